Background: an optimization exercise with open tools, aiming at small area. Do not read the settings as production practice. Where RTL was checked, it was by simulation tests only, not by an equivalence proof against the original. The runs stand in the order in which they began. Some may have run side by side, so a run need not build on the results above it, and the first need not be the original design. Not every run is shown, and edits may drop behaviour that the tests do not exercise. Only the layout flow was run in runs 2, 13 and 25; the RTL was not checked for function there. Power is estimated from default activity; no workload was simulated.

--- run.sh ---
#!/bin/bash
# synth_recipe.tcl (not shown) runs the flow's synth.tcl, then flattens the netlist and writes it again
# the make line also repeats each setting of config.mk as NAME=value (left out here)
make -C /OpenROAD-flow-scripts/flow DESIGN_CONFIG=/design/flow/config.mk WORK_HOME=/design/flow/orfs CLKGATE_MAP_FILE= SYNTH_SCRIPT=/design/flow/synth_recipe.tcl finish
--- config.mk ---
export PLATFORM = sky130hd
export DESIGN_NAME = rgb2gray_uhd_4ppc
export DESIGN_NICKNAME = rgb2gray_uhd_4ppc
export VERILOG_FILES = /design/flow/design.v
export SDC_FILE = /design/flow/constraint.sdc
export NUM_CORES = 4
export LEC_CHECK = 0
export CAP_MARGIN = 20
export CORE_MARGIN = 2
export CORE_UTILIZATION = 40
export SLEW_MARGIN = 20
--- constraint.sdc ---
create_clock -name core_clock -period 4.0 [get_ports {s_axis_video_aclk}]
set_input_delay 0.8000 -clock core_clock [delete_from_list [all_inputs] [get_ports {s_axis_video_aclk}]]
set_output_delay 0.8000 -clock core_clock [all_outputs]
set_load 0.01 [all_outputs]
--- design.v ---
`timescale 1ns / 1ps
module Delay
#(
    parameter Width = 1,
    parameter Delay = 1
)
(
    input [Width-1:0]Input,
    input CLK_in,
    output [Width-1:0]Output
);
wire [Width-1:0]chain[Delay:0];
assign chain[0] = Input;
assign Output = chain[Delay];
genvar i;
generate
    for(i=0;i<Delay;i=i+1)
    begin
        register #(.Width(Width)) reg_i
        (
            .CLK_in(CLK_in),
            .d(chain[i]),
            .q(chain[i+1])
        );
    end
endgenerate
endmodule
module register
#(
    parameter Width=1
)
(
input CLK_in,
input [Width-1:0]d,
output [Width-1:0]q
);
reg [Width-1:0] val;
always @(posedge CLK_in)
begin
    val<=d;
end
assign q=val;
endmodule
`timescale 1ns / 1ps
module mult_R
(
    input CLK,
    input [7:0] A,
    output [15:0] P
);
reg [7:0] a_q;
reg [15:0] p_q1;
reg [15:0] p_q2;
always @(posedge CLK)
begin
    a_q <= A;
    p_q1 <= a_q * 16'd77;
    p_q2 <= p_q1;
end
assign P = p_q2;
endmodule
`timescale 1ns / 1ps
module mult_G
(
    input CLK,
    input [7:0] A,
    output [15:0] P
);
reg [7:0] a_q;
reg [15:0] p_q1;
reg [15:0] p_q2;
always @(posedge CLK)
begin
    a_q <= A;
    p_q1 <= a_q * 16'd150;
    p_q2 <= p_q1;
end
assign P = p_q2;
endmodule
`timescale 1ns / 1ps
module mult_B
(
    input CLK,
    input [7:0] A,
    output [15:0] P
);
reg [7:0] a_q;
reg [15:0] p_q1;
reg [15:0] p_q2;
always @(posedge CLK)
begin
    a_q <= A;
    p_q1 <= a_q * 16'd29;
    p_q2 <= p_q1;
end
assign P = p_q2;
endmodule
`timescale 1ns / 1ps
module adder_rgb2gray
(
    input [15:0] A,
    input [15:0] B,
    input CLK,
    output [15:0] S
);
reg [15:0] s_q1;
reg [15:0] s_q2;
always @(posedge CLK)
begin
    s_q1 <= A + B;
    s_q2 <= s_q1;
end
assign S = s_q2;
endmodule
`timescale 1ns / 1ps
module Delay_B
(
    input [15:0] Input,
    input CLK_in,
    output [15:0] Output
);
Delay #(.Width(16), .Delay(2)) inst
(
    .Input(Input),
    .CLK_in(CLK_in),
    .Output(Output)
);
endmodule
`timescale 1ns / 1ps
module Delay_RGB2GraySync
(
    input [2:0] Input,
    input CLK_in,
    output [2:0] Output
);
Delay #(.Width(3), .Delay(7)) inst
(
    .Input(Input),
    .CLK_in(CLK_in),
    .Output(Output)
);
endmodule
`timescale 1ns / 1ps
module rgb2gray_uhd_4ppc
(
    input [95:0] VIDEO_IN_tdata,
    input VIDEO_IN_tlast,
    output VIDEO_IN_tready,
    input VIDEO_IN_tuser,
    input VIDEO_IN_tvalid,
    input s_axis_video_aclk,
    output [31:0] VIDEO_OUT_tdata,
    output VIDEO_OUT_tlast,
    input VIDEO_OUT_tready,
    output VIDEO_OUT_tuser,
    output VIDEO_OUT_tvalid
);
wire [23:0] px1 = VIDEO_IN_tdata[24*0+:24];
wire [23:0] px2 = VIDEO_IN_tdata[24*1+:24];
wire [23:0] px3 = VIDEO_IN_tdata[24*2+:24];
wire [23:0] px4 = VIDEO_IN_tdata[24*3+:24];
wire [15:0] R_1;
wire [15:0] R_2;
wire [15:0] R_3;
wire [15:0] R_4;
wire [15:0] G_1;
wire [15:0] G_2;
wire [15:0] G_3;
wire [15:0] G_4;
wire [15:0] B_1;
wire [15:0] B_2;
wire [15:0] B_3;
wire [15:0] B_4;
wire [15:0] delB_1;
wire [15:0] delB_2;
wire [15:0] delB_3;
wire [15:0] delB_4;
wire [15:0] RG_1;
wire [15:0] RG_2;
wire [15:0] RG_3;
wire [15:0] RG_4;
wire [15:0] Gray_1;
wire [15:0] Gray_2;
wire [15:0] Gray_3;
wire [15:0] Gray_4;
mult_R R1
(
    .CLK(s_axis_video_aclk),
    .A(px1[16+:8]),
    .P(R_1)
);
mult_R R2
(
    .CLK(s_axis_video_aclk),
    .A(px2[16+:8]),
    .P(R_2)
);
mult_R R3
(
    .CLK(s_axis_video_aclk),
    .A(px3[16+:8]),
    .P(R_3)
);
mult_R R4
(
    .CLK(s_axis_video_aclk),
    .A(px4[16+:8]),
    .P(R_4)
);
mult_B B1
(
    .CLK(s_axis_video_aclk),
    .A(px1[8+:8]),
    .P(B_1)
);
mult_B B2
(
    .CLK(s_axis_video_aclk),
    .A(px2[8+:8]),
    .P(B_2)
);
mult_B B3
(
    .CLK(s_axis_video_aclk),
    .A(px3[8+:8]),
    .P(B_3)
);
mult_B B4
(
    .CLK(s_axis_video_aclk),
    .A(px4[8+:8]),
    .P(B_4)
);
mult_G G1
(
    .CLK(s_axis_video_aclk),
    .A(px1[0+:8]),
    .P(G_1)
);
mult_G G2
(
    .CLK(s_axis_video_aclk),
    .A(px2[0+:8]),
    .P(G_2)
);
mult_G G3
(
    .CLK(s_axis_video_aclk),
    .A(px3[0+:8]),
    .P(G_3)
);
mult_G G4
(
    .CLK(s_axis_video_aclk),
    .A(px4[0+:8]),
    .P(G_4)
);
Delay_B delB1
(
    .Input(B_1),
    .CLK_in(s_axis_video_aclk),
    .Output(delB_1)
);
Delay_B delB2
(
    .Input(B_2),
    .CLK_in(s_axis_video_aclk),
    .Output(delB_2)
);
Delay_B delB3
(
    .Input(B_3),
    .CLK_in(s_axis_video_aclk),
    .Output(delB_3)
);
Delay_B delB4
(
    .Input(B_4),
    .CLK_in(s_axis_video_aclk),
    .Output(delB_4)
);
adder_rgb2gray RG1
(
    .A(R_1),
    .B(G_1),
    .CLK(s_axis_video_aclk),
    .S(RG_1)
);
adder_rgb2gray RG2
(
    .A(R_2),
    .B(G_2),
    .CLK(s_axis_video_aclk),
    .S(RG_2)
);
adder_rgb2gray RG3
(
    .A(R_3),
    .B(G_3),
    .CLK(s_axis_video_aclk),
    .S(RG_3)
);
adder_rgb2gray RG4
(
    .A(R_4),
    .B(G_4),
    .CLK(s_axis_video_aclk),
    .S(RG_4)
);
adder_rgb2gray Gray1
(
    .A(RG_1),
    .B(delB_1),
    .CLK(s_axis_video_aclk),
    .S(Gray_1)
);
adder_rgb2gray Gray2
(
    .A(RG_2),
    .B(delB_2),
    .CLK(s_axis_video_aclk),
    .S(Gray_2)
);
adder_rgb2gray Gray3
(
    .A(RG_3),
    .B(delB_3),
    .CLK(s_axis_video_aclk),
    .S(Gray_3)
);
adder_rgb2gray Gray4
(
    .A(RG_4),
    .B(delB_4),
    .CLK(s_axis_video_aclk),
    .S(Gray_4)
);
Delay_RGB2GraySync DelSync
(
    .Input({VIDEO_IN_tlast, VIDEO_IN_tuser, VIDEO_IN_tvalid}),
    .CLK_in(s_axis_video_aclk),
    .Output({VIDEO_OUT_tlast, VIDEO_OUT_tuser, VIDEO_OUT_tvalid})
);
assign VIDEO_OUT_tdata[0*8+:8] = Gray_1[15:8];
assign VIDEO_OUT_tdata[1*8+:8] = Gray_2[15:8];
assign VIDEO_OUT_tdata[2*8+:8] = Gray_3[15:8];
assign VIDEO_OUT_tdata[3*8+:8] = Gray_4[15:8];
assign VIDEO_IN_tready = VIDEO_OUT_tready;
endmodule
==> impl_metrics.tcl, run 1 <==
set metrics [dict create \
    status "timing/DRC/antenna clean" \
    critPathKind "reg2reg" \
    vias 16780 \
    ant_nets 0 \
    hpwl_um 34900 \
    ys_seq_area_share_pct 50.6 \
    tns_ns 0 \
    multi_input_area_um2 13700 \
    clk_pin_slew_ns 0.06 \
    root_buffer "clkbuf_16" \
    synth_area_leader_cell "dfxtp_1" \
    fillCellCount 6651 \
    nNetsFinal 3397 \
    synth_xor_xnor_area_share_pct 5.38 \
    io_buffer_count 134 \
    post-cts-setup-buffers 0 \
    slowest_delay_ns 0.52 \
    cts_htree_levels 3 \
    synth-edff-count 0 \
    crit_fanout 5 \
    hold_end "RG4.s_q2[7]" \
    cellLeakagePower_nw 16.7 \
    final_core_util_pct 47.5 \
    hold_depth 0 \
    ff_latch_area_um2 15200 \
    rows 100 \
    dr.first_iter.drc_count 509 \
    diodes 0 \
    synth.distinct_cells 54 \
    post-route-period-util_pct 90.6 \
    grt_pass1_wl_um 79800 \
    reg2reg_depth 13 \
    tritoncts "built" \
    worstHoldPathType "reg2reg" \
    required_ns 4.54 \
    setup_violations 0 \
    dieHeight_um 278 \
    max_freq_ghz 0.276 \
    ys_seq_elements 757 \
    die-area_um2 77100 \
    syn-mean-instance-area_um2 12.1 \
    startpoint "R4.a_q[5]" \
    synth-adder-area-share_pct 27.9 \
    place_congestion 0.824 \
    ir_drop_mv 0.366 \
    drv_cap 0 \
    area_growth_pct 17.8 \
    antenna_found_initial 1 \
    setup.worst_path.start_class "flip-flop" \
    reg2reg_to "R4.p_q1[12]" \
    synth_flop_cell "dfxtp_1" \
    cts_resized 0 \
    wl_per_cell_um 12.2 \
    min_from "RG4.s_q1[7]" \
    drt_wl_total_um 45500 \
    io_pins 137 \
    hold_ws_ns 0.310 \
    drive_above_1_share_pct 5.67 \
    relSlewSlack_pct 62.4 \
    grt_start_max_net_pins 16 \
    route.detailed.drc 0 \
    drv_slew 0 \
    finalWorstPathRequiredPeriod_ns 3.62 \
    rsz0062_at_grt "no" \
    arrival_ns 4.17 \
    synthTopCellsByArea "dfxtp_1 (51%), ha_1 (21%), fa_1 (7.2%)" \
    syn-cell-area_um2 30000 \
    clock-sinks 757 \
    endpoint_kind "flip-flop" \
    hold_violations 0 \
    synth_compound_area_share_pct 8.09 \
    cts_made_buffers 80 \
    die_x_um 278 \
    crit_chain "ha_1, ha_1, inv_1, fa_1, fa_1, inv_1, ha_1, nand2_1, o211ai_1, a21o_1, and4_1, o31ai_2, o41a_1" \
    viasPerCell 4.51 \
    grt-ovfl-total 0 \
    skew_ns 0.0182 \
    grt_pass1_vias 17548 \
    yosys.area_share.simple_pct 4.39 \
    core-area_um2 74300 \
    async_reset_ff_share_pct 0 \
    cp_common_cell "ha_1" \
    power_density_nw_per_um2 776 \
    synth_cells 2476 \
    firstDrtPassIters 5 \
    layout_commonest_cell "dfxtp_1" \
    synth_top_family_by_area "adder cells" \
    synth_top_area_share_pct 50.6 \
    mostFrequentLayoutCells "dfxtp_1 (757), ha_1 (496), inv_1 (287)" \
    crit_slowest_cell "fa_1" \
    worst_pin_slew_ns 0.560 \
    synth_mux_area_share_pct 0 \
    reg2reg_from "R4.a_q[5]" \
    r2r_slack_ns 0.38 \
    yosysWarnings 8 \
    postCtsHoldBufs 0 \
    grt_use_total_pct 12.3 \
    cts_buffer_depth 3 \
    initial_core_util_pct 40.3 \
    worstSkewPairLatency_ns 0.61 \
]
per-stage QoR:
step           setup slack (ns)  cell area (um^2)  total power (W)  cells
2_1_floorplan             0.629             30000           0.0178   2476
3_3_place_gp              0.515             32500           0.0198   3579
3_5_place_dp              0.410             32500           0.0200   3579
4_1_cts                   0.363             35300           0.0279   3721
5_1_grt                   0.177             35300           0.0295   3721
6_report                  0.377             35300           0.0274   3721
registers in the layout, indices dropped and copies added, names as in the netlist, 21 cells and up:
register / cells
DelSync.inst.genblk1.reg_i.val: 21
delB3.inst.genblk1.reg_i.val: 26
delB4.inst.genblk1.reg_i.val: 26
delB1.inst.genblk1.reg_i.val: 26
delB2.inst.genblk1.reg_i.val: 26
how the worst max path moves through the flow:
| stage | to | slack (ns) | cells past startpoint |
|---|---|---|---|
| 2_1_floorplan | G3.p_q1[13] | 0.63 | 13 |
| 3_3_place_gp | G3.p_q1[13] | 0.52 | 13 |
| 4_1_cts | R4.p_q1[12] | 0.36 | 13 |
| 5_1_grt | R4.p_q1[12] | 0.18 | 13 |
| 6_report | R4.p_q1[12] | 0.38 | 13 |
| 3_5_place_dp | R4.p_q1[12] | 0.41 | 13 |
metal layers:
layer	vias up	wire, um	global-route usage, %
li1	8770	-	-
met1	7720	21100	15.3
met2	223	21600	21.1
met3	67	1910	2.75
met4	0	871	3.73
met5	-	0	0
critical path, delay by kind of cell (launching register included):
family                     cells  cell delay [ns]
AOI/OAI and AO/OA              4             0.79
and+or+nand+nor                2             0.32
adders and majority gates      5             1.92
DFF                            1             0.42
buffers and inverters          2             0.10
power breakdown:
group | switching (W) | internal (W) | total (W)
sequential | 0.000789 | 0.0104 | 0.0111
combinational | 0.00446 | 0.00419 | 0.00865
clock | 0.00291 | 0.00470 | 0.00761
total | 0.00816 | 0.0192 | 0.0274
cell usage after synthesis, drive strengths merged (10+ instances only):
| library cell | count |
|---|---|
| nor2 | 75 |
| o21ai | 67 |
| fa | 108 |
| dfxtp | 757 |
| nand2 | 80 |
| a21o | 56 |
| ha | 496 |
| nor2b | 19 |
| a211oi | 13 |
| o21bai | 23 |
| a31oi | 11 |
| nor3 | 22 |
| nand2b | 20 |
| o21a | 15 |
| nand3 | 15 |
| a21oi | 121 |
| xor2 | 48 |
| inv | 287 |
| xnor2 | 136 |
| or3 | 10 |
logic make-up (layout without fill, tap and decap cells):
logic type      Yosys count  in the layout
compound gates          366            366
xor+xnor                184            184
fa+ha+maj               604            604
buf+inv                 288            564
flops                   757            757
simple gates            277            277
final cells by class:
cell class                 instances  area share [%]
clock buffer                     108            6.38
timing repair buffer             135            3.82
clock inverter                    34            1.53
inverter                         287            3.05
tap                              969            3.43
multi-input combinational       1431            38.9
sequential                       757            42.9
==> run 2, diff against run 1 <==
==> design.v (replaced) <==
`timescale 1ns / 1ps
module Delay
#(
    parameter Width = 1,
    parameter Delay = 1
)
(
    input [Width-1:0]Input,
    input CLK_in,
    output [Width-1:0]Output
);
wire [Width-1:0]chain[Delay:0];
assign chain[0] = Input;
assign Output = chain[Delay];
genvar i;
generate
    for(i=0;i<Delay;i=i+1)
    begin
        register #(.Width(Width)) reg_i
        (
            .CLK_in(CLK_in),
            .d(chain[i]),
            .q(chain[i+1])
        );
    end
endgenerate
endmodule
module register
#(
    parameter Width=1
)
(
input CLK_in,
input [Width-1:0]d,
output [Width-1:0]q
);
reg [Width-1:0] val;
always @(posedge CLK_in)
begin
    val<=d;
end
assign q=val;
endmodule
`timescale 1ns / 1ps
module mult_R
(
    input CLK,
    input [7:0] A,
    output [15:0] P
);
reg [7:0] a_q;
reg [15:0] p_q1;
reg [15:0] p_q2;
always @(posedge CLK)
begin
    a_q <= A;
    p_q1 <= a_q * 16'd77;
    p_q2 <= p_q1;
end
assign P = p_q2;
endmodule
`timescale 1ns / 1ps
module mult_G
(
    input CLK,
    input [7:0] A,
    output [15:0] P
);
reg [7:0] a_q;
reg [15:0] p_q1;
reg [15:0] p_q2;
always @(posedge CLK)
begin
    a_q <= A;
    p_q1 <= a_q * 16'd150;
    p_q2 <= p_q1;
end
assign P = p_q2;
endmodule
`timescale 1ns / 1ps
module mult_B
(
    input CLK,
    input [7:0] A,
    output [15:0] P
);
reg [7:0] a_q;
reg [15:0] p_q1;
reg [15:0] p_q2;
always @(posedge CLK)
begin
    a_q <= A;
    p_q1 <= a_q * 16'd29;
    p_q2 <= p_q1;
end
assign P = p_q2;
endmodule
`timescale 1ns / 1ps
module adder_rgb2gray
(
    input [15:0] A,
    input [15:0] B,
    input CLK,
    output [15:0] S
);
reg [15:0] s_q1;
reg [15:0] s_q2;
always @(posedge CLK)
begin
    s_q1 <= A + B;
    s_q2 <= s_q1;
end
assign S = s_q2;
endmodule
`timescale 1ns / 1ps
module Delay_B
(
    input [15:0] Input,
    input CLK_in,
    output [15:0] Output
);
Delay #(.Width(16), .Delay(2)) inst
(
    .Input(Input),
    .CLK_in(CLK_in),
    .Output(Output)
);
endmodule
`timescale 1ns / 1ps
module Delay_RGB2GraySync
(
    input [2:0] Input,
    input CLK_in,
    output [2:0] Output
);
Delay #(.Width(3), .Delay(7)) inst
(
    .Input(Input),
    .CLK_in(CLK_in),
    .Output(Output)
);
endmodule
`timescale 1ns / 1ps
module rgb2gray_uhd_4ppc
(
    input [95:0] VIDEO_IN_tdata,
    input VIDEO_IN_tlast,
    output VIDEO_IN_tready,
    input VIDEO_IN_tuser,
    input VIDEO_IN_tvalid,
    input s_axis_video_aclk,
    output [31:0] VIDEO_OUT_tdata,
    output VIDEO_OUT_tlast,
    input VIDEO_OUT_tready,
    output VIDEO_OUT_tuser,
    output VIDEO_OUT_tvalid
);
wire [31:0] gray;
genvar k;
generate
    for (k = 0; k < 4; k = k + 1)
    begin : px
        wire [7:0] a = VIDEO_IN_tdata[24*k+16+:8];
        wire [7:0] b = VIDEO_IN_tdata[24*k+8+:8];
        wire [7:0] c = VIDEO_IN_tdata[24*k+0+:8];
        wire [15:0] s = a * 16'd77 + b * 16'd29 + c * 16'd150;
        assign gray[8*k+:8] = s[15:8];
    end
endgenerate
reg [34:0] r1, r2, r3, r4, r5, r6, r7;
always @(posedge s_axis_video_aclk)
begin
    r1 <= {VIDEO_IN_tlast, VIDEO_IN_tuser, VIDEO_IN_tvalid, gray};
    r2 <= r1;
    r3 <= r2;
    r4 <= r3;
    r5 <= r4;
    r6 <= r5;
    r7 <= r6;
end
assign VIDEO_OUT_tdata = r7[31:0];
assign {VIDEO_OUT_tlast, VIDEO_OUT_tuser, VIDEO_OUT_tvalid} = r7[34:32];
assign VIDEO_IN_tready = VIDEO_OUT_tready;
endmodule
==> impl_metrics.tcl, run 2 <==
set metrics [dict create \
    status "complete, but fails checks" \
    violatedChecks "negative setup slack" \
    antenna_found_initial 0 \
    drv_cap 0 \
    yosysWarnings 1 \
    place_congestion 0.841 \
    grt_start_max_net_pins 17 \
    final_core_util_pct 54.9 \
    async_reset_ff_share_pct 0 \
    worstSkewPairLatency_ns 0.51 \
    firstDrtPassIters 4 \
    nNetsFinal 2562 \
    synth.distinct_cells 52 \
    synth_most_common_cell "inv_1" \
    cts_htree_levels 1 \
    layout_commonest_cell "inv_1" \
    syn-cell-area_um2 17100 \
    die_x_um 211 \
    fillCellCount 3645 \
    worst_pin_slew_ns 0.401 \
    relSlewSlack_pct 73.1 \
    arrival_ns 6.52 \
    rsz0062_at_grt "yes" \
    hpwl_um 26200 \
    rows 75 \
    viasPerCell 4.44 \
    synth_top_area_share_pct 28.7 \
    grt_pass1_vias 11998 \
    diodes 0 \
    synth-edff-count 0 \
    core-area_um2 42000 \
    drive_above_1_share_pct 25.9 \
    mostFrequentLayoutCells "inv_1 (348), ha_1 (275), dfxtp_1 (245)" \
    critPathKind "in2reg" \
    reg2reg_depth 0 \
    wl_per_cell_um 12.5 \
    ant_nets 0 \
    synth_area_leader_cell "dfxtp_1" \
    root_buffer "clkbuf_16" \
    clk_pin_slew_ns 0.07 \
    post-route-period-util_pct 152 \
    dr.first_iter.drc_count 185 \
    hold_violations 0 \
    ys_top_cells_by_count "inv_1 (383), ha_1 (336), dfxtp_1 (245), fa_1 (220), xnor2_1 (49)" \
    ys_seq_area_share_pct 28.7 \
    vias 10915 \
    reg2reg_from "r5[25]" \
    startpoint "VIDEO_IN_tdata[30]" \
    worst_slack_ns -2.08 \
    io_buffer_count 134 \
    worstHoldPathType "reg2reg" \
    die-area_um2 44400 \
    max_freq_ghz 0.164 \
    min_from "r3[28]" \
    initial_core_util_pct 40.7 \
    synth_cells 1503 \
    route.detailed.drc 0 \
    synthTopCellsByArea "dfxtp_1 (29%), fa_1 (26%), ha_1 (25%)" \
    grt-ovfl-total 0 \
    syn-mean-instance-area_um2 11.4 \
    skew_ns 0.0219 \
    grt_use_total_pct 14.6 \
    hold_depth 0 \
    tritoncts "built" \
    io_pins 137 \
    clock-sinks 245 \
    grt_pass1_wl_um 53800 \
    synth_flop_cell "dfxtp_1" \
    crit_fanout 3 \
    setup_violations 32 \
    drv_slew 0 \
    slowest_delay_ns 0.54 \
    required_ns 4.45 \
    drt_wl_total_um 30800 \
    finalWorstPathRequiredPeriod_ns 6.08 \
    cts_made_buffers 22 \
    cts_buffer_depth 3 \
    setup.worst_path.start_class "input port" \
    crit_slowest_cell "fa_1" \
    area_growth_pct 34.9 \
    dieHeight_um 211 \
    ys_seq_elements 245 \
    cp_common_cell "fa_1" \
    endpoint_kind "flip-flop" \
]
==> run 2: logic make-up after synthesis <==
group | after synthesis | synth area share (%)
adder cells (fa/ha/maj) | 556 | 50.3
flip-flops | 245 | 28.7
buffers and inverters | 384 | 8.45
AND/OR/NAND/NOR | 102 | 3.06
multiplexers | 1 | 0.0585
XOR/XNOR | 73 | 3.74
AO/OA/AOI/OAI | 142 | 5.70
==> run 2: worst max-delay path, delay by kind of cell <==
kind	cells	cell delay, ns
adder cells (fa/ha/maj)	10	3.77
AO/OA/AOI/OAI	5	0.98
buffers and inverters	6	0.41
AND/OR/NAND/NOR	3	0.33
XOR/XNOR	2	0.23
==> run 2: cell type report <==
type / count / area (um^2) / area share (%)
Timing Repair Buffer: 379 / 3270 / 14.2
Multi-Input combinational cell: 874 / 12100 / 52.3
Inverter: 383 / 1440 / 6.24
Clock buffer: 25 / 572 / 2.48
Clock inverter: 13 / 144 / 0.624
Sequential cell: 245 / 4900 / 21.3
Tap cell: 539 / 674 / 2.92
==> run 2: what timing repair did <==
item | in CTS | in global routing
gates cloned | 0 | 0
pin swaps | 131 | 62
setup buffers | 19 | 9
gates resized for setup | 245 | 46
endpoints found under the setup margin | 32 | 32
hold buffers | 0 | 0
==> run 2: final timing paths <==
| path | slack (ns) | to |
|---|---|---|
| max | -2.08 | r1[14] |
| min | 0.31 | r4[28] |
| max reg2reg | 3.57 | r6[25] |
| min reg2reg | 0.31 | r4[28] |
==> run 2: per-layer routing <==
metal  GRT usage [%]  vias up  share of wire [%]
met1            19.4     5256                 46
met3            1.93       28                2.1
met5               0        -                  0
met2            26.3       91                 51
li1                -     5540                  -
met4            1.70        0                1.1
==> run 2: stage by stage <==
| stage | setup TNS (ns) | worst slack (ns) | area, um^2 | instances | hold WS (ns) |
|---|---|---|---|---|---|
| 3_5_place_dp | -81.91 | -3.09 | 21200 | 2392 | 0.312 |
| 5_1_grt | -54.97 | -2.19 | 23100 | 2458 | 0.323 |
| 4_1_cts | -50.17 | -2.06 | 22700 | 2449 | 0.312 |
| 6_report | -50.74 | -2.08 | 23100 | 2458 | 0.309 |
| 2_1_floorplan | -57.07 | -2.41 | 17500 | 1503 | 0.310 |
| 3_3_place_gp | -81.08 | -3.05 | 21200 | 2392 | 0.310 |
Power of run 2 is not shown: default switching activity piles up to over one toggle a cycle in this logic, so the estimate is an artifact.
==> run 3, diff against run 2 <==
--- a/design.v
+++ b/design.v
@@ -155,23 +155,271 @@
     output VIDEO_OUT_tuser,
     output VIDEO_OUT_tvalid
 );
+wire [31:0] hx, hy;
+wire [3:0] c8;
 wire [31:0] gray;
+reg [31:0] x1, y1;
+reg [3:0] c1;
+reg [2:0] s1;
+reg [34:0] r2, r3, r4, r5, r6, r7;
 genvar k;
 generate
     for (k = 0; k < 4; k = k + 1)
     begin : px
         wire [7:0] a = VIDEO_IN_tdata[24*k+16+:8];
         wire [7:0] b = VIDEO_IN_tdata[24*k+8+:8];
-        wire [7:0] c = VIDEO_IN_tdata[24*k+0+:8];
-        wire [15:0] s = a * 16'd77 + b * 16'd29 + c * 16'd150;
-        assign gray[8*k+:8] = s[15:8];
+        wire [7:0] c = VIDEO_IN_tdata[24*k+:8];
+        wire hs1;
+        wire hc2;
+        wire fs3;
+        wire fc4;
+        wire fs5;
+        wire fc6;
+        wire hs7;
+        wire hc8;
+        wire fs9;
+        wire fc10;
+        wire fs11;
+        wire fc12;
+        wire hs13;
+        wire hc14;
+        wire fs15;
+        wire fc16;
+        wire fs17;
+        wire fc18;
+        wire fs19;
+        wire fc20;
+        wire fs21;
+        wire fc22;
+        wire fs23;
+        wire fc24;
+        wire fs25;
+        wire fc26;
+        wire fs27;
+        wire fc28;
+        wire fs29;
+        wire fc30;
+        wire hs31;
+        wire hc32;
+        wire fs33;
+        wire fc34;
+        wire fs35;
+        wire fc36;
+        wire fs37;
+        wire fc38;
+        wire fs39;
+        wire fc40;
+        wire fs41;
+        wire fc42;
+        wire fs43;
+        wire fc44;
+        wire fs45;
+        wire fc46;
+        wire fs47;
+        wire fc48;
+        wire fs49;
+        wire fc50;
+        wire fs51;
+        wire fc52;
+        wire fs53;
+        wire fc54;
+        wire fs55;
+        wire fc56;
+        wire fs57;
+        wire fc58;
+        wire fs59;
+        wire fc60;
+        wire fs61;
+        wire fc62;
+        wire fs63;
+        wire fc64;
+        wire hs65;
+        wire hc66;
+        wire fs67;
+        wire fc68;
+        wire fs69;
+        wire fc70;
+        wire fs71;
+        wire fc72;
+        wire fs73;
+        wire fc74;
+        wire fs75;
+        wire fc76;
+        wire fs77;
+        wire fc78;
+        wire fs79;
+        wire fc80;
+        wire fs81;
+        wire fc82;
+        wire fs83;
+        wire fc84;
+        wire fs85;
+        wire fc86;
+        wire fs87;
+        wire fc88;
+        wire fs89;
+        wire fc90;
+        wire fs91;
+        wire fc92;
+        wire fs93;
+        wire fc94;
+        wire fs95;
+        wire fc96;
+        wire fs97;
+        wire fc98;
+        wire hs99;
+        wire hc100;
+        wire fs101;
+        wire fc102;
+        wire fs103;
+        wire fc104;
+        wire fs105;
+        wire fc106;
+        wire fs107;
+        wire fc108;
+        wire fs109;
+        wire fc110;
+        wire fs111;
+        wire fc112;
+        wire fs113;
+        wire fc114;
+        wire fs115;
+        wire fc116;
+        wire fs117;
+        wire fc118;
+        wire fs119;
+        wire fc120;
+        wire hs121;
+        wire hc122;
+        wire fs123;
+        wire fc124;
+        wire fs125;
+        wire fc126;
+        wire fs127;
+        wire fc128;
+        wire fs129;
+        wire fc130;
+        wire fs131;
+        wire fc132;
+        wire fs133;
+        wire fc134;
+        wire fs135;
+        wire fc136;
+        wire fs137;
+        wire fc138;
+        wire fs139;
+        wire fc140;
+        wire fs141;
+        wire fc142;
+        wire fs143;
+        wire fc144;
+        wire fs145;
+        wire fc146;
+            rg_ha u2 (.a(a[4]), .b(a[2]), .s(hs1), .co(hc2));
+            rg_fa u4 (.a(a[5]), .b(a[3]), .c(a[2]), .s(fs3), .co(fc4));
+            rg_fa u6 (.a(a[6]), .b(a[4]), .c(a[3]), .s(fs5), .co(fc6));
+            rg_ha u8 (.a(a[0]), .b(b[6]), .s(hs7), .co(hc8));
+            rg_fa u10 (.a(a[7]), .b(a[5]), .c(a[4]), .s(fs9), .co(fc10));
+            rg_fa u12 (.a(a[1]), .b(b[7]), .c(b[5]), .s(fs11), .co(fc12));
+            rg_ha u14 (.a(b[4]), .b(b[3]), .s(hs13), .co(hc14));
+            rg_fa u16 (.a(a[6]), .b(a[5]), .c(a[2]), .s(fs15), .co(fc16));
+            rg_fa u18 (.a(b[6]), .b(b[5]), .c(b[4]), .s(fs17), .co(fc18));
+            rg_fa u20 (.a(a[7]), .b(a[6]), .c(a[3]), .s(fs19), .co(fc20));
+            rg_fa u22 (.a(a[3]), .b(a[1]), .c(a[0]), .s(fs21), .co(fc22));
+            rg_fa u24 (.a(a[1]), .b(b[4]), .c(b[2]), .s(fs23), .co(fc24));
+            rg_fa u26 (.a(b[1]), .b(b[0]), .c(c[3]), .s(fs25), .co(fc26));
+            rg_fa u28 (.a(b[5]), .b(b[3]), .c(b[2]), .s(fs27), .co(fc28));
+            rg_fa u30 (.a(b[1]), .b(c[4]), .c(c[3]), .s(fs29), .co(fc30));
+            rg_ha u32 (.a(c[1]), .b(hc2), .s(hs31), .co(hc32));
+            rg_fa u34 (.a(b[4]), .b(b[3]), .c(b[2]), .s(fs33), .co(fc34));
+            rg_fa u36 (.a(c[5]), .b(c[4]), .c(c[2]), .s(fs35), .co(fc36));
+            rg_fa u38 (.a(hs7), .b(fc4), .c(fs5), .s(fs37), .co(fc38));
+            rg_fa u40 (.a(c[6]), .b(c[5]), .c(c[3]), .s(fs39), .co(fc40));
+            rg_fa u42 (.a(c[0]), .b(hc8), .c(hs13), .s(fs41), .co(fc42));
+            rg_fa u44 (.a(fc6), .b(fs9), .c(fs11), .s(fs43), .co(fc44));
+            rg_fa u46 (.a(c[7]), .b(c[6]), .c(c[4]), .s(fs45), .co(fc46));
+            rg_fa u48 (.a(c[1]), .b(hc14), .c(fc10), .s(fs47), .co(fc48));
+            rg_fa u50 (.a(fc12), .b(fs15), .c(fs17), .s(fs49), .co(fc50));
+            rg_fa u52 (.a(b[7]), .b(b[6]), .c(b[5]), .s(fs51), .co(fc52));
+            rg_fa u54 (.a(c[7]), .b(c[5]), .c(c[2]), .s(fs53), .co(fc54));
+            rg_fa u56 (.a(fc16), .b(fc18), .c(fs19), .s(fs55), .co(fc56));
+            rg_fa u58 (.a(a[7]), .b(a[4]), .c(b[7]), .s(fs57), .co(fc58));
+            rg_fa u60 (.a(b[6]), .b(c[6]), .c(c[3]), .s(fs59), .co(fc60));
+            rg_fa u62 (.a(a[2]), .b(a[0]), .c(b[2]), .s(fs61), .co(fc62));
+            rg_fa u64 (.a(b[3]), .b(b[1]), .c(b[0]), .s(fs63), .co(fc64));
+            rg_ha u66 (.a(c[2]), .b(c[1]), .s(hs65), .co(hc66));
+            rg_fa u68 (.a(c[2]), .b(c[0]), .c(hs1), .s(fs67), .co(fc68));
+            rg_fa u70 (.a(fc22), .b(fs23), .c(fs25), .s(fs69), .co(fc70));
+            rg_fa u72 (.a(fc24), .b(fc26), .c(fs27), .s(fs71), .co(fc72));
+            rg_fa u74 (.a(fs29), .b(hs31), .c(fs3), .s(fs73), .co(fc74));
+            rg_fa u76 (.a(hc32), .b(fc28), .c(fc30), .s(fs75), .co(fc76));
+            rg_fa u78 (.a(fs33), .b(fs35), .c(fs37), .s(fs77), .co(fc78));
+            rg_fa u80 (.a(fc34), .b(fc36), .c(fs39), .s(fs79), .co(fc80));
+            rg_fa u82 (.a(fs41), .b(fc38), .c(fs43), .s(fs81), .co(fc82));
+            rg_fa u84 (.a(fc40), .b(fs45), .c(fc42), .s(fs83), .co(fc84));
+            rg_fa u86 (.a(fc44), .b(fs47), .c(fs49), .s(fs85), .co(fc86));
+            rg_fa u88 (.a(fc46), .b(fs51), .c(fs53), .s(fs87), .co(fc88));
+            rg_fa u90 (.a(fc48), .b(fc50), .c(fs55), .s(fs89), .co(fc90));
+            rg_fa u92 (.a(fc52), .b(fc54), .c(fc20), .s(fs91), .co(fc92));
+            rg_fa u94 (.a(fs57), .b(fs59), .c(fc56), .s(fs93), .co(fc94));
+            rg_fa u96 (.a(a[5]), .b(b[7]), .c(c[7]), .s(fs95), .co(fc96));
+            rg_fa u98 (.a(c[4]), .b(fc58), .c(fc60), .s(fs97), .co(fc98));
+            rg_ha u100 (.a(b[0]), .b(c[1]), .s(hs99), .co(hc100));
+            rg_fa u102 (.a(hs65), .b(fc62), .c(fs63), .s(fs101), .co(fc102));
+            rg_fa u104 (.a(hc66), .b(fc64), .c(fs67), .s(fs103), .co(fc104));
+            rg_fa u106 (.a(fc68), .b(fc70), .c(fs71), .s(fs105), .co(fc106));
+            rg_fa u108 (.a(fc72), .b(fc74), .c(fs75), .s(fs107), .co(fc108));
+            rg_fa u110 (.a(fc76), .b(fs79), .c(fc78), .s(fs109), .co(fc110));
+            rg_fa u112 (.a(fc80), .b(fs83), .c(fc82), .s(fs111), .co(fc112));
+            rg_fa u114 (.a(fs87), .b(fc84), .c(fc86), .s(fs113), .co(fc114));
+            rg_fa u116 (.a(fc88), .b(fs91), .c(fc90), .s(fs115), .co(fc116));
+            rg_fa u118 (.a(fs95), .b(fc92), .c(fs97), .s(fs117), .co(fc118));
+            rg_fa u120 (.a(a[6]), .b(c[5]), .c(fc96), .s(fs119), .co(fc120));
+            rg_ha u122 (.a(a[1]), .b(b[1]), .s(hs121), .co(hc122));
+            rg_fa u124 (.a(c[0]), .b(hs99), .c(fs61), .s(fs123), .co(fc124));
+            rg_fa u126 (.a(hc100), .b(fs21), .c(fs101), .s(fs125), .co(fc126));
+            rg_fa u128 (.a(fc102), .b(fs69), .c(fs103), .s(fs127), .co(fc128));
+            rg_fa u130 (.a(fs73), .b(fc104), .c(fs105), .s(fs129), .co(fc130));
+            rg_fa u132 (.a(fc106), .b(fs107), .c(fs77), .s(fs131), .co(fc132));
+            rg_fa u134 (.a(fc108), .b(fs81), .c(fs109), .s(fs133), .co(fc134));
+            rg_fa u136 (.a(fs85), .b(fc110), .c(fs111), .s(fs135), .co(fc136));
+            rg_fa u138 (.a(fs89), .b(fc112), .c(fs113), .s(fs137), .co(fc138));
+            rg_fa u140 (.a(fs93), .b(fc114), .c(fs115), .s(fs139), .co(fc140));
+            rg_fa u142 (.a(fc94), .b(fs117), .c(fc116), .s(fs141), .co(fc142));
+            rg_fa u144 (.a(fc98), .b(fs119), .c(fc118), .s(fs143), .co(fc144));
+            rg_fa u146 (.a(a[7]), .b(c[6]), .c(fc120), .s(fs145), .co(fc146));
+        wire [8:0] lc;
+        assign lc[0] = 1'b0;
+        assign lc[1] = (a[0] & b[0]) | (lc[0] & (a[0] | b[0]));
+        assign lc[2] = (c[0] & hs121) | (lc[1] & (c[0] | hs121));
+        assign lc[3] = (hc122 & fs123) | (lc[2] & (hc122 | fs123));
+        assign lc[4] = (fc124 & fs125) | (lc[3] & (fc124 | fs125));
+        assign lc[5] = (fc126 & fs127) | (lc[4] & (fc126 | fs127));
+        assign lc[6] = (fc128 & fs129) | (lc[5] & (fc128 | fs129));
+        assign lc[7] = (fc130 & fs131) | (lc[6] & (fc130 | fs131));
+        assign lc[8] = (fc132 & fs133) | (lc[7] & (fc132 | fs133));
+        assign c8[k] = lc[8];
+        assign hx[8*k+:8] = {1'b0, c[7], fs145, fs143, fc140, fc138, fc136, fc134};
+        assign hy[8*k+:8] = {1'b0, fc146, fc144, fc142, fs141, fs139, fs137, fs135};
+        wire [8:0] rc;
+        assign rc[0] = c1[k];
+        rg_fa f2_0 (.a(x1[8*k+0]), .b(y1[8*k+0]), .c(rc[0]), .s(gray[8*k+0]), .co(rc[1]));
+        rg_fa f2_1 (.a(x1[8*k+1]), .b(y1[8*k+1]), .c(rc[1]), .s(gray[8*k+1]), .co(rc[2]));
+        rg_fa f2_2 (.a(x1[8*k+2]), .b(y1[8*k+2]), .c(rc[2]), .s(gray[8*k+2]), .co(rc[3]));
+        rg_fa f2_3 (.a(x1[8*k+3]), .b(y1[8*k+3]), .c(rc[3]), .s(gray[8*k+3]), .co(rc[4]));
+        rg_fa f2_4 (.a(x1[8*k+4]), .b(y1[8*k+4]), .c(rc[4]), .s(gray[8*k+4]), .co(rc[5]));
+        rg_fa f2_5 (.a(x1[8*k+5]), .b(y1[8*k+5]), .c(rc[5]), .s(gray[8*k+5]), .co(rc[6]));
+        rg_fa f2_6 (.a(x1[8*k+6]), .b(y1[8*k+6]), .c(rc[6]), .s(gray[8*k+6]), .co(rc[7]));
+        rg_fa f2_7 (.a(x1[8*k+7]), .b(y1[8*k+7]), .c(rc[7]), .s(gray[8*k+7]), .co(rc[8]));
     end
 endgenerate
-reg [34:0] r1, r2, r3, r4, r5, r6, r7;
 always @(posedge s_axis_video_aclk)
 begin
-    r1 <= {VIDEO_IN_tlast, VIDEO_IN_tuser, VIDEO_IN_tvalid, gray};
-    r2 <= r1;
+    x1 <= hx;
+    y1 <= hy;
+    c1 <= c8;
+    s1 <= {VIDEO_IN_tlast, VIDEO_IN_tuser, VIDEO_IN_tvalid};
+    r2 <= {s1, gray};
     r3 <= r2;
     r4 <= r3;
     r5 <= r4;
@@ -182,3 +430,11 @@
 assign {VIDEO_OUT_tlast, VIDEO_OUT_tuser, VIDEO_OUT_tvalid} = r7[34:32];
 assign VIDEO_IN_tready = VIDEO_OUT_tready;
 endmodule
+module rg_fa (input a, input b, input c, output s, output co);
+assign s = a ^ b ^ c;
+assign co = (a & b) | (a & c) | (b & c);
+endmodule
+module rg_ha (input a, input b, output s, output co);
+assign s = a ^ b;
+assign co = a & b;
+endmodule
--- a/config.mk
+++ b/config.mk
@@ -9,3 +9,4 @@
 export CORE_MARGIN = 2
 export CORE_UTILIZATION = 40
 export SLEW_MARGIN = 20
+export SYNTH_HIERARCHICAL = 1
==> impl_metrics.tcl, run 3 <==
set metrics [dict create \
    mostFrequentLayoutCells "fa_1 (296), dfxtp_1 (273), clkdlybuf4s50_1 (134)" \
    rsz0062_at_grt "no" \
    async_reset_ff_share_pct 0 \
    die_x_um 179 \
    ys_top_cells_by_count "fa_1 (296), dfxtp_1 (273), ha_1 (28)" \
    grt_pass1_vias 6608 \
    drv_slew 0 \
    rows 63 \
    vias 5789 \
    synth_cells 673 \
    required_ns 4.39 \
    yosysWarnings 7 \
    dieHeight_um 179 \
    hpwl_um 16800 \
    arrival_ns 4.27 \
    initial_core_util_pct 40.9 \
    syn-mean-instance-area_um2 18.1 \
    synth_top_area_share_pct 48.6 \
    worstSkewPairLatency_ns 0.51 \
    nNetsFinal 1363 \
    cts_buffer_depth 3 \
    setup.worst_path.start_class "input port" \
    p_total_w 0.0104 \
    drv_cap 0 \
    synth_most_common_cell "fa_1" \
    wl_per_cell_um 14.3 \
    crit_fanout 4 \
    fin_area_um2 15700 \
    grt_pass1_wl_um 32200 \
    power_density_nw_per_um2 665 \
    synth.distinct_cells 27 \
    ys_seq_elements 273 \
    drive_above_1_share_pct 14.8 \
    place_congestion 0.806 \
    grt_use_total_pct 12.9 \
    clock-sinks 273 \
    drt_wl_total_um 19300 \
    hold_ws_ns 0.318 \
    ir_drop_mv 0.316 \
    grt-ovfl-total 0 \
    dr.first_iter.drc_count 164 \
    endpoint_kind "flip-flop" \
    tritoncts "built" \
    synth_flop_cell "dfxtp_1" \
    firstDrtPassIters 4 \
    antenna_found_initial 0 \
    diodes 0 \
    skew_ns 0.0126 \
    cellLeakagePower_nw 6.32 \
    core-area_um2 29800 \
    ant_nets 0 \
    grt_start_max_net_pins 16 \
    hold_violations 0 \
    synth-edff-count 0 \
    max_freq_ghz 0.258 \
    status "timing/DRC/antenna clean" \
    post-route-period-util_pct 96.9 \
    ys_seq_area_share_pct 44.8 \
    cts_htree_levels 1 \
    post_dp_cell_area_um2 14800 \
    synthTopCellsByArea "fa_1 (49%), dfxtp_1 (45%), ha_1 (2.9%)" \
    finalWorstPathRequiredPeriod_ns 3.88 \
    setup_violations 0 \
    cts_made_buffers 27 \
    route.detailed.drc 0 \
    layout_commonest_cell "fa_1" \
    area_growth_pct 28.9 \
    io_pins 137 \
    root_buffer "clkbuf_16" \
    worstHoldPathType "reg2reg" \
    synth_area_leader_cell "fa_1" \
    die-area_um2 31900 \
    io_buffer_count 134 \
    clk_pin_slew_ns 0.07 \
    viasPerCell 4.30 \
    critPathKind "in2reg" \
    syn-cell-area_um2 12200 \
]
run 3: power by group:
part,internal (W),switching [W],leakage (nW)
Combinational,0.00178,0.00161,3.55
Clock,0.00160,0.000996,0.463
Sequential,0.00410,0.000349,2.30
Total,0.00749,0.00296,6.32
run 3: worst paths after layout:
| path | end | cells after the start | slack, ns | startpoint |
|---|---|---|---|---|
| worst min register to register | r7[27] | 0 | 0.32 | r6[27] |
| worst max register to register | r2[23] | 8 | 0.34 | x1[16] |
| worst max-delay path | c1[0] | 9 | 0.12 | VIDEO_IN_tdata[19] |
| worst min-delay path | r7[27] | 0 | 0.32 | r6[27] |
run 3: metal layers:
layer / vias to the layer above / track usage [%] / share of wire, %
met5: - / 0 / 0
met4: 0 / 2.78 / 1.8
met3: 29 / 2.26 / 3.9
met2: 102 / 21.7 / 50
met1: 2958 / 17.8 / 44
li1: 2700 / - / -
run 3: final cells by class:
| class | instances | area, um^2 |
|---|---|---|
| Fill cell | 2517 | 14100 |
| Clock inverter | 12 | 183 |
| Multi-Input combinational cell | 403 | 6740 |
| Sequential cell | 273 | 5470 |
| Clock buffer | 36 | 759 |
| Inverter | 3 | 11.3 |
| Timing Repair Buffer | 230 | 2060 |
| Tap cell | 390 | 488 |
run 3: per-module statistics from Yosys, one instance, submodules excluded:
module             cell area (um^2)  cells inside  times used  flops+latches
rg_ha                          12.5             1          28              0
rgb2gray_uhd_4ppc              5910           349           1            273
rg_fa                          20.0             1         296              0
run 3: cell families (layout without fill, tap and decap cells):
family | count (synthesis) | count (layout) | share of synthesized area [%]
DFF | 273 | 273 | 44.8
other | 1 | 8 | 0.0308
AOI/OAI and AO/OA | 48 | 48 | 2.66
and+or+nand+nor | 23 | 23 | 0.821
adders and majority gates | 324 | 324 | 51.5
buffers and inverters | 4 | 281 | 0.154
run 3: per-stage QoR:
step,utilization [%],TNS (ns),std cells,setup WS (ns)
after detailed placement,49.5,-1.05,1299,-0.431
after floorplan,-,0,680,0.251
final,52.7,0,1347,0.123
after CTS,52.7,0,1347,0.125
after global routing,52.7,0,1347,0.0299
after global placement,49.5,-0.894,1299,-0.416
run 3: repair_timing:
action | in CTS | in global routing
buffers inserted | 0 | 0
setup endpoints to repair | 0 | 1
resized for setup | 0 | 2
hold buffers | 0 | 0
run 3: critical path: stages:
cell and delay (ns):
clkdlybuf4s50_1 0.58, fa_1 0.47, fa_1 0.48, fa_1 0.39, fa_1 0.51, fa_1 0.42
and2_1 0.18, a2111oi_1 0.35, nor4_1 0.09
==> run 4, diff against run 3 <==
--- a/config.mk
+++ b/config.mk
@@ -8,5 +8,6 @@
 export CAP_MARGIN = 20
 export CORE_MARGIN = 2
 export CORE_UTILIZATION = 40
+export GPL_TIMING_DRIVEN = 0
 export SLEW_MARGIN = 20
 export SYNTH_HIERARCHICAL = 1
==> impl_metrics.tcl, run 4 <==
set metrics [dict create \
    status "timing/DRC/antenna clean" \
    die_x_um 179 \
    synth_most_common_cell "fa_1" \
    layout_commonest_cell "fa_1" \
    cp_common_cell "fa_1" \
    postCtsHoldBufs 0 \
    hold_ws_ns 0.321 \
    grt_start_max_net_pins 16 \
    rsz0062_at_grt "no" \
    async_reset_ff_share_pct 0 \
    grt-ovfl-total 0 \
    ir_drop_mv 0.377 \
    die-area_um2 31900 \
    syn-mean-instance-area_um2 18.1 \
    dp_slack_ns -0.562 \
    crit_chain "clkdlybuf4s50_1, fa_1, fa_1, fa_1, fa_1, fa_1, and2_1, a2111oi_1, nor4_1" \
    final_cells 1253 \
    place_congestion 0.793 \
    dpl.cell_count 1205 \
    critPathKind "in2reg" \
    slowest_delay_ns 0.55 \
    synthTopCellsByArea "fa_1 (49%), dfxtp_1 (45%), ha_1 (2.9%)" \
    cellLeakagePower_nw 5.85 \
    ys_top_cells_by_count "fa_1 (296), dfxtp_1 (273), ha_1 (28)" \
    io_buffer_count 135 \
    root_buffer "clkbuf_16" \
    viasPerCell 4.43 \
    clkPwrFrac_pct 23.6 \
    firstDrtPassIters 4 \
    hpwl_um 15700 \
    post-route-period-util_pct 97.3 \
    arrival_ns 4.28 \
    ys_seq_area_share_pct 44.8 \
    area_growth_pct 22.5 \
    nNetsFinal 1268 \
    diodes 0 \
    synth_flop_cell "dfxtp_1" \
    rows 63 \
    clk_pin_slew_ns 0.06 \
    worstHoldPathType "reg2reg" \
    initial_core_util_pct 40.9 \
    syn-cell-area_um2 12200 \
    ys_seq_elements 273 \
    core-area_um2 29800 \
    grt_pass1_wl_um 31200 \
    intPower_w 0.00725 \
    grt_pass1_vias 6300 \
    antenna_found_initial 0 \
    mostFrequentLayoutCells "fa_1 (296), dfxtp_1 (273), clkdlybuf4s50_1 (130)" \
    drive_above_1_share_pct 5.10 \
    ant_nets 0 \
    grt_use_total_pct 12.6 \
    cts_made_buffers 26 \
    worst_slack_ns 0.107 \
    synth_area_leader_cell "fa_1" \
    wl_per_cell_um 14.9 \
    route.detailed.drc 0 \
    tns_ns 0 \
    post-cts-setup-buffers 0 \
    setup.worst_path.start_class "input port" \
    p_seq_share_pct 43.7 \
    fillCellCount 2534 \
    drv_cap 0 \
    switching_share_pct 28.9 \
    worstSkewPairLatency_ns 0.51 \
    skew_ns 0.0103 \
    hold_violations 0 \
    dr.first_iter.drc_count 139 \
    synth.distinct_cells 27 \
    crit_slowest_cell "clkdlybuf4s50_1" \
    p_sw_w 0.00295 \
    required_ns 4.38 \
    dieHeight_um 179 \
    crit_fanout 4 \
    max_freq_ghz 0.257 \
    synth-edff-count 0 \
    io_pins 137 \
    cts_buffer_depth 3 \
    setup_violations 0 \
    power_density_nw_per_um2 683 \
    tritoncts "built" \
    p_total_w 0.0102 \
    drt_wl_total_um 18600 \
    clock-sinks 273 \
    drv_slew 0 \
    cts_htree_levels 1 \
    yosysWarnings 7 \
    p_comb_share_pct 32.7 \
    synth_top_area_share_pct 48.6 \
    endpoint_kind "flip-flop" \
    finalWorstPathRequiredPeriod_ns 3.89 \
    synth_cells 673 \
    vias 5549 \
]
run 4: per-module statistics from Yosys (local to each module, per instance):
module	flops+latches	cells inside
rg_ha	0	1
rgb2gray_uhd_4ppc	273	349
rg_fa	0	1
run 4: power groups by stage:
stage | clock (W) | sequential (W) | combinational [W]
CTS | 0.00249 | 0.00450 | 0.00344
finish | 0.00241 | 0.00446 | 0.00333
detailed placement | 0 | 0.00455 | 0.00342
floorplan | 0 | 0.00453 | 0.00212
global route | 0.00260 | 0.00460 | 0.00394
global placement | 0 | 0.00452 | 0.00336
run 4: cell families after synthesis:
logic type | after synthesis | share of synthesized area (%)
buf+inv | 4 | 0.154
flops | 273 | 44.8
fa+ha+maj | 324 | 51.5
compound gates | 48 | 2.66
simple gates | 23 | 0.821
other cells | 1 | 0.0308
run 4: metrics by stage:
| stage | area [um^2] | utilization, % |
|---|---|---|
| after floorplan | 12200 | - |
| after global placement | 14100 | 47.2 |
| after detailed placement | 14100 | 47.2 |
| after CTS | 14900 | 50.1 |
| after global routing | 14900 | 50.1 |
| final | 14900 | 50.1 |
run 4: final timing paths:
path | from | end | slack (ns) | cells after the start
worst max-delay path | VIDEO_IN_tdata[18] | c1[0] | 0.11 | 9
worst min-delay path | r3[25] | r4[25] | 0.32 | 0
worst max register to register | x1[24] | r2[31] | 0.30 | 8
worst min register to register | r3[25] | r4[25] | 0.32 | 0
run 4: worst max-delay path: cells and delay by family:
| kind | cells | cell delay [ns] |
|---|---|---|
| adder cells (fa/ha/maj) | 5 | 2.30 |
| AND/OR/NAND/NOR | 2 | 0.28 |
| buffers and inverters | 1 | 0.55 |
| AO/OA/AOI/OAI | 1 | 0.34 |
run 4: cell type report:
| class | count | area [um^2] | share of cell area (%) |
|---|---|---|---|
| sequential | 273 | 5470 | 36.6 |
| clock buffer | 37 | 743 | 4.98 |
| inverter | 3 | 11.3 | 0.0754 |
| clock inverter | 11 | 128 | 0.854 |
| timing repair buffer | 135 | 1360 | 9.08 |
| tap | 390 | 488 | 3.27 |
| buffer | 1 | 7.51 | 0.0503 |
| multi-input combinational | 403 | 6740 | 45.1 |
run 4: repair_timing:
action                                  4_1_cts  5_1_grt
endpoints found under the hold margin         0        0
endpoints found under the setup margin        1        1
resized for setup                             2        5
run 4: metal layers:
| layer | track usage, % | up-vias | wire length, um |
|---|---|---|---|
| li1 | - | 2500 | - |
| met1 | 17.6 | 2910 | 8150 |
| met2 | 21.1 | 112 | 9440 |
| met3 | 1.79 | 27 | 664 |
| met4 | 3.05 | 0 | 381 |
| met5 | 0 | - | 0 |
==> run 5, diff against run 4 <==
--- a/config.mk
+++ b/config.mk
@@ -8,6 +8,7 @@
 export CAP_MARGIN = 20
 export CORE_MARGIN = 2
 export CORE_UTILIZATION = 40
+export CTS_BUF_LIST = sky130_fd_sc_hd__clkbuf_4
 export GPL_TIMING_DRIVEN = 0
 export SLEW_MARGIN = 20
 export SYNTH_HIERARCHICAL = 1
==> impl_metrics.tcl, run 5 <==
set metrics [dict create \
    synth_top_area_share_pct 48.6 \
    core-area_um2 29800 \
    setup.worst_path.start_class "input port" \
    grt_start_max_net_pins 11 \
    rsz0062_at_grt "no" \
    viasPerCell 4.42 \
    cellLeakagePower_nw 5.88 \
    drv_cap 0 \
    use_met1_pct 17.2 \
    worstSkewPairLatency_ns 0.60 \
    route.detailed.drc 0 \
    mostFrequentLayoutCells "fa_1 (296), dfxtp_1 (273), clkdlybuf4s50_1 (135)" \
    grtUsageMet3_pct 3.01 \
    post-route-period-util_pct 98.4 \
    post-cts-setup-buffers 0 \
    async_reset_ff_share_pct 0 \
    tritoncts "built" \
    arrival_ns 4.42 \
    synthTopCellsByArea "fa_1 (49%), dfxtp_1 (45%), ha_1 (2.9%)" \
    grt-busiest-layer "met2" \
    area_growth_pct 22.0 \
    initial_core_util_pct 40.9 \
    synth_cells 673 \
    hold_violations 0 \
    yosysWarnings 7 \
    dieHeight_um 179 \
    nNetsFinal 1310 \
    grt-ovfl-total 0 \
    cts_made_buffers 68 \
    drive_above_1_share_pct 10.6 \
    io_pins 137 \
    max_freq_ghz 0.254 \
    ant_nets 0 \
    dr.first_iter.drc_count 146 \
    synth-edff-count 0 \
    status "timing/DRC/antenna clean" \
    grtUsageMet2_pct 21.3 \
    drt_wl_total_um 18700 \
    place_congestion 0.793 \
    cts_buffer_depth 3 \
    io_buffer_count 135 \
    cts_resized 0 \
    synth.distinct_cells 27 \
    ys_top_cells_by_count "fa_1 (296), dfxtp_1 (273), ha_1 (28)" \
    cts_htree_levels 3 \
    skew_ns 0.0288 \
    power_density_nw_per_um2 669 \
    grt_pass1_wl_um 32000 \
    clock-sinks 273 \
    critPathKind "in2reg" \
    worstHoldPathType "reg2reg" \
    die-area_um2 31900 \
    rows 63 \
    ys_seq_area_share_pct 44.8 \
    synth_most_common_cell "fa_1" \
    clk_pin_slew_ns 0.07 \
    endpoint_kind "flip-flop" \
    final_cells 1307 \
    grt_use_total_pct 13.1 \
    firstDrtPassIters 4 \
    crit_fanout 4 \
    vias 5782 \
    antenna_found_initial 1 \
    synth_area_leader_cell "fa_1" \
    postCtsHoldBufs 0 \
    required_ns 4.48 \
    hpwl_um 15700 \
    layout_commonest_cell "fa_1" \
    syn-cell-area_um2 12200 \
    ys_seq_elements 273 \
    drv_slew 0 \
    wl_per_cell_um 14.3 \
    final_core_util_pct 49.9 \
    die_x_um 179 \
    syn-mean-instance-area_um2 18.1 \
    dpl.cell_count 1205 \
    p_total_w 0.00995 \
    finalWorstPathRequiredPeriod_ns 3.94 \
    synth_flop_cell "dfxtp_1" \
    setup_violations 0 \
    grt_pass1_vias 6694 \
    root_buffer "clkbuf_4" \
    ir_drop_mv 0.251 \
    hold_ws_ns 0.304 \
]
## run 5: cell count changes in the layout (fill, tap and decap cells not counted), sizes merged
cell / before / now
dlymetal6s2s: 3 / 0
diode: 0 / 1
clkinv: 4 / 9
inv: 6 / 4
bufinv: 2 / 4
clkinvlp: 2 / 1
dlygate4sd2: 2 / 0
clkbuf: 37 / 86
clkdlybuf4s50: 130 / 135
## run 5: final cells by class
type	count	area [um^2]
Multi-Input combinational cell	403	6730
Clock buffer	86	646
Antenna cell	1	2.50
Inverter	3	11.3
Fill cell	2581	14900
Sequential cell	273	5470
Clock inverter	15	173
Tap cell	390	488
Timing Repair Buffer	135	1350
Buffer	1	7.51
## run 5: kinds of logic (layout without fill, tap and decap cells)
family                     after synthesis  in the layout  share of synthesized area [%]
adders and majority gates              324            324                           51.5
DFF                                    273            273                           44.8
AOI/OAI and AO/OA                       48             48                           2.66
and+or+nand+nor                         23             23                          0.821
buffers and inverters                    4            240                          0.154
other                                    1              9                         0.0308
## run 5: routing by layer
layer | vias up | part of all wire [%]
li1 | 2608 | -
met5 | - | 0
met4 | 0 | 1.5
met3 | 27 | 4.0
met2 | 128 | 52
met1 | 3019 | 43
## run 5: modules after synthesis (local to each module, per instance)
| module | cell area [um^2] | cells | times used | flip-flops and latches |
|---|---|---|---|---|
| rgb2gray_uhd_4ppc | 5910 | 349 | 1 | 273 |
| rg_fa | 20.0 | 1 | 296 | 0 |
| rg_ha | 12.5 | 1 | 28 | 0 |
## run 5: stage by stage
stage	TNS (ns)	worst slack [ns]	area [um^2]
after global routing	0	0.0244	14900
after global placement	-1.35	-0.510	14100
after floorplan	0	0.251	12200
after CTS	0	0.138	14900
final	0	0.0624	14900
after detailed placement	-1.44	-0.562	14100
## run 5: critical path, stage by stage
cell	delay [ns]
clkdlybuf4s50_1	0.66
fa_1	0.49
fa_1	0.49
fa_1	0.40
fa_1	0.50
fa_1	0.42
and2_1	0.17
a2111oi_0	0.38
nor4_1	0.10
## run 5: worst paths after layout
check / start / end / slack, ns / cells after the start
hold reg to reg: r5[24] / r6[24] / 0.30 / 0
hold / removal: r5[24] / r6[24] / 0.30 / 0
setup reg to reg: x1[0] / r2[7] / 0.36 / 8
setup / recovery: VIDEO_IN_tdata[19] / c1[0] / 0.06 / 9
## run 5: report_power, final
part | internal [W] | total, W | switching [W]
combinational | 0.00170 | 0.00330 | 0.00160
clock | 0.00125 | 0.00219 | 0.000936
sequential | 0.00410 | 0.00446 | 0.000359
==> run 6, diff against run 5 <==
--- a/config.mk
+++ b/config.mk
@@ -8,7 +8,9 @@
 export CAP_MARGIN = 20
 export CORE_MARGIN = 2
 export CORE_UTILIZATION = 40
-export CTS_BUF_LIST = sky130_fd_sc_hd__clkbuf_4
+export CTS_BUF_LIST = sky130_fd_sc_hd__clkbuf_8
+export CTS_CLUSTER_DIAMETER = 50
+export CTS_CLUSTER_SIZE = 15
 export GPL_TIMING_DRIVEN = 0
 export SLEW_MARGIN = 20
 export SYNTH_HIERARCHICAL = 1
==> impl_metrics.tcl, run 6 <==
set metrics [dict create \
    status "timing/DRC/antenna clean" \
    die-area_um2 31900 \
    reg2reg_depth 8 \
    dp_slack_ns -0.562 \
    rsz0062_at_grt "no" \
    root_buffer "clkbuf_8" \
    worstSkewPairLatency_ns 0.53 \
    postCtsHoldBufs 0 \
    wl_met1_um 8140 \
    ant_nets 0 \
    io_buffer_count 135 \
    dr_wl_met3_um 689 \
    area_growth_pct 19.2 \
    mostFrequentLayoutCells "fa_1 (296), dfxtp_1 (273), clkdlybuf4s50_1 (131)" \
    viasPerCell 4.43 \
    wl_per_cell_um 14.8 \
    hold_end "r3[1]" \
    syn-mean-instance-area_um2 18.1 \
    firstDrtPassIters 4 \
    hpwl_um 15700 \
    synth-edff-count 0 \
    wl_met2_um 9230 \
    required_ns 4.40 \
    synth_most_common_cell "fa_1" \
    r2r_slack_ns 0.31 \
    antenna_found_initial 0 \
    reg2reg_from "x1[24]" \
    setup.worst_path.start_class "input port" \
    tritoncts "built" \
    skew_ns 0.0220 \
    tns_ns 0 \
    grt-ovfl-total 0 \
    synth_top_area_share_pct 48.6 \
    drive_above_1_share_pct 4.23 \
    synth_area_leader_cell "fa_1" \
    synth.distinct_cells 27 \
    power_density_nw_per_um2 639 \
    grt_use_total_pct 12.6 \
    ys_top_cells_by_count "fa_1 (296), dfxtp_1 (273), ha_1 (28)" \
    layout_commonest_cell "fa_1" \
    drv_slew 0 \
    core-area_um2 29800 \
    drv_cap 0 \
    top_layer "met4" \
    p_total_w 0.00928 \
    drt_wl_total_um 18400 \
    max_freq_ghz 0.256 \
    syn-cell-area_um2 12200 \
    cellLeakagePower_nw 5.68 \
    fin_area_um2 14500 \
    worst_slack_ns 0.0987 \
    async_reset_ff_share_pct 0 \
    cts_htree_levels 1 \
    synth_flop_cell "dfxtp_1" \
    crit_fanout 4 \
    diodes 0 \
    endpoint_kind "flip-flop" \
    ir_drop_mv 0.314 \
    ys_seq_area_share_pct 44.8 \
    hold_violations 0 \
    ys_seq_elements 273 \
    arrival_ns 4.30 \
    synthTopCellsByArea "fa_1 (49%), dfxtp_1 (45%), ha_1 (2.9%)" \
    grt_pass1_wl_um 31100 \
    critPathKind "in2reg" \
    post_dp_cell_area_um2 14100 \
    setup_violations 0 \
    dr.first_iter.drc_count 175 \
    io_pins 137 \
    post-route-period-util_pct 97.5 \
    dieHeight_um 179 \
    clk_pin_slew_ns 0.08 \
    reg2reg_to "r2[31]" \
    die_x_um 179 \
    vias 5496 \
    worstHoldPathType "reg2reg" \
    place_congestion 0.793 \
    min_from "r2[1]" \
    nNetsFinal 1268 \
    grt_start_max_net_pins 16 \
    finalWorstPathRequiredPeriod_ns 3.90 \
    route.detailed.drc 0 \
    grt_pass1_vias 6256 \
    final_core_util_pct 48.8 \
    synth_cells 673 \
    yosysWarnings 7 \
    post-cts-setup-buffers 0 \
    initial_core_util_pct 40.9 \
    rows 63 \
    cts_made_buffers 26 \
    hold_depth 0 \
    clock-sinks 273 \
    cts_buffer_depth 3 \
]
## run 6: worst max-delay path: stages
cell and delay, ns:
clkdlybuf4s50_1 0.55, fa_1 0.45, fa_1 0.52, fa_1 0.40, fa_1 0.50, fa_1 0.42, and2_1 0.17, a2111oi_0 0.38
nor4_1 0.10
## run 6: what timing repair did
item / CTS / global route
gates resized for setup: 0 / 4
hold endpoints to repair: 0 / 0
setup endpoints to repair: 0 / 1
## run 6: stage by stage
step | cells | hold WS, ns
CTS | 1242 | 0.324
global route | 1242 | 0.321
global placement | 1205 | 0.310
finish | 1242 | 0.324
floorplan | 680 | 0.310
detailed placement | 1205 | 0.312
## run 6: how the worst max path moves through the flow
stage	to	slack, ns	startpoint	depth (start not counted)
floorplan	c1[0]	0.25	VIDEO_IN_tdata[22]	8
CTS	c1[0]	0.01	VIDEO_IN_tdata[19]	9
global placement	c1[0]	-0.51	VIDEO_IN_tdata[22]	9
detailed placement	c1[0]	-0.56	VIDEO_IN_tdata[19]	9
global route	c1[0]	0.04	VIDEO_IN_tdata[14]	9
finish	c1[0]	0.1	VIDEO_IN_tdata[18]	9
## run 6: area by class of cell
type | count | area [um^2]
Timing Repair Buffer | 135 | 1360
Inverter | 3 | 11.3
Sequential cell | 273 | 5470
Tap cell | 390 | 488
Buffer | 1 | 7.51
Clock inverter | 10 | 98.8
Fill cell | 2573 | 15300
Clock buffer | 27 | 372
Multi-Input combinational cell | 403 | 6730
## run 6: metal layers
layer	global-route usage (%)	vias to the layer above
li1	-	2483
met1	17.6	2887
met2	20.8	101
met3	1.90	25
met4	2.71	0
met5	0	-
## run 6: cells by family (layout without fill, tap and decap cells)
family | count (synthesis) | count (layout) | synth area share (%)
compound gates | 48 | 48 | 2.66
other cells | 1 | 8 | 0.0308
flops | 273 | 273 | 44.8
simple gates | 23 | 23 | 0.821
fa+ha+maj | 324 | 324 | 51.5
buf+inv | 4 | 176 | 0.154
## run 6: Yosys stat by module (local to each module, per instance)
module	cells	cell area, um^2	copies in the design	flops+latches
rg_fa	1	20.0	296	0
rg_ha	1	12.5	28	0
rgb2gray_uhd_4ppc	349	5910	1	273
## run 6: report_power, final
group          internal [W]  switching (W)
registers           0.00410       0.000355
clock network      0.000652       0.000876
logic               0.00170        0.00161
==> run 7, diff against run 6 <==
--- a/config.mk
+++ b/config.mk
@@ -8,9 +8,9 @@
 export CAP_MARGIN = 20
 export CORE_MARGIN = 2
 export CORE_UTILIZATION = 40
-export CTS_BUF_LIST = sky130_fd_sc_hd__clkbuf_8
-export CTS_CLUSTER_DIAMETER = 50
-export CTS_CLUSTER_SIZE = 15
+export CTS_BUF_LIST = sky130_fd_sc_hd__clkbuf_16
+export CTS_CLUSTER_DIAMETER = 80
+export CTS_CLUSTER_SIZE = 25
 export GPL_TIMING_DRIVEN = 0
 export SLEW_MARGIN = 20
 export SYNTH_HIERARCHICAL = 1
==> impl_metrics.tcl, run 7 <==
set metrics [dict create \
    core-area_um2 29800 \
    ant_nets 0 \
    ys_seq_area_share_pct 44.8 \
    root_buffer "clkbuf_16" \
    synth_top_family_by_area "adder cells" \
    route.detailed.drc 0 \
    clk_pin_slew_ns 0.09 \
    max_freq_ghz 0.258 \
    place_congestion 0.793 \
    slowest_delay_ns 0.58 \
    grt_start_max_net_pins 26 \
    crit_slowest_cell "clkdlybuf4s50_1" \
    finalWorstPathRequiredPeriod_ns 3.87 \
    cp_common_cell "fa_1" \
    synthTopCellsByArea "fa_1 (49%), dfxtp_1 (45%), ha_1 (2.9%)" \
    p_sw_w 0.00277 \
    firstDrtPassIters 4 \
    mostFrequentLayoutCells "fa_1 (296), dfxtp_1 (273), clkdlybuf4s50_1 (128)" \
    dr.first_iter.drc_count 176 \
    synth_area_leader_cell "fa_1" \
    ys_top_cells_by_count "fa_1 (296), dfxtp_1 (273), ha_1 (28)" \
    hold_violations 0 \
    switching_share_pct 29.9 \
    clkPwrFrac_pct 16.2 \
    endpoint_kind "flip-flop" \
    synth_top_area_share_pct 48.6 \
    power_density_nw_per_um2 640 \
    synth-edff-count 0 \
    async_reset_ff_share_pct 0 \
    rows 63 \
    grt_pass1_vias 6174 \
    synth_mux_area_share_pct 0 \
    r2r_slack_ns 0.31 \
    io_pins 137 \
    syn-cell-area_um2 12200 \
    critPathKind "in2reg" \
    synth_compound_area_share_pct 2.66 \
    post-cts-setup-buffers 0 \
    min_from "r4[30]" \
    drive_above_1_share_pct 2.40 \
    synth_flop_cell "dfxtp_1" \
    reg2reg_to "r2[31]" \
    synth-adder-area-share_pct 51.5 \
    arrival_ns 4.21 \
    synth.distinct_cells 27 \
    crit_fanout 4 \
    reg2reg_from "x1[24]" \
    status "timing/DRC/antenna clean" \
    vias 5473 \
    grt_pass1_wl_um 31000 \
    fillCellCount 2569 \
    tritoncts "built" \
    grt_use_total_pct 12.6 \
    dieHeight_um 179 \
    die_x_um 179 \
    required_ns 4.34 \
    p_seq_share_pct 48.1 \
    p_comb_share_pct 35.7 \
    grt-ovfl-total 0 \
    setup_violations 0 \
    cts_htree_levels 1 \
    area_growth_pct 18.7 \
    nNetsFinal 1257 \
    ir_drop_mv 0.372 \
    synth_xor_xnor_area_share_pct 0 \
    clock-sinks 273 \
    io_buffer_count 135 \
    rsz0062_at_grt "no" \
    drv_slew 0 \
    post-route-period-util_pct 96.8 \
    hold_ws_ns 0.323 \
    intPower_w 0.00649 \
    cts_made_buffers 15 \
    drt_wl_total_um 18400 \
    cts_buffer_depth 3 \
    crit_chain "clkdlybuf4s50_1, fa_1, fa_1, fa_1, fa_1, o22ai_1, a211oi_2, a2111oi_1, nor4_1" \
    yosys.area_share.simple_pct 0.821 \
    worstHoldPathType "reg2reg" \
    cellLeakagePower_nw 5.63 \
    synth_most_common_cell "fa_1" \
    diodes 0 \
    hold_end "r5[30]" \
    worstSkewPairLatency_ns 0.47 \
    layout_commonest_cell "fa_1" \
    yosysWarnings 7 \
    setup.worst_path.start_class "input port" \
    initial_core_util_pct 40.9 \
    reg2reg_depth 8 \
    drv_cap 0 \
    ys_seq_elements 273 \
    wl_per_cell_um 15.0 \
    hpwl_um 15700 \
    skew_ns 0.0119 \
    viasPerCell 4.48 \
    syn-mean-instance-area_um2 18.1 \
    synth_cells 673 \
    antenna_found_initial 0 \
    hold_depth 0 \
    tns_ns 0 \
    die-area_um2 31900 \
]
## run 7: power groups by stage
stage	clock network, W	logic [W]	registers [W]
final	0.00150	0.00331	0.00445
after global routing	0.00168	0.00392	0.00460
after CTS	0.00158	0.00343	0.00449
after detailed placement	0	0.00342	0.00455
after global placement	0	0.00336	0.00452
after floorplan	0	0.00212	0.00453
## run 7: Yosys stat by module (local to each module, per instance)
module             cells inside  times used
rg_fa                         1         296
rg_ha                         1          28
rgb2gray_uhd_4ppc           349           1
## run 7: cell families after synthesis
group           Yosys count
buf+inv                   4
compound gates           48
simple gates             23
other cells               1
flops                   273
fa+ha+maj               324
## run 7: final cells by class
class | instances | area [um^2] | area share (%)
sequential | 273 | 5470 | 37.8
tap | 390 | 488 | 3.37
inverter | 3 | 11.3 | 0.0779
multi-input combinational | 403 | 6730 | 46.5
buffer | 1 | 7.51 | 0.0519
clock inverter | 3 | 30.0 | 0.208
timing repair buffer | 135 | 1350 | 9.36
clock buffer | 15 | 375 | 2.60
## run 7: critical path: cells and delay by family
kind	cells	cell delay, ns
and+or+nand+nor	1	0.10
adders and majority gates	4	1.98
AOI/OAI and AO/OA	3	0.75
buffers and inverters	1	0.58
## run 7: worst max path at each step
stage	start	endpoint	slack, ns	cells past startpoint
finish	VIDEO_IN_tdata[17]	c1[0]	0.13	9
global route	VIDEO_IN_tdata[17]	c1[0]	0.002	9
CTS	VIDEO_IN_tdata[18]	c1[0]	0.06	9
detailed placement	VIDEO_IN_tdata[19]	c1[0]	-0.56	9
global placement	VIDEO_IN_tdata[22]	c1[0]	-0.51	9
floorplan	VIDEO_IN_tdata[22]	c1[0]	0.25	8
## run 7: what timing repair did
action / 4_1_cts / 5_1_grt
setup endpoints to repair: 1 / 1
resized for setup: 4 / 4
hold buffers: 0 / 0
## run 7: layer usage
metal / routed length [um] / vias to the layer above / global-route usage [%]
met2: 9310 / 98 / 21.0
met3: 609 / 18 / 1.49
met1: 8170 / 2902 / 17.8
li1: - / 2455 / -
met4: 303 / 0 / 2.54
met5: 0 / - / 0
## run 7: metrics by stage
step | power [W] | util, % | instance area (um^2) | setup slack [ns] | std cells
3_5_place_dp | 0.00797 | 47.2 | 14100 | -0.562 | 1205
5_1_grt | 0.0102 | 48.5 | 14500 | 0.00202 | 1223
6_report | 0.00926 | 48.5 | 14500 | 0.129 | 1223
4_1_cts | 0.00950 | 48.5 | 14500 | 0.0624 | 1223
2_1_floorplan | 0.00665 | - | 12200 | 0.251 | 680
3_3_place_gp | 0.00788 | 47.2 | 14100 | -0.510 | 1205
==> run 8, diff against run 7 <==
==> flow/run.sh (new file) <==
#!/bin/bash
# Standard layout, with plain buf_1 cells as the port buffers.
set -euo pipefail
export BUFFER_PORTS_ARGS="-buffer_cell sky130_fd_sc_hd__buf_1"
bash standard.sh > standard.log 2>&1
==> standard.sh (new file) <==
#!/bin/bash
# synth_recipe.tcl (not shown) runs the flow's synth.tcl, then flattens the netlist and writes it again
# the make line also repeats each setting of config.mk as NAME=value (left out here)
make -C /OpenROAD-flow-scripts/flow DESIGN_CONFIG=/design/flow/config.mk WORK_HOME=/design/flow/orfs CLKGATE_MAP_FILE= SYNTH_SCRIPT=/design/flow/synth_recipe.tcl "${@:-finish}"
removed: run.sh
==> impl_metrics.tcl, run 8 <==
set metrics [dict create \
    mostFrequentLayoutCells "fa_1 (296), dfxtp_1 (273), buf_1 (135)" \
    finalWorstPathRequiredPeriod_ns 3.66 \
    synth_flop_cell "dfxtp_1" \
    tns_ns 0 \
    syn-mean-instance-area_um2 18.1 \
    yosysWarnings 7 \
    nNetsFinal 1259 \
    synth_top_area_share_pct 48.6 \
    ant_nets 0 \
    critPathKind "in2reg" \
    synth.distinct_cells 27 \
    root_buffer "clkbuf_16" \
    synthTopCellsByArea "fa_1 (49%), dfxtp_1 (45%), ha_1 (2.9%)" \
    rows 63 \
    place_congestion 0.815 \
    required_ns 4.36 \
    endpoint_kind "flip-flop" \
    die-area_um2 31900 \
    startpoint "VIDEO_IN_tdata[20]" \
    grt-ovfl-total 0 \
    area_growth_pct 12.7 \
    ys_seq_elements 273 \
    status "timing/DRC/antenna clean" \
    antenna_found_initial 1 \
    drive_above_1_share_pct 3.21 \
    min_from "r6[9]" \
    clk_pin_slew_ns 0.09 \
    r2r_slack_ns 0.34 \
    post-route-period-util_pct 91.5 \
    dpl.cell_count 1205 \
    hold_violations 0 \
    skew_ns 0.0107 \
    grt_start_max_net_pins 26 \
    worstSkewPairLatency_ns 0.48 \
    worst_slack_ns 0.339 \
    max_freq_ghz 0.273 \
    ys_top_cells_by_count "fa_1 (296), dfxtp_1 (273), ha_1 (28)" \
    synth_area_leader_cell "fa_1" \
    setup_violations 0 \
    final_cells 1231 \
    hold_end "r7[9]" \
    grt_use_total_pct 12.2 \
    diodes 0 \
    io_pins 137 \
    drv_slew 0 \
    hpwl_um 15300 \
    cts_htree_levels 1 \
    dieHeight_um 179 \
    async_reset_ff_share_pct 0 \
    route.detailed.drc 0 \
    firstDrtPassIters 4 \
    core-area_um2 29800 \
    reg2reg_depth 8 \
    io_buffer_count 135 \
    worstHoldPathType "reg2reg" \
    setup.worst_path.start_class "input port" \
    hold_depth 0 \
    cellLeakagePower_nw 5.29 \
    grt_pass1_wl_um 30400 \
    crit_fanout 4 \
    syn-cell-area_um2 12200 \
    synth_cells 673 \
    ir_drop_mv 0.257 \
    die_x_um 179 \
    post-cts-setup-buffers 0 \
    power_density_nw_per_um2 671 \
    cts_resized 0 \
    drv_cap 0 \
    hold_ws_ns 0.323 \
    vias 5447 \
    grt_pass1_vias 6274 \
    synth-edff-count 0 \
    synth_most_common_cell "fa_1" \
    dp_slack_ns -0.189 \
    reg2reg_to "r2[15]" \
    layout_commonest_cell "fa_1" \
    rsz0062_at_grt "no" \
    initial_core_util_pct 40.9 \
    dr.first_iter.drc_count 177 \
    tritoncts "built" \
    clock-sinks 273 \
    viasPerCell 4.42 \
    arrival_ns 4.02 \
    wl_per_cell_um 14.6 \
    cts_made_buffers 17 \
    postCtsHoldBufs 0 \
    drt_wl_total_um 17900 \
    cts_buffer_depth 3 \
    ys_seq_area_share_pct 44.8 \
    reg2reg_from "x1[8]" \
]
[run 8: cell counts after synthesis]
Identical to the previous run, type by type.
[run 8: per-module statistics from Yosys, one instance, submodules excluded]
module	cells inside	cell area, um^2	flops+latches
rgb2gray_uhd_4ppc	349	5910	273
rg_fa	1	20.0	0
rg_ha	1	12.5	0
[run 8: worst max-delay path by stage]
stage	end	slack, ns	cells after the start
after floorplan	c1[0]	0.25	8
after global placement	c1[0]	-0.14	9
after detailed placement	c1[0]	-0.19	9
after CTS	r2[15]	0.27	8
after global routing	c1[0]	0.11	9
final	c1[0]	0.34	9
[run 8: logic make-up after synthesis]
family / after synthesis / share of synthesized area [%]
flip-flops: 273 / 44.8
adder cells (fa/ha/maj): 324 / 51.5
buffers and inverters: 4 / 0.154
AO/OA/AOI/OAI: 48 / 2.66
AND/OR/NAND/NOR: 23 / 0.821
other: 1 / 0.0308
[run 8: layout make-up]
type / count / area (um^2)
Inverter: 3 / 11.3
Multi-Input combinational cell: 403 / 6730
Clock buffer: 17 / 425
Sequential cell: 273 / 5470
Timing Repair Buffer: 135 / 507
Buffer: 1 / 7.51
Fill cell: 2663 / 16100
Tap cell: 390 / 488
Clock inverter: 9 / 106
[run 8: critical path: stages]
cell       delay, ns
buf_1           0.29
fa_1            0.50
fa_1            0.48
fa_1            0.40
fa_1            0.52
fa_1            0.42
and2_1          0.17
a2111oi_0       0.35
nor4_1          0.09
[run 8: stage by stage]
| stage | total power, W | area, um^2 | util (%) |
|---|---|---|---|
| 3_5_place_dp | 0.00769 | 13200 | 44.3 |
| 2_1_floorplan | 0.00665 | 12200 | - |
| 3_3_place_gp | 0.00760 | 13200 | 44.3 |
| 4_1_cts | 0.00947 | 13700 | 46.1 |
| 5_1_grt | 0.0101 | 13700 | 46.1 |
| 6_report | 0.00922 | 13700 | 46.1 |
[run 8: metal layers]
layer  routed length [um]  track usage, %  vias up
met5                    0               0        -
met1                 7820            16.6     2853
met2                 9070            20.6      103
met4                  371            2.95        0
li1                     -               -     2472
met3                  669            1.85       19
[run 8: where the power goes]
part	internal [W]	switching, W
Combinational	0.00143	0.00160
Sequential	0.00409	0.000353
Clock	0.000821	0.000916
==> run 9, diff against run 8 <==
--- a/design.v
+++ b/design.v
@@ -410,7 +410,7 @@
         rg_fa f2_4 (.a(x1[8*k+4]), .b(y1[8*k+4]), .c(rc[4]), .s(gray[8*k+4]), .co(rc[5]));
         rg_fa f2_5 (.a(x1[8*k+5]), .b(y1[8*k+5]), .c(rc[5]), .s(gray[8*k+5]), .co(rc[6]));
         rg_fa f2_6 (.a(x1[8*k+6]), .b(y1[8*k+6]), .c(rc[6]), .s(gray[8*k+6]), .co(rc[7]));
-        rg_fa f2_7 (.a(x1[8*k+7]), .b(y1[8*k+7]), .c(rc[7]), .s(gray[8*k+7]), .co(rc[8]));
+        assign gray[8*k+7] = rc[7];
     end
 endgenerate
 always @(posedge s_axis_video_aclk)
--- a/config.mk
+++ b/config.mk
@@ -9,8 +9,8 @@
 export CORE_MARGIN = 2
 export CORE_UTILIZATION = 40
 export CTS_BUF_LIST = sky130_fd_sc_hd__clkbuf_16
-export CTS_CLUSTER_DIAMETER = 80
-export CTS_CLUSTER_SIZE = 25
+export CTS_CLUSTER_DIAMETER = 100
+export CTS_CLUSTER_SIZE = 35
 export GPL_TIMING_DRIVEN = 0
 export SLEW_MARGIN = 20
 export SYNTH_HIERARCHICAL = 1
==> impl_metrics.tcl, run 9 <==
set metrics [dict create \
    status "timing/DRC/antenna clean" \
    multi_input_area_um2 6620 \
    postCtsHoldBufs 0 \
    layout_commonest_cell "fa_1" \
    area_growth_pct 10.8 \
    firstDrtPassIters 4 \
    setup.worst_path.start_class "input port" \
    initial_core_util_pct 40.7 \
    final_cells 1206 \
    tritoncts "built" \
    syn-mean-instance-area_um2 18.1 \
    route.detailed.drc 0 \
    dieHeight_um 178 \
    synth_cells 668 \
    dpl.cell_count 1193 \
    ir_drop_mv 0.438 \
    synth_compound_area_share_pct 2.68 \
    grt_pass1_vias 6050 \
    synth_most_common_cell "fa_1" \
    hold_violations 0 \
    synth-adder-area-share_pct 51.2 \
    ys_seq_elements 273 \
    wl_met2_um 9030 \
    antenna_found_initial 1 \
    worst_pin_slew_ns 0.440 \
    rsz0062_at_grt "no" \
    synth_area_leader_cell "fa_1" \
    arrival_ns 4.04 \
    fin_area_um2 13400 \
    ys_top_cells_by_count "fa_1 (292), dfxtp_1 (273), ha_1 (28)" \
    hpwl_um 15600 \
    post_dp_cell_area_um2 13100 \
    fillCellCount 2653 \
    mostFrequentLayoutCells "fa_1 (292), dfxtp_1 (273), buf_1 (135)" \
    clock-sinks 273 \
    wl_met1_um 7680 \
    dr_wl_met3_um 947 \
    finalWorstPathRequiredPeriod_ns 3.69 \
    drv_cap 0 \
    rows 63 \
    ff_latch_area_um2 5470 \
    grt_pass1_wl_um 30300 \
    core-area_um2 29700 \
    worstSkewPairLatency_ns 0.48 \
    synth_xor_xnor_area_share_pct 0 \
    clk_pin_slew_ns 0.12 \
    io_pins 137 \
    ant_nets 0 \
    drive_above_1_share_pct 1.84 \
    root_buffer "clkbuf_16" \
    wl_per_cell_um 14.9 \
    nNetsFinal 1237 \
    post-cts-setup-buffers 0 \
    hold_ws_ns 0.318 \
    synth.distinct_cells 26 \
    die-area_um2 31700 \
    vias 5474 \
    cts_buffer_depth 3 \
    synth-edff-count 0 \
    drt_wl_total_um 17900 \
    critPathKind "in2reg" \
    io_buffer_count 135 \
    synthTopCellsByArea "fa_1 (48%), dfxtp_1 (45%), ha_1 (2.9%)" \
    setup_violations 0 \
    crit_fanout 4 \
    async_reset_ff_share_pct 0 \
    max_freq_ghz 0.271 \
    post-route-period-util_pct 92.2 \
    required_ns 4.35 \
    viasPerCell 4.54 \
    synth_mux_area_share_pct 0 \
    diodes 0 \
    grt-ovfl-total 0 \
    cellLeakagePower_nw 5.13 \
    synth_top_family_by_area "adder cells" \
    cts_made_buffers 11 \
    top_layer "met5" \
    p_total_w 0.00876 \
    dr.first_iter.drc_count 195 \
    relSlewSlack_pct 70.7 \
    grt_start_max_net_pins 36 \
    yosys.area_share.simple_pct 0.827 \
    final_core_util_pct 45.1 \
    synth_top_area_share_pct 48.3 \
    endpoint_kind "flip-flop" \
    cts_htree_levels 1 \
    synth_flop_cell "dfxtp_1" \
    skew_ns 0.0226 \
    cts_resized 0 \
    ys_seq_area_share_pct 45.2 \
    grt_use_total_pct 12.2 \
    yosysWarnings 7 \
    worstHoldPathType "reg2reg" \
    syn-cell-area_um2 12100 \
    die_x_um 178 \
    power_density_nw_per_um2 653 \
    drv_slew 0 \
    place_congestion 0.768 \
]
==> run 9: cell type report <==
class,count,area share [%]
clock inverter,2,0.261
tap,390,3.64
clock buffer,11,2.05
sequential,273,40.8
inverter,3,0.0840
buffer,1,0.0560
multi-input combinational,391,49.4
timing repair buffer,135,3.78
==> run 9: power by group <==
part / switching (W) / internal, W
logic: 0.00160 / 0.00142
registers: 0.000354 / 0.00407
clock network: 0.000745 / 0.000570
==> run 9: critical path, stage by stage <==
cell	delay, ns
buf_1	0.30
fa_1	0.50
fa_1	0.48
fa_1	0.39
fa_1	0.51
fa_1	0.42
and2_1	0.18
a2111oi_0	0.35
nor4_1	0.09
==> run 9: per-stage QoR <==
stage | setup TNS (ns) | setup slack [ns]
5_1_grt | 0 | 0.223
4_1_cts | 0 | 0.326
3_3_place_gp | -0.140 | -0.140
2_1_floorplan | 0 | 0.251
6_report | 0 | 0.311
3_5_place_dp | -0.191 | -0.191
==> run 9: worst paths after layout <==
kind                           start  endpoint  slack (ns)  cells after the start
setup / recovery  VIDEO_IN_tdata[19]     c1[0]        0.31                      9
hold / removal                 r4[0]     r5[0]        0.32                      0
setup reg to reg               x1[0]     r2[6]        0.74                      7
hold reg to reg                r4[0]     r5[0]        0.32                      0
==> run 9: routing by layer <==
metal,global-route usage (%),vias to the layer above
met2,20.5,104
met4,1.84,2
met1,16.8,2913
met5,0,-
met3,2.61,24
li1,-,2431
==> run 9: logic make-up (layout without fill, tap and decap cells) <==
logic type / count (synthesis) / count (layout)
AND/OR/NAND/NOR: 23 / 23
AO/OA/AOI/OAI: 48 / 48
adder cells (fa/ha/maj): 320 / 320
buffers and inverters: 4 / 152
flip-flops: 273 / 273
==> run 9: Yosys stat by module, one instance, submodules excluded <==
module             flip-flops and latches  area [um^2]  copies in the design  cells
rg_fa                                   0         20.0                   292      1
rg_ha                                   0         12.5                    28      1
rgb2gray_uhd_4ppc                     273         5910                     1    348
==> run 10, diff against run 9 <==
--- a/config.mk
+++ b/config.mk
@@ -9,8 +9,8 @@
 export CORE_MARGIN = 2
 export CORE_UTILIZATION = 40
 export CTS_BUF_LIST = sky130_fd_sc_hd__clkbuf_16
-export CTS_CLUSTER_DIAMETER = 100
-export CTS_CLUSTER_SIZE = 35
+export CTS_CLUSTER_DIAMETER = 80
+export CTS_CLUSTER_SIZE = 25
 export GPL_TIMING_DRIVEN = 0
 export SLEW_MARGIN = 20
 export SYNTH_HIERARCHICAL = 1
==> impl_metrics.tcl, run 10 <==
set metrics [dict create \
    status "timing/DRC/antenna clean" \
    hold_violations 0 \
    firstDrtPassIters 4 \
    use_met1_pct 16.8 \
    tritoncts "built" \
    async_reset_ff_share_pct 0 \
    dpl.cell_count 1193 \
    grt_pass1_wl_um 30600 \
    switching_share_pct 31.0 \
    drive_above_1_share_pct 2.43 \
    io_buffer_count 135 \
    vias 5486 \
    worst_slack_ns 0.337 \
    path_delay_family "adder cells" \
    yosysWarnings 7 \
    grt_pass1_vias 6102 \
    hpwl_um 15600 \
    cellLeakagePower_nw 5.18 \
    skew_ns 0.0179 \
    setup.worst_path.start_class "input port" \
    intPower_w 0.00620 \
    ant_nets 0 \
    cts_made_buffers 15 \
    p_sw_w 0.00279 \
    finalWorstPathRequiredPeriod_ns 3.66 \
    synth_flop_cell "dfxtp_1" \
    postCtsHoldBufs 0 \
    drv_cap 0 \
    grtUsageMet3_pct 2.76 \
    synth-edff-count 0 \
    cts_resized 0 \
    crit_fanout 4 \
    initial_core_util_pct 40.7 \
    cts_buffer_depth 3 \
    slowest_delay_ns 0.51 \
    drv_slew 0 \
    layout_commonest_cell "fa_1" \
    ys_top_cells_by_count "fa_1 (292), dfxtp_1 (273), ha_1 (28)" \
    crit_slowest_cell "fa_1" \
    required_ns 4.36 \
    antenna_found_initial 1 \
    worstHoldPathType "reg2reg" \
    synth_most_common_cell "fa_1" \
    clkPwrFrac_pct 16.9 \
    ir_drop_mv 0.368 \
    endpoint_kind "flip-flop" \
    crit_chain "buf_1, fa_1, fa_1, fa_1, fa_1, fa_1, and2_1, a2111oi_0, nor4_1" \
    ys_seq_area_share_pct 45.2 \
    ys_seq_elements 273 \
    core-area_um2 29700 \
    synth_cells 668 \
    cp_common_cell "fa_1" \
    area_growth_pct 11.7 \
    clock-sinks 273 \
    synthTopCellsByArea "fa_1 (48%), dfxtp_1 (45%), ha_1 (2.9%)" \
    power_density_nw_per_um2 665 \
    post-route-period-util_pct 91.6 \
    die_x_um 178 \
    grtUsageMet2_pct 20.8 \
    p_seq_share_pct 49.3 \
    cts_htree_levels 1 \
    dp_slack_ns -0.191 \
    grt-busiest-layer "met2" \
    grt-ovfl-total 0 \
    cp_num_buf_inv 1 \
    synth_area_leader_cell "fa_1" \
    route.detailed.drc 0 \
    grt_start_max_net_pins 26 \
    synth.distinct_cells 26 \
    io_pins 137 \
    relSlewSlack_pct 70.9 \
    root_buffer "clkbuf_16" \
    synth_top_area_share_pct 48.3 \
    final_cells 1213 \
    worstSkewPairLatency_ns 0.49 \
    max_freq_ghz 0.273 \
    die-area_um2 31700 \
    wl_per_cell_um 15.0 \
    critPathKind "in2reg" \
    post-cts-setup-buffers 0 \
    mostFrequentLayoutCells "fa_1 (292), dfxtp_1 (273), buf_1 (135)" \
    viasPerCell 4.52 \
    clk_pin_slew_ns 0.09 \
    dieHeight_um 178 \
    nNetsFinal 1241 \
    p_comb_share_pct 33.8 \
    arrival_ns 4.03 \
    syn-cell-area_um2 12100 \
    setup_violations 0 \
    rsz0062_at_grt "no" \
    place_congestion 0.768 \
    diodes 0 \
    dr.first_iter.drc_count 187 \
    fillCellCount 2648 \
    worst_pin_slew_ns 0.436 \
    syn-mean-instance-area_um2 18.1 \
    rows 63 \
    drt_wl_total_um 18200 \
    grt_use_total_pct 12.4 \
]
## run 10: cell counts after synthesis
No cell type changed its count.
## run 10: power by group through the flow
stage	registers, W	logic [W]	clock network (W)
global placement	0.00450	0.00309	0
finish	0.00443	0.00304	0.00152
CTS	0.00447	0.00316	0.00161
detailed placement	0.00453	0.00313	0
global route	0.00459	0.00362	0.00172
floorplan	0.00450	0.00210	0
## run 10: modules after synthesis, one instance, submodules excluded
module	area (um^2)	copies in the design
rgb2gray_uhd_4ppc	5910	1
rg_fa	20.0	292
rg_ha	12.5	28
## run 10: kinds of logic after synthesis
group / Yosys count / synth area share [%]
AO/OA/AOI/OAI: 48 / 2.68
buffers and inverters: 4 / 0.155
flip-flops: 273 / 45.2
AND/OR/NAND/NOR: 23 / 0.827
adder cells (fa/ha/maj): 320 / 51.2
## run 10: final cells by class
class                   instances  area [um^2]  share of cell area (%)
inverters                       3         11.3                  0.0833
multi-input cells             391         6620                    49.0
well taps                     390          488                    3.61
plain buffers                   1         7.51                  0.0555
clock inverters                 5         41.3                   0.305
clock buffers                  15          375                    2.78
repair buffers                135          507                    3.75
flip-flops and latches        273         5470                    40.4
## run 10: final timing paths
check | slack, ns | start | end | depth (start not counted)
max | 0.34 | VIDEO_IN_tdata[19] | c1[0] | 9
min | 0.32 | r4[16] | r5[16] | 0
max reg2reg | 0.71 | x1[0] | r2[6] | 7
min reg2reg | 0.32 | r4[16] | r5[16] | 0
## run 10: per-layer routing
| metal | part of all wire [%] | vias up | wire length (um) |
|---|---|---|---|
| met2 | 50 | 101 | 9050 |
| li1 | - | 2443 | - |
| met5 | 0.044 | - | 8 |
| met3 | 5.3 | 27 | 956 |
| met1 | 43 | 2913 | 7830 |
| met4 | 1.6 | 2 | 299 |
## run 10: metrics by stage
step                setup TNS (ns)  hold WS, ns  instance area [um^2]  power, W  utilization (%)
finish                           0        0.323                 13500   0.00899             45.5
global placement            -0.140        0.310                 13100   0.00759             44.1
global route                     0        0.317                 13500   0.00993             45.5
CTS                              0        0.306                 13500   0.00924             45.5
floorplan                        0        0.310                 12100   0.00661                -
detailed placement          -0.191        0.312                 13100   0.00766             44.1
==> run 11, diff against run 10 <==
--- a/config.mk
+++ b/config.mk
@@ -9,8 +9,8 @@
 export CORE_MARGIN = 2
 export CORE_UTILIZATION = 40
 export CTS_BUF_LIST = sky130_fd_sc_hd__clkbuf_16
-export CTS_CLUSTER_DIAMETER = 80
-export CTS_CLUSTER_SIZE = 25
+export CTS_CLUSTER_DIAMETER = 90
+export CTS_CLUSTER_SIZE = 30
 export GPL_TIMING_DRIVEN = 0
 export SLEW_MARGIN = 20
 export SYNTH_HIERARCHICAL = 1
==> impl_metrics.tcl, run 11 <==
set metrics [dict create \
    status "timing/DRC/antenna clean" \
    rows 63 \
    drv_slew 0 \
    yosysWarnings 7 \
    worstSkewPairLatency_ns 0.47 \
    layout_commonest_cell "fa_1" \
    tritoncts "built" \
    synth_flop_cell "dfxtp_1" \
    synth.distinct_cells 26 \
    top_layer "met5" \
    antenna_found_initial 1 \
    fillCellCount 2625 \
    ys_seq_elements 273 \
    mostFrequentLayoutCells "fa_1 (292), dfxtp_1 (273), buf_1 (135)" \
    max_freq_ghz 0.273 \
    vias 5468 \
    clk_pin_slew_ns 0.10 \
    final_core_util_pct 45.6 \
    power_density_nw_per_um2 665 \
    post_dp_cell_area_um2 13100 \
    p_total_w 0.00901 \
    ir_drop_mv 0.437 \
    initial_core_util_pct 40.7 \
    fin_area_um2 13500 \
    core-area_um2 29700 \
    io_pins 137 \
    die_x_um 178 \
    post-route-period-util_pct 91.6 \
    critPathKind "in2reg" \
    grt_use_total_pct 12.3 \
    cts_htree_levels 1 \
    grt-ovfl-total 0 \
    crit_fanout 4 \
    hold_violations 0 \
    cellLeakagePower_nw 5.19 \
    wl_met1_um 7690 \
    dr_wl_met3_um 962 \
    rsz0062_at_grt "no" \
    area_growth_pct 11.9 \
    synthTopCellsByArea "fa_1 (48%), dfxtp_1 (45%), ha_1 (2.9%)" \
    synth-edff-count 0 \
    ant_nets 0 \
    synth_area_leader_cell "fa_1" \
    wl_met2_um 9060 \
    nNetsFinal 1240 \
    finalWorstPathRequiredPeriod_ns 3.66 \
    cts_buffer_depth 3 \
    reg2reg_depth 7 \
    synth_top_area_share_pct 48.3 \
    grt_pass1_vias 6076 \
    grt_pass1_wl_um 30400 \
    cts_made_buffers 14 \
    setup_violations 0 \
    wl_per_cell_um 14.9 \
    firstDrtPassIters 4 \
    postCtsHoldBufs 0 \
    synth_cells 668 \
    io_buffer_count 135 \
    required_ns 4.37 \
    viasPerCell 4.51 \
    dr.first_iter.drc_count 203 \
    dieHeight_um 178 \
    hold_depth 0 \
    ys_top_cells_by_count "fa_1 (292), dfxtp_1 (273), ha_1 (28)" \
    hpwl_um 15600 \
    dp_slack_ns -0.191 \
    post-cts-setup-buffers 0 \
    syn-mean-instance-area_um2 18.1 \
    async_reset_ff_share_pct 0 \
    worst_pin_slew_ns 0.440 \
    drt_wl_total_um 18000 \
    grt_start_max_net_pins 31 \
    cts_resized 0 \
    place_congestion 0.768 \
    clock-sinks 273 \
    ys_seq_area_share_pct 45.2 \
    die-area_um2 31700 \
    root_buffer "clkbuf_16" \
    drv_cap 0 \
    skew_ns 0.0200 \
    route.detailed.drc 0 \
    endpoint_kind "flip-flop" \
    arrival_ns 4.03 \
    drive_above_1_share_pct 2.55 \
    worst_slack_ns 0.338 \
    worstHoldPathType "reg2reg" \
    syn-cell-area_um2 12100 \
    diodes 0 \
    relSlewSlack_pct 70.7 \
    synth_most_common_cell "fa_1" \
    setup.worst_path.start_class "input port" \
]
run 11: cell counts after synthesis:
No cell type changed its count.
run 11: cell families (layout without fill, tap and decap cells):
kind of cell	after synthesis	in the layout	synth area share (%)
AND/OR/NAND/NOR	23	23	0.827
flip-flops	273	273	45.2
AO/OA/AOI/OAI	48	48	2.68
adder cells (fa/ha/maj)	320	320	51.2
buffers and inverters	4	158	0.155
run 11: Yosys stat by module (local to each module, per instance):
module / flip-flops and latches / cells / area (um^2)
rgb2gray_uhd_4ppc: 273 / 348 / 5910
rg_fa: 0 / 1 / 20.0
rg_ha: 0 / 1 / 12.5
run 11: area by class of cell:
cell class	count	area [um^2]	share of cell area (%)
Clock inverter	4	72.6	0.536
Clock buffer	15	375	2.77
Multi-Input combinational cell	391	6620	48.9
Sequential cell	273	5470	40.3
Timing Repair Buffer	135	507	3.74
Inverter	3	11.3	0.0831
Tap cell	390	488	3.60
Buffer	1	7.51	0.0554
run 11: final timing paths:
path | from | end | slack (ns)
worst min register to register | r3[17] | r4[17] | 0.32
worst min-delay path | r3[17] | r4[17] | 0.32
worst max register to register | x1[0] | r2[6] | 0.72
worst max-delay path | VIDEO_IN_tdata[19] | c1[0] | 0.34
run 11: per-layer routing:
| layer | track usage [%] | vias up |
|---|---|---|
| li1 | - | 2438 |
| met2 | 20.7 | 102 |
| met5 | 0 | - |
| met1 | 16.7 | 2902 |
| met4 | 1.98 | 2 |
| met3 | 2.68 | 24 |
run 11: per-stage QoR:
step	std cells	TNS, ns	hold slack, ns
3_5_place_dp	1193	-0.191	0.312
6_report	1212	0	0.316
4_1_cts	1212	0	0.306
3_3_place_gp	1193	-0.140	0.310
2_1_floorplan	668	0	0.310
5_1_grt	1212	0	0.315
run 11: critical path, cell delays in order:
cell and delay, ns:
buf_1 0.30, fa_1 0.50, fa_1 0.48, fa_1 0.39
fa_1 0.51, fa_1 0.42, and2_1 0.18, a2111oi_0 0.35
nor4_1 0.09
run 11: report_power, final:
part	switching, W	internal [W]	total, W
clock network	0.000846	0.000710	0.00156
registers	0.000355	0.00407	0.00443
logic	0.00160	0.00142	0.00302
total	0.00280	0.00621	0.00901
==> run 12, diff against run 11 <==
==> flow/run.sh (replaced) <==
#!/bin/bash
# Standard layout, with plain buf_1 cells as the port buffers and a clock tree
# without dummy loads.
set -euo pipefail
export BUFFER_PORTS_ARGS="-buffer_cell sky130_fd_sc_hd__buf_1"
export CTS_ARGS="-sink_clustering_enable -repair_clock_nets -sink_clustering_size 25 -sink_clustering_max_diameter 80 -buf_list sky130_fd_sc_hd__clkbuf_16 -dont_use_dummy_load"
bash standard.sh > standard.log 2>&1
--- a/config.mk
+++ b/config.mk
@@ -9,8 +9,8 @@
 export CORE_MARGIN = 2
 export CORE_UTILIZATION = 40
 export CTS_BUF_LIST = sky130_fd_sc_hd__clkbuf_16
-export CTS_CLUSTER_DIAMETER = 90
-export CTS_CLUSTER_SIZE = 30
+export CTS_CLUSTER_DIAMETER = 80
+export CTS_CLUSTER_SIZE = 25
 export GPL_TIMING_DRIVEN = 0
 export SLEW_MARGIN = 20
 export SYNTH_HIERARCHICAL = 1
==> impl_metrics.tcl, run 12 <==
set metrics [dict create \
    required_ns 4.37 \
    hold_violations 0 \
    hold_end "r5[16]" \
    post-route-period-util_pct 91.6 \
    hpwl_um 15600 \
    dieHeight_um 178 \
    worstSkewPairLatency_ns 0.49 \
    relSlewSlack_pct 70.9 \
    grt-ovfl-total 0 \
    io_pins 137 \
    root_buffer "clkbuf_16" \
    dr.first_iter.drc_count 202 \
    nNetsFinal 1241 \
    synth.distinct_cells 26 \
    grt_pass1_wl_um 30500 \
    vias 5469 \
    ys_seq_elements 273 \
    synth_xor_xnor_area_share_pct 0 \
    async_reset_ff_share_pct 0 \
    skew_ns 0.0347 \
    status "timing/DRC/antenna clean" \
    cts_htree_levels 1 \
    drive_above_1_share_pct 2.08 \
    dpl.cell_count 1193 \
    cts_resized 0 \
    cts_buffer_depth 3 \
    intPower_w 0.00617 \
    grt_start_max_net_pins 26 \
    area_growth_pct 11.3 \
    ys_top_cells_by_count "fa_1 (292), dfxtp_1 (273), ha_1 (28)" \
    multi_input_area_um2 6620 \
    firstDrtPassIters 4 \
    post-cts-setup-buffers 0 \
    rows 63 \
    clock-sinks 273 \
    rsz0062_at_grt "no" \
    worstHoldPathType "reg2reg" \
    route.detailed.drc 0 \
    crit_fanout 4 \
    finalWorstPathRequiredPeriod_ns 3.66 \
    place_congestion 0.768 \
    mostFrequentLayoutCells "fa_1 (292), dfxtp_1 (273), buf_1 (135)" \
    reg2reg_from "x1[0]" \
    synth_flop_cell "dfxtp_1" \
    postCtsHoldBufs 0 \
    p_total_w 0.00891 \
    synth_mux_area_share_pct 0 \
    tritoncts "built" \
    ys_seq_area_share_pct 45.2 \
    synth-adder-area-share_pct 51.2 \
    p_sw_w 0.00273 \
    r2r_slack_ns 0.69 \
    setup.worst_path.start_class "input port" \
    yosysWarnings 7 \
    synth-edff-count 0 \
    worst_pin_slew_ns 0.436 \
    diodes 0 \
    power_density_nw_per_um2 661 \
    synth_cells 668 \
    layout_commonest_cell "fa_1" \
    p_comb_share_pct 34.0 \
    io_buffer_count 135 \
    p_seq_share_pct 49.8 \
    syn-mean-instance-area_um2 18.1 \
    reg2reg_depth 7 \
    hold_depth 0 \
    wl_per_cell_um 15.0 \
    fin_area_um2 13500 \
    drt_wl_total_um 18100 \
    yosys.area_share.simple_pct 0.827 \
    grt_use_total_pct 12.3 \
    endpoint_kind "flip-flop" \
    reg2reg_to "r2[6]" \
    synth_top_family_by_area "adder cells" \
    post_dp_cell_area_um2 13100 \
    final_core_util_pct 45.3 \
    final_cells 1208 \
    synth_most_common_cell "fa_1" \
    drv_slew 0 \
    fillCellCount 2647 \
    die_x_um 178 \
    ant_nets 0 \
    ff_latch_area_um2 5470 \
    synthTopCellsByArea "fa_1 (48%), dfxtp_1 (45%), ha_1 (2.9%)" \
    max_freq_ghz 0.273 \
    syn-cell-area_um2 12100 \
    viasPerCell 4.53 \
    setup_violations 0 \
    cellLeakagePower_nw 5.16 \
    cts_made_buffers 15 \
    synth_top_area_share_pct 48.3 \
    clkPwrFrac_pct 16.2 \
    switching_share_pct 30.7 \
    synth_area_leader_cell "fa_1" \
    synth_compound_area_share_pct 2.68 \
    grt_pass1_vias 6093 \
    clk_pin_slew_ns 0.09 \
    arrival_ns 4.03 \
    core-area_um2 29700 \
    ir_drop_mv 0.368 \
    die-area_um2 31700 \
    critPathKind "in2reg" \
    antenna_found_initial 1 \
    drv_cap 0 \
    initial_core_util_pct 40.7 \
    min_from "r4[16]" \
]
## run 12: cell counts after synthesis
No cell type changed its count.
## run 12: how the worst max path moves through the flow
stage,end,slack [ns],cells after the start,start
final,c1[0],0.34,9,VIDEO_IN_tdata[19]
after global routing,c1[0],0.24,9,VIDEO_IN_tdata[22]
after CTS,c1[0],0.34,9,VIDEO_IN_tdata[19]
after detailed placement,c1[0],-0.19,9,VIDEO_IN_tdata[19]
after global placement,c1[0],-0.14,9,VIDEO_IN_tdata[19]
after floorplan,c1[0],0.25,8,VIDEO_IN_tdata[22]
## run 12: power by group through the flow
stage,clock (W),combinational [W],sequential (W)
after floorplan,0,0.00210,0.00450
after global placement,0,0.00309,0.00450
after detailed placement,0,0.00313,0.00453
after CTS,0.00153,0.00316,0.00447
after global routing,0.00164,0.00362,0.00459
final,0.00145,0.00303,0.00443
## run 12: stage by stage
step           worst slack (ns)  setup TNS, ns  hold WS, ns
4_1_cts                   0.343              0        0.291
3_3_place_gp             -0.140         -0.140        0.310
3_5_place_dp             -0.191         -0.191        0.312
6_report                  0.337              0        0.306
5_1_grt                   0.238              0        0.302
2_1_floorplan             0.251              0        0.310
## run 12: critical path, stage by stage
cell and delay (ns):
buf_1 0.30, fa_1 0.50, fa_1 0.48, fa_1 0.39, fa_1 0.51, fa_1 0.42, and2_1 0.18, a2111oi_0 0.35
nor4_1 0.09
## run 12: final cells by class
| class | count | share of cell area (%) |
|---|---|---|
| flip-flops and latches | 273 | 40.6 |
| repair buffers | 135 | 3.76 |
| inverters | 3 | 0.0836 |
| multi-input cells | 391 | 49.1 |
| plain buffers | 1 | 0.0557 |
| clock buffers | 15 | 2.79 |
| well taps | 390 | 3.62 |
## run 12: logic make-up (layout without fill, tap and decap cells)
logic type / after synthesis / after routing
compound gates: 48 / 48
fa+ha+maj: 320 / 320
buf+inv: 4 / 154
flops: 273 / 273
simple gates: 23 / 23
## run 12: per-module statistics from Yosys, one instance, submodules excluded
module | cells inside | copies in the design | cell area, um^2
rg_fa | 1 | 292 | 20.0
rg_ha | 1 | 28 | 12.5
rgb2gray_uhd_4ppc | 348 | 1 | 5910
## run 12: routing by layer
layer	routed length [um]	GRT usage [%]
met3	967	2.78
met1	7820	16.8
met5	8	0
met4	300	1.98
met2	9040	20.7
==> run 13, diff against run 12 <==
--- a/design.v
+++ b/design.v
@@ -391,13 +391,13 @@
         wire [8:0] lc;
         assign lc[0] = 1'b0;
         assign lc[1] = (a[0] & b[0]) | (lc[0] & (a[0] | b[0]));
-        assign lc[2] = (c[0] & hs121) | (lc[1] & (c[0] | hs121));
-        assign lc[3] = (hc122 & fs123) | (lc[2] & (hc122 | fs123));
-        assign lc[4] = (fc124 & fs125) | (lc[3] & (fc124 | fs125));
-        assign lc[5] = (fc126 & fs127) | (lc[4] & (fc126 | fs127));
-        assign lc[6] = (fc128 & fs129) | (lc[5] & (fc128 | fs129));
-        assign lc[7] = (fc130 & fs131) | (lc[6] & (fc130 | fs131));
-        assign lc[8] = (fc132 & fs133) | (lc[7] & (fc132 | fs133));
+        rg_maj m1 (.a(c[0]), .b(hs121), .c(lc[1]), .y(lc[2]));
+        rg_maj m2 (.a(hc122), .b(fs123), .c(lc[2]), .y(lc[3]));
+        rg_maj m3 (.a(fc124), .b(fs125), .c(lc[3]), .y(lc[4]));
+        rg_maj m4 (.a(fc126), .b(fs127), .c(lc[4]), .y(lc[5]));
+        rg_maj m5 (.a(fc128), .b(fs129), .c(lc[5]), .y(lc[6]));
+        rg_maj m6 (.a(fc130), .b(fs131), .c(lc[6]), .y(lc[7]));
+        rg_maj m7 (.a(fc132), .b(fs133), .c(lc[7]), .y(lc[8]));
         assign c8[k] = lc[8];
         assign hx[8*k+:8] = {1'b0, c[7], fs145, fs143, fc140, fc138, fc136, fc134};
         assign hy[8*k+:8] = {1'b0, fc146, fc144, fc142, fs141, fs139, fs137, fs135};
@@ -434,6 +434,9 @@
 assign s = a ^ b ^ c;
 assign co = (a & b) | (a & c) | (b & c);
 endmodule
+module rg_maj (input a, input b, input c, output y);
+assign y = (a & b) | (a & c) | (b & c);
+endmodule
 module rg_ha (input a, input b, output s, output co);
 assign s = a ^ b;
 assign co = a & b;
==> impl_metrics.tcl, run 13 <==
set metrics [dict create \
    hpwl_um 14700 \
    ant_nets 0 \
    ys_top_cells_by_count "fa_1 (292), dfxtp_1 (273), ha_1 (28), maj3_2 (28), and2_1 (4)" \
    final_core_util_pct 45.1 \
    clock-sinks 273 \
    post-route-period-util_pct 94.1 \
    grt_pass1_vias 5919 \
    firstDrtPassIters 4 \
    hold_ws_ns 0.295 \
    core-area_um2 29600 \
    ys_seq_elements 273 \
    area_growth_pct 11.4 \
    synthTopCellsByArea "fa_1 (49%), dfxtp_1 (46%), ha_1 (2.9%)" \
    place_congestion 0.791 \
    layout_commonest_cell "fa_1" \
    finalWorstPathRequiredPeriod_ns 3.76 \
    reg2reg_depth 7 \
    dieHeight_um 177 \
    post-cts-setup-buffers 0 \
    mostFrequentLayoutCells "fa_1 (292), dfxtp_1 (273), buf_1 (135)" \
    critical_path.endpoint "c1[0]" \
    arrival_ns 4.10 \
    grt_start_max_net_pins 26 \
    cts_resized 0 \
    reg2reg_to "r2[6]" \
    async_reset_ff_share_pct 0 \
    synth_cells 626 \
    endpoint_kind "flip-flop" \
    synth.distinct_cells 6 \
    syn-mean-instance-area_um2 19.2 \
    max_freq_ghz 0.266 \
    required_ns 4.33 \
    rsz0062_at_grt "no" \
    yosysWarnings 7 \
    syn-cell-area_um2 12000 \
    synth_area_leader_cell "fa_1" \
    cellLeakagePower_nw 5.14 \
    dr.first_iter.drc_count 138 \
    synth_flop_cell "dfxtp_1" \
    fin_area_um2 13400 \
    skew_ns 0.0304 \
    diodes 0 \
    nNetsFinal 1199 \
    ys_seq_area_share_pct 45.5 \
    vias 5085 \
    clk_pin_slew_ns 0.09 \
    drive_above_1_share_pct 5.67 \
    crit_fanout 4 \
    grt_pass1_wl_um 29500 \
    ir_drop_mv 0.406 \
    viasPerCell 4.36 \
    root_buffer "clkbuf_16" \
    wl_per_cell_um 14.5 \
    cts_buffer_depth 3 \
    io_pins 137 \
    hold_violations 0 \
    drv_cap 0 \
    postCtsHoldBufs 0 \
    grt-ovfl-total 0 \
    power_density_nw_per_um2 640 \
    worst_slack_ns 0.237 \
    dp_slack_ns -0.245 \
    drt_wl_total_um 16900 \
    critPathKind "in2reg" \
    hold_depth 0 \
    synth_most_common_cell "fa_1" \
    synth_top_area_share_pct 48.7 \
    final_cells 1166 \
    post_dp_cell_area_um2 13000 \
    relSlewSlack_pct 70.0 \
    setup.worst_path.start_class "input port" \
    startpoint "VIDEO_IN_tdata[18]" \
    worst_pin_slew_ns 0.449 \
    worstHoldPathType "reg2reg" \
    grt_use_total_pct 12.0 \
    status "timing/DRC/antenna clean" \
    antenna_found_initial 0 \
    reg2reg_from "x1[0]" \
    tritoncts "built" \
    initial_core_util_pct 40.5 \
    route.detailed.drc 0 \
    cts_made_buffers 15 \
    setup_violations 0 \
    die_x_um 177 \
    synth-edff-count 0 \
    die-area_um2 31400 \
    cts_htree_levels 1 \
    io_buffer_count 135 \
    dpl.cell_count 1151 \
    drv_slew 0 \
    r2r_slack_ns 0.73 \
    rows 63 \
    worstSkewPairLatency_ns 0.47 \
]
## run 13: per-layer routing
layer | global-route usage [%] | share of wire, % | vias to the layer above
li1 | - | - | 2243
met1 | 16.3 | 42 | 2746
met2 | 20.3 | 52 | 81
met3 | 2.60 | 4.9 | 15
met4 | 1.67 | 1.3 | 0
met5 | 0 | 0 | -
## run 13: worst min path at each step
stage            from  endpoint  slack, ns
4_1_cts         r2[5]     r3[5]       0.29
5_1_grt         r2[6]     r3[6]       0.30
3_5_place_dp   r3[11]    r4[11]       0.31
2_1_floorplan   s1[0]    r2[32]       0.31
6_report        r2[5]     r3[5]       0.29
3_3_place_gp   r4[25]    r5[25]       0.31
## run 13: where the power goes
part | switching [W] | internal, W
Combinational | 0.00136 | 0.00135
Sequential | 0.000347 | 0.00408
Clock | 0.000754 | 0.000671
## run 13: cells by family (layout without fill, tap and decap cells)
kind of cell             count (synthesis)  in the layout  share of synthesized area, %
flip-flops                             273            273                          45.5
adder cells (fa/ha/maj)                348            348                          54.2
buffers and inverters                    1            151                        0.0625
AND/OR/NAND/NOR                          4              4                         0.208
## run 13: modules after synthesis (local to each module, per instance)
| module | flops+latches | copies in the design | cell area [um^2] |
|---|---|---|---|
| rgb2gray_uhd_4ppc | 273 | 1 | 5500 |
| rg_ha | 0 | 28 | 12.5 |
| rg_maj | 0 | 28 | 11.3 |
| rg_fa | 0 | 292 | 20.0 |
## run 13: final cells by class
cell class	instances	area, um^2
tap	390	488
fill	2691	16300
multi-input combinational	352	6540
timing repair buffer	135	507
sequential	273	5470
buffer	1	7.51
clock buffer	15	375
## run 13: through the flow
stage,total power [W],TNS (ns)
3_3_place_gp,0.00733,-0.893
4_1_cts,0.00883,0
6_report,0.00856,0
3_5_place_dp,0.00737,-0.891
5_1_grt,0.00950,0
2_1_floorplan,0.00643,0
## run 13: critical path, stage by stage
cell    delay, ns
buf_1        0.31
ha_1         0.35
fa_1         0.46
fa_1         0.51
fa_1         0.41
maj3_2       0.32
maj3_2       0.31
maj3_2       0.31
maj3_2       0.30
==> run 14, diff against run 13 <==
--- a/design.v
+++ b/design.v
@@ -396,8 +396,8 @@
         rg_maj m3 (.a(fc124), .b(fs125), .c(lc[3]), .y(lc[4]));
         rg_maj m4 (.a(fc126), .b(fs127), .c(lc[4]), .y(lc[5]));
         rg_maj m5 (.a(fc128), .b(fs129), .c(lc[5]), .y(lc[6]));
-        rg_maj m6 (.a(fc130), .b(fs131), .c(lc[6]), .y(lc[7]));
-        rg_maj m7 (.a(fc132), .b(fs133), .c(lc[7]), .y(lc[8]));
+        assign lc[7] = (fc130 & fs131) | (lc[6] & (fc130 | fs131));
+        assign lc[8] = (fc132 & fs133) | (lc[7] & (fc132 | fs133));
         assign c8[k] = lc[8];
         assign hx[8*k+:8] = {1'b0, c[7], fs145, fs143, fc140, fc138, fc136, fc134};
         assign hy[8*k+:8] = {1'b0, fc146, fc144, fc142, fs141, fs139, fs137, fs135};
==> impl_metrics.tcl, run 14 <==
set metrics [dict create \
    ir_drop_mv 0.433 \
    antenna_found_initial 3 \
    dpl.cell_count 1159 \
    path_delay_family "adder cells" \
    setup_violations 0 \
    core-area_um2 29600 \
    io_buffer_count 135 \
    place_congestion 0.793 \
    synth-edff-count 0 \
    ant_nets 0 \
    grt-ovfl-total 0 \
    drv_cap 0 \
    endpoint_kind "flip-flop" \
    synth_area_leader_cell "fa_1" \
    worstHoldPathType "reg2reg" \
    slowest_delay_ns 0.51 \
    cellLeakagePower_nw 5.15 \
    worst_slack_ns 0.657 \
    rsz0062_at_grt "no" \
    viasPerCell 4.36 \
    drive_above_1_share_pct 4.71 \
    wl_met1_um 7410 \
    synthTopCellsByArea "fa_1 (49%), dfxtp_1 (46%), ha_1 (2.9%)" \
    cts_resized 0 \
    dp_slack_ns 0.163 \
    finalWorstPathRequiredPeriod_ns 3.34 \
    status "timing/DRC/antenna clean" \
    synth_top_area_share_pct 48.7 \
    grt_pass1_wl_um 29800 \
    wl_met2_um 8460 \
    post-route-period-util_pct 83.6 \
    dieHeight_um 177 \
    ys_seq_elements 273 \
    crit_fanout 4 \
    grt_use_total_pct 12.1 \
    die_x_um 177 \
    worstSkewPairLatency_ns 0.48 \
    max_freq_ghz 0.299 \
    clock-sinks 273 \
    worst_pin_slew_ns 0.433 \
    grt_pass1_vias 6048 \
    grt_start_max_net_pins 26 \
    dr_wl_met3_um 902 \
    critPathKind "in2reg" \
    tritoncts "built" \
    route.detailed.drc 0 \
    hold_ws_ns 0.292 \
    cts_buffer_depth 3 \
    diodes 0 \
    initial_core_util_pct 40.6 \
    final_core_util_pct 45.3 \
    postCtsHoldBufs 0 \
    synth_flop_cell "dfxtp_1" \
    required_ns 4.36 \
    dr.first_iter.drc_count 167 \
    async_reset_ff_share_pct 0 \
    die-area_um2 31400 \
    fillCellCount 2645 \
    synth.distinct_cells 10 \
    synth_most_common_cell "fa_1" \
    wl_per_cell_um 14.6 \
    hold_violations 0 \
    crit_slowest_cell "fa_1" \
    hpwl_um 14600 \
    synth_cells 634 \
    tns_ns 0 \
    arrival_ns 3.71 \
    cp_common_cell "fa_1" \
    multi_input_area_um2 6530 \
    firstDrtPassIters 4 \
    nNetsFinal 1208 \
    power_density_nw_per_um2 646 \
    drt_wl_total_um 17100 \
    vias 5120 \
    drv_slew 0 \
    final_cells 1175 \
    clk_pin_slew_ns 0.09 \
    io_pins 137 \
    syn-cell-area_um2 12000 \
    yosysWarnings 7 \
    skew_ns 0.0396 \
    cp_num_buf_inv 1 \
    ys_seq_area_share_pct 45.5 \
    ff_latch_area_um2 5470 \
    setup.worst_path.start_class "input port" \
    mostFrequentLayoutCells "fa_1 (292), dfxtp_1 (273), buf_1 (135)" \
    layout_commonest_cell "fa_1" \
    cts_htree_levels 1 \
    crit_chain "buf_1, fa_1, fa_1, fa_1, fa_1, fa_1, o22ai_1, o21ai_1" \
    ys_top_cells_by_count "fa_1 (292), dfxtp_1 (273), ha_1 (28), maj3_2 (20)" \
    syn-mean-instance-area_um2 18.9 \
    cts_made_buffers 16 \
    root_buffer "clkbuf_16" \
    post-cts-setup-buffers 0 \
    relSlewSlack_pct 71.1 \
    area_growth_pct 11.6 \
    rows 63 \
    top_layer "met5" \
]
## run 14: cell count changes in the layout (fill, tap and decap cells not counted), sizes merged
cell | previous run | this run
maj3 | 28 | 20
o21ai | 0 | 4
o22ai | 0 | 4
a21oi | 0 | 4
clkbuf | 15 | 16
nand2 | 0 | 4
## run 14: power breakdown
part / internal [W] / switching (W) / leakage (nW)
registers: 0.00408 / 0.000338 / 2.30
logic: 0.00134 / 0.00141 / 2.65
clock network: 0.000714 / 0.000775 / 0.197
total: 0.00613 / 0.00253 / 5.15
## run 14: modules after synthesis, one instance, submodules excluded
module / cells inside / flip-flops and latches / copies in the design
rg_fa: 1 / 0 / 292
rg_maj: 1 / 0 / 20
rgb2gray_uhd_4ppc: 294 / 273 / 1
rg_ha: 1 / 0 / 28
## run 14: worst paths after layout
path                      start  depth (start not counted)  slack (ns)  endpoint
max          VIDEO_IN_tdata[19]                          8        0.66     c1[0]
min                      r3[21]                          0        0.29    r4[21]
max reg2reg               x1[0]                          7        0.73     r2[6]
min reg2reg              r3[21]                          0        0.29    r4[21]
## run 14: stage by stage
| stage | power (W) | area [um^2] |
|---|---|---|
| 2_1_floorplan | 0.00643 | 12000 |
| 3_3_place_gp | 0.00730 | 13000 |
| 3_5_place_dp | 0.00737 | 13000 |
| 4_1_cts | 0.00889 | 13400 |
| 5_1_grt | 0.00959 | 13400 |
| 6_report | 0.00865 | 13400 |
## run 14: cell type report
type / instances / share of cell area (%)
Clock buffer: 16 / 2.99
Tap cell: 390 / 3.64
Buffer: 1 / 0.0560
Sequential cell: 273 / 40.8
Timing Repair Buffer: 135 / 3.78
Multi-Input combinational cell: 360 / 48.7
## run 14: routing by layer
layer / vias to the layer above / GRT usage, %
met5: - / 0
met1: 2716 / 16.1
met4: 6 / 2.58
li1: 2278 / -
met2: 95 / 20.5
met3: 25 / 2.73
## run 14: cell families (layout without fill, tap and decap cells)
family	after synthesis	count (layout)	synth area share, %
flops	273	273	45.5
fa+ha+maj	340	340	53.5
compound gates	12	12	0.542
simple gates	8	8	0.334
buf+inv	1	152	0.0626
==> run 15, diff against run 14 <==
==> flow/run.sh (replaced) <==
#!/bin/bash
# Standard layout, with plain buf_1 cells as the port buffers and a clock tree
# without dummy loads and with a small root buffer.
set -euo pipefail
export BUFFER_PORTS_ARGS="-buffer_cell sky130_fd_sc_hd__buf_1"
export CTS_ARGS="-sink_clustering_enable -repair_clock_nets -sink_clustering_size 25 -sink_clustering_max_diameter 80 -buf_list {sky130_fd_sc_hd__clkbuf_8 sky130_fd_sc_hd__clkbuf_16} -sink_clustering_buffer sky130_fd_sc_hd__clkbuf_16 -root_buf sky130_fd_sc_hd__clkbuf_4 -dont_use_dummy_load"
bash standard.sh > standard.log 2>&1
==> impl_metrics.tcl, run 15 <==
set metrics [dict create \
    worst_pin_slew_ns 0.433 \
    drt_wl_total_um 17100 \
    synth_cells 634 \
    root_buffer "clkbuf_4" \
    hold_depth 1 \
    synth_compound_area_share_pct 0.542 \
    syn-mean-instance-area_um2 18.9 \
    endpoint_kind "flip-flop" \
    tns_ns 0 \
    dr.first_iter.drc_count 178 \
    tritoncts "built" \
    drv_slew 0 \
    grt_use_total_pct 12.1 \
    initial_core_util_pct 40.6 \
    wl_met1_um 7380 \
    cts_made_buffers 16 \
    viasPerCell 4.36 \
    antenna_found_initial 4 \
    worstHoldPathType "in2reg" \
    rsz0062_at_grt "no" \
    post-cts-setup-buffers 0 \
    synth_area_leader_cell "fa_1" \
    synth-edff-count 0 \
    clk_pin_slew_ns 0.10 \
    synth_flop_cell "dfxtp_1" \
    setup_violations 0 \
    hold_end "s1[0]" \
    dr_wl_met3_um 928 \
    critPathKind "reg2reg" \
    power_density_nw_per_um2 639 \
    core-area_um2 29600 \
    wl_met2_um 8450 \
    worst_slack_ns 0.732 \
    final_core_util_pct 45.1 \
    cts_buffer_depth 3 \
    firstDrtPassIters 4 \
    synth_mux_area_share_pct 0 \
    drive_above_1_share_pct 4.71 \
    reg2reg_depth 7 \
    rows 63 \
    place_congestion 0.793 \
    hold_violations 0 \
    yosys.area_share.simple_pct 0.334 \
    grt_pass1_wl_um 29800 \
    synthTopCellsByArea "fa_1 (49%), dfxtp_1 (46%), ha_1 (2.9%)" \
    skew_ns 0.0402 \
    postCtsHoldBufs 0 \
    ant_nets 0 \
    r2r_slack_ns 0.73 \
    grt-ovfl-total 0 \
    setup.worst_path.start_class "flip-flop" \
    async_reset_ff_share_pct 0 \
    dp_slack_ns 0.163 \
    drv_cap 0 \
    top_layer "met5" \
    status "timing/DRC/antenna clean" \
    route.detailed.drc 0 \
    vias 5129 \
    crit_fanout 1 \
    max_freq_ghz 0.306 \
    post-route-period-util_pct 81.7 \
    worstSkewPairLatency_ns 0.65 \
    mostFrequentLayoutCells "fa_1 (292), dfxtp_1 (273), buf_1 (135)" \
    die-area_um2 31400 \
    dieHeight_um 177 \
    grt_start_max_net_pins 26 \
    ys_top_cells_by_count "fa_1 (292), dfxtp_1 (273), ha_1 (28), maj3_2 (20)" \
    yosysWarnings 7 \
    finalWorstPathRequiredPeriod_ns 3.27 \
    min_from "VIDEO_IN_tvalid" \
    synth_xor_xnor_area_share_pct 0 \
    p_total_w 0.00853 \
    area_growth_pct 11.2 \
    relSlewSlack_pct 71.1 \
    synth_most_common_cell "fa_1" \
    io_pins 137 \
    cts_resized 0 \
    layout_commonest_cell "fa_1" \
    clock-sinks 273 \
    synth_top_family_by_area "adder cells" \
    fillCellCount 2650 \
    required_ns 4.49 \
    syn-cell-area_um2 12000 \
    hold_ws_ns 0.271 \
    ir_drop_mv 0.431 \
    arrival_ns 3.76 \
    die_x_um 177 \
    cellLeakagePower_nw 5.13 \
    synth_top_area_share_pct 48.7 \
    reg2reg_to "r2[6]" \
    synth.distinct_cells 10 \
    ys_seq_area_share_pct 45.5 \
    wl_per_cell_um 14.5 \
    cts_htree_levels 1 \
    nNetsFinal 1208 \
    synth-adder-area-share_pct 53.5 \
    hpwl_um 14600 \
    grt_pass1_vias 6048 \
    reg2reg_from "x1[0]" \
    io_buffer_count 135 \
    ys_seq_elements 273 \
]
## run 15: worst max-delay path, stage by stage (launching register included)
cell	delay, ns
dfxtp_1	0.33
fa_1	0.43
fa_1	0.39
fa_1	0.39
fa_1	0.38
fa_1	0.38
fa_1	0.40
fa_1	0.44
## run 15: power breakdown
group / switching (W) / internal [W] / total, W
sequential: 0.000338 / 0.00408 / 0.00441
clock: 0.000766 / 0.000604 / 0.00137
combinational: 0.00141 / 0.00134 / 0.00275
total: 0.00252 / 0.00602 / 0.00853
## run 15: kinds of logic after synthesis
kind of cell,after synthesis
fa+ha+maj,340
flops,273
simple gates,8
buf+inv,1
compound gates,12
## run 15: metrics by stage
| stage | area (um^2) | instances |
|---|---|---|
| 3_5_place_dp | 13000 | 1159 |
| 6_report | 13300 | 1176 |
| 5_1_grt | 13300 | 1176 |
| 3_3_place_gp | 13000 | 1159 |
| 2_1_floorplan | 12000 | 634 |
| 4_1_cts | 13300 | 1175 |
## run 15: cell type report
cell class	count	area [um^2]	share of cell area (%)
Clock buffer	16	348	2.61
Buffer	1	7.51	0.0563
Tap cell	390	488	3.66
Antenna cell	1	2.50	0.0188
Timing Repair Buffer	135	507	3.80
Multi-Input combinational cell	360	6530	48.9
Sequential cell	273	5470	41.0
## run 15: how the worst max path moves through the flow
stage,start,to,slack (ns),cells after the start
after detailed placement,VIDEO_IN_tdata[9],c1[0],0.16,9
after global routing,x1[24],r2[30],0.63,7
after global placement,VIDEO_IN_tdata[81],c1[3],0.19,9
final,x1[0],r2[6],0.73,7
after CTS,x1[24],r2[30],0.69,7
after floorplan,VIDEO_IN_tdata[22],c1[0],0.60,7
## run 15: per-module statistics from Yosys (local to each module, per instance)
| module | area (um^2) | times used |
|---|---|---|
| rgb2gray_uhd_4ppc | 5580 | 1 |
| rg_maj | 11.3 | 20 |
| rg_ha | 12.5 | 28 |
| rg_fa | 20.0 | 292 |
## run 15: routing by layer
metal	global-route usage [%]	vias up
li1	-	2278
met2	20.5	99
met4	2.58	6
met1	16.1	2721
met5	0	-
met3	2.73	25
==> run 16, diff against run 15 <==
==> flow/run.sh (replaced) <==
#!/bin/bash
# Standard layout, with plain buf_1 cells as the port buffers and a clock tree
# without dummy loads and with a small root buffer.
set -euo pipefail
export BUFFER_PORTS_ARGS="-buffer_cell sky130_fd_sc_hd__buf_1"
export CTS_ARGS="-sink_clustering_enable -repair_clock_nets -sink_clustering_size 20 -sink_clustering_max_diameter 60 -buf_list {sky130_fd_sc_hd__clkbuf_8 sky130_fd_sc_hd__clkbuf_16} -sink_clustering_buffer sky130_fd_sc_hd__clkbuf_8 -root_buf sky130_fd_sc_hd__clkbuf_4 -dont_use_dummy_load"
bash standard.sh > standard.log 2>&1
==> impl_metrics.tcl, run 16 <==
set metrics [dict create \
    clk_pin_slew_ns 0.11 \
    endpoint_kind "flip-flop" \
    rows 63 \
    firstDrtPassIters 6 \
    worstSkewPairLatency_ns 0.63 \
    place_congestion 0.793 \
    layout_commonest_cell "fa_1" \
    syn-cell-area_um2 12000 \
    hold_violations 0 \
    drv_cap 0 \
    synth_most_common_cell "fa_1" \
    initial_core_util_pct 40.6 \
    hold_ws_ns 0.294 \
    dieHeight_um 177 \
    worst_pin_slew_ns 0.435 \
    synth_cells 634 \
    post-cts-setup-buffers 0 \
    cts_htree_levels 1 \
    required_ns 4.48 \
    post-route-period-util_pct 81.7 \
    async_reset_ff_share_pct 0 \
    yosysWarnings 7 \
    grt_pass1_vias 6082 \
    grt_start_max_net_pins 21 \
    drv_slew 0 \
    clock-sinks 273 \
    drive_above_1_share_pct 5.20 \
    crit_fanout 1 \
    switching_share_pct 29.9 \
    relSlewSlack_pct 71.0 \
    cts_resized 0 \
    die_x_um 177 \
    hpwl_um 14600 \
    tritoncts "built" \
    final_cells 1180 \
    cts_buffer_depth 3 \
    drt_wl_total_um 17000 \
    grt_use_total_pct 12.1 \
    power_density_nw_per_um2 626 \
    ys_seq_elements 273 \
    root_buffer "clkbuf_4" \
    finalWorstPathRequiredPeriod_ns 3.27 \
    arrival_ns 3.75 \
    ir_drop_mv 0.390 \
    intPower_w 0.00582 \
    area_growth_pct 10.4 \
    p_sw_w 0.00248 \
    nNetsFinal 1212 \
    core-area_um2 29600 \
    vias 5140 \
    skew_ns 0.0585 \
    setup.worst_path.start_class "flip-flop" \
    ys_seq_area_share_pct 45.5 \
    synthTopCellsByArea "fa_1 (49%), dfxtp_1 (46%), ha_1 (2.9%)" \
    tns_ns 0 \
    setup_violations 0 \
    critPathKind "reg2reg" \
    rsz0062_at_grt "no" \
    ant_nets 0 \
    die-area_um2 31400 \
    cts_made_buffers 20 \
    synth_flop_cell "dfxtp_1" \
    dpl.cell_count 1159 \
    antenna_found_initial 3 \
    clkPwrFrac_pct 13.8 \
    grt_pass1_wl_um 29800 \
    viasPerCell 4.36 \
    wl_per_cell_um 14.4 \
    final_core_util_pct 44.8 \
    ys_top_cells_by_count "fa_1 (292), dfxtp_1 (273), ha_1 (28), maj3_2 (20)" \
    mostFrequentLayoutCells "fa_1 (292), dfxtp_1 (273), buf_1 (135)" \
    io_pins 137 \
    cellLeakagePower_nw 5.09 \
    p_comb_share_pct 33.0 \
    synth.distinct_cells 10 \
    grt-ovfl-total 0 \
    route.detailed.drc 0 \
    p_seq_share_pct 53.2 \
    synth_area_leader_cell "fa_1" \
    worstHoldPathType "reg2reg" \
    postCtsHoldBufs 0 \
    dr.first_iter.drc_count 172 \
    io_buffer_count 135 \
    max_freq_ghz 0.306 \
    status "timing/DRC/antenna clean" \
    synth-edff-count 0 \
    syn-mean-instance-area_um2 18.9 \
    synth_top_area_share_pct 48.7 \
]
-- run 16: cell counts after synthesis --
Identical to the previous run, type by type.
-- run 16: layout make-up --
cell class | count | area, um^2
fillers | 2660 | 16300
multi-input cells | 360 | 6530
flip-flops and latches | 273 | 5470
repair buffers | 135 | 507
well taps | 390 | 488
clock buffers | 20 | 256
plain buffers | 1 | 7.51
diodes | 1 | 2.50
-- run 16: power by group through the flow --
stage               Sequential (W)  Clock [W]  Combinational (W)
finish                     0.00441    0.00115            0.00274
global route               0.00455    0.00133            0.00335
CTS                        0.00444    0.00123            0.00286
detailed placement         0.00451          0            0.00286
global placement           0.00448          0            0.00282
floorplan                  0.00450          0            0.00193
-- run 16: kinds of logic after synthesis --
family | share of synthesized area (%)
AOI/OAI and AO/OA | 0.542
adders and majority gates | 53.5
buffers and inverters | 0.0626
DFF | 45.5
and+or+nand+nor | 0.334
-- run 16: path summary, 6_finish.rpt --
kind | depth (start not counted) | end | slack, ns | startpoint
worst min register to register | 0 | r3[18] | 0.29 | r2[18]
worst min-delay path | 0 | r3[18] | 0.29 | r2[18]
worst max-delay path | 7 | r2[22] | 0.73 | x1[16]
worst max register to register | 7 | r2[22] | 0.73 | x1[16]
-- run 16: worst max-delay path: stages, from the launching register on --
cell,delay [ns]
dfxtp_1,0.33
fa_1,0.43
fa_1,0.38
fa_1,0.39
fa_1,0.39
fa_1,0.38
fa_1,0.39
fa_1,0.43
-- run 16: through the flow --
| stage | setup WS (ns) | power, W | cell area [um^2] |
|---|---|---|---|
| floorplan | 0.601 | 0.00643 | 12000 |
| global placement | 0.186 | 0.00730 | 13000 |
| detailed placement | 0.163 | 0.00737 | 13000 |
| CTS | 0.692 | 0.00854 | 13300 |
| global route | 0.635 | 0.00923 | 13300 |
| finish | 0.731 | 0.00830 | 13300 |
-- run 16: modules after synthesis (local to each module, per instance) --
module             flops+latches  times used  cells inside  cell area [um^2]
rg_ha                          0          28             1              12.5
rgb2gray_uhd_4ppc            273           1           294              5580
rg_maj                         0          20             1              11.3
rg_fa                          0         292             1              20.0
-- run 16: routing by layer --
metal	wire length [um]	track usage [%]	share of wire [%]
met3	857	2.58	5.0
met2	8450	20.4	50
met5	27	0	0.16
met4	365	2.82	2.1
met1	7300	15.9	43
==> run 17, diff against run 16 <==
==> flow/run.sh (replaced) <==
#!/bin/bash
# Standard layout, with plain buf_1 cells as the port buffers and a clock tree
# without dummy loads and with a small root buffer.
set -euo pipefail
export BUFFER_PORTS_ARGS="-buffer_cell sky130_fd_sc_hd__buf_1"
export CTS_ARGS="-sink_clustering_enable -repair_clock_nets -sink_clustering_size 16 -sink_clustering_max_diameter 50 -buf_list {sky130_fd_sc_hd__clkbuf_8 sky130_fd_sc_hd__clkbuf_16} -sink_clustering_buffer sky130_fd_sc_hd__clkbuf_8 -root_buf sky130_fd_sc_hd__clkbuf_4 -dont_use_dummy_load"
bash standard.sh > standard.log 2>&1
==> impl_metrics.tcl, run 17 <==
set metrics [dict create \
    status "timing/DRC/antenna clean" \
    cts_htree_levels 1 \
    min_from "VIDEO_IN_tvalid" \
    die_x_um 177 \
    switching_share_pct 29.6 \
    dr.first_iter.drc_count 144 \
    die-area_um2 31400 \
    grt_start_max_net_pins 17 \
    p_comb_share_pct 32.5 \
    hold_violations 0 \
    dieHeight_um 177 \
    clkPwrFrac_pct 15.3 \
    reg2reg_depth 7 \
    synth_most_common_cell "fa_1" \
    required_ns 4.52 \
    rsz0062_at_grt "no" \
    setup_violations 0 \
    place_congestion 0.793 \
    crit_fanout 1 \
    post-cts-setup-buffers 0 \
    slowest_delay_ns 0.44 \
    reg2reg_to "r2[30]" \
    fillCellCount 2668 \
    cp_common_cell "fa_1" \
    drive_above_1_share_pct 5.91 \
    route.detailed.drc 0 \
    skew_ns 0.0572 \
    r2r_slack_ns 0.76 \
    reg2reg_from "x1[24]" \
    syn-cell-area_um2 12000 \
    nNetsFinal 1218 \
    rows 63 \
    worst_pin_slew_ns 0.435 \
    p_seq_share_pct 52.2 \
    mostFrequentLayoutCells "fa_1 (292), dfxtp_1 (273), buf_1 (135)" \
    relSlewSlack_pct 71.0 \
    hpwl_um 14600 \
    antenna_found_initial 4 \
    synth_cells 634 \
    synth.distinct_cells 10 \
    post-route-period-util_pct 81.1 \
    worstSkewPairLatency_ns 0.63 \
    layout_commonest_cell "fa_1" \
    synth_top_area_share_pct 48.7 \
    max_freq_ghz 0.308 \
    grt_pass1_wl_um 29700 \
    p_sw_w 0.00250 \
    synth_area_leader_cell "fa_1" \
    finalWorstPathRequiredPeriod_ns 3.24 \
    drv_cap 0 \
    p_total_w 0.00845 \
    crit_slowest_cell "fa_1" \
    cellLeakagePower_nw 5.13 \
    io_buffer_count 135 \
    hold_end "s1[0]" \
    tritoncts "built" \
    hold_depth 1 \
    ys_top_cells_by_count "fa_1 (292), dfxtp_1 (273), ha_1 (28), maj3_2 (20)" \
    cp_num_buf_inv 0 \
    drt_wl_total_um 17000 \
    cts_made_buffers 26 \
    drv_slew 0 \
    clock-sinks 273 \
    postCtsHoldBufs 0 \
    ir_drop_mv 0.395 \
    async_reset_ff_share_pct 0 \
    area_growth_pct 11.2 \
    arrival_ns 3.76 \
    critPathKind "reg2reg" \
    ys_seq_area_share_pct 45.5 \
    synthTopCellsByArea "fa_1 (49%), dfxtp_1 (46%), ha_1 (2.9%)" \
    core-area_um2 29600 \
    viasPerCell 4.35 \
    crit_chain "fa_1, fa_1, fa_1, fa_1, fa_1, fa_1, fa_1" \
    endpoint_kind "flip-flop" \
    tns_ns 0 \
    worstHoldPathType "in2reg" \
    grt_use_total_pct 12.1 \
    initial_core_util_pct 40.6 \
    intPower_w 0.00595 \
    cts_buffer_depth 3 \
    firstDrtPassIters 4 \
    syn-mean-instance-area_um2 18.9 \
    root_buffer "clkbuf_4" \
    power_density_nw_per_um2 633 \
    yosysWarnings 7 \
    grt-ovfl-total 0 \
    clk_pin_slew_ns 0.09 \
    ant_nets 0 \
    path_delay_family "adder cells" \
    ys_seq_elements 273 \
    wl_per_cell_um 14.3 \
    synth_flop_cell "dfxtp_1" \
    setup.worst_path.start_class "flip-flop" \
    synth-edff-count 0 \
    io_pins 137 \
    vias 5169 \
    cts_resized 0 \
    grt_pass1_vias 6109 \
]
## run 17: changes by cell type in the layout (fill, tap and decap cells not counted)
cell	before	now
clkbuf_8	17	23
diode_2	1	2
## run 17: kinds of logic after synthesis
logic type | after synthesis | share of synthesized area [%]
adder cells (fa/ha/maj) | 340 | 53.5
flip-flops | 273 | 45.5
AO/OA/AOI/OAI | 12 | 0.542
AND/OR/NAND/NOR | 8 | 0.334
buffers and inverters | 1 | 0.0626
## run 17: layout make-up
type / instances / area, um^2 / share of cell area (%)
Sequential cell: 273 / 5470 / 41.0
Tap cell: 390 / 488 / 3.66
Antenna cell: 2 / 5.00 / 0.0375
Timing Repair Buffer: 135 / 507 / 3.80
Multi-Input combinational cell: 360 / 6530 / 48.9
Buffer: 1 / 7.51 / 0.0563
Clock buffer: 26 / 339 / 2.54
## run 17: worst max path at each step
stage          cells past startpoint  slack, ns     end                from
2_1_floorplan                      7       0.60   c1[0]  VIDEO_IN_tdata[22]
3_3_place_gp                       9       0.19   c1[3]  VIDEO_IN_tdata[81]
3_5_place_dp                       9       0.16   c1[0]   VIDEO_IN_tdata[9]
4_1_cts                            7       0.72  r2[30]              x1[24]
5_1_grt                            7       0.64  r2[30]              x1[24]
6_report                           7       0.76  r2[30]              x1[24]
## run 17: power groups by stage
stage	Sequential (W)	Clock (W)	Combinational, W
detailed placement	0.00451	0	0.00286
CTS	0.00444	0.00139	0.00286
floorplan	0.00450	0	0.00193
global route	0.00455	0.00149	0.00335
global placement	0.00448	0	0.00282
finish	0.00441	0.00129	0.00274
## run 17: metal layers
| metal | GRT usage (%) | vias up | share of wire (%) |
|---|---|---|---|
| met4 | 2.65 | 6 | 1.5 |
| met3 | 3.20 | 24 | 6.1 |
| met5 | 0 | - | 0.24 |
| met1 | 15.7 | 2735 | 43 |
| li1 | - | 2296 | - |
| met2 | 20.4 | 108 | 50 |
## run 17: worst register-to-register path: cells and delay by family (launching register included)
kind	cells	cell delay (ns)
DFF	1	0.33
adders and majority gates	7	2.81
## run 17: per-module statistics from Yosys (local to each module, per instance)
module	cells inside	cell area (um^2)
rg_maj	1	11.3
rgb2gray_uhd_4ppc	294	5580
rg_fa	1	20.0
rg_ha	1	12.5
## run 17: stage by stage
step | utilization, % | std cells | worst slack [ns] | instance area [um^2] | hold WS (ns)
3_5_place_dp | 44.0 | 1159 | 0.163 | 13000 | 0.312
5_1_grt | 45.1 | 1187 | 0.643 | 13300 | 0.160
2_1_floorplan | - | 634 | 0.601 | 12000 | 0.310
3_3_place_gp | 44.0 | 1159 | 0.186 | 13000 | 0.310
4_1_cts | 45.1 | 1185 | 0.723 | 13300 | 0.162
6_report | 45.1 | 1187 | 0.756 | 13300 | 0.260
==> run 18, diff against run 17 <==
==> flow/run.sh (replaced) <==
#!/bin/bash
# Standard layout, with plain buf_1 cells as the port buffers and a clock tree
# without dummy loads and with a small root buffer.
set -euo pipefail
export BUFFER_PORTS_ARGS="-buffer_cell sky130_fd_sc_hd__buf_1"
export CTS_ARGS="-sink_clustering_enable -repair_clock_nets -sink_clustering_size 18 -sink_clustering_max_diameter 60 -buf_list {sky130_fd_sc_hd__clkbuf_8 sky130_fd_sc_hd__clkbuf_16} -sink_clustering_buffer sky130_fd_sc_hd__clkbuf_8 -root_buf sky130_fd_sc_hd__clkbuf_4 -dont_use_dummy_load"
bash standard.sh > standard.log 2>&1
==> impl_metrics.tcl, run 18 <==
set metrics [dict create \
    synth_cells 634 \
    hold_depth 0 \
    dr.first_iter.drc_count 176 \
    final_core_util_pct 44.9 \
    yosys.area_share.simple_pct 0.334 \
    cellLeakagePower_nw 5.10 \
    tns_ns 0 \
    io_pins 137 \
    endpoint_kind "flip-flop" \
    rsz0062_at_grt "no" \
    syn-mean-instance-area_um2 18.9 \
    wl_per_cell_um 14.4 \
    drt_wl_total_um 17100 \
    cts_buffer_depth 3 \
    dpl.cell_count 1159 \
    vias 5147 \
    setup.worst_path.start_class "flip-flop" \
    cts_resized 0 \
    place_congestion 0.793 \
    route.detailed.drc 0 \
    hpwl_um 14600 \
    drive_above_1_share_pct 5.44 \
    synth_compound_area_share_pct 0.542 \
    synth_top_family_by_area "adder cells" \
    mostFrequentLayoutCells "fa_1 (292), dfxtp_1 (273), buf_1 (135)" \
    die-area_um2 31400 \
    grt_pass1_wl_um 29800 \
    clk_pin_slew_ns 0.10 \
    async_reset_ff_share_pct 0 \
    layout_commonest_cell "fa_1" \
    die_x_um 177 \
    ys_seq_area_share_pct 45.5 \
    setup_violations 0 \
    worstSkewPairLatency_ns 0.64 \
    p_total_w 0.00835 \
    crit_chain "fa_1, fa_1, fa_1, fa_1, fa_1, fa_1, fa_1" \
    cts_htree_levels 1 \
    cp_common_cell "fa_1" \
    ys_top_cells_by_count "fa_1 (292), dfxtp_1 (273), ha_1 (28), maj3_2 (20)" \
    rows 63 \
    post-cts-setup-buffers 0 \
    root_buffer "clkbuf_4" \
    relSlewSlack_pct 71.0 \
    syn-cell-area_um2 12000 \
    crit_slowest_cell "fa_1" \
    required_ns 4.48 \
    synth_mux_area_share_pct 0 \
    skew_ns 0.0673 \
    grt_pass1_vias 6092 \
    hold_violations 0 \
    io_buffer_count 135 \
    viasPerCell 4.35 \
    dieHeight_um 177 \
    grt_start_max_net_pins 19 \
    synth_most_common_cell "fa_1" \
    synth-adder-area-share_pct 53.5 \
    cts_made_buffers 22 \
    critPathKind "reg2reg" \
    worstHoldPathType "reg2reg" \
    synth_xor_xnor_area_share_pct 0 \
    synth_flop_cell "dfxtp_1" \
    reg2reg_from "x1[24]" \
    arrival_ns 3.75 \
    worst_pin_slew_ns 0.435 \
    reg2reg_depth 7 \
    grt-ovfl-total 0 \
    grt_use_total_pct 12.1 \
    min_from "r2[8]" \
    status "timing/DRC/antenna clean" \
    synth_top_area_share_pct 48.7 \
    firstDrtPassIters 6 \
    synth.distinct_cells 10 \
    synthTopCellsByArea "fa_1 (49%), dfxtp_1 (46%), ha_1 (2.9%)" \
    drv_slew 0 \
    post-route-period-util_pct 81.6 \
    synth_area_leader_cell "fa_1" \
    yosysWarnings 7 \
    core-area_um2 29600 \
    drv_cap 0 \
    finalWorstPathRequiredPeriod_ns 3.26 \
    antenna_found_initial 4 \
    ant_nets 0 \
    initial_core_util_pct 40.6 \
    crit_fanout 1 \
    power_density_nw_per_um2 629 \
    slowest_delay_ns 0.44 \
    clock-sinks 273 \
    tritoncts "built" \
    ys_seq_elements 273 \
    max_freq_ghz 0.306 \
    postCtsHoldBufs 0 \
    synth-edff-count 0 \
    ir_drop_mv 0.372 \
    area_growth_pct 10.7 \
    final_cells 1183 \
    nNetsFinal 1214 \
    startpoint "x1[24]" \
]
## run 18: cell count changes in the layout (fill, tap and decap cells not counted), sizes merged
cell,before,now
clkbuf,26,22
## run 18: power by group
part           internal, W  leakage [nW]  switching, W
Combinational      0.00133          2.65       0.00141
Clock             0.000453         0.150      0.000746
Sequential         0.00407          2.30      0.000335
## run 18: final timing paths
| kind | end | slack [ns] |
|---|---|---|
| worst max-delay path | r2[30] | 0.74 |
| worst min-delay path | r3[8] | 0.27 |
| worst max register to register | r2[30] | 0.74 |
| worst min register to register | r3[8] | 0.27 |
## run 18: area by class of cell
| class | count | area, um^2 |
|---|---|---|
| plain buffers | 1 | 7.51 |
| clock buffers | 22 | 284 |
| repair buffers | 135 | 507 |
| diodes | 2 | 5.00 |
| flip-flops and latches | 273 | 5470 |
| well taps | 390 | 488 |
| fillers | 2658 | 16300 |
| multi-input cells | 360 | 6530 |
## run 18: critical path, delay by kind of cell (launching register included)
kind	cells	cell delay [ns]
adders and majority gates	7	2.80
DFF	1	0.33
## run 18: per-layer routing
layer | wire, um | share of wire, % | global-route usage (%) | up-vias
met1 | 7270 | 43 | 15.8 | 2723
li1 | - | - | - | 2287
met4 | 377 | 2.2 | 2.89 | 6
met3 | 934 | 5.5 | 2.90 | 35
met5 | 41 | 0.24 | 0 | -
met2 | 8450 | 49 | 20.5 | 96
## run 18: stage by stage
step	instance area (um^2)	worst slack [ns]	hold slack [ns]
final	13300	0.736	0.268
after detailed placement	13000	0.163	0.312
after floorplan	12000	0.601	0.310
after global routing	13300	0.617	0.207
after global placement	13000	0.186	0.310
after CTS	13300	0.704	0.201
## run 18: cell families (layout without fill, tap and decap cells)
group | after synthesis | in the layout
simple gates | 8 | 8
compound gates | 12 | 12
other cells | 0 | 2
fa+ha+maj | 340 | 340
buf+inv | 1 | 158
flops | 273 | 273
## run 18: per-module statistics from Yosys, one instance, submodules excluded
| module | cells | flops+latches |
|---|---|---|
| rg_maj | 1 | 0 |
| rgb2gray_uhd_4ppc | 294 | 273 |
| rg_fa | 1 | 0 |
| rg_ha | 1 | 0 |
==> run 19, diff against run 18 <==
==> config.mk (replaced) <==
export PLATFORM = sky130hd
export DESIGN_NAME = rgb2gray_uhd_4ppc
export DESIGN_NICKNAME = rgb2gray_uhd_4ppc
export VERILOG_FILES = /design/flow/design.v
export SDC_FILE = /design/flow/constraint.sdc
export NUM_CORES = 4
export LEC_CHECK = 0
export ABC_AREA = 1
export CAP_MARGIN = 20
export CORE_MARGIN = 2
export CORE_UTILIZATION = 40
export GPL_TIMING_DRIVEN = 0
export SLEW_MARGIN = 20
export SYNTH_HIERARCHICAL = 1
==> impl_metrics.tcl, run 19 <==
set metrics [dict create \
    status "timing/DRC/antenna clean" \
    initial_core_util_pct 40.5 \
    hold_violations 0 \
    worstSkewPairLatency_ns 0.63 \
    reg2reg_from "x1[0]" \
    root_buffer "clkbuf_4" \
    viasPerCell 4.34 \
    cellLeakagePower_nw 5.48 \
    fin_area_um2 13600 \
    dieHeight_um 179 \
    arrival_ns 3.82 \
    worstHoldPathType "in2reg" \
    ys_seq_elements 273 \
    drt_wl_total_um 17600 \
    firstDrtPassIters 4 \
    ys_seq_area_share_pct 44.4 \
    rsz0062_at_grt "no" \
    critPathKind "reg2reg" \
    power_density_nw_per_um2 640 \
    ys_top_cells_by_count "fa_1 (292), dfxtp_1 (273), nand2_1 (88), ha_1 (28), inv_1 (24)" \
    drive_above_1_share_pct 4.95 \
    synth_cells 730 \
    dr.first_iter.drc_count 116 \
    mostFrequentLayoutCells "fa_1 (292), dfxtp_1 (273), buf_1 (135)" \
    tns_ns 0 \
    finalWorstPathRequiredPeriod_ns 3.32 \
    syn-cell-area_um2 12300 \
    post_dp_cell_area_um2 13300 \
    core-area_um2 30400 \
    skew_ns 0.0568 \
    startpoint "x1[0]" \
    relSlewSlack_pct 68.8 \
    fillCellCount 2774 \
    layout_commonest_cell "fa_1" \
    async_reset_ff_share_pct 0 \
    drv_slew 0 \
    place_congestion 0.807 \
    grt_start_max_net_pins 19 \
    required_ns 4.50 \
    synth_area_leader_cell "fa_1" \
    yosysWarnings 7 \
    setup.worst_path.start_class "flip-flop" \
    ant_nets 0 \
    drv_cap 0 \
    reg2reg_to "r2[6]" \
    setup_violations 0 \
    reg2reg_depth 7 \
    synth_flop_cell "dfxtp_1" \
    vias 5577 \
    hpwl_um 15100 \
    syn-mean-instance-area_um2 16.9 \
    rows 64 \
    post-cts-setup-buffers 0 \
    postCtsHoldBufs 0 \
    synth_top_area_share_pct 47.5 \
    critical_path.endpoint "r2[6]" \
    worst_pin_slew_ns 0.469 \
    clock-sinks 273 \
    area_growth_pct 10.6 \
    grt_pass1_vias 6373 \
    grt-ovfl-total 0 \
    cts_buffer_depth 3 \
    cts_made_buffers 23 \
    io_pins 137 \
    grt_use_total_pct 12.0 \
    route.detailed.drc 0 \
    max_freq_ghz 0.302 \
    die_x_um 179 \
    nNetsFinal 1311 \
    wl_per_cell_um 13.7 \
    crit_fanout 1 \
    synth_most_common_cell "fa_1" \
    r2r_slack_ns 0.68 \
    synth-edff-count 0 \
    clk_pin_slew_ns 0.10 \
    cts_htree_levels 1 \
    tritoncts "built" \
    post-route-period-util_pct 82.9 \
    ir_drop_mv 0.365 \
    synth.distinct_cells 8 \
    cts_resized 0 \
    synthTopCellsByArea "fa_1 (47%), dfxtp_1 (44%), ha_1 (2.8%)" \
    grt_pass1_wl_um 31300 \
    antenna_found_initial 1 \
    endpoint_kind "flip-flop" \
    die-area_um2 32200 \
    io_buffer_count 135 \
]
[run 19: changes by cell type after synthesis, sizes merged, moves of 20 or more]
cell | before | now
inv | 0 | 24
maj3 | 20 | 0
nand2 | 4 | 88
nand3 | 0 | 24
[run 19: worst min path at each step]
stage | from | end | slack [ns] | cells after the start
after global routing | VIDEO_IN_tuser | s1[1] | 0.17 | 1
after detailed placement | r3[1] | r4[1] | 0.31 | 0
after floorplan | s1[0] | r2[32] | 0.31 | 0
after CTS | VIDEO_IN_tuser | s1[1] | 0.17 | 1
after global placement | r5[17] | r6[17] | 0.31 | 0
final | VIDEO_IN_tuser | s1[1] | 0.23 | 1
[run 19: final cells by class]
| cell class | count | area (um^2) | area share, % |
|---|---|---|---|
| multi-input combinational | 432 | 6750 | 49.6 |
| buffer | 1 | 7.51 | 0.0552 |
| timing repair buffer | 135 | 507 | 3.72 |
| inverter | 24 | 90.1 | 0.662 |
| clock buffer | 23 | 298 | 2.19 |
| antenna | 1 | 2.50 | 0.0184 |
| tap | 396 | 495 | 3.64 |
| sequential | 273 | 5470 | 40.2 |
[run 19: power breakdown]
group          switching [W]  total, W  leakage, nW  internal [W]
combinational        0.00163   0.00304         3.02       0.00141
clock               0.000766   0.00124        0.158      0.000474
sequential          0.000348   0.00443         2.30       0.00408
[run 19: logic make-up (layout without fill, tap and decap cells)]
family | Yosys count | after routing | share of synthesized area, %
other | 0 | 1 | 0
DFF | 273 | 273 | 44.4
buffers and inverters | 25 | 183 | 0.793
adders and majority gates | 320 | 320 | 50.3
and+or+nand+nor | 112 | 112 | 4.47
[run 19: modules after synthesis, one instance, submodules excluded]
module,flip-flops and latches,copies in the design,cell area [um^2]
rg_fa,0,292,20.0
rg_maj,0,20,21.3
rgb2gray_uhd_4ppc,273,1,5690
rg_ha,0,28,12.5
[run 19: per-layer routing]
layer	vias up	global-route usage (%)	part of all wire (%)
met3	24	2.41	4.4
met2	90	20.6	51
met5	-	0	0
li1	2540	-	-
met1	2923	15.8	43
met4	0	2.70	2.1
[run 19: critical path, cell delays in order (launching register included)]
cell     delay, ns
dfxtp_1       0.33
fa_1          0.44
fa_1          0.40
fa_1          0.40
fa_1          0.40
fa_1          0.40
fa_1          0.39
fa_1          0.43
[run 19: stage by stage]
stage                     hold slack, ns  utilization [%]  cells  setup slack (ns)  power (W)
final                              0.226             44.7   1285             0.685    0.00871
after global routing               0.172             44.7   1285             0.559    0.00974
after CTS                          0.170             44.7   1284             0.624    0.00897
after detailed placement           0.312             43.7   1261             0.218    0.00769
after global placement             0.310             43.7   1261             0.235    0.00761
after floorplan                    0.310                -    730             0.630    0.00667
==> run 20, diff against run 19 <==
==> flow/run.sh (replaced) <==
#!/bin/bash
# Standard layout, with plain buf_1 cells as the port buffers and a clock tree
# without dummy loads and with a small root buffer.
set -euo pipefail
export BUFFER_PORTS_ARGS="-buffer_cell sky130_fd_sc_hd__buf_1"
export CTS_ARGS="-sink_clustering_enable -repair_clock_nets -sink_clustering_size 10 -sink_clustering_max_diameter 40 -buf_list {sky130_fd_sc_hd__clkbuf_8 sky130_fd_sc_hd__clkbuf_16} -sink_clustering_buffer sky130_fd_sc_hd__clkbuf_4 -root_buf sky130_fd_sc_hd__clkbuf_4 -dont_use_dummy_load"
bash standard.sh > standard.log 2>&1
--- a/config.mk
+++ b/config.mk
@@ -5,10 +5,12 @@
 export SDC_FILE = /design/flow/constraint.sdc
 export NUM_CORES = 4
 export LEC_CHECK = 0
-export ABC_AREA = 1
 export CAP_MARGIN = 20
 export CORE_MARGIN = 2
 export CORE_UTILIZATION = 40
+export CTS_BUF_LIST = sky130_fd_sc_hd__clkbuf_16
+export CTS_CLUSTER_DIAMETER = 80
+export CTS_CLUSTER_SIZE = 25
 export GPL_TIMING_DRIVEN = 0
 export SLEW_MARGIN = 20
 export SYNTH_HIERARCHICAL = 1
==> impl_metrics.tcl, run 20 <==
set metrics [dict create \
    status "timing/DRC/antenna clean" \
    initial_core_util_pct 40.6 \
    ys_top_cells_by_count "fa_1 (292), dfxtp_1 (273), ha_1 (28), maj3_2 (20)" \
    viasPerCell 4.39 \
    postCtsHoldBufs 0 \
    drt_wl_total_um 17100 \
    setup_violations 0 \
    synth_most_common_cell "fa_1" \
    io_pins 137 \
    rsz0062_at_grt "no" \
    p_seq_share_pct 52.8 \
    clk_pin_slew_ns 0.10 \
    die-area_um2 31400 \
    finalWorstPathRequiredPeriod_ns 3.26 \
    required_ns 4.49 \
    clock-sinks 273 \
    async_reset_ff_share_pct 0 \
    vias 5255 \
    synth.distinct_cells 10 \
    hold_ws_ns 0.285 \
    p_sw_w 0.00251 \
    firstDrtPassIters 6 \
    core-area_um2 29600 \
    place_congestion 0.793 \
    p_comb_share_pct 32.8 \
    wl_per_cell_um 14.2 \
    post-cts-setup-buffers 0 \
    tritoncts "built" \
    ys_seq_area_share_pct 45.5 \
    grt_pass1_wl_um 29900 \
    mostFrequentLayoutCells "fa_1 (292), dfxtp_1 (273), buf_1 (135)" \
    grt_use_total_pct 12.2 \
    syn-mean-instance-area_um2 18.9 \
    cts_htree_levels 2 \
    syn-cell-area_um2 12000 \
    relSlewSlack_pct 71.0 \
    drv_slew 0 \
    hold_violations 0 \
    cts_resized 0 \
    nNetsFinal 1230 \
    ant_nets 0 \
    synth-edff-count 0 \
    route.detailed.drc 0 \
    dp_slack_ns 0.163 \
    skew_ns 0.0553 \
    power_density_nw_per_um2 629 \
    critPathKind "reg2reg" \
    synth_top_area_share_pct 48.7 \
    arrival_ns 3.75 \
    worst_pin_slew_ns 0.434 \
    post-route-period-util_pct 81.5 \
    worstHoldPathType "reg2reg" \
    synth_flop_cell "dfxtp_1" \
    cts_made_buffers 38 \
    layout_commonest_cell "fa_1" \
    rows 63 \
    setup.worst_path.start_class "flip-flop" \
    worstSkewPairLatency_ns 0.59 \
    cellLeakagePower_nw 5.13 \
    tns_ns 0 \
    grt_pass1_vias 6243 \
    crit_fanout 1 \
    ys_seq_elements 273 \
    switching_share_pct 30.0 \
    io_buffer_count 135 \
    cts_buffer_depth 3 \
    clkPwrFrac_pct 14.4 \
    synth_area_leader_cell "fa_1" \
    drive_above_1_share_pct 7.31 \
    die_x_um 177 \
    yosysWarnings 7 \
    dr.first_iter.drc_count 146 \
    drv_cap 0 \
    grt_start_max_net_pins 11 \
    grt-ovfl-total 0 \
    dieHeight_um 177 \
    hpwl_um 14600 \
    ir_drop_mv 0.411 \
    endpoint_kind "flip-flop" \
    max_freq_ghz 0.307 \
    p_total_w 0.00835 \
    antenna_found_initial 4 \
    synth_cells 634 \
    area_growth_pct 10.7 \
    synthTopCellsByArea "fa_1 (49%), dfxtp_1 (46%), ha_1 (2.9%)" \
    root_buffer "clkbuf_4" \
    intPower_w 0.00585 \
    worst_slack_ns 0.741 \
]
[run 20: cell types whose count changed in the layout (fill, tap and decap cells not counted), sizes merged]
cell	before	now
inv	24	0
and2	0	4
a21oi	0	4
o21ai	0	4
o22ai	0	4
clkbuf	23	38
nand2	88	4
nand3	24	0
maj3	0	20
[run 20: cell type report]
class                   count  area (um^2)
fillers                  2670        16300
multi-input cells         360         6530
flip-flops and latches    273         5470
repair buffers            135          507
well taps                 390          488
clock buffers              38          285
plain buffers               1         7.51
diodes                      1         2.50
[run 20: per-module statistics from Yosys (local to each module, per instance)]
| module | flip-flops and latches | copies in the design |
|---|---|---|
| rg_fa | 0 | 292 |
| rg_ha | 0 | 28 |
| rg_maj | 0 | 20 |
| rgb2gray_uhd_4ppc | 273 | 1 |
[run 20: worst max-delay path, cell delays in order, from the launching register on]
cell,delay [ns]
dfxtp_1,0.33
fa_1,0.43
fa_1,0.39
fa_1,0.39
fa_1,0.38
fa_1,0.38
fa_1,0.40
fa_1,0.44
[run 20: metrics by stage]
stage	cells	util (%)	cell area (um^2)
detailed placement	1159	44.0	13000
CTS	1197	44.9	13300
global route	1198	44.9	13300
floorplan	634	-	12000
global placement	1159	44.0	13000
finish	1198	44.9	13300
[run 20: path summary, 6_finish.rpt]
path                            start  endpoint  slack, ns  cells after the start
worst max-delay path            x1[0]     r2[6]       0.74                      7
worst min-delay path            s1[0]    r2[32]       0.29                      0
worst max register to register  x1[0]     r2[6]       0.74                      7
worst min register to register  s1[0]    r2[32]       0.29                      0
[run 20: power by group through the flow]
stage,clock [W],combinational (W),sequential [W]
after floorplan,0,0.00193,0.00450
after global placement,0,0.00282,0.00448
after detailed placement,0,0.00286,0.00451
after CTS,0.00129,0.00286,0.00444
after global routing,0.00140,0.00335,0.00455
final,0.00120,0.00274,0.00441
[run 20: kinds of logic (layout without fill, tap and decap cells)]
| family | Yosys count | in the layout | share of synthesized area [%] |
|---|---|---|---|
| and+or+nand+nor | 8 | 8 | 0.334 |
| buffers and inverters | 1 | 174 | 0.0626 |
| AOI/OAI and AO/OA | 12 | 12 | 0.542 |
| DFF | 273 | 273 | 45.5 |
| other | 0 | 1 | 0 |
| adders and majority gates | 340 | 340 | 53.5 |
[run 20: layer usage]
metal	wire length, um	vias up	track usage (%)
li1	-	2334	-
met1	7200	2769	15.6
met5	41	-	0
met2	8490	111	20.4
met4	342	6	3.75
met3	984	35	3.26
==> run 21, diff against run 20 <==
==> flow/run.sh (replaced) <==
#!/bin/bash
# Standard layout, with plain buf_1 cells as the port buffers and a clock tree
# without dummy loads and with a small root buffer.
set -euo pipefail
export BUFFER_PORTS_ARGS="-buffer_cell sky130_fd_sc_hd__buf_1"
export CTS_ARGS="-sink_clustering_enable -repair_clock_nets -sink_clustering_size 12 -sink_clustering_max_diameter 45 -buf_list {sky130_fd_sc_hd__clkbuf_8 sky130_fd_sc_hd__clkbuf_16} -sink_clustering_buffer sky130_fd_sc_hd__clkbuf_4 -root_buf sky130_fd_sc_hd__clkbuf_4 -dont_use_dummy_load"
bash standard.sh > standard.log 2>&1
==> impl_metrics.tcl, run 21 <==
set metrics [dict create \
    hpwl_um 14600 \
    rsz0062_at_grt "no" \
    syn-cell-area_um2 12000 \
    post_dp_cell_area_um2 13000 \
    reg2reg_depth 7 \
    firstDrtPassIters 4 \
    ys_seq_area_share_pct 45.5 \
    hold_depth 1 \
    multi_input_area_um2 6530 \
    crit_fanout 1 \
    setup_violations 0 \
    required_ns 4.55 \
    tns_ns 0 \
    drt_wl_total_um 17100 \
    grt_use_total_pct 12.1 \
    worstHoldPathType "in2reg" \
    root_buffer "clkbuf_4" \
    mostFrequentLayoutCells "fa_1 (292), dfxtp_1 (273), buf_1 (135)" \
    crit_chain "fa_1, fa_1, fa_1, fa_1, fa_1, fa_1, fa_1" \
    cts_resized 0 \
    cts_buffer_depth 3 \
    ys_top_cells_by_count "fa_1 (292), dfxtp_1 (273), ha_1 (28), maj3_2 (20)" \
    syn-mean-instance-area_um2 18.9 \
    synth_top_area_share_pct 48.7 \
    grt_pass1_wl_um 29800 \
    layout_commonest_cell "fa_1" \
    drive_above_1_share_pct 6.50 \
    switching_share_pct 30.1 \
    cp_num_buf_inv 0 \
    max_freq_ghz 0.308 \
    post-route-period-util_pct 81.2 \
    ir_drop_mv 0.396 \
    p_comb_share_pct 33.3 \
    ff_latch_area_um2 5470 \
    grt_pass1_vias 6148 \
    core-area_um2 29600 \
    ant_nets 0 \
    cts_htree_levels 1 \
    cp_common_cell "fa_1" \
    finalWorstPathRequiredPeriod_ns 3.25 \
    crit_slowest_cell "fa_1" \
    antenna_found_initial 4 \
    dieHeight_um 177 \
    clkPwrFrac_pct 13.2 \
    tritoncts "built" \
    nNetsFinal 1223 \
    clk_pin_slew_ns 0.11 \
    yosysWarnings 7 \
    initial_core_util_pct 40.6 \
    synth.distinct_cells 10 \
    io_buffer_count 135 \
    synth_most_common_cell "fa_1" \
    wl_per_cell_um 14.3 \
    io_pins 137 \
    slowest_delay_ns 0.44 \
    status "timing/DRC/antenna clean" \
    fin_area_um2 13200 \
    die_x_um 177 \
    synthTopCellsByArea "fa_1 (49%), dfxtp_1 (46%), ha_1 (2.9%)" \
    setup.worst_path.start_class "flip-flop" \
    ys_seq_elements 273 \
    vias 5193 \
    synth_cells 634 \
    relSlewSlack_pct 71.0 \
    fillCellCount 2670 \
    path_depth 7 \
    rows 63 \
    post-cts-setup-buffers 0 \
    die-area_um2 31400 \
    dr.first_iter.drc_count 156 \
    async_reset_ff_share_pct 0 \
    cts_made_buffers 31 \
    p_sw_w 0.00248 \
    place_congestion 0.793 \
    synth-edff-count 0 \
    drv_slew 0 \
    viasPerCell 4.36 \
    arrival_ns 3.80 \
    grt_start_max_net_pins 16 \
    endpoint_kind "flip-flop" \
    cellLeakagePower_nw 5.09 \
    critPathKind "reg2reg" \
    synth_flop_cell "dfxtp_1" \
    power_density_nw_per_um2 623 \
    grt-ovfl-total 0 \
    clock-sinks 273 \
    path_delay_family "adder cells" \
    area_growth_pct 10.2 \
    intPower_w 0.00576 \
    postCtsHoldBufs 0 \
    synth_area_leader_cell "fa_1" \
    p_seq_share_pct 53.5 \
    worstSkewPairLatency_ns 0.66 \
    worst_pin_slew_ns 0.434 \
    drv_cap 0 \
    skew_ns 0.0666 \
    hold_violations 0 \
    route.detailed.drc 0 \
]
==> run 21: cell count changes in the layout (fill, tap and decap cells not counted), sizes merged <==
cell | previous run | this run
clkbuf | 38 | 31
==> run 21: through the flow <==
step / power [W] / utilization (%) / worst slack (ns) / instances / hold slack (ns)
floorplan: 0.00643 / - / 0.601 / 634 / 0.310
global placement: 0.00730 / 44.0 / 0.186 / 1159 / 0.310
detailed placement: 0.00737 / 44.0 / 0.163 / 1159 / 0.312
CTS: 0.00849 / 44.7 / 0.722 / 1190 / 0.162
global route: 0.00919 / 44.8 / 0.634 / 1191 / 0.169
finish: 0.00824 / 44.8 / 0.753 / 1191 / 0.262
==> run 21: kinds of logic (layout without fill, tap and decap cells) <==
logic type / after synthesis / after routing / synth area share [%]
compound gates: 12 / 12 / 0.542
fa+ha+maj: 340 / 340 / 53.5
buf+inv: 1 / 167 / 0.0626
flops: 273 / 273 / 45.5
other cells: 0 / 1 / 0
simple gates: 8 / 8 / 0.334
==> run 21: final timing paths <==
path             startpoint      to  slack (ns)
max                  x1[24]  r2[30]        0.75
min          VIDEO_IN_tlast   s1[2]        0.26
max reg2reg          x1[24]  r2[30]        0.75
min reg2reg          r4[32]  r5[32]        0.29
==> run 21: power by group through the flow <==
stage	clock network (W)	logic [W]	registers [W]
floorplan	0	0.00193	0.00450
global placement	0	0.00282	0.00448
detailed placement	0	0.00286	0.00451
CTS	0.00119	0.00286	0.00444
global route	0.00129	0.00335	0.00455
finish	0.00109	0.00274	0.00441
==> run 21: final cells by class <==
class | instances | share of cell area [%]
Buffer | 1 | 0.0567
Clock buffer | 31 | 1.76
Multi-Input combinational cell | 360 | 49.3
Timing Repair Buffer | 135 | 3.83
Tap cell | 390 | 3.69
Antenna cell | 1 | 0.0189
Sequential cell | 273 | 41.3
==> run 21: per-layer routing <==
metal / routed length, um / vias up / global-route usage [%] / share of wire (%)
li1: - / 2313 / - / -
met3: 1020 / 30 / 3.20 / 6.0
met2: 8480 / 108 / 20.4 / 50
met5: 41 / - / 0 / 0.24
met1: 7190 / 2736 / 15.6 / 42
met4: 316 / 6 / 2.75 / 1.9
==> run 21: modules after synthesis (local to each module, per instance) <==
module / cell area [um^2] / cells / flops+latches
rgb2gray_uhd_4ppc: 5580 / 294 / 273
rg_ha: 12.5 / 1 / 0
rg_fa: 20.0 / 1 / 0
rg_maj: 11.3 / 1 / 0
==> run 22, diff against run 21 <==
==> flow/run.sh (replaced) <==
#!/bin/bash
# Standard layout, with plain buf_1 cells as the port buffers and a clock tree
# without dummy loads and with a small root buffer.
set -euo pipefail
export BUFFER_PORTS_ARGS="-buffer_cell sky130_fd_sc_hd__buf_1"
export CTS_ARGS="-sink_clustering_enable -repair_clock_nets -sink_clustering_size 20 -sink_clustering_max_diameter 60 -buf_list {sky130_fd_sc_hd__clkbuf_8 sky130_fd_sc_hd__clkbuf_16} -sink_clustering_buffer sky130_fd_sc_hd__clkbuf_8 -root_buf sky130_fd_sc_hd__clkbuf_4 -dont_use_dummy_load"
bash standard.sh > standard.log 2>&1
--- a/config.mk
+++ b/config.mk
@@ -7,10 +7,7 @@
 export LEC_CHECK = 0
 export CAP_MARGIN = 20
 export CORE_MARGIN = 2
-export CORE_UTILIZATION = 40
-export CTS_BUF_LIST = sky130_fd_sc_hd__clkbuf_16
-export CTS_CLUSTER_DIAMETER = 80
-export CTS_CLUSTER_SIZE = 25
+export CORE_UTILIZATION = 75
 export GPL_TIMING_DRIVEN = 0
 export SLEW_MARGIN = 20
 export SYNTH_HIERARCHICAL = 1
==> impl_metrics.tcl, run 22 <==
set metrics [dict create \
    crit_chain "buf_1, fa_1, fa_1, fa_1, maj3_2, maj3_2, maj3_2, a21oi_1, o21ai_1" \
    cellLeakagePower_nw 5.07 \
    drv_cap 0 \
    final_core_util_pct 82.5 \
    clock-sinks 273 \
    core-area_um2 15800 \
    io_pins 137 \
    viasPerCell 5.42 \
    reg2reg_to "r2[14]" \
    status "timing/DRC/antenna clean" \
    synth_cells 634 \
    cts_buffer_depth 3 \
    root_buffer "clkbuf_4" \
    synth_area_leader_cell "fa_1" \
    cp_num_buf_inv 1 \
    r2r_slack_ns 0.68 \
    synth_top_area_share_pct 48.7 \
    grt_use_total_pct 25.7 \
    cts_htree_levels 1 \
    crit_fanout 4 \
    ir_drop_mv 0.407 \
    slowest_delay_ns 0.59 \
    yosysWarnings 7 \
    synth.distinct_cells 10 \
    ant_nets 0 \
    place_congestion 0.891 \
    wl_per_cell_um 19.8 \
    worst_pin_slew_ns 0.450 \
    setup_violations 0 \
    firstDrtPassIters 4 \
    drive_above_1_share_pct 4.96 \
    ys_seq_area_share_pct 45.5 \
    rows 46 \
    critPathKind "in2reg" \
    skew_ns 0.0607 \
    rsz0062_at_grt "no" \
    grt-ovfl-total 0 \
    tns_ns 0 \
    synth-edff-count 0 \
    async_reset_ff_share_pct 0 \
    power_density_nw_per_um2 658 \
    endpoint_kind "flip-flop" \
    crit_slowest_cell "fa_1" \
    post-route-period-util_pct 83.7 \
    drv_slew 0 \
    cts_made_buffers 18 \
    setup.worst_path.start_class "input port" \
    synthTopCellsByArea "fa_1 (49%), dfxtp_1 (46%), ha_1 (2.9%)" \
    hold_end "s1[1]" \
    arrival_ns 3.87 \
    initial_core_util_pct 76.1 \
    die_x_um 130 \
    worstSkewPairLatency_ns 0.62 \
    post-cts-setup-buffers 0 \
    tritoncts "built" \
    ys_top_cells_by_count "fa_1 (292), dfxtp_1 (273), ha_1 (28), maj3_2 (20)" \
    die-area_um2 17000 \
    finalWorstPathRequiredPeriod_ns 3.35 \
    hold_ws_ns 0.265 \
    vias 5432 \
    hpwl_um 16900 \
    reg2reg_from "x1[8]" \
    syn-cell-area_um2 12000 \
    clk_pin_slew_ns 0.10 \
    grt_pass1_wl_um 31800 \
    drt_wl_total_um 19900 \
    required_ns 4.52 \
    p_total_w 0.00855 \
    reg2reg_depth 7 \
    route.detailed.drc 0 \
    max_freq_ghz 0.299 \
    worstHoldPathType "in2reg" \
    hold_depth 1 \
    hold_violations 0 \
    synth_most_common_cell "fa_1" \
    area_growth_pct 8.38 \
    synth_flop_cell "dfxtp_1" \
    dr.first_iter.drc_count 228 \
    min_from "VIDEO_IN_tuser" \
    cts_resized 0 \
    dieHeight_um 130 \
    ys_seq_elements 273 \
    antenna_found_initial 0 \
    postCtsHoldBufs 0 \
    relSlewSlack_pct 70.0 \
    path_delay_family "adder cells" \
    syn-mean-instance-area_um2 18.9 \
    layout_commonest_cell "fa_1" \
    grt_pass1_vias 6576 \
    nNetsFinal 1210 \
    diodes 0 \
    grt_start_max_net_pins 21 \
    io_buffer_count 135 \
    mostFrequentLayoutCells "fa_1 (292), dfxtp_1 (273), buf_1 (135)" \
    path_depth 9 \
]
==> run 22: changes by cell type in the layout (fill, tap and decap cells not counted) <==
cell	delta
clkbuf_4	-28
clkbuf_8	+15
diode_2	-1
==> run 22: per-stage QoR <==
step / setup slack, ns / cells / area [um^2]
final: 0.650 / 1003 / 13000
after global routing: 0.574 / 1003 / 13000
after CTS: 0.642 / 1003 / 13000
after floorplan: 0.601 / 634 / 12000
after global placement: 0.201 / 985 / 12800
after detailed placement: 0.141 / 985 / 12800
==> run 22: final cells by class <==
class                   instances  area, um^2
plain buffers                   1        7.51
clock buffers                  18         229
fillers                       806        2770
multi-input cells             360        6530
flip-flops and latches        273        5470
well taps                     216         270
repair buffers                135         507
==> run 22: worst max-delay path by stage <==
| stage | startpoint | to |
|---|---|---|
| after floorplan | VIDEO_IN_tdata[22] | c1[0] |
| final | VIDEO_IN_tdata[81] | c1[3] |
| after global routing | x1[8] | r2[14] |
| after detailed placement | VIDEO_IN_tdata[33] | c1[1] |
| after global placement | VIDEO_IN_tdata[33] | c1[1] |
| after CTS | x1[8] | r2[14] |
==> run 22: layer usage <==
layer / up-vias / global-route usage [%] / part of all wire (%)
met5: - / 0 / 0
met2: 205 / 48.0 / 57
met4: 0 / 10.5 / 4.4
li1: 2279 / - / -
met3: 67 / 4.36 / 4.6
met1: 2881 / 29.4 / 34
==> run 22: Yosys stat by module, one instance, submodules excluded <==
| module | flip-flops and latches | cells |
|---|---|---|
| rgb2gray_uhd_4ppc | 273 | 294 |
| rg_ha | 0 | 1 |
| rg_fa | 0 | 1 |
| rg_maj | 0 | 1 |
==> run 22: cell families (layout without fill, tap and decap cells) <==
| family | count (synthesis) | after routing | share of synthesized area [%] |
|---|---|---|---|
| adder cells (fa/ha/maj) | 340 | 340 | 53.5 |
| AO/OA/AOI/OAI | 12 | 12 | 0.542 |
| flip-flops | 273 | 273 | 45.5 |
| buffers and inverters | 1 | 154 | 0.0626 |
| AND/OR/NAND/NOR | 8 | 8 | 0.334 |
==> run 22: power by group <==
group / switching [W] / internal [W] / leakage (nW)
logic: 0.00156 / 0.00142 / 2.65
clock network: 0.000731 / 0.000371 / 0.122
registers: 0.000395 / 0.00408 / 2.30
total: 0.00269 / 0.00587 / 5.07
==> run 23, diff against run 22 <==
==> flow/run.sh (replaced) <==
#!/bin/bash
# Standard layout, with plain buf_1 cells as the port buffers and a clock tree
# without dummy loads and with a small root buffer.
set -euo pipefail
export BUFFER_PORTS_ARGS="-buffer_cell sky130_fd_sc_hd__buf_1"
export CTS_ARGS="-sink_clustering_enable -repair_clock_nets -sink_clustering_size 18 -sink_clustering_max_diameter 60 -buf_list {sky130_fd_sc_hd__clkbuf_8 sky130_fd_sc_hd__clkbuf_16} -sink_clustering_buffer sky130_fd_sc_hd__clkbuf_8 -root_buf sky130_fd_sc_hd__clkbuf_4 -dont_use_dummy_load"
bash standard.sh > standard.log 2>&1
--- a/config.mk
+++ b/config.mk
@@ -7,7 +7,7 @@
 export LEC_CHECK = 0
 export CAP_MARGIN = 20
 export CORE_MARGIN = 2
-export CORE_UTILIZATION = 75
+export CORE_UTILIZATION = 80
 export GPL_TIMING_DRIVEN = 0
 export SLEW_MARGIN = 20
 export SYNTH_HIERARCHICAL = 1
==> impl_metrics.tcl, run 23 <==
set metrics [dict create \
    yosysWarnings 7 \
    synthTopCellsByArea "fa_1 (49%), dfxtp_1 (46%), ha_1 (2.9%)" \
    rows 44 \
    io_buffer_count 135 \
    synth_flop_cell "dfxtp_1" \
    syn-mean-instance-area_um2 18.9 \
    die_x_um 126 \
    status "aborted with a tool error" \
    ys_top_cells_by_count "fa_1 (292), dfxtp_1 (273), ha_1 (28), maj3_2 (20)" \
    hpwl_um 21200 \
    place_congestion 0.865 \
    io_pins 137 \
    synth_area_leader_cell "fa_1" \
    synth-edff-count 0 \
    initial_core_util_pct 82.2 \
    async_reset_ff_share_pct 0 \
    synth_most_common_cell "fa_1" \
    synth.distinct_cells 10 \
    lastStage "3_5_place_dp" \
    synth_cells 634 \
    ys_seq_elements 273 \
    ys_seq_area_share_pct 45.5 \
    syn-cell-area_um2 12000 \
    dieHeight_um 126 \
    error "[ERROR DPL-0033] detailed placement checks failed during check placement." \
    synth_top_area_share_pct 48.7 \
]
[run 23: cell counts after synthesis]
Identical to the previous run, type by type.
[run 23: logic make-up after synthesis]
group / share of synthesized area (%)
and+or+nand+nor: 0.334
AOI/OAI and AO/OA: 0.542
buffers and inverters: 0.0626
adders and majority gates: 53.5
DFF: 45.5
[run 23: metrics by stage]
stage	area (um^2)	worst slack [ns]
after floorplan	12000	0.601
after global placement	12700	0.196
[run 23: how the worst max path moves through the flow]
stage / to / slack [ns] / cells past startpoint
after floorplan: c1[0] / 0.60 / 7
after global placement: c1[1] / 0.20 / 9
[run 23: per-module statistics from Yosys, one instance, submodules excluded]
module             cells inside  flip-flops and latches  times used
rg_ha                         1                       0          28
rg_maj                        1                       0          20
rgb2gray_uhd_4ppc           294                     273           1
rg_fa                         1                       0         292
==> run 24, diff against run 23 <==
--- a/config.mk
+++ b/config.mk
@@ -7,7 +7,7 @@
 export LEC_CHECK = 0
 export CAP_MARGIN = 20
 export CORE_MARGIN = 2
-export CORE_UTILIZATION = 80
+export CORE_UTILIZATION = 60
 export GPL_TIMING_DRIVEN = 0
 export SLEW_MARGIN = 20
 export SYNTH_HIERARCHICAL = 1
==> impl_metrics.tcl, run 24 <==
set metrics [dict create \
    post-route-period-util_pct 81.0 \
    io_buffer_count 135 \
    nNetsFinal 1211 \
    required_ns 4.46 \
    die-area_um2 21100 \
    cts_resized 0 \
    synth.distinct_cells 10 \
    route.detailed.drc 0 \
    hpwl_um 14700 \
    intPower_w 0.00581 \
    core-area_um2 19500 \
    crit_slowest_cell "fa_1" \
    ys_seq_area_share_pct 45.5 \
    io_pins 137 \
    drv_cap 0 \
    rows 51 \
    cts_buffer_depth 3 \
    crit_fanout 1 \
    synth_top_area_share_pct 48.7 \
    tritoncts "built" \
    critPathKind "reg2reg" \
    cp_common_cell "fa_1" \
    clk_pin_slew_ns 0.10 \
    synth_cells 634 \
    grt_start_max_net_pins 19 \
    p_sw_w 0.00249 \
    cellLeakagePower_nw 5.08 \
    drv_slew 0 \
    diodes 0 \
    ir_drop_mv 0.435 \
    worstSkewPairLatency_ns 0.58 \
    dp_slack_ns 0.136 \
    clock-sinks 273 \
    postCtsHoldBufs 0 \
    dr.first_iter.drc_count 115 \
    grt-ovfl-total 0 \
    drt_wl_total_um 16800 \
    max_freq_ghz 0.308 \
    synth_xor_xnor_area_share_pct 0 \
    synth_mux_area_share_pct 0 \
    crit_chain "fa_1, fa_1, fa_1, fa_1, fa_1, fa_1, fa_1" \
    slowest_delay_ns 0.44 \
    synth_area_leader_cell "fa_1" \
    wl_per_cell_um 15.9 \
    endpoint_kind "flip-flop" \
    syn-mean-instance-area_um2 18.9 \
    dieHeight_um 145 \
    synth_most_common_cell "fa_1" \
    root_buffer "clkbuf_4" \
    fillCellCount 1424 \
    finalWorstPathRequiredPeriod_ns 3.24 \
    mostFrequentLayoutCells "fa_1 (292), dfxtp_1 (273), buf_1 (135)" \
    skew_ns 0.0178 \
    worstHoldPathType "reg2reg" \
    synth-edff-count 0 \
    worst_pin_slew_ns 0.439 \
    antenna_found_initial 0 \
    arrival_ns 3.70 \
    area_growth_pct 9.01 \
    initial_core_util_pct 61.5 \
    cts_made_buffers 19 \
    drive_above_1_share_pct 5.08 \
    reg2reg_from "x1[0]" \
    power_density_nw_per_um2 635 \
    grt_pass1_vias 6355 \
    viasPerCell 4.87 \
    clkPwrFrac_pct 13.2 \
    post-cts-setup-buffers 0 \
    synth_top_family_by_area "adder cells" \
    status "timing/DRC/antenna clean" \
    grt_pass1_wl_um 30200 \
    ys_seq_elements 273 \
    yosysWarnings 7 \
    synth_compound_area_share_pct 0.542 \
    synthTopCellsByArea "fa_1 (49%), dfxtp_1 (46%), ha_1 (2.9%)" \
    vias 5126 \
    layout_commonest_cell "fa_1" \
    syn-cell-area_um2 12000 \
    setup.worst_path.start_class "flip-flop" \
    switching_share_pct 30.0 \
    hold_violations 0 \
    ys_top_cells_by_count "fa_1 (292), dfxtp_1 (273), ha_1 (28), maj3_2 (20)" \
    setup_violations 0 \
    cts_htree_levels 1 \
    tns_ns 0 \
    p_seq_share_pct 53.5 \
    yosys.area_share.simple_pct 0.334 \
    synth_flop_cell "dfxtp_1" \
    rsz0062_at_grt "no" \
    synth-adder-area-share_pct 53.5 \
    grt_use_total_pct 17.9 \
    firstDrtPassIters 4 \
    min_from "r6[5]" \
    ant_nets 0 \
    place_congestion 0.870 \
    p_comb_share_pct 33.3 \
    worst_slack_ns 0.758 \
    startpoint "x1[0]" \
    async_reset_ff_share_pct 0 \
    relSlewSlack_pct 70.7 \
    die_x_um 145 \
]
run 24: cell families after synthesis:
| family | after synthesis |
|---|---|
| adder cells (fa/ha/maj) | 340 |
| flip-flops | 273 |
| AO/OA/AOI/OAI | 12 |
| AND/OR/NAND/NOR | 8 |
| buffers and inverters | 1 |
run 24: power groups by stage:
stage                     clock (W)  sequential [W]  combinational, W
after floorplan                   0         0.00450           0.00193
after global placement            0         0.00448           0.00279
after detailed placement          0         0.00453           0.00287
after CTS                   0.00116         0.00447           0.00288
after global routing        0.00126         0.00458           0.00335
final                       0.00110         0.00444           0.00277
run 24: per-module statistics from Yosys (local to each module, per instance):
module | flip-flops and latches | cell area (um^2) | copies in the design
rgb2gray_uhd_4ppc | 273 | 5580 | 1
rg_fa | 0 | 20.0 | 292
rg_ha | 0 | 12.5 | 28
rg_maj | 0 | 11.3 | 20
run 24: worst max-delay path, delay by kind of cell, from the launching register on:
family     cells  cell delay [ns]
fa+ha+maj      7             2.80
flops          1             0.33
run 24: cell type report:
class | instances | area, um^2 | share of cell area [%]
timing repair buffer | 135 | 507 | 3.87
clock buffer | 19 | 243 | 1.86
sequential | 273 | 5470 | 41.8
buffer | 1 | 7.51 | 0.0574
tap | 265 | 332 | 2.53
multi-input combinational | 360 | 6530 | 49.9
run 24: worst paths after layout:
path,slack (ns),to,depth (start not counted)
max,0.76,r2[6],7
min,0.31,r7[5],0
max reg2reg,0.76,r2[6],7
min reg2reg,0.31,r7[5],0
run 24: metrics by stage:
| stage | power (W) | instance area (um^2) | hold WS (ns) | instances | util, % |
|---|---|---|---|---|---|
| 6_report | 0.00830 | 13100 | 0.313 | 1053 | 67.0 |
| 5_1_grt | 0.00920 | 13100 | 0.265 | 1053 | 67.0 |
| 4_1_cts | 0.00851 | 13100 | 0.269 | 1053 | 67.0 |
| 3_5_place_dp | 0.00740 | 12800 | 0.312 | 1034 | 65.7 |
| 3_3_place_gp | 0.00728 | 12800 | 0.310 | 1034 | 65.7 |
| 2_1_floorplan | 0.00643 | 12000 | 0.310 | 634 | - |
run 24: routing by layer:
metal | up-vias | wire length, um | global-route usage, %
met4 | 0 | 181 | 2.70
met1 | 2737 | 6820 | 23.9
met2 | 92 | 9160 | 32.1
met5 | - | 0 | 0
met3 | 15 | 613 | 2.85
li1 | 2282 | - | -
==> run 25, diff against run 24 <==
--- a/design.v
+++ b/design.v
@@ -161,7 +161,7 @@
 reg [31:0] x1, y1;
 reg [3:0] c1;
 reg [2:0] s1;
-reg [34:0] r2, r3, r4, r5, r6, r7;
+reg [34:0] r2, r3, r4, r5, r6, r7, r8;
 genvar k;
 generate
     for (k = 0; k < 4; k = k + 1)
@@ -401,33 +401,73 @@
         assign c8[k] = lc[8];
         assign hx[8*k+:8] = {1'b0, c[7], fs145, fs143, fc140, fc138, fc136, fc134};
         assign hy[8*k+:8] = {1'b0, fc146, fc144, fc142, fs141, fs139, fs137, fs135};
-        wire [8:0] rc;
-        assign rc[0] = c1[k];
-        rg_fa f2_0 (.a(x1[8*k+0]), .b(y1[8*k+0]), .c(rc[0]), .s(gray[8*k+0]), .co(rc[1]));
-        rg_fa f2_1 (.a(x1[8*k+1]), .b(y1[8*k+1]), .c(rc[1]), .s(gray[8*k+1]), .co(rc[2]));
-        rg_fa f2_2 (.a(x1[8*k+2]), .b(y1[8*k+2]), .c(rc[2]), .s(gray[8*k+2]), .co(rc[3]));
-        rg_fa f2_3 (.a(x1[8*k+3]), .b(y1[8*k+3]), .c(rc[3]), .s(gray[8*k+3]), .co(rc[4]));
-        rg_fa f2_4 (.a(x1[8*k+4]), .b(y1[8*k+4]), .c(rc[4]), .s(gray[8*k+4]), .co(rc[5]));
-        rg_fa f2_5 (.a(x1[8*k+5]), .b(y1[8*k+5]), .c(rc[5]), .s(gray[8*k+5]), .co(rc[6]));
-        rg_fa f2_6 (.a(x1[8*k+6]), .b(y1[8*k+6]), .c(rc[6]), .s(gray[8*k+6]), .co(rc[7]));
-        assign gray[8*k+7] = rc[7];
+        wire [7:0] pg_g, pg_p, pg_s;
+        wire [8:0] cc;
+        assign cc[0] = c8[k];
+        assign pg_g[0] = hx[8*k+0] & hy[8*k+0];
+        assign pg_p[0] = hx[8*k+0] ^ hy[8*k+0];
+        assign pg_g[1] = hx[8*k+1] & hy[8*k+1];
+        assign pg_p[1] = hx[8*k+1] ^ hy[8*k+1];
+        assign pg_g[2] = hx[8*k+2] & hy[8*k+2];
+        assign pg_p[2] = hx[8*k+2] ^ hy[8*k+2];
+        assign pg_g[3] = hx[8*k+3] & hy[8*k+3];
+        assign pg_p[3] = hx[8*k+3] ^ hy[8*k+3];
+        assign pg_g[4] = hx[8*k+4] & hy[8*k+4];
+        assign pg_p[4] = hx[8*k+4] ^ hy[8*k+4];
+        assign pg_g[5] = hx[8*k+5] & hy[8*k+5];
+        assign pg_p[5] = hx[8*k+5] ^ hy[8*k+5];
+        assign pg_g[6] = hx[8*k+6] & hy[8*k+6];
+        assign pg_p[6] = hx[8*k+6] ^ hy[8*k+6];
+        assign pg_g[7] = hx[8*k+7] & hy[8*k+7];
+        assign pg_p[7] = hx[8*k+7] ^ hy[8*k+7];
+        wire sk0_1g = pg_g[0] | (pg_p[0] & cc[0]);
+        wire sk0_1p = pg_p[0] & 1'b0;
+        wire sk0_3g = pg_g[2] | (pg_p[2] & pg_g[1]);
+        wire sk0_3p = pg_p[2] & pg_p[1];
+        wire sk0_5g = pg_g[4] | (pg_p[4] & pg_g[3]);
+        wire sk0_5p = pg_p[4] & pg_p[3];
+        wire sk0_7g = pg_g[6] | (pg_p[6] & pg_g[5]);
+        wire sk0_7p = pg_p[6] & pg_p[5];
+        wire sk1_2g = pg_g[1] | (pg_p[1] & sk0_1g);
+        wire sk1_2p = pg_p[1] & sk0_1p;
+        wire sk1_3g = sk0_3g | (sk0_3p & sk0_1g);
+        wire sk1_3p = sk0_3p & sk0_1p;
+        wire sk1_6g = pg_g[5] | (pg_p[5] & sk0_5g);
+        wire sk1_6p = pg_p[5] & sk0_5p;
+        wire sk1_7g = sk0_7g | (sk0_7p & sk0_5g);
+        wire sk1_7p = sk0_7p & sk0_5p;
+        wire sk2_4g = pg_g[3] | (pg_p[3] & sk1_3g);
+        wire sk2_4p = pg_p[3] & sk1_3p;
+        wire sk2_5g = sk0_5g | (sk0_5p & sk1_3g);
+        wire sk2_5p = sk0_5p & sk1_3p;
+        wire sk2_6g = sk1_6g | (sk1_6p & sk1_3g);
+        wire sk2_6p = sk1_6p & sk1_3p;
+        wire sk2_7g = sk1_7g | (sk1_7p & sk1_3g);
+        wire sk2_7p = sk1_7p & sk1_3p;
+        wire sk3_8g = pg_g[7] | (pg_p[7] & sk2_7g);
+        wire sk3_8p = pg_p[7] & sk2_7p;
+        assign gray[8*k+0] = pg_p[0] ^ cc[0];
+        assign gray[8*k+1] = pg_p[1] ^ sk0_1g;
+        assign gray[8*k+2] = pg_p[2] ^ sk1_2g;
+        assign gray[8*k+3] = pg_p[3] ^ sk1_3g;
+        assign gray[8*k+4] = pg_p[4] ^ sk2_4g;
+        assign gray[8*k+5] = pg_p[5] ^ sk2_5g;
+        assign gray[8*k+6] = pg_p[6] ^ sk2_6g;
+        assign gray[8*k+7] = pg_p[7] ^ sk2_7g;
     end
 endgenerate
 always @(posedge s_axis_video_aclk)
 begin
-    x1 <= hx;
-    y1 <= hy;
-    c1 <= c8;
-    s1 <= {VIDEO_IN_tlast, VIDEO_IN_tuser, VIDEO_IN_tvalid};
-    r2 <= {s1, gray};
+    r2 <= {VIDEO_IN_tlast, VIDEO_IN_tuser, VIDEO_IN_tvalid, gray};
     r3 <= r2;
     r4 <= r3;
     r5 <= r4;
     r6 <= r5;
     r7 <= r6;
+    r8 <= r7;
 end
-assign VIDEO_OUT_tdata = r7[31:0];
-assign {VIDEO_OUT_tlast, VIDEO_OUT_tuser, VIDEO_OUT_tvalid} = r7[34:32];
+assign VIDEO_OUT_tdata = r8[31:0];
+assign {VIDEO_OUT_tlast, VIDEO_OUT_tuser, VIDEO_OUT_tvalid} = r8[34:32];
 assign VIDEO_IN_tready = VIDEO_OUT_tready;
 endmodule
 module rg_fa (input a, input b, input c, output s, output co);
==> impl_metrics.tcl, run 25 <==
set metrics [dict create \
    arrival_ns 5.12 \
    drt_wl_total_um 18100 \
    grt_pass1_vias 6774 \
    area_growth_pct 13.2 \
    grt-ovfl-total 0 \
    dp_slack_ns -1.53 \
    tns_ns -13.96 \
    drv_cap 0 \
    crit_slowest_cell "fa_1" \
    wl_per_cell_um 16.2 \
    vias 5639 \
    clock-sinks 245 \
    worstSkewPairLatency_ns 0.59 \
    grt_use_total_pct 18.7 \
    power_density_nw_per_um2 816 \
    dieHeight_um 145 \
    core-area_um2 19500 \
    fillCellCount 1364 \
    synth_flop_cell "dfxtp_1" \
    ys_seq_area_share_pct 41.0 \
    dr.first_iter.drc_count 161 \
    antenna_found_initial 0 \
    slowest_delay_ns 0.51 \
    hold_violations 0 \
    max_freq_ghz 0.213 \
    crit_fanout 4 \
    ys_top_cells_by_count "fa_1 (276), dfxtp_1 (245), ha_1 (52), maj3_2 (20)" \
    viasPerCell 5.03 \
    synthTopCellsByArea "fa_1 (46%), dfxtp_1 (41%), ha_1 (5.4%)" \
    io_pins 137 \
    skew_ns 0.0577 \
    synth-edff-count 0 \
    die-area_um2 21100 \
    place_congestion 0.834 \
    grt_pass1_wl_um 31700 \
    firstDrtPassIters 4 \
    layout_commonest_cell "fa_1" \
    clk_pin_slew_ns 0.09 \
    async_reset_ff_share_pct 0 \
    setup.worst_path.start_class "input port" \
    ant_nets 0 \
    finalWorstPathRequiredPeriod_ns 4.69 \
    endpoint_kind "flip-flop" \
    required_ns 4.44 \
    yosysWarnings 7 \
    cp_common_cell "maj3_2" \
    final_cells 1121 \
    post-route-period-util_pct 117 \
    rsz0062_at_grt "yes" \
    drive_above_1_share_pct 17.8 \
    die_x_um 145 \
    syn-cell-area_um2 12000 \
    grt_start_max_net_pins 19 \
    status "complete, but fails checks" \
    io_buffer_count 135 \
    synth_cells 682 \
    initial_core_util_pct 61.3 \
    route.detailed.drc 0 \
    critPathKind "in2reg" \
    dpl.cell_count 1082 \
    hpwl_um 15700 \
    worst_pin_slew_ns 0.458 \
    tritoncts "built" \
    violatedChecks "negative setup slack" \
    ys_seq_elements 245 \
    cellLeakagePower_nw 5.42 \
    cts_buffer_depth 3 \
    synth_area_leader_cell "fa_1" \
    nNetsFinal 1287 \
    relSlewSlack_pct 69.5 \
    worstHoldPathType "reg2reg" \
    synth.distinct_cells 23 \
    synth_top_area_share_pct 46.2 \
    worst_slack_ns -0.688 \
    ir_drop_mv 0.801 \
    rows 51 \
    cts_made_buffers 18 \
    diodes 0 \
    drv_slew 0 \
    setup_violations 28 \
    root_buffer "clkbuf_4" \
    cts_htree_levels 1 \
    mostFrequentLayoutCells "fa_1 (260), dfxtp_1 (245), buf_1 (85)" \
    synth_most_common_cell "fa_1" \
    syn-mean-instance-area_um2 17.5 \
    crit_chain "buf_2, ha_1, fa_1, fa_1, fa_1, maj3_2, maj3_2, maj3_2, maj3_2, fa_2, buf_6, a211oi_4, nor3_2, or3_1" \
]
## run 25: worst max-delay path: cells and delay by family
kind	cells	cell delay, ns
compound gates	1	0.28
fa+ha+maj	9	3.36
buf+inv	2	0.28
simple gates	2	0.41
## run 25: final cells by class
class                      instances  area [um^2]  share of cell area [%]
clock buffer                      18          229                    1.69
tap                              265          332                    2.45
multi-input combinational        432         7190                    53.1
inverter                           4         15.0                   0.111
sequential                       245         4900                    36.2
timing repair buffer             156          866                    6.39
buffer                             1         7.51                  0.0554
## run 25: worst paths after layout
path                      start  endpoint  slack [ns]  depth (start not counted)
min reg2reg               r6[7]     r7[7]        0.26                          0
min                       r6[7]     r7[7]        0.26                          0
max          VIDEO_IN_tdata[68]    r2[22]       -0.69                         14
max reg2reg               r2[6]     r3[6]        3.53                          0
## run 25: layer usage
metal / vias to the layer above / track usage (%) / wire length (um)
li1: 2549 / - / -
met1: 2971 / 24.3 / 7330
met2: 101 / 33.2 / 9760
met3: 18 / 3.90 / 787
met4: 0 / 3.04 / 228
met5: - / 0 / 0
## run 25: repair_timing
| action | in CTS | in global routing |
|---|---|---|
| pin swaps | 35 | 26 |
| cloned | 0 | 0 |
| buffers inserted | 12 | 9 |
| gates resized for setup | 91 | 27 |
| hold buffers | 0 | 0 |
| endpoints found under the setup margin | 32 | 29 |
## run 25: report_power, final
part | internal, W | switching, W | leakage, nW
Clock | 0.000369 | 0.000625 | 0.122
Combinational | 0.00313 | 0.00294 | 3.23
Sequential | 0.00375 | 0.000243 | 2.07
Total | 0.00725 | 0.00381 | 5.42
## run 25: stage by stage
step / hold WS, ns / util (%) / power, W / instance area [um^2]
2_1_floorplan: 0.310 / - / 0.00806 / 12000
3_3_place_gp: 0.310 / 65.8 / 0.00906 / 12800
3_5_place_dp: 0.312 / 65.8 / 0.00928 / 12800
4_1_cts: 0.258 / 68.7 / 0.0110 / 13400
5_1_grt: 0.253 / 69.4 / 0.0122 / 13500
6_report: 0.257 / 69.4 / 0.0111 / 13500
## run 25: per-module statistics from Yosys (local to each module, per instance)
module,flops+latches,cells,cell area (um^2)
rg_fa,0,1,20.0
rg_maj,0,1,11.3
rgb2gray_uhd_4ppc,245,370,6110
rg_ha,0,1,12.5
## run 25: logic make-up after synthesis
group / count (synthesis) / share of synthesized area [%]
fa+ha+maj: 356 / 54.2
xor+xnor: 12 / 0.878
simple gates: 24 / 1.21
flops: 245 / 41.0
compound gates: 40 / 2.59
buf+inv: 5 / 0.188
==> run 26, diff against run 25 <==
==> design.v: back to that of run 14 <==
==> flow/run.sh (replaced) <==
#!/bin/bash
# Standard layout, with plain buf_1 cells as the port buffers and a clock tree
# without dummy loads and with a small root buffer.
set -euo pipefail
export BUFFER_PORTS_ARGS="-buffer_cell sky130_fd_sc_hd__buf_1"
export CTS_ARGS="-sink_clustering_enable -repair_clock_nets -sink_clustering_size 20 -sink_clustering_max_diameter 55 -buf_list {sky130_fd_sc_hd__clkbuf_8 sky130_fd_sc_hd__clkbuf_16} -sink_clustering_buffer sky130_fd_sc_hd__clkbuf_8 -root_buf sky130_fd_sc_hd__clkbuf_4 -dont_use_dummy_load"
bash standard.sh > standard.log 2>&1
--- a/config.mk
+++ b/config.mk
@@ -7,7 +7,7 @@
 export LEC_CHECK = 0
 export CAP_MARGIN = 20
 export CORE_MARGIN = 2
-export CORE_UTILIZATION = 60
+export CORE_UTILIZATION = 50
 export GPL_TIMING_DRIVEN = 0
 export SLEW_MARGIN = 20
 export SYNTH_HIERARCHICAL = 1
==> impl_metrics.tcl, run 26 <==
set metrics [dict create \
    viasPerCell 4.61 \
    cp_num_buf_inv 0 \
    synth_area_leader_cell "fa_1" \
    vias 5097 \
    dieHeight_um 159 \
    path_delay_family "adder cells" \
    max_freq_ghz 0.306 \
    setup_violations 0 \
    syn-mean-instance-area_um2 18.9 \
    io_buffer_count 135 \
    clock-sinks 273 \
    min_from "r3[8]" \
    die_x_um 159 \
    relSlewSlack_pct 71.7 \
    layout_commonest_cell "fa_1" \
    setup.worst_path.start_class "flip-flop" \
    cp_common_cell "fa_1" \
    postCtsHoldBufs 0 \
    hold_violations 0 \
    slowest_delay_ns 0.45 \
    nNetsFinal 1210 \
    initial_core_util_pct 51.0 \
    route.detailed.drc 0 \
    dp_slack_ns 0.155 \
    drv_slew 0 \
    p_total_w 0.00825 \
    cts_made_buffers 18 \
    worstHoldPathType "reg2reg" \
    drive_above_1_share_pct 4.96 \
    post-cts-setup-buffers 0 \
    startpoint "x1[24]" \
    synth_most_common_cell "fa_1" \
    yosysWarnings 7 \
    rows 56 \
    arrival_ns 3.74 \
    worstSkewPairLatency_ns 0.59 \
    worst_pin_slew_ns 0.425 \
    ant_nets 0 \
    firstDrtPassIters 4 \
    tns_ns 0 \
    rsz0062_at_grt "no" \
    tritoncts "built" \
    cts_resized 0 \
    async_reset_ff_share_pct 0 \
    synth-edff-count 0 \
    drt_wl_total_um 16800 \
    finalWorstPathRequiredPeriod_ns 3.27 \
    synth.distinct_cells 10 \
    final_core_util_pct 55.8 \
    place_congestion 0.814 \
    crit_fanout 1 \
    root_buffer "clkbuf_4" \
    ys_seq_area_share_pct 45.5 \
    ir_drop_mv 0.313 \
    fillCellCount 1929 \
    cellLeakagePower_nw 5.07 \
    worst_slack_ns 0.727 \
    clk_pin_slew_ns 0.11 \
    synth_cells 634 \
    status "timing/DRC/antenna clean" \
    endpoint_kind "flip-flop" \
    critPathKind "reg2reg" \
    antenna_found_initial 0 \
    grt_pass1_wl_um 30300 \
    synthTopCellsByArea "fa_1 (49%), dfxtp_1 (46%), ha_1 (2.9%)" \
    post-route-period-util_pct 81.8 \
    hpwl_um 14700 \
    synth_flop_cell "dfxtp_1" \
    syn-cell-area_um2 12000 \
    core-area_um2 23500 \
    skew_ns 0.0506 \
    mostFrequentLayoutCells "fa_1 (292), dfxtp_1 (273), buf_1 (135)" \
    grt-ovfl-total 0 \
    grt_start_max_net_pins 21 \
    drv_cap 0 \
    die-area_um2 25300 \
    reg2reg_from "x1[24]" \
    power_density_nw_per_um2 628 \
    diodes 0 \
    ys_top_cells_by_count "fa_1 (292), dfxtp_1 (273), ha_1 (28), maj3_2 (20)" \
    cts_buffer_depth 3 \
    io_pins 137 \
    crit_slowest_cell "fa_1" \
    grt_use_total_pct 14.7 \
    ys_seq_elements 273 \
    synth_top_area_share_pct 48.7 \
    area_growth_pct 9.46 \
    required_ns 4.47 \
    dr.first_iter.drc_count 197 \
    wl_per_cell_um 15.2 \
    grt_pass1_vias 6369 \
    crit_chain "fa_1, fa_1, fa_1, fa_1, fa_1, fa_1, fa_1" \
    cts_htree_levels 1 \
]
run 26: cell types whose count changed after synthesis, sizes merged, moves of 8 or more:
cell	before	now
xor2	8	0
maj3	28	20
a21o	8	0
dfxtp	245	273
fa	276	292
ha	52	28
run 26: layout make-up:
cell class | count | area (um^2) | share of cell area, %
Timing Repair Buffer | 135 | 507 | 3.86
Buffer | 1 | 7.51 | 0.0572
Sequential cell | 273 | 5470 | 41.6
Multi-Input combinational cell | 360 | 6530 | 49.7
Clock buffer | 18 | 229 | 1.74
Tap cell | 319 | 399 | 3.04
run 26: path summary, 6_finish.rpt:
path                  to  slack [ns]  depth (start not counted)
setup / recovery  r2[30]        0.73                          7
hold / removal     r4[8]        0.27                          0
setup reg to reg  r2[30]        0.73                          7
hold reg to reg    r4[8]        0.27                          0
run 26: per-stage QoR:
stage	hold slack, ns	cells	instance area (um^2)
floorplan	0.310	634	12000
global placement	0.310	1088	12900
detailed placement	0.312	1088	12900
CTS	0.243	1106	13100
global route	0.234	1106	13100
finish	0.272	1106	13100
run 26: kinds of logic (layout without fill, tap and decap cells):
kind of cell	Yosys count	in the layout	share of synthesized area (%)
AOI/OAI and AO/OA	12	12	0.542
DFF	273	273	45.5
buffers and inverters	1	154	0.0626
adders and majority gates	340	340	53.5
and+or+nand+nor	8	8	0.334
run 26: power breakdown:
group | internal, W | total (W) | switching [W]
Combinational | 0.00133 | 0.00275 | 0.00142
Clock | 0.000371 | 0.00107 | 0.000703
Sequential | 0.00408 | 0.00443 | 0.000353
run 26: routing by layer:
| metal | GRT usage, % | share of wire, % |
|---|---|---|
| met1 | 19.4 | 42 |
| met3 | 2.82 | 4.0 |
| met4 | 2.27 | 1.5 |
| met5 | 0 | 0 |
| met2 | 26.2 | 52 |
run 26: modules after synthesis (local to each module, per instance):
module	flops+latches	area, um^2	cells inside
rg_fa	0	20.0	1
rg_maj	0	11.3	1
rgb2gray_uhd_4ppc	273	5580	294
rg_ha	0	12.5	1
==> run 27, diff against run 26 <==
==> flow/run.sh (replaced) <==
#!/bin/bash
# Standard layout, with plain buf_1 cells as the port buffers and a clock tree
# without dummy loads and with a small root buffer.
set -euo pipefail
export BUFFER_PORTS_ARGS="-buffer_cell sky130_fd_sc_hd__buf_1"
export CTS_ARGS="-sink_clustering_enable -repair_clock_nets -sink_clustering_size 20 -sink_clustering_max_diameter 60 -buf_list {sky130_fd_sc_hd__clkbuf_8 sky130_fd_sc_hd__clkbuf_16} -sink_clustering_buffer sky130_fd_sc_hd__clkbuf_8 -root_buf sky130_fd_sc_hd__clkbuf_4 -dont_use_dummy_load"
bash standard.sh > standard.log 2>&1
--- a/config.mk
+++ b/config.mk
@@ -7,7 +7,7 @@
 export LEC_CHECK = 0
 export CAP_MARGIN = 20
 export CORE_MARGIN = 2
-export CORE_UTILIZATION = 50
+export CORE_UTILIZATION = 60
 export GPL_TIMING_DRIVEN = 0
 export SLEW_MARGIN = 20
 export SYNTH_HIERARCHICAL = 1
==> impl_metrics.tcl, run 27 <==
set metrics [dict create \
    async_reset_ff_share_pct 0 \
    ant_nets 0 \
    dpl.cell_count 1034 \
    post-route-period-util_pct 81.3 \
    ir_drop_mv 0.359 \
    max_freq_ghz 0.308 \
    skew_ns 0.0428 \
    ys_seq_elements 273 \
    tns_ns 0 \
    synth_top_area_share_pct 48.7 \
    post-cts-setup-buffers 0 \
    diodes 0 \
    fillCellCount 1414 \
    dr.first_iter.drc_count 117 \
    place_congestion 0.870 \
    area_growth_pct 8.89 \
    dp_slack_ns 0.136 \
    synth.distinct_cells 10 \
    cts_buffer_depth 3 \
    endpoint_kind "flip-flop" \
    viasPerCell 4.85 \
    hold_violations 0 \
    cellLeakagePower_nw 5.07 \
    root_buffer "clkbuf_4" \
    clock-sinks 273 \
    final_cells 1052 \
    grt_pass1_wl_um 30200 \
    die_x_um 145 \
    route.detailed.drc 0 \
    postCtsHoldBufs 0 \
    core-area_um2 19500 \
    grt_use_total_pct 17.8 \
    power_density_nw_per_um2 633 \
    hpwl_um 14700 \
    initial_core_util_pct 61.5 \
    grt_start_max_net_pins 21 \
    ys_seq_area_share_pct 45.5 \
    dieHeight_um 145 \
    vias 5107 \
    synth_flop_cell "dfxtp_1" \
    synth_most_common_cell "fa_1" \
    io_buffer_count 135 \
    finalWorstPathRequiredPeriod_ns 3.25 \
    worst_pin_slew_ns 0.435 \
    ys_top_cells_by_count "fa_1 (292), dfxtp_1 (273), ha_1 (28), maj3_2 (20)" \
    grt-ovfl-total 0 \
    drv_cap 0 \
    drive_above_1_share_pct 4.96 \
    cts_made_buffers 18 \
    wl_per_cell_um 15.9 \
    layout_commonest_cell "fa_1" \
    clk_pin_slew_ns 0.10 \
    critPathKind "reg2reg" \
    status "timing/DRC/antenna clean" \
    required_ns 4.49 \
    crit_fanout 1 \
    drv_slew 0 \
    arrival_ns 3.74 \
    final_core_util_pct 66.9 \
    syn-cell-area_um2 12000 \
    syn-mean-instance-area_um2 18.9 \
    tritoncts "built" \
    die-area_um2 21100 \
    rows 51 \
    cts_resized 0 \
    setup.worst_path.start_class "flip-flop" \
    synthTopCellsByArea "fa_1 (49%), dfxtp_1 (46%), ha_1 (2.9%)" \
    nNetsFinal 1210 \
    setup_violations 0 \
    rsz0062_at_grt "no" \
    firstDrtPassIters 4 \
    worst_slack_ns 0.749 \
    synth_area_leader_cell "fa_1" \
    relSlewSlack_pct 71.0 \
    grt_pass1_vias 6350 \
    antenna_found_initial 0 \
    drt_wl_total_um 16800 \
    synth-edff-count 0 \
    cts_htree_levels 1 \
    yosysWarnings 7 \
    mostFrequentLayoutCells "fa_1 (292), dfxtp_1 (273), buf_1 (135)" \
    worstHoldPathType "reg2reg" \
    worstSkewPairLatency_ns 0.61 \
    io_pins 137 \
    synth_cells 634 \
]
## run 27: cell counts after synthesis
Identical to the previous run, type by type.
## run 27: through the flow
step / hold slack [ns] / power (W) / instance area [um^2]
5_1_grt: 0.273 / 0.00916 / 13100
3_3_place_gp: 0.310 / 0.00728 / 12800
6_report: 0.316 / 0.00827 / 13100
2_1_floorplan: 0.310 / 0.00643 / 12000
3_5_place_dp: 0.312 / 0.00740 / 12800
4_1_cts: 0.279 / 0.00848 / 13100
## run 27: per-module statistics from Yosys (local to each module, per instance)
module | times used | area (um^2)
rg_maj | 20 | 11.3
rgb2gray_uhd_4ppc | 1 | 5580
rg_ha | 28 | 12.5
rg_fa | 292 | 20.0
## run 27: where the power goes
| part | switching (W) | internal (W) |
|---|---|---|
| Combinational | 0.00142 | 0.00134 |
| Clock | 0.000700 | 0.000371 |
| Sequential | 0.000359 | 0.00408 |
| Total | 0.00248 | 0.00579 |
## run 27: logic make-up after synthesis
group	share of synthesized area, %
flops	45.5
fa+ha+maj	53.5
compound gates	0.542
simple gates	0.334
buf+inv	0.0626
## run 27: worst paths after layout
| path | slack [ns] | endpoint | cells after the start | startpoint |
|---|---|---|---|---|
| max | 0.75 | r2[6] | 7 | x1[0] |
| min reg2reg | 0.32 | r3[8] | 0 | r2[8] |
| min | 0.32 | r3[8] | 0 | r2[8] |
| max reg2reg | 0.75 | r2[6] | 7 | x1[0] |
## run 27: area by class of cell
type / instances / area, um^2 / share of cell area [%]
Sequential cell: 273 / 5470 / 41.8
Clock buffer: 18 / 229 / 1.75
Buffer: 1 / 7.51 / 0.0575
Tap cell: 265 / 332 / 2.54
Timing Repair Buffer: 135 / 507 / 3.88
Multi-Input combinational cell: 360 / 6530 / 49.9
## run 27: critical path, stage by stage (launching register included)
cell and delay (ns):
dfxtp_1 0.33, fa_1 0.43, fa_1 0.38, fa_1 0.39, fa_1 0.39, fa_1 0.38
fa_1 0.38, fa_1 0.44
## run 27: per-layer routing
metal,wire (um),global-route usage [%],up-vias,share of wire (%)
met2,9060,32.0,95,54
met1,6850,23.7,2714,41
met4,240,2.99,0,1.4
li1,-,-,2279,-
met5,0,0,-,0
met3,626,2.85,19,3.7

[re-timing with driven ports]
The flow's constraints put no driver on any port. The routed layouts listed below were extracted and timed again, unchanged, in two steps.
Step 1, drivers: a clkbuf_16 drives s_axis_video_aclk and a buf_2 each remaining input, both assumed.
Step 2, shift: input delay + t, output delay - t, t = (earliest + latest rising clock arrival at the registers) / 2. This alone moves slack from input paths to output paths.
Three values: ideal, step 1, step 2; two values: the first two.
run	t (ns)	slack for setup (ns)	latest minus earliest clock arrival (ns)
run 1	0.649	0.377 / 0.377 / 0.377	0.022 / 0.022
run 2	0.544	-2.079 / -2.071 / -2.615	0.024 / 0.024
run 3	0.545	0.123 / 0.139 / -0.406	0.018 / 0.018
run 4	0.546	0.107 / 0.121 / -0.425	0.016 / 0.016
run 5	0.629	0.062 / 0.077 / -0.551	0.037 / 0.037
run 6	0.558	0.099 / 0.109 / -0.449	0.023 / 0.024
run 7	0.504	0.129 / 0.149 / -0.355	0.021 / 0.021
run 8	0.520	0.339 / 0.340 / -0.160	0.016 / 0.016
run 9	0.507	0.311 / 0.328 / -0.179	0.025 / 0.026
run 10	0.516	0.337 / 0.354 / -0.162	0.019 / 0.020
run 11	0.508	0.338 / 0.353 / -0.155	0.031 / 0.032
run 12	0.507	0.337 / 0.355 / -0.152	0.037 / 0.038
run 13	0.492	0.237 / 0.256 / -0.237	0.031 / 0.031
run 14	0.500	0.657 / 0.679 / 0.178	0.041 / 0.041
run 15	0.665	0.732 / 0.732 / 0.156	0.047 / 0.047
run 16	0.627	0.731 / 0.731 / 0.190	0.075 / 0.075
run 17	0.661	0.756 / 0.756 / 0.162	0.082 / 0.082
run 18	0.648	0.736 / 0.736 / 0.178	0.070 / 0.070
run 19	0.661	0.685 / 0.685 / 0.260	0.090 / 0.090
run 20	0.600	0.741 / 0.741 / 0.186	0.087 / 0.087
run 21	0.650	0.753 / 0.753 / 0.198	0.097 / 0.097
run 22	0.630	0.650 / 0.659 / 0.029	0.065 / 0.066
run 24	0.609	0.758 / 0.758 / 0.184	0.023 / 0.024
run 25	0.594	-0.688 / -0.677 / -1.271	0.062 / 0.062
run 26	0.599	0.727 / 0.727 / 0.172	0.051 / 0.051
run 27	0.621	0.749 / 0.749 / 0.157	0.046 / 0.047
Met with ideal ports but missed after step 2: setup timing in 11 of these runs. For run 22, which loses most, drivers alone change the setup slack by +0.009 ns; drivers and shift together by -0.621 ns.
